This is an optimization exercise on Yosys and OpenROAD, whose aim is small area, a short achievable clock period and few clock cycles per item, not a production implementation.
At most, simulation tests tie the RTL to the original design; equivalence was not proved.
Runs are listed by start time; runs that overlapped did not see each other's results, and the first one shown may already differ from the original design.
Some runs may be left out. An edit can pass the tests and still lose a function that they never use.
For runs 2 to 6 and 8, only the layout was checked, not whether the RTL still works.

--- flow/design.v ---
module VECTOR_MODE
   #(
      parameter DATA_LENGTH = 13,
      parameter ITER_IDX    = 3 ,
      parameter NUM_SIGN    = 2
      )
   (in_X,in_Y,iter_num,sign_d,out_X,out_Y);
  input  signed [DATA_LENGTH-1:0]  in_X;
  input  signed [DATA_LENGTH-1:0]  in_Y;
  input         [NUM_SIGN:0]   iter_num;
  output        [NUM_SIGN-1:0]   sign_d;
  output signed [DATA_LENGTH-1:0] out_X;
  output signed [DATA_LENGTH-1:0] out_Y;
wire [ITER_IDX-1:0] iter_num_add1 = iter_num + 'd1;
wire sign_even = in_X[12] ^ in_Y[12];
wire signed [DATA_LENGTH-1:0] cal_X_temp_w = sign_even ? in_X  + (in_Y >>> iter_num) : in_X  - (in_Y >>> iter_num);
wire signed [DATA_LENGTH-1:0] cal_Y_temp_w = sign_even ? in_Y  - (in_X >>> iter_num) : in_Y  + (in_X >>> iter_num);
wire sign_odd  = cal_X_temp_w[12] ^ cal_Y_temp_w[12];
assign sign_d = {sign_odd,sign_even};
assign out_X = sign_odd ? cal_X_temp_w  + (cal_Y_temp_w >>> iter_num_add1) : cal_X_temp_w  - (cal_Y_temp_w >>> iter_num_add1);
assign out_Y = sign_odd ? cal_Y_temp_w  - (cal_X_temp_w >>> iter_num_add1) : cal_Y_temp_w  + (cal_X_temp_w >>> iter_num_add1);
endmodule
module ROTATION_MODE
   #(
      parameter DATA_LENGTH = 13,
      parameter ITER_IDX    = 3 ,
      parameter NUM_SIGN    = 2
      )
   (in_X,in_Y,iter_num,sign_d,out_X,out_Y);
  input signed  [DATA_LENGTH-1:0]  in_X;
  input signed  [DATA_LENGTH-1:0]  in_Y;
  input         [ITER_IDX-1:0] iter_num;
  input         [NUM_SIGN-1:0]   sign_d;
  output signed [DATA_LENGTH-1:0] out_X;
  output signed [DATA_LENGTH-1:0] out_Y;
wire [ITER_IDX-1:0] iter_num_add1 = iter_num + 'd1;
wire signed [12:0] cal_X_temp_w = sign_d[0] ? in_X  + (in_Y >>> iter_num) : in_X  - (in_Y >>> iter_num);
wire signed [12:0] cal_Y_temp_w = sign_d[0] ? in_Y  - (in_X >>> iter_num) : in_Y  + (in_X >>> iter_num);
assign out_X = sign_d[1] ? cal_X_temp_w  + (cal_Y_temp_w >>> iter_num_add1) : cal_X_temp_w  - (cal_Y_temp_w >>> iter_num_add1);
assign out_Y = sign_d[1] ? cal_Y_temp_w  - (cal_X_temp_w >>> iter_num_add1) : cal_Y_temp_w  + (cal_X_temp_w >>> iter_num_add1);
endmodule
module QR_CORDIC #(
parameter  DATA_LENGTH = 13,
parameter  NUM_SIGN  = 2,  
parameter  ITER_IDX  = 3  
  )
  (
    input                        clk,
    input                        rst_n,
    input                        valid,
    output                       out_vallid,
    input    [51:0] in,
    output   [51:0] out
  );
integer i;
localparam signed [10:0] K = 11'sb01001101110;
localparam IDLE = 2'b00;
localparam CAL  = 2'b01;
localparam OUT  = 2'b10;
localparam K_LENGTH  = 11;
localparam ROW_INDEX = 3;  
localparam NUM_COL   = 4;  
localparam NUM_ROW   = 8;  
localparam NUM_STATE = 2;  
reg [NUM_STATE-1:0] cur_state;
reg [ROW_INDEX-1:0] counter;
reg [ITER_IDX-1:0] iter_num_r_gg1,iter_num_r_gg2,iter_num_r_gg3,iter_num_r_gg4;
reg [ITER_IDX-1:0] iter_num_r_gg1_d,iter_num_r_gg2_d,iter_num_r_gg3_d;
reg [ITER_IDX-1:0] iter_num_r_gg1_d2,iter_num_r_gg2_d2;
reg [ITER_IDX-1:0] iter_num_r_gg1_d3;
reg [ROW_INDEX-1:0] row_index_gg1,row_index_gg2,row_index_gg3,row_index_gg4;
reg [ROW_INDEX-1:0] row_index_gg1_d,row_index_gg2_d,row_index_gg3_d;
reg [ROW_INDEX-1:0] row_index_gg1_d2,row_index_gg2_d2;
reg [ROW_INDEX-1:0] row_index_gg1_d3;
reg [ROW_INDEX-1:0] row_index_gg1_sub1_d,row_index_gg2_sub1_d,row_index_gg3_sub1_d;
reg [ROW_INDEX-1:0] row_index_gg1_sub1_d2,row_index_gg2_sub1_d2;
reg [ROW_INDEX-1:0] row_index_gg1_sub1_d3;
reg signed [DATA_LENGTH-1:0] in_reg_c0[0:NUM_ROW-1];  
reg signed [DATA_LENGTH-1:0] in_reg_c1[0:NUM_ROW-1];  
reg signed [DATA_LENGTH-1:0] in_reg_c2[0:NUM_ROW-1];  
reg signed [DATA_LENGTH-1:0] in_reg_c3[0:NUM_ROW-1];  
reg [NUM_COL-1:0] enable_gg; 
reg [NUM_COL-2:0] enable_d;  
reg [NUM_COL-3:0] enable_d2; 
reg [NUM_COL-4:0] enable_d3; 
reg [NUM_COL-1:0] stall_gg; 
reg [NUM_COL-2:0] stall_d;  
reg [NUM_COL-3:0] stall_d2; 
reg [NUM_COL-4:0] stall_d3; 
reg signed [DATA_LENGTH-1:0] in_m1_w;
reg signed [DATA_LENGTH-1:0] in_m2_w;
reg signed [DATA_LENGTH-1:0] in_m3_w;
reg signed [DATA_LENGTH-1:0] in_m4_w;
reg signed [DATA_LENGTH-1:0] in_gg1_X_w;
reg signed [DATA_LENGTH-1:0] in_gg2_X_w;
reg signed [DATA_LENGTH-1:0] in_gg3_X_w;
reg signed [DATA_LENGTH-1:0] in_gg4_X_w;
reg signed [DATA_LENGTH-1:0] in_gg1_Y_w;
reg signed [DATA_LENGTH-1:0] in_gg2_Y_w;
reg signed [DATA_LENGTH-1:0] in_gg3_Y_w;
reg signed [DATA_LENGTH-1:0] in_gg4_Y_w;
wire signed [DATA_LENGTH-1:0] out_gg1_X_w;
wire signed [DATA_LENGTH-1:0] out_gg2_X_w;
wire signed [DATA_LENGTH-1:0] out_gg3_X_w;
wire signed [DATA_LENGTH-1:0] out_gg4_X_w;
wire signed [DATA_LENGTH-1:0] out_gg1_Y_w;
wire signed [DATA_LENGTH-1:0] out_gg2_Y_w;
wire signed [DATA_LENGTH-1:0] out_gg3_Y_w;
wire signed [DATA_LENGTH-1:0] out_gg4_Y_w;
wire [NUM_SIGN-1:0] sign_gg1,sign_gg2,sign_gg3,sign_gg4;
reg  [NUM_SIGN-1:0] sign_gg1_d,sign_gg2_d,sign_gg3_d; 
reg  [NUM_SIGN-1:0] sign_gg1_d2,sign_gg2_d2; 
reg  [NUM_SIGN-1:0] sign_gg1_d3; 
reg  signed [DATA_LENGTH-1:0] in_gr1_X_w,in_gr2_X_w,in_gr3_X_w,in_gr4_X_w,in_gr5_X_w,in_gr6_X_w;
reg  signed [DATA_LENGTH-1:0] in_gr1_Y_w,in_gr2_Y_w,in_gr3_Y_w,in_gr4_Y_w,in_gr5_Y_w,in_gr6_Y_w;
wire signed [DATA_LENGTH-1:0] out_gr1_X_w,out_gr2_X_w,out_gr3_X_w,out_gr4_X_w,out_gr5_X_w,out_gr6_X_w;
wire signed [DATA_LENGTH-1:0] out_gr1_Y_w,out_gr2_Y_w,out_gr3_Y_w,out_gr4_Y_w,out_gr5_Y_w,out_gr6_Y_w;
wire cal_start = valid          && counter       == 'd0;
wire cal_done  = stall_gg[3]    && row_index_gg4 == 'd4;
wire out_done  = counter == 'd0 && cur_state[1];
wire signed [DATA_LENGTH+K_LENGTH-1:0] out_m1_w = in_m1_w * K;
wire signed [DATA_LENGTH+K_LENGTH-1:0] out_m2_w = in_m2_w * K;
wire signed [DATA_LENGTH+K_LENGTH-1:0] out_m3_w = in_m3_w * K;
wire signed [DATA_LENGTH+K_LENGTH-1:0] out_m4_w = in_m4_w * K;
wire [ROW_INDEX-1:0] row_index_gg1_sub1 = row_index_gg1 - 'd1;
wire [ROW_INDEX-1:0] row_index_gg2_sub1 = row_index_gg2 - 'd1;
wire [ROW_INDEX-1:0] row_index_gg3_sub1 = row_index_gg3 - 'd1;
wire [ROW_INDEX-1:0] row_index_gg4_sub1 = row_index_gg4 - 'd1;
wire [ITER_IDX-1:0] iter_num_r_gg1_add2 = iter_num_r_gg1 + 'd2;
wire [ITER_IDX-1:0] iter_num_r_gg2_add2 = iter_num_r_gg2 + 'd2;
wire [ITER_IDX-1:0] iter_num_r_gg3_add2 = iter_num_r_gg3 + 'd2;
wire [ITER_IDX-1:0] iter_num_r_gg4_add2 = iter_num_r_gg4 + 'd2;
assign out_vallid = cur_state[1];
assign out        = cur_state[1] ? {in_reg_c3[counter],in_reg_c2[counter],in_reg_c1[counter],in_reg_c0[counter]} : 'd0;
always @(posedge clk or negedge rst_n) begin 
  if(!rst_n) begin
    cur_state <= IDLE;
  end 
  else begin
    if     (cal_start) cur_state <= CAL;
    else if(cal_done)  cur_state <= cur_state << 1;
    else if(out_done)  cur_state <= IDLE;
  end
end
always @(posedge clk or negedge rst_n) begin 
   if(!rst_n) begin
     counter <= NUM_ROW - 1;
   end 
   else if(valid) begin
     counter <= counter - 'd1;
   end
   else if(cur_state[1]) begin
     counter <= counter - 'd1;
   end
end 
always @(posedge clk or negedge rst_n) begin 
  if(!rst_n) begin
    for(i=0;i<NUM_ROW;i=i+1) begin
      in_reg_c0[i] <= 'd0;
    end
  end 
  else if(valid) begin
    in_reg_c0[counter] <= $signed(in[12:0] );
  end
  else begin 
    if(enable_gg[0]) begin
      in_reg_c0[row_index_gg1       ] <= (stall_gg[0] ? {out_m1_w[23],out_m1_w[21:10]} : out_gg1_X_w);  
      in_reg_c0[row_index_gg1_sub1  ] <= (stall_gg[0] ? {out_m2_w[23],out_m2_w[21:10]} : out_gg1_Y_w);  
    end
  end
end
always @(posedge clk or negedge rst_n) begin 
  if(!rst_n) begin
    for(i=0;i<NUM_ROW;i=i+1) begin
      in_reg_c1[i] <= 'd0;
    end
  end 
  else if(valid) begin
    in_reg_c1[counter] <= $signed(in[25:13] );
  end
  else begin
    if(enable_gg[1]) begin
      in_reg_c1[row_index_gg2       ]  <=  (stall_gg[1] ? {out_m3_w[23],out_m3_w[21:10]} : out_gg2_X_w);  
      in_reg_c1[row_index_gg2_sub1  ]  <=  (stall_gg[1] ? {out_m4_w[23],out_m4_w[21:10]} : out_gg2_Y_w);  
    end
    if(enable_d [0]) begin
      in_reg_c1[row_index_gg1_d     ]  <=  (stall_d [0] ? {out_m1_w[23],out_m1_w[21:10]} : out_gr1_X_w);  
      in_reg_c1[row_index_gg1_sub1_d]  <=  (stall_d [0] ? {out_m2_w[23],out_m2_w[21:10]} : out_gr1_Y_w);  
    end
  end
end
always @(posedge clk or negedge rst_n) begin 
  if(!rst_n) begin
    for(i=0;i<NUM_ROW;i=i+1) begin
      in_reg_c2[i] <= 'd0;
    end
  end 
  else if(valid) begin
    in_reg_c2[counter] <= $signed(in[38:26] );
  end
  else begin
    if(enable_gg[2]) begin
      in_reg_c2[row_index_gg3        ]  <= (stall_gg[2] ? {out_m3_w[23],out_m3_w[21:10]} : out_gg3_X_w);  
      in_reg_c2[row_index_gg3_sub1   ]  <= (stall_gg[2] ? {out_m4_w[23],out_m4_w[21:10]} : out_gg3_Y_w);  
    end
    if(enable_d [1]) begin
      in_reg_c2[row_index_gg2_d      ]  <= (stall_d [1] ? {out_m3_w[23],out_m3_w[21:10]} : out_gr4_X_w);  
      in_reg_c2[row_index_gg2_sub1_d ]  <= (stall_d [1] ? {out_m4_w[23],out_m4_w[21:10]} : out_gr4_Y_w);  
    end
    if(enable_d2[0]) begin
      in_reg_c2[row_index_gg1_d2     ]  <= (stall_d2[0] ? {out_m1_w[23],out_m1_w[21:10]} : out_gr2_X_w);  
      in_reg_c2[row_index_gg1_sub1_d2]  <= (stall_d2[0] ? {out_m2_w[23],out_m2_w[21:10]} : out_gr2_Y_w);  
    end
  end
end
always @(posedge clk or negedge rst_n) begin 
  if(!rst_n) begin
    for(i=0;i<NUM_ROW;i=i+1) begin
      in_reg_c3[i] <= 'd0;
    end
  end 
  else if(valid) begin
    in_reg_c3[counter] <= $signed(in[51:39] );
  end
  else begin
    if(enable_gg[3]) begin
      in_reg_c3[row_index_gg4        ]  <= (stall_gg[3] ? {out_m1_w[23],out_m1_w[21:10]} : out_gg4_X_w);  
      in_reg_c3[row_index_gg4_sub1   ]  <= (stall_gg[3] ? {out_m2_w[23],out_m2_w[21:10]} : out_gg4_Y_w);  
    end
    if(enable_d [2]) begin
      in_reg_c3[row_index_gg3_d      ]  <= (stall_d [2] ? {out_m3_w[23],out_m3_w[21:10]} : out_gr6_X_w);  
      in_reg_c3[row_index_gg3_sub1_d ]  <= (stall_d [2] ? {out_m4_w[23],out_m4_w[21:10]} : out_gr6_Y_w);  
    end
    if(enable_d2[1]) begin
      in_reg_c3[row_index_gg2_d2     ]  <= (stall_d2[1] ? {out_m3_w[23],out_m3_w[21:10]} : out_gr5_X_w);  
      in_reg_c3[row_index_gg2_sub1_d2]  <= (stall_d2[1] ? {out_m4_w[23],out_m4_w[21:10]} : out_gr5_Y_w);  
    end
    if(enable_d3   ) begin
      in_reg_c3[row_index_gg1_d3     ]  <= (stall_d3    ? {out_m1_w[23],out_m1_w[21:10]} : out_gr3_X_w);  
      in_reg_c3[row_index_gg1_sub1_d3]  <= (stall_d3    ? {out_m2_w[23],out_m2_w[21:10]} : out_gr3_Y_w);  
    end
  end
end
always @(posedge clk or negedge rst_n) begin 
   if(!rst_n)                     stall_gg    <=  4'b0000;
   else if(out_done)              stall_gg    <=  4'b0000;
   else if(iter_num_r_gg1 == 'd6) stall_gg    <=  4'b0001;
   else if(iter_num_r_gg2 == 'd6) stall_gg    <=  4'b0010;
   else if(iter_num_r_gg3 == 'd6) stall_gg    <=  4'b0100;
   else if(iter_num_r_gg4 == 'd6) stall_gg    <=  4'b1000;
   else                           stall_gg    <=  4'b0000;
end 
always @(posedge clk or negedge rst_n) begin 
   if(!rst_n) begin
     stall_d <= 'd0;
   end
   else if(out_done) begin
     stall_d <= 'd0;
   end
   else begin
     stall_d <= stall_gg[2:0];
   end
end 
always @(posedge clk or negedge rst_n) begin 
   if(!rst_n) begin
     stall_d2 <= 'd0;
   end
   else if(out_done) begin
     stall_d2 <= 'd0;
   end
   else begin
     stall_d2 <= stall_d[1:0];
   end
end 
always @(posedge clk or negedge rst_n) begin 
   if(!rst_n) begin
     stall_d3 <= 'd0;
   end
   else if(out_done) begin
     stall_d3 <= 'd0;
   end
   else begin
     stall_d3 <= stall_d2[0];
   end
end
always @(posedge clk or negedge rst_n) begin 
   if(!rst_n) begin
     enable_gg <= 'd0;
   end
   else if(out_done) begin
     enable_gg <= 'd0;
   end
   else if(cal_start) begin
     enable_gg[0] <= 1;
   end
   else if(cur_state[0]) begin
     if     (row_index_gg1 == 'd5 && iter_num_r_gg1 == 'd0 && !stall_gg[0]) enable_gg[1] <= 1;
     else if(row_index_gg2 == 'd5 && iter_num_r_gg2 == 'd4                ) enable_gg[2] <= 1;
     else if(row_index_gg1 == 'd1 && stall_gg[0]) enable_gg    <= 4'b1110;
     else if(row_index_gg2 == 'd2 && stall_gg[1]) enable_gg[1] <= 0;
     else if(row_index_gg3 == 'd3 && stall_gg[2]) enable_gg[2] <= 0;
     else if(row_index_gg4 == 'd4 && stall_gg[3]) enable_gg[3] <= 0;
   end
end 
always @(posedge clk or negedge rst_n) begin 
   if(!rst_n) begin
     enable_d <= 'd0;
   end
   else if(out_done) begin
     enable_d <= 'd0;
   end
   else begin
     enable_d <= enable_gg[2:0];
   end
end 
always @(posedge clk or negedge rst_n) begin 
   if(!rst_n) begin
     enable_d2 <= 'd0;
   end
   else if(out_done) begin
     enable_d2 <= 'd0;
   end
   else begin
     enable_d2 <= enable_d[1:0];
   end
end 
always @(posedge clk or negedge rst_n) begin 
   if(!rst_n) begin
     enable_d3 <= 'd0;
   end
   else if(out_done) begin
     enable_d3 <= 'd0;
   end
   else begin
     enable_d3 <= enable_d2[0];
   end
end
always @(posedge clk or negedge rst_n) begin 
   if(!rst_n) begin
     {sign_gg1_d,sign_gg2_d,sign_gg3_d} <= 'd0;
   end
   else if(out_done) begin
     {sign_gg1_d,sign_gg2_d,sign_gg3_d} <= 'd0;
   end
   else begin
     {sign_gg1_d,sign_gg2_d,sign_gg3_d} <= {sign_gg1,sign_gg2,sign_gg3};
   end
end
always @(posedge clk or negedge rst_n) begin 
   if(!rst_n) begin
     {sign_gg1_d2,sign_gg2_d2} <= 'd0;
   end
   else if(out_done) begin
     {sign_gg1_d2,sign_gg2_d2} <= 'd0;
   end
   else begin
     {sign_gg1_d2,sign_gg2_d2} <= {sign_gg1_d,sign_gg2_d};
   end
end
always @(posedge clk or negedge rst_n) begin 
   if(!rst_n) begin
     sign_gg1_d3 <= 'd0;
   end
   else if(out_done) begin
     sign_gg1_d3 <= 'd0;
   end
   else begin
     sign_gg1_d3 <= sign_gg1_d2;
   end
end
always @(posedge clk or negedge rst_n) begin 
   if(!rst_n) begin
     iter_num_r_gg1 <= 'd0;
   end
   else if(out_done) begin
     iter_num_r_gg1 <= 'd0;
   end
   else if(cur_state[0]) begin
     iter_num_r_gg1 <= enable_gg[0] ? (stall_gg[0] ? iter_num_r_gg1 : iter_num_r_gg1_add2) : 'd0;
   end
end 
always @(posedge clk or negedge rst_n) begin 
   if(!rst_n) begin
     iter_num_r_gg2 <= 'd0;
   end
   else if(out_done) begin
     iter_num_r_gg2 <= 'd0;
   end
   else if(cur_state[0]) begin
     iter_num_r_gg2 <= enable_gg[1] ? (stall_gg[1] ? iter_num_r_gg2 : iter_num_r_gg2_add2) : 'd0;
   end
end
always @(posedge clk or negedge rst_n) begin 
   if(!rst_n) begin
     iter_num_r_gg3 <= 'd0;
   end
   else if(out_done) begin
     iter_num_r_gg3 <= 'd0;
   end
   else if(cur_state[0]) begin
     iter_num_r_gg3 <= enable_gg[2] ? (stall_gg[2] ? iter_num_r_gg3 : iter_num_r_gg3_add2) : 'd0;
   end
end
always @(posedge clk or negedge rst_n) begin 
   if(!rst_n) begin
     iter_num_r_gg4 <= 'd0;
   end
   else if(out_done) begin
     iter_num_r_gg4 <= 'd0;
   end
   else if(cur_state[0]) begin
     iter_num_r_gg4 <= enable_gg[3] ? (stall_gg[3] ? iter_num_r_gg4 : iter_num_r_gg4_add2) : 'd0;
   end
end
always @(posedge clk or negedge rst_n) begin 
   if(!rst_n) begin
     {iter_num_r_gg1_d,iter_num_r_gg2_d,iter_num_r_gg3_d} <= 'd0;
   end
   else if(out_done) begin
     {iter_num_r_gg1_d,iter_num_r_gg2_d,iter_num_r_gg3_d} <= 'd0;
   end
   else if(cur_state[0]) begin
     {iter_num_r_gg1_d,iter_num_r_gg2_d,iter_num_r_gg3_d} <= {iter_num_r_gg1,iter_num_r_gg2,iter_num_r_gg3};
   end
end
always @(posedge clk or negedge rst_n) begin 
   if(!rst_n) begin
     {iter_num_r_gg1_d2,iter_num_r_gg2_d2} <= 'd0;
   end
   else if(out_done) begin
     {iter_num_r_gg1_d2,iter_num_r_gg2_d2} <= 'd0;
   end
   else if(cur_state[0]) begin
     {iter_num_r_gg1_d2,iter_num_r_gg2_d2} <= {iter_num_r_gg1_d,iter_num_r_gg2_d};
   end
end
always @(posedge clk or negedge rst_n) begin 
   if(!rst_n) begin
     iter_num_r_gg1_d3 <= 'd0;
   end
   else if(out_done) begin
     iter_num_r_gg1_d3 <= 'd0;
   end
   else if(cur_state[0]) begin
     iter_num_r_gg1_d3 <= iter_num_r_gg1_d2;
   end
end
always @(posedge clk or negedge rst_n) begin 
   if(!rst_n) begin
     row_index_gg1 <= 'd7;
   end
   else if(out_done) begin
     row_index_gg1 <= 'd7;
   end
   else if(stall_gg[0] & enable_gg[0]) begin
     row_index_gg1 <= row_index_gg1_sub1;
   end
end 
always @(posedge clk or negedge rst_n) begin 
   if(!rst_n) begin
     row_index_gg2 <= 'd7;
   end
   else if(out_done) begin
     row_index_gg2 <= 'd7;
   end
   else if(stall_gg[1] & enable_gg[1]) begin
     row_index_gg2 <= row_index_gg2_sub1;
   end
end 
always @(posedge clk or negedge rst_n) begin 
   if(!rst_n) begin
     row_index_gg3 <= 'd7;
   end
   else if(out_done) begin
     row_index_gg3 <= 'd7;
   end
   else if(stall_gg[2] & enable_gg[2]) begin
     row_index_gg3 <= row_index_gg3_sub1;
   end
end 
always @(posedge clk or negedge rst_n) begin 
   if(!rst_n) begin
     row_index_gg4 <= 'd7;
   end
   else if(out_done) begin
     row_index_gg4 <= 'd7;
   end
   else if(stall_gg[3] & enable_gg[3]) begin
     row_index_gg4 <= row_index_gg4_sub1;
   end
end 
always @(posedge clk or negedge rst_n) begin 
   if(!rst_n) begin
     {row_index_gg1_d,row_index_gg2_d,row_index_gg3_d} <= 'd0;
   end
   else if(out_done) begin
     {row_index_gg1_d,row_index_gg2_d,row_index_gg3_d} <= 'd0;
   end
   else if(cur_state[0]) begin
     {row_index_gg1_d,row_index_gg2_d,row_index_gg3_d} <= {row_index_gg1,row_index_gg2,row_index_gg3};
   end
end
always @(posedge clk or negedge rst_n) begin 
   if(!rst_n) begin
     {row_index_gg1_d2,row_index_gg2_d2} <= 'd0;
   end
   else if(out_done) begin
     {row_index_gg1_d2,row_index_gg2_d2} <= 'd0;
   end
   else if(cur_state[0]) begin
     {row_index_gg1_d2,row_index_gg2_d2} <= {row_index_gg1_d,row_index_gg2_d};
   end
end
always @(posedge clk or negedge rst_n) begin 
   if(!rst_n) begin
     row_index_gg1_d3 <= 'd0;
   end
   else if(out_done) begin
     row_index_gg1_d3 <= 'd0;
   end
   else if(cur_state[0]) begin
     row_index_gg1_d3 <= row_index_gg1_d2;
   end
end
always @(posedge clk or negedge rst_n) begin 
   if(!rst_n) begin
     {row_index_gg1_sub1_d,row_index_gg2_sub1_d,row_index_gg3_sub1_d} <= 'd0;
   end
   else if(out_done) begin
     {row_index_gg1_sub1_d,row_index_gg2_sub1_d,row_index_gg3_sub1_d} <= 'd0;
   end
   else if(cur_state[0]) begin
     {row_index_gg1_sub1_d,row_index_gg2_sub1_d,row_index_gg3_sub1_d} <= {row_index_gg1_sub1,row_index_gg2_sub1,row_index_gg3_sub1};
   end
end
always @(posedge clk or negedge rst_n) begin 
   if(!rst_n) begin
     {row_index_gg1_sub1_d2,row_index_gg2_sub1_d2} <= 'd0;
   end
   else if(out_done) begin
     {row_index_gg1_sub1_d2,row_index_gg2_sub1_d2} <= 'd0;
   end
   else if(cur_state[0]) begin
     {row_index_gg1_sub1_d2,row_index_gg2_sub1_d2} <= {row_index_gg1_sub1_d,row_index_gg2_sub1_d};
   end
end
always @(posedge clk or negedge rst_n) begin 
   if(!rst_n) begin
     row_index_gg1_sub1_d3 <= 'd0;
   end
   else if(out_done) begin
     row_index_gg1_sub1_d3 <= 'd0;
   end
   else if(cur_state[0]) begin
     row_index_gg1_sub1_d3 <= row_index_gg1_sub1_d2;
   end
end
always @(*) begin
  if(cur_state[0]) begin
    in_gg1_X_w = in_reg_c0[row_index_gg1];
    in_gg2_X_w = in_reg_c1[row_index_gg2];
    in_gg3_X_w = in_reg_c2[row_index_gg3];
    in_gg4_X_w = in_reg_c3[row_index_gg4];
    in_gg1_Y_w = in_reg_c0[row_index_gg1_sub1];
    in_gg2_Y_w = in_reg_c1[row_index_gg2_sub1];
    in_gg3_Y_w = in_reg_c2[row_index_gg3_sub1];
    in_gg4_Y_w = in_reg_c3[row_index_gg4_sub1];
  end
  else begin
    in_gg1_X_w = 'd0;
    in_gg2_X_w = 'd0;
    in_gg3_X_w = 'd0;
    in_gg4_X_w = 'd0;
    in_gg1_Y_w = 'd0;
    in_gg2_Y_w = 'd0;
    in_gg3_Y_w = 'd0;
    in_gg4_Y_w = 'd0;
  end
end
always @(*) begin
  if(cur_state[0]) begin
    in_gr1_X_w = in_reg_c1[row_index_gg1_d ];
    in_gr2_X_w = in_reg_c2[row_index_gg1_d2];
    in_gr3_X_w = in_reg_c3[row_index_gg1_d3];
    in_gr4_X_w = in_reg_c2[row_index_gg2_d ];
    in_gr5_X_w = in_reg_c3[row_index_gg2_d2];
    in_gr6_X_w = in_reg_c3[row_index_gg3_d ];
    in_gr1_Y_w = in_reg_c1[row_index_gg1_sub1_d ];
    in_gr2_Y_w = in_reg_c2[row_index_gg1_sub1_d2];
    in_gr3_Y_w = in_reg_c3[row_index_gg1_sub1_d3];
    in_gr4_Y_w = in_reg_c2[row_index_gg2_sub1_d ];
    in_gr5_Y_w = in_reg_c3[row_index_gg2_sub1_d2];
    in_gr6_Y_w = in_reg_c3[row_index_gg3_sub1_d ];
  end
  else begin
    in_gr1_X_w = 'd0;
    in_gr2_X_w = 'd0;
    in_gr3_X_w = 'd0;
    in_gr4_X_w = 'd0;
    in_gr5_X_w = 'd0;
    in_gr6_X_w = 'd0;
    in_gr1_Y_w = 'd0;
    in_gr2_Y_w = 'd0;
    in_gr3_Y_w = 'd0;
    in_gr4_Y_w = 'd0;
    in_gr5_Y_w = 'd0;
    in_gr6_Y_w = 'd0;
  end
end
always @(*) begin
  if     (stall_gg[0]) in_m1_w = in_reg_c0[row_index_gg1   ];
  else if(stall_d [0]) in_m1_w = in_reg_c1[row_index_gg1_d ];
  else if(stall_d2[0]) in_m1_w = in_reg_c2[row_index_gg1_d2];
  else if(stall_d3[0]) in_m1_w = in_reg_c3[row_index_gg1_d3];
  else if(stall_gg[3]) in_m1_w = in_reg_c3[row_index_gg4   ];
  else                 in_m1_w = 'd0;
end
always @(*) begin
  if     (stall_gg[0]) in_m2_w = in_reg_c0[row_index_gg1_sub1   ];
  else if(stall_d [0]) in_m2_w = in_reg_c1[row_index_gg1_sub1_d ];
  else if(stall_d2[0]) in_m2_w = in_reg_c2[row_index_gg1_sub1_d2];
  else if(stall_d3[0]) in_m2_w = in_reg_c3[row_index_gg1_sub1_d3];
  else if(stall_gg[3]) in_m2_w = in_reg_c3[row_index_gg4_sub1   ];
  else                 in_m2_w = 'd0;
end
always @(*) begin
  if     (stall_gg[1]) in_m3_w = in_reg_c1[row_index_gg2   ];
  else if(stall_d [1]) in_m3_w = in_reg_c2[row_index_gg2_d ];
  else if(stall_d2[1]) in_m3_w = in_reg_c3[row_index_gg2_d2];
  else if(stall_gg[2]) in_m3_w = in_reg_c2[row_index_gg3   ];
  else if(stall_d [2]) in_m3_w = in_reg_c3[row_index_gg3_d ];
  else                 in_m3_w = 'd0;
end
always @(*) begin
  if     (stall_gg[1]) in_m4_w = in_reg_c1[row_index_gg2_sub1   ];
  else if(stall_d [1]) in_m4_w = in_reg_c2[row_index_gg2_sub1_d ];
  else if(stall_d2[1]) in_m4_w = in_reg_c3[row_index_gg2_sub1_d2];
  else if(stall_gg[2]) in_m4_w = in_reg_c2[row_index_gg3_sub1   ];
  else if(stall_d [2]) in_m4_w = in_reg_c3[row_index_gg3_sub1_d ];
  else                 in_m4_w = 'd0;
end
    VECTOR_MODE 
    #(
      .DATA_LENGTH(DATA_LENGTH),
      .ITER_IDX(ITER_IDX),
      .NUM_SIGN(NUM_SIGN)
      )
    inst_GG1(
      .in_X     (in_gg1_X_w),
      .in_Y     (in_gg1_Y_w),
      .iter_num (iter_num_r_gg1),
      .sign_d   (sign_gg1),
      .out_X    (out_gg1_X_w),
      .out_Y    (out_gg1_Y_w)
    );
    VECTOR_MODE
    #(
      .DATA_LENGTH(DATA_LENGTH),
      .ITER_IDX(ITER_IDX),
      .NUM_SIGN(NUM_SIGN)
      ) 
    inst_GG2(
      .in_X     (in_gg2_X_w),
      .in_Y     (in_gg2_Y_w),
      .iter_num (iter_num_r_gg2),
      .sign_d   (sign_gg2),
      .out_X    (out_gg2_X_w),
      .out_Y    (out_gg2_Y_w)
    );
    VECTOR_MODE 
    #(
      .DATA_LENGTH(DATA_LENGTH),
      .ITER_IDX(ITER_IDX),
      .NUM_SIGN(NUM_SIGN)
      )
    inst_GG3(
      .in_X     (in_gg3_X_w),
      .in_Y     (in_gg3_Y_w),
      .iter_num (iter_num_r_gg3),
      .sign_d   (sign_gg3),
      .out_X    (out_gg3_X_w),
      .out_Y    (out_gg3_Y_w)
    );
    VECTOR_MODE 
    #(
      .DATA_LENGTH(DATA_LENGTH),
      .ITER_IDX(ITER_IDX),
      .NUM_SIGN(NUM_SIGN)
      )
    inst_GG4(
      .in_X     (in_gg4_X_w),
      .in_Y     (in_gg4_Y_w),
      .iter_num (iter_num_r_gg4),
      .sign_d   (sign_gg4),
      .out_X    (out_gg4_X_w),
      .out_Y    (out_gg4_Y_w)
    );
    ROTATION_MODE 
    #(
      .DATA_LENGTH(DATA_LENGTH),
      .ITER_IDX(ITER_IDX),
      .NUM_SIGN(NUM_SIGN)
      )
    inst_GR1(
      .in_X     (in_gr1_X_w),
      .in_Y     (in_gr1_Y_w),
      .iter_num (iter_num_r_gg1_d),
      .sign_d   (sign_gg1_d),
      .out_X    (out_gr1_X_w),
      .out_Y    (out_gr1_Y_w)
    );
    ROTATION_MODE 
    #(
      .DATA_LENGTH(DATA_LENGTH),
      .ITER_IDX(ITER_IDX),
      .NUM_SIGN(NUM_SIGN)
      )
    inst_GR2(
      .in_X     (in_gr2_X_w),
      .in_Y     (in_gr2_Y_w),
      .iter_num (iter_num_r_gg1_d2),
      .sign_d   (sign_gg1_d2),
      .out_X    (out_gr2_X_w),
      .out_Y    (out_gr2_Y_w)
    );
    ROTATION_MODE 
    #(
      .DATA_LENGTH(DATA_LENGTH),
      .ITER_IDX(ITER_IDX),
      .NUM_SIGN(NUM_SIGN)
      )
    inst_GR3(
      .in_X     (in_gr3_X_w),
      .in_Y     (in_gr3_Y_w),
      .iter_num (iter_num_r_gg1_d3),
      .sign_d   (sign_gg1_d3),
      .out_X    (out_gr3_X_w),
      .out_Y    (out_gr3_Y_w)
    );
    ROTATION_MODE 
    #(
      .DATA_LENGTH(DATA_LENGTH),
      .ITER_IDX(ITER_IDX),
      .NUM_SIGN(NUM_SIGN)
      )
    inst_GR4(
      .in_X     (in_gr4_X_w),
      .in_Y     (in_gr4_Y_w),
      .iter_num (iter_num_r_gg2_d),
      .sign_d   (sign_gg2_d),
      .out_X    (out_gr4_X_w),
      .out_Y    (out_gr4_Y_w)
    );
    ROTATION_MODE 
    #(
      .DATA_LENGTH(DATA_LENGTH),
      .ITER_IDX(ITER_IDX),
      .NUM_SIGN(NUM_SIGN)
      )
    inst_GR5(
      .in_X     (in_gr5_X_w),
      .in_Y     (in_gr5_Y_w),
      .iter_num (iter_num_r_gg2_d2),
      .sign_d   (sign_gg2_d2),
      .out_X    (out_gr5_X_w),
      .out_Y    (out_gr5_Y_w)
    );
    ROTATION_MODE 
    #(
      .DATA_LENGTH(DATA_LENGTH),
      .ITER_IDX(ITER_IDX),
      .NUM_SIGN(NUM_SIGN)
      )
    inst_GR6(
      .in_X     (in_gr6_X_w),
      .in_Y     (in_gr6_Y_w),
      .iter_num (iter_num_r_gg3_d),
      .sign_d   (sign_gg3_d),
      .out_X    (out_gr6_X_w),
      .out_Y    (out_gr6_Y_w)
    );
endmodule
--- flow/run.sh ---
#!/bin/bash
# synth_recipe.tcl (not shown) runs the flow's synth.tcl, then flattens the netlist and writes it again
# the make line also repeats each setting of config.mk as NAME=value (left out here)
make -C /OpenROAD-flow-scripts/flow DESIGN_CONFIG=/design/flow/config.mk WORK_HOME=/design/flow/orfs CLKGATE_MAP_FILE= SYNTH_SCRIPT=/design/flow/synth_recipe.tcl finish
--- flow/config.mk ---
export PLATFORM = sky130hd
export DESIGN_NAME = QR_CORDIC
export DESIGN_NICKNAME = QR_CORDIC
export VERILOG_FILES = /design/flow/design.v
export SDC_FILE = /design/flow/constraint.sdc
export NUM_CORES = 4
export LEC_CHECK = 0
export CAP_MARGIN = 20
export CORE_MARGIN = 2
export CORE_UTILIZATION = 22
export PLACE_DENSITY = 0.35
export SLEW_MARGIN = 20
--- flow/constraint.sdc ---
create_clock -name core_clock -period 13.0 [get_ports {clk}]
set_input_delay 2.6000 -clock core_clock [delete_from_list [all_inputs] [get_ports {clk}]]
set_output_delay 2.6000 -clock core_clock [all_outputs]
set_load 0.01 [all_outputs]
==> Implementation_results.wiki, run 1 <==
{| class="wikitable"
! Metric !! Value
|-
| Count of nets left with antenna violations after detail routing || 0
|-
| Core Box Area || 0.573 mm^2
|-
| Total area of sequential cells || 0.0132 mm^2
|-
| Non-filler instance count after layout || 25678
|-
| Number of warnings reported in the yosys synthesis log || 5
|-
| Slew Viols, Final || 0
|-
| Instance count after placement with tap cells included || 25429
|-
| Final worst path period need || 12.63 ns
|-
| Area of combinational cells with multiple inputs || 0.104 mm^2
|-
| Number of buffers between clock root and the deepest sink || 4
|-
| Std cell rows || 278
|-
| Placer Congestion || 1.07
|-
| Number of hold buffers added after CTS || 0
|-
| Number of buffers created by CTS || 93
|-
| Critical path startpoint category || flip-flop
|-
| Synthesized Nets || 19387
|-
| Fraction of the cycle the final worst path needs || 97.2%
|-
| Layout cells sized above 1 || 10.9%
|-
| Number of buffers and inverters on the critical path || 5
|-
| Main synth FF type || sky130_fd_sc_hd__dfrtp_1
|-
| Post-Syn Area || 0.126 mm^2
|-
| Asr flop ratio synth || 100%
|-
| Normalized max-slew margin || 12.1%
|-
| Vias per inst || 6.22
|-
| Pin count of the biggest net entering global routing || 131
|-
| Number of distinct library cells after synthesis || 115
|-
| Most common cell type on the critical path || sky130_fd_sc_hd__fa_1
|-
| Most frequent cells in the layout || sky130_fd_sc_hd__nand2_1 (1955), sky130_fd_sc_hd__nor2_1 (1712), sky130_fd_sc_hd__a21oi_1 (1450)
|-
| Y dimension of the die || 762 um
|-
| # DRC || 0
|-
| CP endpoint kind || flip-flop
|-
| Crit path arrival time || 13.35 ns
|-
| Family of cells with the greatest summed delay on the critical path || compound AO/OA/AOI/OAI gates
|-
| First-pass GRT wire length || 1340000 um
|-
| Max FO, Critical Path || 24
|-
| GRT Residual Overflow || 0
|-
| Slew at the pin closest to its max-slew limit || 1.32 ns
|-
| Largest cells by area after synthesis || sky130_fd_sc_hd__dfrtp_1 (10%), sky130_fd_sc_hd__ha_1 (7.8%), sky130_fd_sc_hd__a21oi_1 (5.8%)
|-
| Fmax || 79.2 MHz
|-
| Maximum cell stage delay along the critical path || 0.98 ns
|-
| Filler Cells Inserted || 64219
|-
| Required time reported for the critical path endpoint || 13.72 ns
|-
| Antenna violations before repair || 123
|-
| Vias after detailed routing || 159753
|-
| Cell with the largest stage delay on the worst path || sky130_fd_sc_hd__dfrtp_1
|-
| Effective utilization at floorplan || 22.1%
|-
| Share of the yosys chip area belonging to registers || 10.4%
|-
| Number of setup buffers added after CTS || 0
|-
| Routed length per instance || 39.2 um
|-
| Count of clock tree sinks || 524
|-
| Floorplan die width || 762 um
|-
| Average cell area after synthesis || 6.90 um^2
|-
| Worst min-delay path class || reg2reg
|-
| Clock skew after layout || 0.153 ns
|-
| Dpl hpwl || 773000 um
|-
| Total Wirelength || 1010000 um
|-
| Count of final hold-check violations || 0
|-
| Count of buffers inserted at the top-level ports || 107
|-
| DIE AREA || 0.581 mm^2
|-
| Ports placed on the boundary || 108
|-
| Area share of the largest cell type after synthesis || 10.1%
|-
| Unrepaired setup endpoints after global routing || false
|-
| Final layout net count || 19029
|-
| TritonRoute pass-1 iters || 11
|-
| Clock slew at the register clock pins of the worst setup and hold paths || 0.06 ns
|-
| Pre-CTS WS || 0.559 ns
|-
| Synth Register Bits || 524
|-
| Class of the most critical setup path || reg2reg
|-
| Finish-stage setup viols || 0
|-
| Result of the run || no timing/DRC/antenna violations
|-
| Setup TNS || 0 ns
|-
| Clock tree from TritonCTS || built
|-
| Deepest level of the CTS H-tree || 3
|-
| Root buffer selected by CTS || sky130_fd_sc_hd__clkbuf_16
|-
| EDFF count, synth || 0
|-
| Relative area change from synthesis to final layout || 13.3%
|-
| DRC violation total after the first TritonRoute iteration || 22851
|-
| Least setup slack across all paths after layout || 0.366 ns
|-
| Clock latency at the later pin of the worst-skew pair || 0.99 ns
|-
| Syn Inst Count || 18325
|-
| Vias in the first global route || 148558
|-
| All-layer global routing usage || 32.9%
|-
| Cell type with the largest total area after synthesis || sky130_fd_sc_hd__dfrtp_1
|-
| Leading cell type in the layout, fill and taps excluded || sky130_fd_sc_hd__nand2_1
|-
| Count of maximum capacitance violations || 0
|}
worst register-to-register path, delay by kind of cell (launching register included):
family | cells | cell delay, ns
simple gates | 4 | 1.07
compound gates | 15 | 6.58
fa+ha+maj | 6 | 2.62
flops | 1 | 0.98
buf+inv | 5 | 1.23
timing repair:
action | CTS | global route
setup endpoints to repair | 0 | 3
gates resized for setup | 0 | 3
hold endpoints to repair | 0 | 0
cells in the mapped netlist (all sizes together) (220+ instances only):
| library cell | instances |
|---|---|
| mux2 | 235 |
| a31oi | 420 |
| nand2 | 1960 |
| nor2 | 1719 |
| o21ai | 1325 |
| xor2 | 266 |
| a21oi | 1470 |
| inv | 1019 |
| clkbuf | 1207 |
| buf | 364 |
| mux2i | 639 |
| fa | 220 |
| o22ai | 867 |
| xnor2 | 447 |
| a211oi | 295 |
| nor3 | 344 |
| dfrtp | 509 |
| a22oi | 289 |
| nand3 | 301 |
| a221oi | 326 |
| ha | 787 |
cells by family after synthesis:
group,Yosys count,synth area share (%)
AOI/OAI and AO/OA,6960,36.5
xor gates and xnor gates,718,5.05
adders and majority gates,1007,11.3
buffers and inverters,2605,7.92
DFF,524,10.4
muxes,985,9.13
and+or+nand+nor,5526,19.8
path summary, 6_finish.rpt:
path                                               start               end  slack, ns  cells past startpoint
worst max-delay path            row_index_gg1_sub1_d3[0]  in_reg_c3[5][12]       0.37                     30
worst min-delay path                    row_index_gg4[1]  row_index_gg4[1]       0.54                      2
worst max register to register  row_index_gg1_sub1_d3[0]  in_reg_c3[5][12]       0.37                     30
worst min register to register          row_index_gg4[1]  row_index_gg4[1]       0.54                      2
max in group asynchronous                          rst_n   in_reg_c3[5][1]       8.78                      3
min in group asynchronous                          rst_n   in_reg_c1[5][3]       1.71                      1
registers in the layout (all words and copies together) (netlist names), 4 cells and up:
signal / flops
in_reg_c2: 104
stall_gg: 4
in_reg_c0: 104
in_reg_c3: 104
enable_gg: 4
in_reg_c1: 104
metrics by stage:
| stage | instance area [um^2] | hold WS [ns] | utilization [%] |
|---|---|---|---|
| floorplan | 126000 | 0.479 | - |
| global placement | 140000 | 0.526 | 24.4 |
| detailed placement | 140000 | 0.529 | 24.4 |
| CTS | 143000 | 0.538 | 24.9 |
| global route | 143000 | 0.562 | 25.0 |
| finish | 143000 | 0.540 | 25.0 |
per-layer routing:
metal | vias up | wire (um) | track usage (%)
met3 | 2594 | 104000 | 9.43
met2 | 10159 | 415000 | 48.3
met4 | 75 | 74900 | 20.0
met5 | - | 860 | 0.557
li1 | 67454 | - | -
met1 | 79471 | 412000 | 42.4
layout make-up:
type / count / area share [%]
Antenna cell: 82 / 0.143
Clock buffer: 122 / 1.80
Clock inverter: 42 / 0.400
Inverter: 1034 / 2.73
Multi-Input combinational cell: 15196 / 73.0
Sequential cell: 524 / 9.24
Tap cell: 7560 / 6.61
Timing Repair Buffer: 1118 / 6.11
Testbench counts, summed over its fixed seeds: cycles 22,720, items 320.
Power of run 1 is not shown: default switching activity piles up to over one toggle a cycle in this logic, so the estimate is an artifact.
==> run 2, diff against run 1 <==
==> flow/design.v (replaced) <==
module VECTOR_MODE (
  input  signed [12:0] x,
  output signed [12:0] y
);
  wire signed [22:0] xe = x;
  wire signed [22:0] p  = (xe <<< 9) + (xe <<< 7) - (xe <<< 4) - (xe <<< 1);
  assign y = p[22:10];
endmodule
module ROTATION_MODE (
  input  signed [12:0] in_X,
  input  signed [12:0] in_Y,
  input         [2:0]  k,
  input                sgn,
  output signed [12:0] out_X,
  output signed [12:0] out_Y
);
  wire signed [12:0] ys = in_Y >>> k;
  wire signed [12:0] xs = in_X >>> k;
  assign out_X = in_X + (ys ^ {13{~sgn}}) + {12'd0, ~sgn};
  assign out_Y = in_Y + (xs ^ {13{sgn}})  + {12'd0, sgn};
endmodule
module QR_CORDIC (
    input          clk,
    input          rst_n,
    input          valid,
    output         out_vallid,
    input  [51:0]  in,
    output [51:0]  out
);
reg [3:0] loaded;    
reg [3:0] k;         
reg [3:0] s;         
reg       done0;     
reg [1:0] wcnt;      
reg       outst;     
reg [2:0] ocnt;
wire ld     = valid & ~loaded[3] & ~outst;
wire outrot = outst;
assign out_vallid = outst;
wire go = ~done0 & ((k != 4'd0) | (loaded > {1'b0, s[2:0]}) | s[3]);
wire last_out = outst & (ocnt == 3'd7);
always @(posedge clk or negedge rst_n) begin
  if (!rst_n) begin
    loaded <= 4'd0;
    k      <= 4'd0;
    s      <= 4'd1;
    done0  <= 1'b0;
    wcnt   <= 2'd0;
    outst  <= 1'b0;
    ocnt   <= 3'd0;
  end else if (last_out) begin
    loaded <= 4'd0;
    k      <= 4'd0;
    s      <= 4'd1;
    done0  <= 1'b0;
    wcnt   <= 2'd0;
    outst  <= 1'b0;
    ocnt   <= 3'd0;
  end else begin
    if (ld) loaded <= loaded + 4'd1;
    if (go) begin
      if (k == 4'd8) begin
        k <= 4'd0;
        s <= s + 4'd1;
        if (s == 4'd10) done0 <= 1'b1;
      end else begin
        k <= k + 4'd1;
      end
    end
    if (done0 & ~outst) begin
      wcnt <= wcnt + 2'd1;
      if (wcnt == 2'd2) outst <= 1'b1;
    end
    if (outst) ocnt <= ocnt + 3'd1;
  end
end
wire [3:0] act0;
assign act0[0] = (s >= 4'd1) & (s <= 4'd7);
assign act0[1] = (s >= 4'd3) & (s <= 4'd8);
assign act0[2] = (s >= 4'd5) & (s <= 4'd9);
assign act0[3] = (s >= 4'd7) & (s <= 4'd10);
wire [9:0] ctl0 = {go & (k == 4'd7), go & ~k[3], go & k[3], k[2:0], act0};
reg  [9:0] ctl1, ctl2, ctl3;
always @(posedge clk or negedge rst_n) begin
  if (!rst_n) begin
    ctl1 <= 10'd0;
    ctl2 <= 10'd0;
    ctl3 <= 10'd0;
  end else begin
    ctl1 <= ctl0;
    ctl2 <= ctl1;
    ctl3 <= ctl2;
  end
end
wire [39:0] ctl = {ctl3, ctl2, ctl1, ctl0};
wire [415:0] R;
wire [207:0] BX, BY;
wire [51:0] SX, SY;
wire [3:0] sgnv;
reg  [2:0] sd0;
reg  [1:0] sd1;
reg        sd2;
always @(posedge clk) begin
  sd0 <= {sd0[1:0], sgnv[0]};
  sd1 <= {sd1[0], sgnv[1]};
  sd2 <= sgnv[2];
end
genvar c, j, p;
generate
  for (j = 0; j < 4; j = j + 1) begin : g_stage
    wire [12:0] vx = R[(8*j + 2*j) * 13 +: 13];
    wire [12:0] vy = R[(8*j + ((2*j + 7) % 8)) * 13 +: 13];
    assign sgnv[j] = vx[12] ^ vy[12];
    reg [12:0] mx, my;
    integer cc;
    always @(*) begin
      mx = 13'd0;
      my = 13'd0;
      for (cc = j; cc < 4; cc = cc + 1) begin
        if (ctl[cc*10 + 9]) begin
          mx = mx | BX[(4*cc + j) * 13 +: 13];
          my = my | BY[(4*cc + j) * 13 +: 13];
        end
      end
    end
    reg [12:0] sxin, syin;
    always @(posedge clk) begin
      sxin <= mx;
      syin <= my;
    end
    VECTOR_MODE u_sx (.x(sxin), .y(SX[j*13 +: 13]));
    VECTOR_MODE u_sy (.x(syin), .y(SY[j*13 +: 13]));
  end
  for (c = 0; c < 4; c = c + 1) begin : g_col
    wire       step = ctl[c*10 + 8];
    wire       rot  = ctl[c*10 + 7];
    wire [2:0] kk   = ctl[c*10 + 4 +: 3];
    wire [3:0] act  = ctl[c*10 +: 4];
    reg  [2:0] cfg;
    always @(posedge clk or negedge rst_n) begin
      if (!rst_n)        cfg <= 3'd1;
      else if (last_out) cfg <= 3'd1;
      else if (rot)      cfg <= cfg + 3'd1;
    end
    wire [2:0] waddr = cfg + {2'd0, rot} + 3'd7 - loaded[2:0];
    for (j = 0; j < 4; j = j + 1) begin : g_cell
      if (j <= c) begin : g_on
        wire sg;
        if (c == j)          assign sg = sgnv[j];
        else if (j == 0)     assign sg = sd0[c-1];
        else if (j == 1)     assign sg = sd1[c-2];
        else                 assign sg = sd2;
        ROTATION_MODE u_bf (
          .in_X  (R[(8*c + 2*j) * 13 +: 13]),
          .in_Y  (R[(8*c + ((2*j + 7) % 8)) * 13 +: 13]),
          .k     (kk),
          .sgn   (sg),
          .out_X (BX[(4*c + j) * 13 +: 13]),
          .out_Y (BY[(4*c + j) * 13 +: 13])
        );
      end else begin : g_off
        assign BX[(4*c + j) * 13 +: 13] = 13'd0;
        assign BY[(4*c + j) * 13 +: 13] = 13'd0;
      end
    end
    for (p = 0; p < 8; p = p + 1) begin : g_pos
      localparam integer SRC = (p + 7) % 8;        
      localparam integer OWN = p / 2;              
      localparam integer CMP = ((p + 1) % 8) / 2;  
      reg [12:0] q;
      assign R[(8*c + p) * 13 +: 13] = q;
      wire [12:0] prev = R[(8*c + SRC) * 13 +: 13];
      wire [12:0] scl  = (p % 2 == 1) ? SX[OWN*13 +: 13] : SY[OWN*13 +: 13];
      wire [12:0] bfo  = (p % 2 == 0) ? BX[(4*c + CMP) * 13 +: 13] : BY[(4*c + CMP) * 13 +: 13];
      wire own_on = (OWN <= c) && act[OWN];
      wire cmp_on = (CMP <= c) && act[CMP];
      wire wr_in  = ld && (waddr == p);
      always @(posedge clk) begin
        if (wr_in) begin
          q <= in[13*c +: 13];
        end else if (outrot) begin
          q <= prev;
        end else if (rot) begin
          q <= own_on ? scl : prev;
        end else if (step & cmp_on) begin
          q <= bfo;
        end
      end
    end
  end
endgenerate
assign out = {R[(8*3 + 2) * 13 +: 13], R[(8*2 + 2) * 13 +: 13],
              R[(8*1 + 2) * 13 +: 13], R[(8*0 + 2) * 13 +: 13]};
endmodule
--- a/flow/config.mk
+++ b/flow/config.mk
@@ -5,8 +5,9 @@
 export SDC_FILE = /design/flow/constraint.sdc
 export NUM_CORES = 4
 export LEC_CHECK = 0
+export ABC_CLOCK_PERIOD_IN_PS = 4000
 export CAP_MARGIN = 20
 export CORE_MARGIN = 2
-export CORE_UTILIZATION = 22
-export PLACE_DENSITY = 0.35
+export CORE_UTILIZATION = 45
+export PLACE_DENSITY = 0.65
 export SLEW_MARGIN = 20
==> run 2 against run 1 <==
Against the previous run: still clean on timing, DRC and antenna; clock skew fell by 0.090 ns; final cell count shrank 67%; setup slack better by 6.9 ns; die area fell by 76%; register-to-register slack better by 6.9 ns; synthesized area fell by 52%; clock-buffer cell count shrank 41; fmax grew 120%; non-clock buffer count fell by 910; wire length shrank 76%; first-iteration DRC count decreased by 70%.
==> Implementation_results.wiki, run 2 <==
{| class="wikitable"
! Metric !! Value
|-
| Capture instance of the worst register-to-register path || g_col[3].g_pos[7].q[12]
|-
| Cell type with the largest total area after synthesis || sky130_fd_sc_hd__edfxtp_1
|-
| Y dimension of the die || 372 um (-51%)
|-
| Dpl hpwl || 182000 um (-76%)
|-
| Relative area change from synthesis to final layout || 8.16%
|-
| Std cell rows || 135 (-51%)
|-
| Most common cell in the synthesized netlist || sky130_fd_sc_hd__nand2_1
|-
| Count of clock tree sinks || 587 (+12%)
|-
| Combinational family with the most area after synthesis || compound AO/OA/AOI/OAI gates
|-
| Instance count after placement with tap cells included || 8414 (-67%)
|-
| Total Wirelength || 238000 um (-76%)
|-
| CP endpoint kind || flip-flop
|-
| Share of the yosys chip area belonging to registers || 26.6% (+16 points)
|-
| Critical path startpoint category || flip-flop
|-
| Post-synthesis compound-gate area fraction || 19.4% (-17 points)
|-
| Number of warnings reported in the yosys synthesis log || 1 (-4)
|-
| Antenna violations before repair || 14 (-89%)
|-
| Vias after detailed routing || 54698 (-66%)
|-
| Class of the most critical setup path || reg2reg
|-
| Largest cells by area after synthesis || sky130_fd_sc_hd__edfxtp_1 (21%), sky130_fd_sc_hd__ha_1 (10%), sky130_fd_sc_hd__mux2i_1 (6.1%)
|-
| Required time reported for the critical path endpoint || 13.47 ns (-0.25 ns)
|-
| Area share of fa/ha/maj cells after synthesis || 15.9% (+4.6 points)
|-
| Setup TNS || 0 ns (unchanged)
|-
| Top post-synthesis cells by count || sky130_fd_sc_hd__nand2_1 (615), sky130_fd_sc_hd__a21oi_1 (508), sky130_fd_sc_hd__ha_1 (489), sky130_fd_sc_hd__nor2_1 (489), sky130_fd_sc_hd__inv_1 (473)
|-
| Leading cell type in the layout, fill and taps excluded || sky130_fd_sc_hd__nand2_1
|-
| Hold path cells || 0 (-2)
|-
| Final worst path period need || 5.69 ns (-6.94 ns)
|-
| Fraction of synthesized area in multiplexers || 11.6% (+2.5 points)
|-
| DRC violation total after the first TritonRoute iteration || 6914 (-70%)
|-
| Number of buffers between clock root and the deepest sink || 3 (-1)
|-
| DIE AREA || 0.138 mm^2 (-76%)
|-
| Asr flop ratio synth || 10.4% (-90 points)
|-
| Vias per inst || 6.40 (+2.8%)
|-
| Slew at the pin closest to its max-slew limit || 1.28 ns (-0.0385 ns)
|-
| Number of flip-flops in the largest register || 416
|-
| Main synth FF type || sky130_fd_sc_hd__edfxtp_1
|-
| Clock skew after layout || 0.0634 ns (-0.0900 ns)
|-
| Clock latency at the later pin of the worst-skew pair || 0.69 ns (-0.30 ns)
|-
| Number of distinct library cells after synthesis || 90 (-22%)
|-
| Count of final hold-check violations || 0 (unchanged)
|-
| Max FO, Critical Path || 39 (+63%)
|-
| Area share of the largest cell type after synthesis || 20.5% (+10 points)
|-
| Synthesized Nets || 7568 (-61%)
|-
| Reg-to-reg slack, setup || 7.31 ns (+6.94 ns)
|-
| Worst Hold Endpoint || ctl2[5]
|-
| Normalized max-slew margin || 14.1% (+2.0 points)
|-
| Effective utilization at floorplan || 45.2% (+23 points)
|-
| Post-Syn Area || 0.0609 mm^2 (-52%)
|-
| First-pass GRT wire length || 343000 um (-74%)
|-
| Number of setup buffers added after CTS || 0 (unchanged)
|-
| Routed length per instance || 27.8 um (-29%)
|-
| Synth Register Bits || 587 (+12%)
|-
| Clock slew at the register clock pins of the worst setup and hold paths || 0.07 ns (about the same)
|-
| All-layer global routing usage || 33.5% (+0.58 points)
|-
| Average cell area after synthesis || 8.90 um^2 (+29%)
|-
| Syn Inst Count || 6845 (-63%)
|-
| Core Box Area || 0.135 mm^2 (-76%)
|-
| GRT Residual Overflow || 0 (unchanged)
|-
| Post-CTS resize count || 0 (unchanged)
|-
| TritonRoute pass-1 iters || 10 (-1)
|-
| Origin of the worst setup path || ctl3[4]
|-
| Placer Congestion || 1.07 (+0.52%)
|-
| Count of nets left with antenna violations after detail routing || 0 (unchanged)
|-
| Post-route worst hold slack || 0.391 ns (-0.150 ns)
|-
| Floorplan die width || 372 um (-51%)
|-
| Final layout net count || 7431 (-61%)
|-
| EDFF count, synth || 416 (+416)
|-
| Slew Viols, Final || 0 (unchanged)
|-
| Root buffer selected by CTS || sky130_fd_sc_hd__clkbuf_16
|-
| Startpoint of the worst-slack reg-to-reg timing path || ctl3[4]
|-
| Number of buffers created by CTS || 71 (-24%)
|-
| Vias in the first global route || 51601 (-65%)
|-
| Crit path arrival time || 6.17 ns (-7.18 ns)
|-
| Fraction of the cycle the final worst path needs || 43.8% (-53 points)
|-
| Fmax || 176 MHz (+120%)
|-
| Most frequent cells in the layout || sky130_fd_sc_hd__nand2_1 (615), sky130_fd_sc_hd__a21oi_1 (508), sky130_fd_sc_hd__ha_1 (489)
|-
| Logic depth of the worst register-to-register path || 15 (-50%)
|-
| Ports placed on the boundary || 108 (unchanged)
|-
| Synth Area in Simple Gates || 12.0% (-7.7 points)
|-
| Layout cells sized above 1 || 8.09% (-2.8 points)
|-
| Post-synthesis share of cell area spent on xor and xnor gates || 8.38% (+3.3 points)
|-
| Deepest level of the CTS H-tree || 3 (unchanged)
|-
| # DRC || 0 (unchanged)
|-
| Number of hold buffers added after CTS || 0 (unchanged)
|-
| Clock tree from TritonCTS || built
|-
| Worst min-delay path class || reg2reg
|-
| Beginning of the worst hold path || ctl1[5]
|-
| Count of maximum capacitance violations || 0 (unchanged)
|-
| Count of buffers inserted at the top-level ports || 107 (unchanged)
|-
| Unrepaired setup endpoints after global routing || false
|-
| Non-filler instance count after layout || 8553 (-67%)
|-
| Finish-stage setup viols || 0 (unchanged)
|-
| Pin count of the biggest net entering global routing || 72 (-45%)
|-
| Register with the highest flop count || g_col.g_pos.q
|-
| Largest registers || g_col.g_pos.q x416, g_stage.sxin x52, g_stage.syin x52
|-
| Result of the run || no timing/DRC/antenna violations
|}
[run 2: cell count changes after synthesis, moves of 268 or more]
cell,previous run,this run
sky130_fd_sc_hd__a21oi_1,1470,508
sky130_fd_sc_hd__a221oi_1,324,56
sky130_fd_sc_hd__a31oi_1,420,90
sky130_fd_sc_hd__clkbuf_1,1202,280
sky130_fd_sc_hd__dfrtp_1,509,56
sky130_fd_sc_hd__edfxtp_1,0,416
sky130_fd_sc_hd__ha_1,787,489
sky130_fd_sc_hd__inv_1,1014,473
sky130_fd_sc_hd__nand2_1,1960,615
sky130_fd_sc_hd__nor2_1,1718,489
sky130_fd_sc_hd__o21ai_0,1224,451
sky130_fd_sc_hd__o22ai_1,867,68
[run 2: per-layer routing]
metal / vias to the layer above / global-route usage [%] / wire length (um)
met5: - / 0 / 60
met4: 10 / 23.1 / 19800
met3: 805 / 8.12 / 26200
met2: 3286 / 50.8 / 102000
met1: 26220 / 42.0 / 90000
li1: 24377 / - / -
[run 2: cell families after synthesis]
group	after synthesis
AOI/OAI and AO/OA	1854
and+or+nand+nor	1642
buffers and inverters	898
adders and majority gates	668
muxes	614
DFF	587
xor gates and xnor gates	582
[run 2: cell type report]
| type | count | area, um^2 |
|---|---|---|
| diodes | 8 | 20.0 |
| clock buffers | 81 | 1850 |
| clock inverters | 48 | 652 |
| fillers | 12662 | 69100 |
| inverters | 480 | 1800 |
| multi-input cells | 5360 | 41300 |
| flip-flops and latches | 587 | 16300 |
| well taps | 1781 | 2230 |
| repair buffers | 208 | 1830 |
[run 2: critical path, stage by stage (launching register included)]
cell and delay, ns:
sky130_fd_sc_hd__dfrtp_2 0.53, sky130_fd_sc_hd__inv_2 0.49, sky130_fd_sc_hd__buf_4 0.55, sky130_fd_sc_hd__mux4_2 0.60, sky130_fd_sc_hd__mux2_2 0.31, sky130_fd_sc_hd__fa_1 0.44, sky130_fd_sc_hd__a21o_1 0.21, sky130_fd_sc_hd__a21oi_1 0.22
sky130_fd_sc_hd__nor2b_1 0.08, sky130_fd_sc_hd__o21a_1 0.22, sky130_fd_sc_hd__o2111ai_1 0.26, sky130_fd_sc_hd__a21boi_0 0.12, sky130_fd_sc_hd__o22ai_1 0.20, sky130_fd_sc_hd__xor2_1 0.77, sky130_fd_sc_hd__a221oi_1 0.21, sky130_fd_sc_hd__o21ai_0 0.22
[run 2: how the worst max path moves through the flow]
stage	end	depth (start not counted)
detailed placement	g_col[1].g_pos[7].q[3]	6
global placement	g_col[1].g_pos[7].q[3]	6
floorplan	g_col[2].g_pos[2].q[12]	18
global route	g_col[3].g_pos[7].q[12]	15
CTS	g_col[3].g_pos[5].q[12]	15
finish	g_col[3].g_pos[7].q[12]	15
[run 2: per-stage QoR]
step / worst slack (ns) / cell area, um^2 / util, %
floorplan: 8.20 / 60900 / -
global placement: 7.32 / 63300 / 46.9
detailed placement: 7.26 / 63400 / 46.9
CTS: 7.50 / 65900 / 48.8
global route: 7.00 / 65900 / 48.8
finish: 7.31 / 65900 / 48.8
Power of run 2 is not shown: the default activity estimate is doubtful for this run.
==> run 3, diff against run 2 <==
--- a/flow/design.v
+++ b/flow/design.v
@@ -28,68 +28,74 @@
     output [51:0]  out
 );
 reg [3:0] loaded;    
+reg       acc;       
 reg [3:0] k;         
 reg [3:0] s;         
 reg       done0;     
 reg [1:0] wcnt;      
 reg       outst;     
 reg [2:0] ocnt;
-wire ld     = valid & ~loaded[3] & ~outst;
+wire ld     = valid & acc;
 wire outrot = outst;
 assign out_vallid = outst;
-wire go = ~done0 & ((k != 4'd0) | (loaded > {1'b0, s[2:0]}) | s[3]);
+wire [3:0] loaded_n = loaded + {3'd0, ld};
+wire issue = ~done0 & ((k != 4'd0) | (loaded_n > s) | s[3]);
 wire last_out = outst & (ocnt == 3'd7);
+wire [3:0] act0;
+assign act0[0] = (s >= 4'd1) & (s <= 4'd7);
+assign act0[1] = (s >= 4'd3) & (s <= 4'd8);
+assign act0[2] = (s >= 4'd5) & (s <= 4'd9);
+assign act0[3] = (s >= 4'd7) & (s <= 4'd10);
+reg  [9:0] ctl0, ctl1, ctl2, ctl3;
 always @(posedge clk or negedge rst_n) begin
   if (!rst_n) begin
     loaded <= 4'd0;
+    acc    <= 1'b1;
     k      <= 4'd0;
     s      <= 4'd1;
     done0  <= 1'b0;
     wcnt   <= 2'd0;
     outst  <= 1'b0;
     ocnt   <= 3'd0;
-  end else if (last_out) begin
-    loaded <= 4'd0;
-    k      <= 4'd0;
-    s      <= 4'd1;
-    done0  <= 1'b0;
-    wcnt   <= 2'd0;
-    outst  <= 1'b0;
-    ocnt   <= 3'd0;
-  end else begin
-    if (ld) loaded <= loaded + 4'd1;
-    if (go) begin
-      if (k == 4'd8) begin
-        k <= 4'd0;
-        s <= s + 4'd1;
-        if (s == 4'd10) done0 <= 1'b1;
-      end else begin
-        k <= k + 4'd1;
-      end
-    end
-    if (done0 & ~outst) begin
-      wcnt <= wcnt + 2'd1;
-      if (wcnt == 2'd2) outst <= 1'b1;
-    end
-    if (outst) ocnt <= ocnt + 3'd1;
-  end
-end
-wire [3:0] act0;
-assign act0[0] = (s >= 4'd1) & (s <= 4'd7);
-assign act0[1] = (s >= 4'd3) & (s <= 4'd8);
-assign act0[2] = (s >= 4'd5) & (s <= 4'd9);
-assign act0[3] = (s >= 4'd7) & (s <= 4'd10);
-wire [9:0] ctl0 = {go & (k == 4'd7), go & ~k[3], go & k[3], k[2:0], act0};
-reg  [9:0] ctl1, ctl2, ctl3;
-always @(posedge clk or negedge rst_n) begin
-  if (!rst_n) begin
-    ctl1 <= 10'd0;
-    ctl2 <= 10'd0;
-    ctl3 <= 10'd0;
+    ctl0   <= 10'd0;
+    ctl1   <= 10'd0;
+    ctl2   <= 10'd0;
+    ctl3   <= 10'd0;
   end else begin
     ctl1 <= ctl0;
     ctl2 <= ctl1;
     ctl3 <= ctl2;
+    if (last_out) begin
+      loaded <= 4'd0;
+      acc    <= 1'b1;
+      k      <= 4'd0;
+      s      <= 4'd1;
+      done0  <= 1'b0;
+      wcnt   <= 2'd0;
+      outst  <= 1'b0;
+      ocnt   <= 3'd0;
+      ctl0   <= 10'd0;
+    end else begin
+      loaded <= loaded_n;
+      if (ld & (loaded == 4'd7)) acc <= 1'b0;
+      if (issue) begin
+        ctl0 <= {k == 4'd7, ~k[3], k[3], k[2:0], act0};
+        if (k == 4'd8) begin
+          k <= 4'd0;
+          s <= s + 4'd1;
+          if (s == 4'd10) done0 <= 1'b1;
+        end else begin
+          k <= k + 4'd1;
+        end
+      end else begin
+        ctl0 <= 10'd0;
+      end
+      if (done0 & ~outst) begin
+        wcnt <= wcnt + 2'd1;
+        if (wcnt == 2'd3) outst <= 1'b1;
+      end
+      if (outst) ocnt <= ocnt + 3'd1;
+    end
   end
 end
 wire [39:0] ctl = {ctl3, ctl2, ctl1, ctl0};
@@ -111,18 +117,14 @@
     wire [12:0] vx = R[(8*j + 2*j) * 13 +: 13];
     wire [12:0] vy = R[(8*j + ((2*j + 7) % 8)) * 13 +: 13];
     assign sgnv[j] = vx[12] ^ vy[12];
-    reg [12:0] mx, my;
-    integer cc;
-    always @(*) begin
-      mx = 13'd0;
-      my = 13'd0;
-      for (cc = j; cc < 4; cc = cc + 1) begin
-        if (ctl[cc*10 + 9]) begin
-          mx = mx | BX[(4*cc + j) * 13 +: 13];
-          my = my | BY[(4*cc + j) * 13 +: 13];
-        end
-      end
-    end
+    wire [12:0] mx = ({13{ctl[ 9]}} & BX[(4*0 + j) * 13 +: 13])
+                   | ({13{ctl[19]}} & BX[(4*1 + j) * 13 +: 13])
+                   | ({13{ctl[29]}} & BX[(4*2 + j) * 13 +: 13])
+                   | ({13{ctl[39]}} & BX[(4*3 + j) * 13 +: 13]);
+    wire [12:0] my = ({13{ctl[ 9]}} & BY[(4*0 + j) * 13 +: 13])
+                   | ({13{ctl[19]}} & BY[(4*1 + j) * 13 +: 13])
+                   | ({13{ctl[29]}} & BY[(4*2 + j) * 13 +: 13])
+                   | ({13{ctl[39]}} & BY[(4*3 + j) * 13 +: 13]);
     reg [12:0] sxin, syin;
     always @(posedge clk) begin
       sxin <= mx;
@@ -136,13 +138,13 @@
     wire       rot  = ctl[c*10 + 7];
     wire [2:0] kk   = ctl[c*10 + 4 +: 3];
     wire [3:0] act  = ctl[c*10 +: 4];
-    reg  [2:0] cfg;
+    reg  [2:0] wp;
     always @(posedge clk or negedge rst_n) begin
-      if (!rst_n)        cfg <= 3'd1;
-      else if (last_out) cfg <= 3'd1;
-      else if (rot)      cfg <= cfg + 3'd1;
+      if (!rst_n)        wp <= 3'd0;
+      else if (last_out) wp <= 3'd0;
+      else               wp <= wp + {2'd0, rot} - {2'd0, ld};
     end
-    wire [2:0] waddr = cfg + {2'd0, rot} + 3'd7 - loaded[2:0];
+    wire [2:0] waddr = wp + {2'd0, rot};
     for (j = 0; j < 4; j = j + 1) begin : g_cell
       if (j <= c) begin : g_on
         wire sg;
@@ -174,17 +176,16 @@
       wire [12:0] bfo  = (p % 2 == 0) ? BX[(4*c + CMP) * 13 +: 13] : BY[(4*c + CMP) * 13 +: 13];
       wire own_on = (OWN <= c) && act[OWN];
       wire cmp_on = (CMP <= c) && act[CMP];
-      wire wr_in  = ld && (waddr == p);
+      wire wr_in  = valid & acc & (waddr == p);
       always @(posedge clk) begin
-        if (wr_in) begin
+        if (wr_in)
           q <= in[13*c +: 13];
-        end else if (outrot) begin
+        else if (outrot | (rot & ~own_on))
           q <= prev;
-        end else if (rot) begin
-          q <= own_on ? scl : prev;
-        end else if (step & cmp_on) begin
+        else if (rot)
+          q <= scl;
+        else if (step & cmp_on)
           q <= bfo;
-        end
       end
     end
   end
==> run 3 against run 2 <==
Against the previous run: core utilization grew 0.30 points; worst hold slack worse by 0.043 ns; final cell count rose by 6.2%; critical endpoint is now g_col[3].g_pos[4].q[12]; critical path type unchanged; first-iteration DRC count rose by 30%; highest routed layer unchanged; register-to-register slack worse by 0.45 ns; global-route usage is 2.7 points higher.
==> Implementation_results.wiki, run 3 <==
{| class="wikitable"
! Metric !! Value
|-
| Final standard cell area without fillers || 0.0685 mm^2 (+3.9%)
|-
| Asr flop ratio synth || 12.0% (+1.6 points)
|-
| Number of distinct library cells after synthesis || 95 (+5.6%)
|-
| Unrepaired setup endpoints after global routing || false
|-
| Effective utilization at floorplan || 45.2% (+0.085 points)
|-
| Normalized max-slew margin || 7.99% (-6.1 points)
|-
| CP endpoint kind || flip-flop
|-
| Post-CTS resize count || 0 (unchanged)
|-
| Vias in the first global route || 54122 (+4.9%)
|-
| Placed Instance Area || 0.0659 mm^2 (+3.9%)
|-
| Final worst path period need || 6.15 ns (+0.453 ns)
|-
| Area share of the largest cell type after synthesis || 19.8% (-0.68 points)
|-
| Required time reported for the critical path endpoint || 13.45 ns (-0.02 ns)
|-
| Register with the highest flop count || g_col.g_pos.q
|-
| Clock slew at the register clock pins of the worst setup and hold paths || 0.06 ns (about the same)
|-
| Deepest level of the CTS H-tree || 3 (unchanged)
|-
| Clock skew after layout || 0.0226 ns (-0.0408 ns)
|-
| Leading cell type in the layout, fill and taps excluded || sky130_fd_sc_hd__nand2_1
|-
| Count of final hold-check violations || 0 (unchanged)
|-
| Count of nets left with antenna violations after detail routing || 0 (unchanged)
|-
| Number of warnings reported in the yosys synthesis log || 1 (unchanged)
|-
| EDFF count, synth || 416 (unchanged)
|-
| Pin count of the biggest net entering global routing || 72 (unchanged)
|-
| Root buffer selected by CTS || sky130_fd_sc_hd__clkbuf_16
|-
| Family of cells with the greatest summed delay on the critical path || compound AO/OA/AOI/OAI gates
|-
| Fmax || 163 MHz (-7.4%)
|-
| Y dimension of the die || 378 um (+1.7%)
|-
| Count of clock tree sinks || 598 (+1.9%)
|-
| Number of buffers and inverters on the critical path || 3 (+1)
|-
| # DRC || 0 (unchanged)
|-
| Fraction of the cycle the final worst path needs || 47.3% (+3.5 points)
|-
| Core Box Area || 0.139 mm^2 (+3.3%)
|-
| All-layer global routing usage || 36.2% (+2.7 points)
|-
| Synth Register Bits || 598 (+1.9%)
|-
| Antenna violations before repair || 23 (+9)
|-
| Clock latency at the later pin of the worst-skew pair || 0.71 ns (+0.02 ns)
|-
| DRC violation total after the first TritonRoute iteration || 8978 (+30%)
|-
| Number of buffers created by CTS || 75 (+5.6%)
|-
| Layout cells sized above 1 || 7.68% (-0.41 points)
|-
| Synthesized Nets || 8031 (+6.1%)
|-
| Max FO, Critical Path || 50 (+28%)
|-
| Cell with the largest stage delay on the worst path || sky130_fd_sc_hd__buf_4
|-
| Maximum cell stage delay along the critical path || 0.72 ns (-0.05 ns)
|-
| Slew Viols, Final || 0 (unchanged)
|-
| Crit path arrival time || 6.60 ns (+0.43 ns)
|-
| Placer Congestion || 1.04 (-3.6%)
|-
| Count of maximum capacitance violations || 0 (unchanged)
|-
| Ports placed on the boundary || 108 (unchanged)
|-
| Main synth FF type || sky130_fd_sc_hd__edfxtp_1
|-
| Cell type with the largest total area after synthesis || sky130_fd_sc_hd__edfxtp_1
|-
| TritonRoute pass-1 iters || 10 (unchanged)
|-
| GRT Residual Overflow || 0 (unchanged)
|-
| Class of the most critical setup path || reg2reg
|-
| Dpl hpwl || 200000 um (+9.8%)
|-
| Routed length per instance || 29.2 um (+5.1%)
|-
| Slew at the pin closest to its max-slew limit || 1.38 ns (+0.0993 ns)
|-
| Setup TNS || 0 ns (unchanged)
|-
| Most common cell in the synthesized netlist || sky130_fd_sc_hd__nand2_1
|-
| DIE AREA || 0.143 mm^2 (+3.4%)
|-
| Result of the run || no timing/DRC/antenna violations
|-
| Largest registers || g_col.g_pos.q x416, g_stage.sxin x52, g_stage.syin x52
|-
| Share of the yosys chip area belonging to registers || 26.2% (-0.46 points)
|-
| Number of buffers between clock root and the deepest sink || 3 (unchanged)
|-
| Largest cells by area after synthesis || sky130_fd_sc_hd__edfxtp_1 (20%), sky130_fd_sc_hd__ha_1 (10%), sky130_fd_sc_hd__mux2i_1 (7.3%)
|-
| Most frequent cells in the layout || sky130_fd_sc_hd__nand2_1 (705), sky130_fd_sc_hd__o21ai_0 (664), sky130_fd_sc_hd__a21oi_1 (568)
|-
| Floorplan die width || 378 um (+1.7%)
|-
| Average cell area after synthesis || 8.63 um^2 (-3.0%)
|-
| Total Wirelength || 265000 um (+12%)
|-
| Number of hold buffers added after CTS || 0 (unchanged)
|-
| Number of setup buffers added after CTS || 0 (unchanged)
|-
| Vias per inst || 6.43 (+0.61%)
|-
| Critical path startpoint category || flip-flop
|-
| Top post-synthesis cells by count || sky130_fd_sc_hd__nand2_1 (705), sky130_fd_sc_hd__o21ai_0 (668), sky130_fd_sc_hd__a21oi_1 (572)
|-
| Post-Syn Area || 0.0630 mm^2 (+3.5%)
|-
| Number of flip-flops in the largest register || 416 (unchanged)
|-
| First-pass GRT wire length || 376000 um (+9.5%)
|-
| Worst min-delay path class || reg2reg
|-
| Clock tree from TritonCTS || built
|-
| Syn Inst Count || 7301 (+6.7%)
|-
| Std cell rows || 137 (+1.5%)
|-
| Count of buffers inserted at the top-level ports || 107 (unchanged)
|-
| Finish-stage setup viols || 0 (unchanged)
|-
| Ordered list of cells on the worst path || buf_4 -> buf_4 -> nor2_1 -> buf_4 -> a22o_1 -> o21ai_0 -> o21ai_0 -> fa_1 -> a21o_1 -> a21oi_1 -> nor2b_1 -> o41ai_1 -> o21ai_0 -> o41a_1 -> xor2_1 -> o221ai_1 -> nor2_1 -> a21o_1
|-
| Relative area change from synthesis to final layout || 8.62%
|-
| Final layout net count || 7861 (+5.8%)
|-
| Vias after detailed routing || 58466 (+6.9%)
|}
==> run 3: through the flow <==
step	instances	worst slack [ns]	utilization (%)	hold slack [ns]
CTS	9066	6.96	49.0	0.352
detailed placement	8929	6.75	47.3	0.339
floorplan	7301	7.97	-	0.329
global route	9070	6.51	49.1	0.356
global placement	8928	6.77	47.2	0.336
finish	9087	6.85	49.1	0.348
==> run 3: worst paths after layout <==
check                         from                      end  depth (start not counted)  slack (ns)
setup / recovery           ctl3[5]  g_col[3].g_pos[4].q[12]                         18        6.85
hold / removal             ctl0[2]                  ctl1[2]                          0        0.35
setup reg to reg           ctl3[5]  g_col[3].g_pos[4].q[12]                         18        6.85
hold reg to reg            ctl0[2]                  ctl1[2]                          0        0.35
max in group asynchronous    rst_n                  ctl1[6]                          2        9.87
min in group asynchronous    rst_n                  ctl1[1]                          1        1.94
==> run 3: kinds of logic after synthesis <==
group                      Yosys count  share of synthesized area [%]
and+or+nand+nor                   1839                           12.9
AOI/OAI and AO/OA                 2034                           19.7
DFF                                598                           26.2
muxes                              622                           11.4
xor gates and xnor gates           602                           8.36
buffers and inverters              931                           5.97
adders and majority gates          675                           15.4
==> run 3: layout make-up <==
class / instances / area, um^2
timing repair buffer: 240 / 2070
antenna: 20 / 50.0
multi-input combinational: 5772 / 43300
clock inverter: 29 / 308
tap: 1876 / 2350
fill: 13203 / 70900
sequential: 598 / 16500
clock buffer: 108 / 2160
inverter: 444 / 1670
==> run 3: metal layers <==
layer,share of wire (%),GRT usage (%)
met1,36,45.3
met5,0.16,0.720
met2,41,51.8
met4,8.7,26.1
met3,14,12.4
==> run 3: worst reg2reg max path, cell delays in order (launching register included) <==
cell and delay (ns):
sky130_fd_sc_hd__dfrtp_4 0.70, sky130_fd_sc_hd__buf_4 0.65, sky130_fd_sc_hd__buf_4 0.80, sky130_fd_sc_hd__nor2_1 0.29, sky130_fd_sc_hd__buf_4 0.28, sky130_fd_sc_hd__a22o_1 0.21, sky130_fd_sc_hd__o21ai_0 0.19, sky130_fd_sc_hd__o21ai_0 0.23
sky130_fd_sc_hd__fa_1 0.48, sky130_fd_sc_hd__a21o_1 0.17, sky130_fd_sc_hd__a21oi_1 0.22, sky130_fd_sc_hd__nor2b_1 0.09, sky130_fd_sc_hd__o41ai_1 0.39, sky130_fd_sc_hd__o21ai_0 0.22, sky130_fd_sc_hd__o41a_1 0.36, sky130_fd_sc_hd__xor2_1 0.17
sky130_fd_sc_hd__o221ai_1 0.21, sky130_fd_sc_hd__nor2_1 0.08, sky130_fd_sc_hd__a21o_1 0.15
Power of run 3 is not shown: default switching activity piles up to over one toggle a cycle in this logic, so the estimate is an artifact.
==> run 4, diff against run 3 <==
--- a/flow/design.v
+++ b/flow/design.v
@@ -36,10 +36,14 @@
 reg       outst;     
 reg [2:0] ocnt;
 wire ld     = valid & acc;
+wire ld_first  = ld & (loaded == 4'd0);
+wire ld_second = ld & (loaded == 4'd1);
+wire ld_rest   = ld & (loaded[3:1] != 3'd0);
 wire outrot = outst;
 assign out_vallid = outst;
 wire [3:0] loaded_n = loaded + {3'd0, ld};
-wire issue = ~done0 & ((k != 4'd0) | (loaded_n > s) | s[3]);
+wire issue = ~done0 & ((s != 4'd1) | ((k == 4'd0) ? (loaded_n >= 4'd2) :
+                                       (k == 4'd7) ? loaded_n[3] : 1'b1));
 wire last_out = outst & (ocnt == 3'd7);
 wire [3:0] act0;
 assign act0[0] = (s >= 4'd1) & (s <= 4'd7);
@@ -138,13 +142,6 @@
     wire       rot  = ctl[c*10 + 7];
     wire [2:0] kk   = ctl[c*10 + 4 +: 3];
     wire [3:0] act  = ctl[c*10 +: 4];
-    reg  [2:0] wp;
-    always @(posedge clk or negedge rst_n) begin
-      if (!rst_n)        wp <= 3'd0;
-      else if (last_out) wp <= 3'd0;
-      else               wp <= wp + {2'd0, rot} - {2'd0, ld};
-    end
-    wire [2:0] waddr = wp + {2'd0, rot};
     for (j = 0; j < 4; j = j + 1) begin : g_cell
       if (j <= c) begin : g_on
         wire sg;
@@ -176,11 +173,12 @@
       wire [12:0] bfo  = (p % 2 == 0) ? BX[(4*c + CMP) * 13 +: 13] : BY[(4*c + CMP) * 13 +: 13];
       wire own_on = (OWN <= c) && act[OWN];
       wire cmp_on = (CMP <= c) && act[CMP];
-      wire wr_in  = valid & acc & (waddr == p);
+      wire wr_in  = (p == 0) ? ld_first : (p == 7) ? ld_second : (p == 1) ? ld_rest : 1'b0;
+      wire wr_sh  = (p >= 2 && p <= 6) ? ld_rest : 1'b0;
       always @(posedge clk) begin
         if (wr_in)
           q <= in[13*c +: 13];
-        else if (outrot | (rot & ~own_on))
+        else if (wr_sh | outrot | (rot & ~own_on))
           q <= prev;
         else if (rot)
           q <= scl;
==> flow/config.mk (replaced) <==
export PLATFORM = sky130hd
export DESIGN_NAME = QR_CORDIC
export DESIGN_NICKNAME = QR_CORDIC
export VERILOG_FILES = /design/flow/design.v
export SDC_FILE = /design/flow/constraint.sdc
export NUM_CORES = 4
export LEC_CHECK = 0
export ABC_AREA = 1
export CAP_MARGIN = 20
export CORE_MARGIN = 2
export CORE_UTILIZATION = 55
export PLACE_DENSITY = 0.7
export SLEW_MARGIN = 20
==> run 4 against run 3 <==
Against the previous run: still clean; register-to-register slack improved by 0.66 ns; die area fell by 18%; clock-buffer cell count fell by 10; non-clock buffer count fell by 75; worst hold slack got worse by 0.00096 ns; synthesized cell count rose by 24%.
==> Implementation_results.wiki, run 4 <==
{| class="wikitable"
! Metric !! Value
|-
| Result of the run || no timing/DRC/antenna violations
|-
| Asr flop ratio synth || 10.2% (-1.8 points)
|-
| Top post-synthesis cells by count || sky130_fd_sc_hd__nand2_1 (2371), sky130_fd_sc_hd__inv_1 (1035), sky130_fd_sc_hd__o21ai_0 (918)
|-
| Vias per inst || 6.30 (-2.1%)
|-
| Fmax || 178 MHz (+9.6%)
|-
| Origin of the worst setup path || valid
|-
| Worst min-delay path class || reg2reg
|-
| Clock latency at the later pin of the worst-skew pair || 0.68 ns (-0.03 ns)
|-
| Relative area change from synthesis to final layout || 6.39%
|-
| Register with the highest flop count || g_col.g_pos.q
|-
| Post-Syn Area || 0.0627 mm^2 (-0.58%)
|-
| Layout cells sized above 1 || 3.45% (-4.2 points)
|-
| Final worst path period need || 5.61 ns (-0.539 ns)
|-
| Normalized max-slew margin || 16.5% (+8.5 points)
|-
| Number of hold buffers added after CTS || 0 (unchanged)
|-
| Vias in the first global route || 58971 (+9.0%)
|-
| EDFF count, synth || 416 (unchanged)
|-
| Number of buffers created by CTS || 72 (-4.0%)
|-
| Pin count of the biggest net entering global routing || 108 (+50%)
|-
| Most common cell in the synthesized netlist || sky130_fd_sc_hd__nand2_1
|-
| Final layout net count || 9605 (+22%)
|-
| Vias after detailed routing || 65884 (+13%)
|-
| Startpoint of the worst-slack reg-to-reg timing path || ctl3[4]
|-
| All-layer global routing usage || 44.9% (+8.7 points)
|-
| Unrepaired setup endpoints after global routing || false
|-
| Antenna violations before repair || 22 (-4.3%)
|-
| Count of final hold-check violations || 0 (unchanged)
|-
| GRT Residual Overflow || 0 (unchanged)
|-
| Y dimension of the die || 342 um (-9.7%)
|-
| Deepest level of the CTS H-tree || 3 (unchanged)
|-
| Core Box Area || 0.113 mm^2 (-19%)
|-
| Main synth FF type || sky130_fd_sc_hd__edfxtp_1
|-
| Std cell rows || 123 (-10%)
|-
| Total Wirelength || 270000 um (+1.7%)
|-
| TritonRoute pass-1 iters || 7 (-3)
|-
| Slew Viols, Final || 0 (unchanged)
|-
| Number of distinct library cells after synthesis || 57 (-40%)
|-
| # DRC || 0 (unchanged)
|-
| Class of the most critical setup path || in2reg
|-
| Routed length per instance || 25.8 um (-12%)
|-
| Count of clock tree sinks || 586 (-2.0%)
|-
| Crit path arrival time || 5.98 ns (-0.62 ns)
|-
| Count of buffers inserted at the top-level ports || 107 (unchanged)
|-
| Hold path cells || 0 (unchanged)
|-
| Clock slew at the register clock pins of the worst setup and hold paths || 0.06 ns (about the same)
|-
| Filler Cells Inserted || 10909 (-17%)
|-
| Count of maximum capacitance violations || 0 (unchanged)
|-
| Placer Congestion || 1.13 (+8.7%)
|-
| Ports placed on the boundary || 108 (unchanged)
|-
| Post-CTS resize count || 0 (unchanged)
|-
| Floorplan die width || 342 um (-9.7%)
|-
| Effective utilization at floorplan || 55.6% (+10 points)
|-
| Clock skew after layout || 0.0408 ns (+0.0182 ns)
|-
| Slew at the pin closest to its max-slew limit || 1.25 ns (-0.130 ns)
|-
| CP Capture Point || g_col[0].g_pos[5].q[1]
|-
| DIE AREA || 0.117 mm^2 (-18%)
|-
| Syn Inst Count || 9042 (+24%)
|-
| Cell type with the largest total area after synthesis || sky130_fd_sc_hd__edfxtp_1
|-
| Largest registers || g_col.g_pos.q x416, g_stage.sxin x52, g_stage.syin x52
|-
| DRC violation total after the first TritonRoute iteration || 10866 (+21%)
|-
| Fraction of the cycle the final worst path needs || 43.1% (-4.1 points)
|-
| Max FO, Critical Path || 77 (+54%)
|-
| Share of the yosys chip area belonging to registers || 25.8% (-0.33 points)
|-
| CP endpoint kind || flip-flop
|-
| Number of setup buffers added after CTS || 0 (unchanged)
|-
| Finish-stage setup viols || 0 (unchanged)
|-
| Leading cell type in the layout, fill and taps excluded || sky130_fd_sc_hd__nand2_1
|-
| Most frequent cells in the layout || sky130_fd_sc_hd__nand2_1 (2371), sky130_fd_sc_hd__inv_1 (1027), sky130_fd_sc_hd__o21ai_0 (916)
|-
| Reg-to-reg slack, setup || 7.51 ns (+0.66 ns)
|-
| Synthesized Nets || 9756 (+21%)
|-
| Area share of the largest cell type after synthesis || 19.9% (+0.11 points)
|-
| Required time reported for the critical path endpoint || 13.37 ns (-0.08 ns)
|-
| Logic depth of the worst register-to-register path || 17 (-1)
|-
| Clock tree from TritonCTS || built
|-
| First-pass GRT wire length || 386000 um (+2.8%)
|-
| Capture instance of the worst register-to-register path || g_col[3].g_pos[4].q[10]
|-
| Synth Register Bits || 586 (-2.0%)
|-
| Setup TNS || 0 ns (unchanged)
|-
| Critical path startpoint category || input port
|-
| Dpl hpwl || 218000 um (+8.8%)
|-
| Count of nets left with antenna violations after detail routing || 0 (unchanged)
|-
| Largest cells by area after synthesis || sky130_fd_sc_hd__edfxtp_1 (20%), sky130_fd_sc_hd__nand2_1 (14%), sky130_fd_sc_hd__ha_1 (9.7%)
|-
| Number of buffers between clock root and the deepest sink || 3 (unchanged)
|-
| Root buffer selected by CTS || sky130_fd_sc_hd__clkbuf_16
|-
| Number of warnings reported in the yosys synthesis log || 1 (unchanged)
|-
| Average cell area after synthesis || 6.93 um^2 (-20%)
|-
| Number of flip-flops in the largest register || 416 (unchanged)
|}
## run 4: cell types whose count changed after synthesis, sizes merged, moves of 101 or more
cell / delta
clkbuf: -128
mux2i: -422
o21ai: +299
xor2: +123
inv: +611
nand2: +1682
xnor2: -318
nand3: +741
a211oi: -101
## run 4: cell type report
class                      count  area (um^2)  area share (%)
clock inverter                36          367           0.550
inverter                    1058         3980            5.96
antenna                        7         17.5          0.0263
multi-input combinational   7008        40700            61.0
clock buffer                  98         2060            3.08
timing repair buffer         165         1500            2.26
sequential                   586        16200            24.3
tap                         1500         1880            2.81
## run 4: how the worst min path moves through the flow
| stage | from | end | slack (ns) |
|---|---|---|---|
| floorplan | sd0[0] | sd0[1] | 0.33 |
| global placement | ctl1[3] | ctl2[3] | 0.34 |
| detailed placement | ctl0[3] | ctl1[3] | 0.34 |
| CTS | ctl0[3] | ctl1[3] | 0.35 |
| global route | ctl0[3] | ctl1[3] | 0.35 |
| finish | ctl0[3] | ctl1[3] | 0.35 |
## run 4: cell families (layout without fill, tap and decap cells)
group	Yosys count	count (layout)	share of synthesized area [%]
AO/OA/AOI/OAI	1861	1861	16.2
XOR/XNOR	407	407	5.70
adder cells (fa/ha/maj)	659	659	15.2
buffers and inverters	1448	1357	9.34
flip-flops	586	586	25.8
multiplexers	40	40	0.639
other	0	7	0
AND/OR/NAND/NOR	4041	4041	27.1
## run 4: layer usage
metal	up-vias	share of wire, %	GRT usage (%)
li1	29810	-	-
met1	30765	39	62.3
met2	4562	39	61.3
met3	727	17	17.6
met4	20	5.3	19.5
met5	-	0.076	0.613
## run 4: per-stage QoR
step | hold WS [ns] | area, um^2 | util (%) | cells | setup slack, ns
2_1_floorplan | 0.329 | 62700 | - | 9042 | 8.33
3_3_place_gp | 0.338 | 64200 | 56.9 | 10317 | 6.98
3_5_place_dp | 0.336 | 64200 | 56.9 | 10317 | 6.75
4_1_cts | 0.345 | 66600 | 59.1 | 10451 | 7.42
5_1_grt | 0.347 | 66700 | 59.1 | 10452 | 7.23
6_report | 0.347 | 66700 | 59.1 | 10458 | 7.39
## run 4: worst max-delay path, cell delays in order
cell                              delay, ns
sky130_fd_sc_hd__clkdlybuf4s50_1       0.50
sky130_fd_sc_hd__nand2_1               0.15
sky130_fd_sc_hd__inv_2                 0.10
sky130_fd_sc_hd__nand2_2               0.11
sky130_fd_sc_hd__inv_2                 0.58
sky130_fd_sc_hd__nor2_4                0.02
sky130_fd_sc_hd__buf_4                 0.30
sky130_fd_sc_hd__inv_4                 0.60
sky130_fd_sc_hd__buf_4                 0.71
sky130_fd_sc_hd__o21ai_0               0.24
Power of run 4 is left out for the same reason.
==> run 5, diff against run 4 <==
--- a/flow/design.v
+++ b/flow/design.v
@@ -51,6 +51,7 @@
 assign act0[2] = (s >= 4'd5) & (s <= 4'd9);
 assign act0[3] = (s >= 4'd7) & (s <= 4'd10);
 reg  [9:0] ctl0, ctl1, ctl2, ctl3;
+wire [9:0] ctl0_n = (issue & ~last_out) ? {k == 4'd7, ~k[3], k[3], k[2:0], act0} : 10'd0;
 always @(posedge clk or negedge rst_n) begin
   if (!rst_n) begin
     loaded <= 4'd0;
@@ -82,8 +83,8 @@
     end else begin
       loaded <= loaded_n;
       if (ld & (loaded == 4'd7)) acc <= 1'b0;
+      ctl0 <= ctl0_n;
       if (issue) begin
-        ctl0 <= {k == 4'd7, ~k[3], k[3], k[2:0], act0};
         if (k == 4'd8) begin
           k <= 4'd0;
           s <= s + 4'd1;
@@ -91,8 +92,6 @@
         end else begin
           k <= k + 4'd1;
         end
-      end else begin
-        ctl0 <= 10'd0;
       end
       if (done0 & ~outst) begin
         wcnt <= wcnt + 2'd1;
@@ -103,6 +102,7 @@
   end
 end
 wire [39:0] ctl = {ctl3, ctl2, ctl1, ctl0};
+wire [39:0] ctl_n = {ctl2, ctl1, ctl0, ctl0_n};
 wire [415:0] R;
 wire [207:0] BX, BY;
 wire [51:0] SX, SY;
@@ -140,7 +140,6 @@
   for (c = 0; c < 4; c = c + 1) begin : g_col
     wire       step = ctl[c*10 + 8];
     wire       rot  = ctl[c*10 + 7];
-    wire [2:0] kk   = ctl[c*10 + 4 +: 3];
     wire [3:0] act  = ctl[c*10 +: 4];
     for (j = 0; j < 4; j = j + 1) begin : g_cell
       if (j <= c) begin : g_on
@@ -149,10 +148,12 @@
         else if (j == 0)     assign sg = sd0[c-1];
         else if (j == 1)     assign sg = sd1[c-2];
         else                 assign sg = sd2;
+        reg [2:0] ksh;
+        always @(posedge clk) ksh <= ctl_n[c*10 + 4 +: 3] & {3{ctl_n[c*10 + j]}};
         ROTATION_MODE u_bf (
           .in_X  (R[(8*c + 2*j) * 13 +: 13]),
           .in_Y  (R[(8*c + ((2*j + 7) % 8)) * 13 +: 13]),
-          .k     (kk),
+          .k     (ksh),
           .sgn   (sg),
           .out_X (BX[(4*c + j) * 13 +: 13]),
           .out_Y (BY[(4*c + j) * 13 +: 13])
==> run 5 against run 4 <==
Against the previous run: fmax up 0.81%; worst hold slack better by 0.013 ns; critical path depth is 1 lower; core utilization fell by 0.11 points; setup slack better by 0.045 ns; wire length shrank 5.3%; clock skew fell by 0.0035 ns; non-clock buffer count is 13 lower; cell area is 1.0% higher; flip-flop and latch count up 27; sequential share of layout area up 0.51 points.
==> Implementation_results.wiki, run 5 <==
{| class="wikitable"
! Metric !! Value
|-
| Clock tree from TritonCTS || built
|-
| Clock latency at the later pin of the worst-skew pair || 0.69 ns (about the same)
|-
| Antenna violations before repair || 11 (-50%)
|-
| Finish-stage setup viols || 0 (unchanged)
|-
| Normalized max-slew margin || 11.0% (-5.5 points)
|-
| Number of buffers between clock root and the deepest sink || 3 (unchanged)
|-
| Leading cell type in the layout, fill and taps excluded || sky130_fd_sc_hd__nand2_1
|-
| Vias in the first global route || 58676 (-0.50%)
|-
| Worst min-delay path class || reg2reg
|-
| Global-route track usage on met1 || 57.2% (-5.1 points)
|-
| Asr flop ratio synth || 9.30% (-0.94 points)
|-
| Clock skew after layout || 0.0373 ns (-0.00350 ns)
|-
| Most common cell type on the critical path || sky130_fd_sc_hd__inv_2
|-
| Final worst path period need || 5.56 ns (-0.0449 ns)
|-
| CP endpoint kind || flip-flop
|-
| Max FO, Critical Path || 94 (+22%)
|-
| Slew Viols, Final || 0 (unchanged)
|-
| GRT met3 Usage || 9.20% (-8.4 points)
|-
| GRT Residual Overflow || 0 (unchanged)
|-
| Count of nets left with antenna violations after detail routing || 0 (unchanged)
|-
| Floorplan die width || 343 um (+0.49%)
|-
| Number of distinct library cells after synthesis || 62 (+8.8%)
|-
| Maximum cell stage delay along the critical path || 0.80 ns (+0.09 ns)
|-
| Top post-synthesis cells by count || sky130_fd_sc_hd__nand2_1 (2407), sky130_fd_sc_hd__inv_1 (1037), sky130_fd_sc_hd__o21ai_0 (914)
|-
| Class of the most critical setup path || in2reg
|-
| Worst Hold Endpoint || ctl1[3]
|-
| Count of buffers inserted at the top-level ports || 107 (unchanged)
|-
| Main synth FF type || sky130_fd_sc_hd__edfxtp_1
|-
| Pin count of the biggest net entering global routing || 95 (-12%)
|-
| Hold path cells || 0 (unchanged)
|-
| Post-CTS resize count || 0 (unchanged)
|-
| Startpoint of the worst-slack reg-to-reg timing path || g_col[3].g_cell[1].g_on.ksh[1]
|-
| Register with the highest flop count || g_col.g_pos.q
|-
| Synthesized Nets || 9828 (+0.74%)
|-
| Logic depth of the worst register-to-register path || 15 (-2)
|-
| Vias per inst || 6.14 (-2.5%)
|-
| Count of final hold-check violations || 0 (unchanged)
|-
| Share of the yosys chip area belonging to registers || 26.4% (+0.57 points)
|-
| Dpl hpwl || 206000 um (-5.2%)
|-
| Layout cells sized above 1 || 3.34% (-0.12 points)
|-
| Clock slew at the register clock pins of the worst setup and hold paths || 0.06 ns (about the same)
|-
| Critical path startpoint category || input port
|-
| Syn Inst Count || 9114 (+0.80%)
|-
| Number of warnings reported in the yosys synthesis log || 1 (unchanged)
|-
| Most frequent cells in the layout || sky130_fd_sc_hd__nand2_1 (2407), sky130_fd_sc_hd__inv_1 (1033), sky130_fd_sc_hd__o21ai_0 (908)
|-
| Fmax || 180 MHz (+0.81%)
|-
| Final layout net count || 9678 (+0.76%)
|-
| Count of clock tree sinks || 613 (+4.6%)
|-
| Cell type with the largest total area after synthesis || sky130_fd_sc_hd__edfxtp_1
|-
| Core Box Area || 0.114 mm^2 (+1.2%)
|-
| Deepest level of the CTS H-tree || 3 (unchanged)
|-
| Placer Congestion || 1.08 (-4.5%)
|-
| Largest registers || g_col.g_pos.q x416, g_stage.sxin x52, g_stage.syin x52
|-
| Result of the run || no timing/DRC/antenna violations
|-
| DIE AREA || 0.118 mm^2 (+0.99%)
|-
| Capture instance of the worst register-to-register path || g_col[3].g_pos[1].q[12]
|-
| Origin of the worst setup path || valid
|-
| DRC violation total after the first TritonRoute iteration || 8673 (-20%)
|-
| Vias after detailed routing || 64722 (-1.8%)
|-
| Average cell area after synthesis || 6.95 um^2 (+0.20%)
|-
| Fraction of the cycle the final worst path needs || 42.8% (-0.35 points)
|-
| Routed length per instance || 24.2 um (-6.0%)
|-
| Largest cells by area after synthesis || sky130_fd_sc_hd__edfxtp_1 (20%), sky130_fd_sc_hd__nand2_1 (14%), sky130_fd_sc_hd__ha_1 (9.6%)
|-
| Top Usage Layer GRT || met2
|-
| Y dimension of the die || 343 um (+0.49%)
|-
| Post-Syn Area || 0.0633 mm^2 (+1.0%)
|-
| Beginning of the worst hold path || ctl0[3]
|-
| Slew at the pin closest to its max-slew limit || 1.33 ns (+0.0822 ns)
|-
| Relative area change from synthesis to final layout || 6.42% (about the same)
|-
| Ports placed on the boundary || 108 (unchanged)
|-
| First-pass GRT wire length || 372000 um (-3.7%)
|-
| Count of maximum capacitance violations || 0 (unchanged)
|-
| Synth Register Bits || 613 (+4.6%)
|-
| Reg-to-reg slack, setup || 8.10 ns (+0.59 ns)
|-
| Crit path arrival time || 5.94 ns (-0.04 ns)
|-
| Area share of the largest cell type after synthesis || 19.7% (-0.20 points)
|-
| Met2 GRT Util || 62.2% (+0.91 points)
|-
| Number of flip-flops in the largest register || 416 (unchanged)
|-
| Std cell rows || 124 (+0.81%)
|-
| All-layer global routing usage || 42.3% (-2.6 points)
|-
| Total Wirelength || 256000 um (-5.3%)
|-
| Unrepaired setup endpoints after global routing || false
|-
| Most common cell in the synthesized netlist || sky130_fd_sc_hd__nand2_1
|-
| Cell with the largest stage delay on the worst path || sky130_fd_sc_hd__buf_4
|-
| TritonRoute pass-1 iters || 7 (unchanged)
|-
| Ordered list of cells on the worst path || clkdlybuf4s50_1 -> nand2_1 -> inv_2 -> nand2_4 -> inv_2 -> nor2_4 -> inv_4 -> buf_4 -> o21ai_0
|-
| Required time reported for the critical path endpoint || 13.37 ns (about the same)
|-
| # DRC || 0 (unchanged)
|-
| Number of setup buffers added after CTS || 0 (unchanged)
|-
| Setup TNS || 0 ns (unchanged)
|-
| Effective utilization at floorplan || 55.4% (-0.12 points)
|-
| EDFF count, synth || 416 (unchanged)
|-
| Filler Cells Inserted || 11020 (+1.0%)
|-
| Root buffer selected by CTS || sky130_fd_sc_hd__clkbuf_16
|-
| Number of hold buffers added after CTS || 0 (unchanged)
|-
| Number of buffers created by CTS || 73 (+1.4%)
|}
==> run 5: changes by cell type after synthesis, sizes merged, moves of 7 or more <==
cell | before | now
nand2 | 2387 | 2418
dfxtp | 110 | 140
inv | 1051 | 1079
nand3 | 846 | 828
buf | 201 | 184
nor2 | 547 | 562
a31oi | 83 | 92
or2 | 56 | 47
o21a | 27 | 19
nand4 | 70 | 63
xor2 | 329 | 322
==> run 5: area by class of cell <==
class                   count  area (um^2)  share of cell area, %
multi-input cells        7038        40700                   60.5
diodes                      4         10.0                 0.0149
repair buffers            152         1420                   2.10
clock inverters            43          528                  0.784
clock buffers              92         1970                   2.92
flip-flops and latches    613        16700                   24.8
well taps                1512         1890                   2.81
inverters                1086         4090                   6.07
==> run 5: worst max path at each step <==
stage                                    to  slack [ns]  depth (start not counted)
floorplan            g_col[0].g_pos[2].q[0]        7.48                          7
global placement     g_col[0].g_pos[4].q[0]        6.60                         10
detailed placement  g_col[0].g_pos[2].q[12]        6.41                         10
CTS                 g_col[0].g_pos[2].q[12]        7.13                         10
global route         g_col[0].g_pos[5].q[4]        7.26                          9
finish               g_col[0].g_pos[4].q[3]        7.44                          9
==> run 5: worst max-delay path: cells and delay by family <==
family | cells | cell delay, ns
buffers and inverters | 5 | 2.39
AO/OA/AOI/OAI | 1 | 0.27
AND/OR/NAND/NOR | 3 | 0.57
==> run 5: stage by stage <==
stage | area, um^2 | hold slack, ns | setup slack (ns) | cells | util, %
floorplan | 63300 | 0.329 | 7.48 | 9114 | -
global placement | 64800 | 0.338 | 6.60 | 10400 | 56.8
finish | 67400 | 0.360 | 7.44 | 10540 | 59.0
global route | 67400 | 0.363 | 7.26 | 10536 | 59.0
CTS | 67300 | 0.361 | 7.13 | 10535 | 59.0
detailed placement | 64800 | 0.348 | 6.41 | 10400 | 56.8
==> run 5: cells by family after synthesis <==
kind of cell / count (synthesis) / synth area share, %
compound gates: 1876 / 16.1
mux: 39 / 0.617
fa+ha+maj: 659 / 15.1
buf+inv: 1463 / 9.31
xor+xnor: 404 / 5.60
flops: 613 / 26.4
simple gates: 4060 / 26.9
==> run 5: metal layers <==
layer | vias to the layer above | share of wire [%]
met5 | - | 0.032
met4 | 14 | 7.2
met3 | 744 | 12
met2 | 3902 | 41
met1 | 30047 | 39
li1 | 30015 | -
Power of run 5 is left out for the same reason.
==> run 6, diff against run 5 <==
--- a/flow/design.v
+++ b/flow/design.v
@@ -9,15 +9,17 @@
 module ROTATION_MODE (
   input  signed [12:0] in_X,
   input  signed [12:0] in_Y,
-  input         [2:0]  k,
-  input                sgn,
+  input         [2:0]  kx_n,
+  input         [2:0]  ky,
+  input                sgn_x,
+  input                sgn_y,
   output signed [12:0] out_X,
   output signed [12:0] out_Y
 );
-  wire signed [12:0] ys = in_Y >>> k;
-  wire signed [12:0] xs = in_X >>> k;
-  assign out_X = in_X + (ys ^ {13{~sgn}}) + {12'd0, ~sgn};
-  assign out_Y = in_Y + (xs ^ {13{sgn}})  + {12'd0, sgn};
+  wire signed [12:0] ys = in_Y >>> ky;
+  wire signed [12:0] xs = in_X >>> (~kx_n);
+  assign out_X = in_X + (ys ^ {13{~sgn_x}}) + {12'd0, ~sgn_x};
+  assign out_Y = in_Y + (xs ^ {13{sgn_y}})  + {12'd0, sgn_y};
 endmodule
 module QR_CORDIC (
     input          clk,
@@ -29,13 +31,16 @@
 );
 reg [3:0] loaded;    
 reg       acc;       
+reg [2:0] taken;     
+reg       vin;       
+reg [51:0] in_r;     
 reg [3:0] k;         
 reg [3:0] s;         
 reg       done0;     
 reg [1:0] wcnt;      
 reg       outst;     
 reg [2:0] ocnt;
-wire ld     = valid & acc;
+wire ld     = vin;
 wire ld_first  = ld & (loaded == 4'd0);
 wire ld_second = ld & (loaded == 4'd1);
 wire ld_rest   = ld & (loaded[3:1] != 3'd0);
@@ -56,6 +61,8 @@
   if (!rst_n) begin
     loaded <= 4'd0;
     acc    <= 1'b1;
+    taken  <= 3'd0;
+    vin    <= 1'b0;
     k      <= 4'd0;
     s      <= 4'd1;
     done0  <= 1'b0;
@@ -73,6 +80,8 @@
     if (last_out) begin
       loaded <= 4'd0;
       acc    <= 1'b1;
+      taken  <= 3'd0;
+      vin    <= 1'b0;
       k      <= 4'd0;
       s      <= 4'd1;
       done0  <= 1'b0;
@@ -82,7 +91,11 @@
       ctl0   <= 10'd0;
     end else begin
       loaded <= loaded_n;
-      if (ld & (loaded == 4'd7)) acc <= 1'b0;
+      vin <= valid & acc;
+      if (valid & acc) begin
+        taken <= taken + 3'd1;
+        if (taken == 3'd7) acc <= 1'b0;
+      end
       ctl0 <= ctl0_n;
       if (issue) begin
         if (k == 4'd8) begin
@@ -95,25 +108,29 @@
       end
       if (done0 & ~outst) begin
         wcnt <= wcnt + 2'd1;
-        if (wcnt == 2'd3) outst <= 1'b1;
+        if (wcnt == 2'd2) outst <= 1'b1;
       end
       if (outst) ocnt <= ocnt + 3'd1;
     end
   end
 end
 wire [39:0] ctl = {ctl3, ctl2, ctl1, ctl0};
+always @(posedge clk) in_r <= in;
 wire [39:0] ctl_n = {ctl2, ctl1, ctl0, ctl0_n};
 wire [415:0] R;
 wire [207:0] BX, BY;
 wire [51:0] SX, SY;
 wire [3:0] sgnv;
-reg  [2:0] sd0;
-reg  [1:0] sd1;
-reg        sd2;
+reg  [2:0] sd0, sd0_n;
+reg  [1:0] sd1, sd1_n;
+reg        sd2, sd2_n;
 always @(posedge clk) begin
-  sd0 <= {sd0[1:0], sgnv[0]};
-  sd1 <= {sd1[0], sgnv[1]};
-  sd2 <= sgnv[2];
+  sd0   <= {sd0[1:0], sgnv[0]};
+  sd0_n <= {sd0_n[1:0], ~sgnv[0]};
+  sd1   <= {sd1[0], sgnv[1]};
+  sd1_n <= {sd1_n[0], ~sgnv[1]};
+  sd2   <= sgnv[2];
+  sd2_n <= ~sgnv[2];
 end
 genvar c, j, p;
 generate
@@ -143,18 +160,32 @@
     wire [3:0] act  = ctl[c*10 +: 4];
     for (j = 0; j < 4; j = j + 1) begin : g_cell
       if (j <= c) begin : g_on
-        wire sg;
-        if (c == j)          assign sg = sgnv[j];
-        else if (j == 0)     assign sg = sd0[c-1];
-        else if (j == 1)     assign sg = sd1[c-2];
-        else                 assign sg = sd2;
-        reg [2:0] ksh;
-        always @(posedge clk) ksh <= ctl_n[c*10 + 4 +: 3] & {3{ctl_n[c*10 + j]}};
+        wire sgx, sgy;
+        if (c == j) begin : g_vec
+          assign sgx = sgnv[j];
+          assign sgy = sgnv[j];
+        end else if (j == 0) begin : g_r0
+          assign sgx = sd0[c-1];
+          assign sgy = ~sd0_n[c-1];
+        end else if (j == 1) begin : g_r1
+          assign sgx = sd1[c-2];
+          assign sgy = ~sd1_n[c-2];
+        end else begin : g_r2
+          assign sgx = sd2;
+          assign sgy = ~sd2_n;
+        end
+        reg [2:0] kx_n, ky;
+        always @(posedge clk) begin
+          ky   <=   ctl_n[c*10 + 4 +: 3] & {3{ctl_n[c*10 + j]}};
+          kx_n <= ~(ctl_n[c*10 + 4 +: 3] & {3{ctl_n[c*10 + j]}});
+        end
         ROTATION_MODE u_bf (
           .in_X  (R[(8*c + 2*j) * 13 +: 13]),
           .in_Y  (R[(8*c + ((2*j + 7) % 8)) * 13 +: 13]),
-          .k     (ksh),
-          .sgn   (sg),
+          .kx_n  (kx_n),
+          .ky    (ky),
+          .sgn_x (sgx),
+          .sgn_y (sgy),
           .out_X (BX[(4*c + j) * 13 +: 13]),
           .out_Y (BY[(4*c + j) * 13 +: 13])
         );
@@ -178,8 +209,8 @@
       wire wr_sh  = (p >= 2 && p <= 6) ? ld_rest : 1'b0;
       always @(posedge clk) begin
         if (wr_in)
-          q <= in[13*c +: 13];
-        else if (wr_sh | outrot | (rot & ~own_on))
+          q <= in_r[13*c +: 13];
+        else if (wr_sh | (outrot & ~rot) | (rot & ~own_on))
           q <= prev;
         else if (rot)
           q <= scl;
@@ -189,6 +220,6 @@
     end
   end
 endgenerate
-assign out = {R[(8*3 + 2) * 13 +: 13], R[(8*2 + 2) * 13 +: 13],
+assign out = {R[(8*3 + 1) * 13 +: 13], R[(8*2 + 2) * 13 +: 13],
               R[(8*1 + 2) * 13 +: 13], R[(8*0 + 2) * 13 +: 13]};
 endmodule
==> run 6 against run 5 <==
Against the previous run: flip-flop and latch count up 92; critical path type is now reg2out; final cell count up 2.0%; synthesized area up 3.0%; via count up 1.7%; first-iteration DRC count up 9.1%; global-route usage up 0.11 points; register-to-register slack better by 0.52 ns; largest cell class unchanged; worst hold slack better by 0.016 ns; sequential share of layout area up 1.7 points; critical path depth down 8; still clean on timing, DRC and antenna; synthesized cell count up 1.5%.
==> Implementation_results.wiki, run 6 <==
{| class="wikitable"
! Metric !! Value
|-
| Cell with the largest stage delay on the worst path || sky130_fd_sc_hd__edfxtp_1
|-
| Leading cell type in the layout, fill and taps excluded || sky130_fd_sc_hd__nand2_1
|-
| Total area of sequential cells || 0.0186 mm^2 (+11%)
|-
| Std cell rows || 126 (+1.6%)
|-
| DIE AREA || 0.121 mm^2 (+3.0%)
|-
| First-pass GRT wire length || 385000 um (+3.4%)
|-
| Clock tree from TritonCTS || built
|-
| Normalized max-slew margin || 21.4% (+10 points)
|-
| DRC violation total after the first TritonRoute iteration || 9463 (+9.1%)
|-
| Placer Congestion || 1.08 (+0.46%)
|-
| Hold path cells || 0 (unchanged)
|-
| Number of setup buffers added after CTS || 0 (unchanged)
|-
| Fraction of the cycle the final worst path needs || 36.4% (-6.4 points)
|-
| Syn Inst Count || 9255 (+1.5%)
|-
| Asr flop ratio synth || 8.65% (-0.65 points)
|-
| Routed length per instance || 24.6 um (+1.4%)
|-
| Number of distinct library cells after synthesis || 67 (+8.1%)
|-
| Class of the most critical setup path || reg2out
|-
| Floorplan die width || 348 um (+1.5%)
|-
| Startpoint of the worst-slack reg-to-reg timing path || g_col[2].g_pos[4].q[12]
|-
| Ordered list of cells on the worst path || clkdlybuf4s50_1
|-
| Slew at the pin closest to its max-slew limit || 1.17 ns (-0.156 ns)
|-
| Register with the highest flop count || g_col.g_pos.q
|-
| Reg-to-reg slack, setup || 8.62 ns (+0.52 ns)
|-
| Max FO, Critical Path || 5 (-95%)
|-
| Count of maximum capacitance violations || 0 (unchanged)
|-
| Synth Register Bits || 705 (+15%)
|-
| Result of the run || no timing/DRC/antenna violations
|-
| Unrepaired setup endpoints after global routing || false
|-
| Slew Viols, Final || 0 (unchanged)
|-
| All-layer global routing usage || 42.4% (+0.11 points)
|-
| Maximum cell stage delay along the critical path || 0.75 ns (-0.05 ns)
|-
| Cell type with the largest total area after synthesis || sky130_fd_sc_hd__edfxtp_1
|-
| Layout cells sized above 1 || 3.19% (-0.14 points)
|-
| Y dimension of the die || 348 um (+1.5%)
|-
| Share of the yosys chip area belonging to registers || 28.5% (+2.1 points)
|-
| TritonRoute pass-1 iters || 9 (+2)
|-
| Number of flip-flops in the largest register || 416 (unchanged)
|-
| Effective utilization at floorplan || 55.4% (about the same)
|-
| Largest cells by area after synthesis || sky130_fd_sc_hd__edfxtp_1 (19%), sky130_fd_sc_hd__nand2_1 (14%), sky130_fd_sc_hd__ha_1 (9.4%)
|-
| Final layout net count || 9854 (+1.8%)
|-
| Deepest level of the CTS H-tree || 3 (unchanged)
|-
| Number of buffers between clock root and the deepest sink || 3 (unchanged)
|-
| Count of final hold-check violations || 0 (unchanged)
|-
| Final worst path period need || 4.73 ns (-0.837 ns)
|-
| Crit path arrival time || 2.13 ns (-3.81 ns)
|-
| Synthesized Nets || 9971 (+1.5%)
|-
| EDFF count, synth || 416 (unchanged)
|-
| Fmax || 212 MHz (+18%)
|-
| Vias in the first global route || 60755 (+3.5%)
|-
| Number of buffers and inverters on the critical path || 1 (-4)
|-
| Ports placed on the boundary || 108 (unchanged)
|-
| Logic depth of the worst register-to-register path || 14 (-1)
|-
| Count of clock tree sinks || 705 (+15%)
|-
| Total Wirelength || 264000 um (+3.5%)
|-
| Root buffer selected by CTS || sky130_fd_sc_hd__clkbuf_16
|-
| Number of buffers created by CTS || 84 (+15%)
|-
| Vias per inst || 6.12 (-0.27%)
|-
| Most frequent cells in the layout || sky130_fd_sc_hd__nand2_1 (2473), sky130_fd_sc_hd__inv_1 (1111), sky130_fd_sc_hd__o21ai_0 (972)
|-
| Core Box Area || 0.118 mm^2 (+3.1%)
|-
| Capture instance of the worst register-to-register path || g_col[2].g_pos[4].q[10]
|-
| Vias after detailed routing || 65837 (+1.7%)
|-
| # DRC || 0 (unchanged)
|-
| Required time reported for the critical path endpoint || 10.40 ns (-2.97 ns)
|-
| Finish-stage setup viols || 0 (unchanged)
|-
| Clock slew at the register clock pins of the worst setup and hold paths || 0.07 ns (about the same)
|-
| Pin count of the biggest net entering global routing || 116 (+22%)
|-
| Top post-synthesis cells by count || sky130_fd_sc_hd__nand2_1 (2474), sky130_fd_sc_hd__inv_1 (1113), sky130_fd_sc_hd__o21ai_0 (976)
|-
| Antenna violations before repair || 12 (+1)
|-
| Clock latency at the later pin of the worst-skew pair || 0.71 ns (+0.02 ns)
|-
| Worst Hold Endpoint || ctl1[3]
|-
| Number of hold buffers added after CTS || 0 (unchanged)
|-
| Area share of the largest cell type after synthesis || 19.2% (-0.58 points)
|-
| Main synth FF type || sky130_fd_sc_hd__edfxtp_1
|-
| Dpl hpwl || 211000 um (+2.3%)
|-
| Count of nets left with antenna violations after detail routing || 0 (unchanged)
|-
| Count of buffers inserted at the top-level ports || 107 (unchanged)
|-
| Most common cell in the synthesized netlist || sky130_fd_sc_hd__nand2_1
|-
| Filler Cells Inserted || 11098 (+0.71%)
|-
| Beginning of the worst hold path || ctl0[3]
|-
| Clock skew after layout || 0.0266 ns (-0.0107 ns)
|-
| Post-CTS resize count || 0 (unchanged)
|-
| GRT Residual Overflow || 0 (unchanged)
|-
| Number of warnings reported in the yosys synthesis log || 1 (unchanged)
|-
| Post-Syn Area || 0.0652 mm^2 (+3.0%)
|-
| Worst min-delay path class || reg2reg
|-
| CP endpoint kind || output port
|-
| Family of cells with the greatest summed delay on the critical path || flip-flops
|-
| Area of combinational cells with multiple inputs || 0.0408 mm^2 (about the same)
|-
| Relative area change from synthesis to final layout || 7.28%
|-
| Setup TNS || 0 ns (unchanged)
|-
| Critical path startpoint category || flip-flop
|-
| Average cell area after synthesis || 7.05 um^2 (+1.5%)
|}
==> run 6: cell types whose count changed in the layout (fill, tap and decap cells not counted), moves of 24 or more <==
cell,before,now
sky130_fd_sc_hd__o21ai_1,58,32
sky130_fd_sc_hd__inv_1,1033,1111
sky130_fd_sc_hd__nand3_1,826,742
sky130_fd_sc_hd__dfxtp_1,139,228
sky130_fd_sc_hd__nand2_1,2407,2473
sky130_fd_sc_hd__xor2_1,321,345
sky130_fd_sc_hd__o21ai_0,908,972
==> run 6: final cells by class <==
| class | count | share of cell area, % |
|---|---|---|
| Clock buffer | 115 | 3.54 |
| Inverter | 1154 | 6.21 |
| Sequential cell | 705 | 26.6 |
| Tap cell | 1536 | 2.75 |
| Clock inverter | 43 | 0.733 |
| Timing Repair Buffer | 145 | 1.94 |
| Multi-Input combinational cell | 7048 | 58.2 |
| Antenna cell | 5 | 0.0179 |
==> run 6: worst max path at each step <==
stage                                  from  cells after the start                      end
finish              g_col[3].g_pos[1].q[10]                      1                  out[49]
global route        g_col[2].g_pos[4].q[12]                     14  g_col[2].g_pos[4].q[10]
CTS                  g_col[3].g_pos[1].q[7]                      1                  out[46]
detailed placement  g_col[2].g_pos[4].q[12]                     14  g_col[2].g_pos[4].q[10]
global placement    g_col[2].g_pos[4].q[12]                     14  g_col[2].g_pos[4].q[10]
floorplan                         loaded[2]                      6   g_col[0].g_pos[2].q[0]
==> run 6: metrics by stage <==
step | worst slack (ns) | utilization, % | instances | instance area (um^2) | hold slack (ns)
after global routing | 8.27 | 59.4 | 10747 | 70000 | 0.375
final | 8.27 | 59.4 | 10751 | 70000 | 0.376
after detailed placement | 8.69 | 56.9 | 10588 | 67000 | 0.354
after floorplan | 9.71 | - | 9255 | 65200 | 0.329
after CTS | 8.35 | 59.4 | 10746 | 70000 | 0.373
after global placement | 8.76 | 56.9 | 10588 | 67000 | 0.345
==> run 6: kinds of logic after synthesis <==
logic type	synth area share [%]
AOI/OAI and AO/OA	16.0
xor gates and xnor gates	5.85
adders and majority gates	14.7
buffers and inverters	9.05
DFF	28.5
muxes	0.445
and+or+nand+nor	25.5
==> run 6: per-layer routing <==
metal	vias up	part of all wire [%]	track usage (%)	wire length (um)
li1	30418	-	-	-
met1	30684	39	56.6	104000
met2	3956	41	61.9	109000
met3	771	12	10.9	32000
met4	8	7.1	25.2	18800
met5	-	0.018	0	47
Power of run 6 is left out for the same reason.
==> run 7, diff against run 6 <==
--- a/flow/design.v
+++ b/flow/design.v
@@ -9,17 +9,15 @@
 module ROTATION_MODE (
   input  signed [12:0] in_X,
   input  signed [12:0] in_Y,
-  input         [2:0]  kx_n,
-  input         [2:0]  ky,
-  input                sgn_x,
-  input                sgn_y,
+  input         [2:0]  k,
+  input                sgn,
   output signed [12:0] out_X,
   output signed [12:0] out_Y
 );
-  wire signed [12:0] ys = in_Y >>> ky;
-  wire signed [12:0] xs = in_X >>> (~kx_n);
-  assign out_X = in_X + (ys ^ {13{~sgn_x}}) + {12'd0, ~sgn_x};
-  assign out_Y = in_Y + (xs ^ {13{sgn_y}})  + {12'd0, sgn_y};
+  wire signed [12:0] ys = in_Y >>> k;
+  wire signed [12:0] xs = in_X >>> k;
+  assign out_X = in_X + (ys ^ {13{~sgn}}) + {12'd0, ~sgn};
+  assign out_Y = in_Y + (xs ^ {13{sgn}})  + {12'd0, sgn};
 endmodule
 module QR_CORDIC (
     input          clk,
@@ -121,16 +119,13 @@
 wire [207:0] BX, BY;
 wire [51:0] SX, SY;
 wire [3:0] sgnv;
-reg  [2:0] sd0, sd0_n;
-reg  [1:0] sd1, sd1_n;
-reg        sd2, sd2_n;
+reg  [2:0] sd0;
+reg  [1:0] sd1;
+reg        sd2;
 always @(posedge clk) begin
-  sd0   <= {sd0[1:0], sgnv[0]};
-  sd0_n <= {sd0_n[1:0], ~sgnv[0]};
-  sd1   <= {sd1[0], sgnv[1]};
-  sd1_n <= {sd1_n[0], ~sgnv[1]};
-  sd2   <= sgnv[2];
-  sd2_n <= ~sgnv[2];
+  sd0 <= {sd0[1:0], sgnv[0]};
+  sd1 <= {sd1[0], sgnv[1]};
+  sd2 <= sgnv[2];
 end
 genvar c, j, p;
 generate
@@ -160,32 +155,18 @@
     wire [3:0] act  = ctl[c*10 +: 4];
     for (j = 0; j < 4; j = j + 1) begin : g_cell
       if (j <= c) begin : g_on
-        wire sgx, sgy;
-        if (c == j) begin : g_vec
-          assign sgx = sgnv[j];
-          assign sgy = sgnv[j];
-        end else if (j == 0) begin : g_r0
-          assign sgx = sd0[c-1];
-          assign sgy = ~sd0_n[c-1];
-        end else if (j == 1) begin : g_r1
-          assign sgx = sd1[c-2];
-          assign sgy = ~sd1_n[c-2];
-        end else begin : g_r2
-          assign sgx = sd2;
-          assign sgy = ~sd2_n;
-        end
-        reg [2:0] kx_n, ky;
-        always @(posedge clk) begin
-          ky   <=   ctl_n[c*10 + 4 +: 3] & {3{ctl_n[c*10 + j]}};
-          kx_n <= ~(ctl_n[c*10 + 4 +: 3] & {3{ctl_n[c*10 + j]}});
-        end
+        wire sg;
+        if (c == j)          assign sg = sgnv[j];
+        else if (j == 0)     assign sg = sd0[c-1];
+        else if (j == 1)     assign sg = sd1[c-2];
+        else                 assign sg = sd2;
+        reg [2:0] ksh;
+        always @(posedge clk) ksh <= ctl_n[c*10 + 4 +: 3] & {3{ctl_n[c*10 + j]}};
         ROTATION_MODE u_bf (
           .in_X  (R[(8*c + 2*j) * 13 +: 13]),
           .in_Y  (R[(8*c + ((2*j + 7) % 8)) * 13 +: 13]),
-          .kx_n  (kx_n),
-          .ky    (ky),
-          .sgn_x (sgx),
-          .sgn_y (sgy),
+          .k     (ksh),
+          .sgn   (sg),
           .out_X (BX[(4*c + j) * 13 +: 13]),
           .out_Y (BY[(4*c + j) * 13 +: 13])
         );
==> run 7 against run 6 <==
Against the previous run: synthesized area fell by 1.0%; core utilization down 0.10 points; global-route usage increased by 0.42 points; fmax is essentially flat; final cell count down 0.42%; first-iteration DRC count shrank 0.75%; cell area shrank 1.4%.
==> Implementation_results.wiki, run 7 <==
{| class="wikitable"
! Metric !! Value
|-
| Critical path startpoint category || flip-flop
|-
| Fmax || 212 MHz (about the same)
|-
| Max FO, Critical Path || 5 (unchanged)
|-
| Post-CTS resize count || 0 (unchanged)
|-
| Startpoint of the worst-slack reg-to-reg timing path || ctl3[7]
|-
| Beginning of the worst hold path || ctl1[3]
|-
| Normalized max-slew margin || 16.3% (-5.1 points)
|-
| Synthesized Nets || 9963 (-0.080%)
|-
| All-layer global routing usage || 42.8% (+0.42 points)
|-
| Number of setup buffers added after CTS || 0 (unchanged)
|-
| Layout cells sized above 1 || 3.19% (about the same)
|-
| Clock latency at the later pin of the worst-skew pair || 0.71 ns (about the same)
|-
| Vias per inst || 6.16 (+0.62%)
|-
| Maximum cell stage delay along the critical path || 0.77 ns (+0.02 ns)
|-
| Final layout net count || 9821 (-0.33%)
|-
| Hold path cells || 0 (unchanged)
|-
| Class of the most critical setup path || reg2out
|-
| Worst min-delay path class || reg2reg
|-
| GRT Residual Overflow || 0 (unchanged)
|-
| EDFF count, synth || 416 (unchanged)
|-
| Number of buffers between clock root and the deepest sink || 3 (unchanged)
|-
| Setup TNS || 0 ns (unchanged)
|-
| Placer Congestion || 1.07 (-0.81%)
|-
| Number of buffers and inverters on the critical path || 1 (unchanged)
|-
| Leading cell type in the layout, fill and taps excluded || sky130_fd_sc_hd__nand2_1
|-
| Logic depth of the worst register-to-register path || 8 (-6)
|-
| Syn Inst Count || 9249 (-0.065%)
|-
| Capture instance of the worst register-to-register path || g_col[3].g_pos[2].q[6]
|-
| Average cell area after synthesis || 6.98 um^2 (-0.94%)
|-
| Synth Register Bits || 669 (-5.1%)
|-
| Most common cell in the synthesized netlist || sky130_fd_sc_hd__nand2_1
|-
| Reg-to-reg slack, setup || 8.29 ns (-0.33 ns)
|-
| Core Box Area || 0.116 mm^2 (-1.2%)
|-
| Root buffer selected by CTS || sky130_fd_sc_hd__clkbuf_16
|-
| Clock skew after layout || 0.0321 ns (+0.00548 ns)
|-
| Largest cells by area after synthesis || sky130_fd_sc_hd__edfxtp_1 (19%), sky130_fd_sc_hd__nand2_1 (15%), sky130_fd_sc_hd__ha_1 (9.4%)
|-
| Ordered list of cells on the worst path || clkdlybuf4s50_1
|-
| Slew at the pin closest to its max-slew limit || 1.25 ns (+0.0762 ns)
|-
| Total Wirelength || 264000 um (-0.20%)
|-
| Pin count of the biggest net entering global routing || 111 (-4.3%)
|-
| Number of warnings reported in the yosys synthesis log || 1 (unchanged)
|-
| Cell with the largest stage delay on the worst path || sky130_fd_sc_hd__edfxtp_1
|-
| Cell type with the largest total area after synthesis || sky130_fd_sc_hd__edfxtp_1
|-
| Register with the highest flop count || g_col.g_pos.q
|-
| Worst Hold Endpoint || ctl2[3]
|-
| Most frequent cells in the layout || sky130_fd_sc_hd__nand2_1 (2498), sky130_fd_sc_hd__inv_1 (1053), sky130_fd_sc_hd__o21ai_0 (930)
|-
| Area share of the largest cell type after synthesis || 19.3% (+0.19 points)
|-
| Family of cells with the greatest summed delay on the critical path || flip-flops
|-
| Vias after detailed routing || 65967 (+0.20%)
|-
| Dpl hpwl || 210000 um (-0.49%)
|-
| Number of buffers created by CTS || 82 (-2.4%)
|-
| Deepest level of the CTS H-tree || 3 (unchanged)
|-
| Least setup slack across all paths after layout || 8.28 ns (+0.00252 ns)
|-
| Antenna violations before repair || 11 (-1)
|-
| Unrepaired setup endpoints after global routing || false
|-
| Routed length per instance || 24.7 um (+0.22%)
|-
| DIE AREA || 0.120 mm^2 (-0.99%)
|-
| Relative area change from synthesis to final layout || 6.89%
|-
| DRC violation total after the first TritonRoute iteration || 9392 (-0.75%)
|-
| Count of maximum capacitance violations || 0 (unchanged)
|-
| # DRC || 0 (unchanged)
|-
| Clock slew at the register clock pins of the worst setup and hold paths || 0.06 ns (about the same)
|-
| Number of flip-flops in the largest register || 416 (unchanged)
|-
| Ports placed on the boundary || 108 (unchanged)
|-
| Number of hold buffers added after CTS || 0 (unchanged)
|-
| TritonRoute pass-1 iters || 7 (-2)
|-
| Effective utilization at floorplan || 55.5% (+0.11 points)
|-
| Final worst path period need || 4.72 ns (-0.00252 ns)
|-
| Top post-synthesis cells by count || sky130_fd_sc_hd__nand2_1 (2499), sky130_fd_sc_hd__inv_1 (1057), sky130_fd_sc_hd__o21ai_0 (934)
|-
| Result of the run || no timing/DRC/antenna violations
|-
| Finish-stage setup viols || 0 (unchanged)
|-
| Count of clock tree sinks || 669 (-5.1%)
|-
| Count of buffers inserted at the top-level ports || 107 (unchanged)
|-
| Clock tree from TritonCTS || built
|-
| Post-Syn Area || 0.0646 mm^2 (-1.0%)
|-
| CP endpoint kind || output port
|-
| Count of nets left with antenna violations after detail routing || 0 (unchanged)
|-
| Main synth FF type || sky130_fd_sc_hd__edfxtp_1
|-
| Y dimension of the die || 347 um (-0.50%)
|-
| Pre-CTS WS || 8.41 ns (-0.286 ns)
|-
| Required time reported for the critical path endpoint || 10.40 ns (about the same)
|-
| Vias in the first global route || 61201 (+0.73%)
|-
| Count of final hold-check violations || 0 (unchanged)
|-
| First-pass GRT wire length || 387000 um (+0.70%)
|-
| Crit path arrival time || 2.12 ns (about the same)
|-
| Slew Viols, Final || 0 (unchanged)
|-
| Fraction of the cycle the final worst path needs || 36.3% (about the same)
|-
| Filler Cells Inserted || 11162 (+0.58%)
|-
| Number of distinct library cells after synthesis || 61 (-9.0%)
|-
| Floorplan die width || 347 um (-0.50%)
|-
| Share of the yosys chip area belonging to registers || 27.7% (-0.83 points)
|-
| Std cell rows || 125 (-0.79%)
|-
| Asr flop ratio synth || 9.12% (+0.47 points)
|}
-- run 7: changes by cell type after synthesis, sizes merged, moves of 9 or more --
cell / delta
nor2: +20
xnor2: -13
xor2: -24
a21oi: -16
o21ai: -44
dfxtp: -36
clkinv: -9
nand3: +112
inv: -56
clkbuf: -21
buf: +58
o211ai: +15
nand2: +26
-- run 7: area by class of cell --
cell class / instances / area, um^2 / share of cell area [%]
Multi-Input combinational cell: 7106 / 40800 / 59.1
Sequential cell: 669 / 17900 / 25.9
Inverter: 1089 / 4090 / 5.93
Clock buffer: 108 / 2330 / 3.37
Tap cell: 1524 / 1910 / 2.76
Timing Repair Buffer: 159 / 1460 / 2.11
Clock inverter: 46 / 533 / 0.772
Antenna cell: 5 / 12.5 / 0.0181
-- run 7: cell families after synthesis --
family | count (synthesis) | synth area share [%]
fa+ha+maj | 659 | 14.8
compound gates | 1849 | 15.6
simple gates | 4169 | 26.9
xor+xnor | 396 | 5.37
flops | 669 | 27.7
buf+inv | 1474 | 9.16
mux | 33 | 0.512
-- run 7: worst max-delay path by stage --
stage,start,end,slack [ns],cells past startpoint
6_report,g_col[3].g_pos[1].q[3],out[42],8.28,1
5_1_grt,g_col[0].g_cell[0].g_on.ksh[1],g_stage[0].syin[4],7.94,12
4_1_cts,g_col[3].g_pos[1].q[3],out[42],8.35,1
3_5_place_dp,g_col[0].g_cell[0].g_on.ksh[1],g_stage[0].syin[4],8.41,12
3_3_place_gp,g_col[0].g_cell[0].g_on.ksh[1],g_stage[0].syin[4],7.57,11
2_1_floorplan,loaded[2],g_col[0].g_pos[2].q[0],9.75,6
-- run 7: routing by layer --
| metal | wire, um | up-vias | share of wire [%] | GRT usage [%] |
|---|---|---|---|---|
| li1 | - | 30431 | - | - |
| met1 | 105000 | 30620 | 40 | 58.4 |
| met2 | 109000 | 4173 | 41 | 62.9 |
| met3 | 32000 | 739 | 12 | 9.88 |
| met4 | 17400 | 4 | 6.6 | 23.4 |
| met5 | 22 | - | 0.0083 | 0.120 |
-- run 7: stage by stage --
step	hold slack [ns]	instance area (um^2)	std cells	utilization [%]
after floorplan	0.326	64600	9249	-
after global placement	0.341	66100	10546	56.8
after detailed placement	0.340	66100	10547	56.8
after CTS	0.354	69000	10701	59.3
after global routing	0.369	69000	10701	59.3
final	0.354	69000	10706	59.3
Testbench counts for the RTL of run 7, summed over its fixed seeds: cycles 32,960, items 320.
Power of run 7 is left out for the same reason.
==> run 8, diff against run 7 <==
==> flow/design.v: back to that of run 6 <==
==> flow/flow/run.sh (new file) <==
#!/bin/bash
# The standard layout, with a tighter setup margin for ORFS's timing repair
# (after CTS and after global routing). The clock period and all constraints
# are the design's; only the repair aims further below them.
set -euo pipefail
export SETUP_SLACK_MARGIN=8.5
export TNS_END_PERCENT=100
bash standard.sh finish SETUP_SLACK_MARGIN=8.5 TNS_END_PERCENT=100 > standard_flow.log 2>&1
==> flow/standard.sh (new file) <==
#!/bin/bash
# synth_recipe.tcl (not shown) runs the flow's synth.tcl, then flattens the netlist and writes it again
# the make line also repeats each setting of config.mk as NAME=value (left out here)
make -C /OpenROAD-flow-scripts/flow DESIGN_CONFIG=/design/flow/config.mk WORK_HOME=/design/flow/orfs CLKGATE_MAP_FILE= SYNTH_SCRIPT=/design/flow/synth_recipe.tcl "${@:-finish}"
--- a/flow/config.mk
+++ b/flow/config.mk
@@ -10,4 +10,6 @@
 export CORE_MARGIN = 2
 export CORE_UTILIZATION = 55
 export PLACE_DENSITY = 0.7
+export SETUP_SLACK_MARGIN = 5
 export SLEW_MARGIN = 20
+export TNS_END_PERCENT = 100
removed: flow/run.sh
==> run 8 against run 7 <==
Against the previous run: global-route usage down 0.36 points; synthesized area increased by 1.0%; die area grew 1.0%; setup slack improved by 0.23 ns; first-iteration DRC count down 0.57%; register-to-register slack improved by 0.42 ns; clock-buffer cell count grew 7; core utilization rose by 0.22 points; critical path type unchanged; wire length increased by 0.42%; worst hold slack better by 0.020 ns; still clean on timing, DRC and antenna; critical path depth unchanged.
==> Implementation_results.wiki, run 8 <==
{| class="wikitable"
! Metric !! Value
|-
| Crit path arrival time || 1.90 ns (-0.22 ns)
|-
| Number of warnings reported in the yosys synthesis log || 1 (unchanged)
|-
| Ports placed on the boundary || 108 (unchanged)
|-
| Clock tree from TritonCTS || built
|-
| Ordered list of cells on the worst path || clkdlybuf4s50_1
|-
| Maximum cell stage delay along the critical path || 0.62 ns (-0.15 ns)
|-
| Met3 WL post-DR || 32800 um (+2.6%)
|-
| Asr flop ratio synth || 8.65% (-0.47 points)
|-
| Family of cells with the greatest summed delay on the critical path || buffers and inverters
|-
| Post-synthesis share of cell area spent on xor and xnor gates || 5.85% (+0.48 points)
|-
| Final core occ || 59.5% (+0.22 points)
|-
| Result of the run || no timing/DRC/antenna violations
|-
| All-layer global routing usage || 42.5% (-0.36 points)
|-
| Vias after detailed routing || 66095 (+0.19%)
|-
| Class of the most critical setup path || reg2out
|-
| Combinational family with the most area after synthesis || simple AND/OR/NAND/NOR gates
|-
| Finish-stage setup viols || 0 (unchanged)
|-
| Synthesized Nets || 9971 (+0.080%)
|-
| Main synth FF type || sky130_fd_sc_hd__edfxtp_1
|-
| Syn Inst Count || 9255 (+0.065%)
|-
| Share of the yosys chip area belonging to registers || 28.5% (+0.83 points)
|-
| Cell type with the largest total area after synthesis || sky130_fd_sc_hd__edfxtp_1
|-
| Fmax || 222 MHz (+5.1%)
|-
| EDFF count, synth || 416 (unchanged)
|-
| Synth Area in Simple Gates || 25.5% (-1.4 points)
|-
| Final layout net count || 9868 (+0.48%)
|-
| Std cell rows || 126 (+0.80%)
|-
| Number of buffers created by CTS || 84 (+2.4%)
|-
| Count of buffers inserted at the top-level ports || 107 (unchanged)
|-
| Average cell area after synthesis || 7.05 um^2 (+0.94%)
|-
| DIE AREA || 0.121 mm^2 (+1.0%)
|-
| # DRC || 0 (unchanged)
|-
| Worst min-delay path class || reg2reg
|-
| Vias per inst || 6.14 (-0.38%)
|-
| Y dimension of the die || 348 um (+0.50%)
|-
| Post-Syn Area || 0.0652 mm^2 (+1.0%)
|-
| Fraction of synthesized area in multiplexers || 0.445% (-0.066 points)
|-
| Count of maximum capacitance violations || 0 (unchanged)
|-
| Largest cells by area after synthesis || sky130_fd_sc_hd__edfxtp_1 (19%), sky130_fd_sc_hd__nand2_1 (14%), sky130_fd_sc_hd__ha_1 (9.4%)
|-
| Top layer in use || met5
|-
| Wire length on met2 || 109000 um (about the same)
|-
| Layout cells sized above 1 || 3.35% (+0.16 points)
|-
| Fraction of the cycle the final worst path needs || 34.6% (-1.8 points)
|-
| Most common cell in the synthesized netlist || sky130_fd_sc_hd__nand2_1
|-
| Routed length per instance || 24.6 um (-0.15%)
|-
| DRC violation total after the first TritonRoute iteration || 9338 (-0.57%)
|-
| TritonRoute pass-1 iters || 7 (unchanged)
|-
| Area share of the largest cell type after synthesis || 19.2% (-0.19 points)
|-
| Relative area change from synthesis to final layout || 7.49%
|-
| Area share of fa/ha/maj cells after synthesis || 14.7% (-0.11 points)
|-
| Required time reported for the critical path endpoint || 10.40 ns (about the same)
|-
| GRT Residual Overflow || 0 (unchanged)
|-
| Placer Congestion || 1.08 (+0.82%)
|-
| Synth Register Bits || 705 (+5.4%)
|-
| Register with the highest flop count || g_col.g_pos.q
|-
| Slew at the pin closest to its max-slew limit || 1.23 ns (-0.0255 ns)
|-
| Deepest level of the CTS H-tree || 3 (unchanged)
|-
| Most frequent cells in the layout || sky130_fd_sc_hd__nand2_1 (2473), sky130_fd_sc_hd__inv_1 (1111), sky130_fd_sc_hd__o21ai_0 (972)
|-
| Core Box Area || 0.118 mm^2 (+1.2%)
|-
| Number of flip-flops in the largest register || 416 (unchanged)
|-
| Vias in the first global route || 60752 (-0.73%)
|-
| Setup TNS || 0 ns (unchanged)
|-
| Top post-synthesis cells by count || sky130_fd_sc_hd__nand2_1 (2474), sky130_fd_sc_hd__inv_1 (1113), sky130_fd_sc_hd__o21ai_0 (976)
|-
| Met1 wire length || 104000 um (-0.88%)
|-
| Critical path startpoint category || flip-flop
|-
| Count of clock tree sinks || 705 (+5.4%)
|-
| Leading cell type in the layout, fill and taps excluded || sky130_fd_sc_hd__nand2_1
|-
| Post-synthesis compound-gate area fraction || 16.0% (+0.36 points)
|-
| Number of buffers between clock root and the deepest sink || 3 (unchanged)
|-
| Number of hold buffers added after CTS || 0 (unchanged)
|-
| Total Wirelength || 265000 um (+0.42%)
|-
| Antenna violations before repair || 9 (-2)
|-
| Unrepaired setup endpoints after global routing || false
|-
| Root buffer selected by CTS || sky130_fd_sc_hd__clkbuf_16
|-
| First-pass GRT wire length || 385000 um (-0.59%)
|-
| Number of buffers and inverters on the critical path || 1 (unchanged)
|-
| Final worst path period need || 4.50 ns (-0.228 ns)
|-
| Floorplan die width || 348 um (+0.50%)
|-
| Effective utilization at floorplan || 55.4% (-0.11 points)
|-
| Pin count of the biggest net entering global routing || 116 (+4.5%)
|-
| Cell with the largest stage delay on the worst path || sky130_fd_sc_hd__clkdlybuf4s50_1
|-
| Normalized max-slew margin || 18.0% (+1.7 points)
|-
| CP endpoint kind || output port
|-
| Clock latency at the later pin of the worst-skew pair || 0.72 ns (about the same)
|-
| Count of nets left with antenna violations after detail routing || 0 (unchanged)
|-
| Clock slew at the register clock pins of the worst setup and hold paths || 0.07 ns (about the same)
|-
| Dpl hpwl || 211000 um (+0.49%)
|-
| Number of distinct library cells after synthesis || 67 (+9.8%)
|-
| Max FO, Critical Path || 5 (unchanged)
|-
| Count of final hold-check violations || 0 (unchanged)
|-
| Slew Viols, Final || 0 (unchanged)
|-
| Clock skew after layout || 0.0271 ns (-0.00497 ns)
|}
run 8: logic make-up after synthesis:
family / after synthesis
DFF: 705
muxes: 29
xor gates and xnor gates: 433
AOI/OAI and AO/OA: 1909
adders and majority gates: 661
buffers and inverters: 1502
and+or+nand+nor: 4016
run 8: final timing paths:
kind / startpoint / to / slack (ns) / depth (start not counted)
max: g_col[2].g_pos[2].q[6] / out[32] / 8.50 / 1
min: ctl0[3] / ctl1[3] / 0.37 / 0
max reg2reg: g_stage[0].syin[2] / g_col[2].g_pos[0].q[2] / 8.71 / 12
min reg2reg: ctl0[3] / ctl1[3] / 0.37 / 0
max in group asynchronous: rst_n / ctl3[7] / 10.20 / 1
min in group asynchronous: rst_n / s[3] / 2.04 / 1
run 8: metal layers:
metal	track usage [%]	vias to the layer above
met5	0	-
met4	24.5	12
met3	10.9	797
met2	62.2	4044
met1	56.8	30789
li1	-	30453
run 8: worst reg2reg max path, cell delays in order, from the launching register on:
cell and delay [ns]:
sky130_fd_sc_hd__dfxtp_1 0.47, sky130_fd_sc_hd__inv_1 0.16, sky130_fd_sc_hd__fa_1 0.51, sky130_fd_sc_hd__fa_1 0.49, sky130_fd_sc_hd__inv_1 0.04, sky130_fd_sc_hd__ha_1 0.33
sky130_fd_sc_hd__nand2_1 0.12, sky130_fd_sc_hd__nor2_1 0.14, sky130_fd_sc_hd__nor3b_1 0.46, sky130_fd_sc_hd__a21oi_1 0.17, sky130_fd_sc_hd__xor2_1 0.78, sky130_fd_sc_hd__o21ai_0 0.26
sky130_fd_sc_hd__a31oi_1 0.19
run 8: metrics by stage:
step	area [um^2]	hold WS (ns)	cells	setup slack (ns)
final	70100	0.374	10768	8.50
after global routing	70100	0.375	10761	8.50
after CTS	70000	0.373	10756	8.50
after detailed placement	67000	0.354	10588	8.69
after global placement	67000	0.345	10588	8.76
after floorplan	65200	0.329	9255	9.71
run 8: repair_timing:
action                                  in CTS  in global routing
setup buffers                               10                  4
endpoints found under the setup margin      12                 10
gates cloned                                 0                  0
gates resized for setup                      3                  6
run 8: layout make-up:
cell class	instances	area, um^2
Multi-Input combinational cell	7048	40800
Sequential cell	705	18600
Antenna cell	8	20.0
Clock inverter	43	513
Fill cell	11089	47700
Inverter	1154	4350
Tap cell	1536	1920
Timing Repair Buffer	159	1480
Clock buffer	115	2480
Power of run 8 is left out for the same reason.
==> run 9, diff against run 8 <==
--- a/flow/design.v
+++ b/flow/design.v
@@ -50,6 +50,7 @@
 wire issue = ~done0 & ((s != 4'd1) | ((k == 4'd0) ? (loaded_n >= 4'd2) :
                                        (k == 4'd7) ? loaded_n[3] : 1'b1));
 wire last_out = outst & (ocnt == 3'd7);
+wire outst_n = ~last_out & (outst | (done0 & (wcnt == 2'd2)));
 wire [3:0] act0;
 assign act0[0] = (s >= 4'd1) & (s <= 4'd7);
 assign act0[1] = (s >= 4'd3) & (s <= 4'd8);
@@ -118,6 +119,7 @@
 always @(posedge clk) in_r <= in;
 wire [39:0] ctl_n = {ctl2, ctl1, ctl0, ctl0_n};
 wire [415:0] R;
+wire [51:0] O;
 wire [207:0] BX, BY;
 wire [51:0] SX, SY;
 wire [3:0] sgnv;
@@ -207,19 +209,18 @@
       wire cmp_on = (CMP <= c) && act[CMP];
       wire wr_in  = (p == 0) ? ld_first : (p == 7) ? ld_second : (p == 1) ? ld_rest : 1'b0;
       wire wr_sh  = (p >= 2 && p <= 6) ? ld_rest : 1'b0;
-      always @(posedge clk) begin
-        if (wr_in)
-          q <= in_r[13*c +: 13];
-        else if (wr_sh | (outrot & ~rot) | (rot & ~own_on))
-          q <= prev;
-        else if (rot)
-          q <= scl;
-        else if (step & cmp_on)
-          q <= bfo;
+      wire [12:0] qn = wr_in ? in_r[13*c +: 13] :
+                       (wr_sh | (outrot & ~rot) | (rot & ~own_on)) ? prev :
+                       rot ? scl :
+                       (step & cmp_on) ? bfo : q;
+      always @(posedge clk) q <= qn;
+      if (p == ((c == 3) ? 1 : 2)) begin : g_out
+        reg [12:0] qo;
+        always @(posedge clk) if (outst_n) qo <= qn;
+        assign O[13*c +: 13] = qo;
       end
     end
   end
 endgenerate
-assign out = {R[(8*3 + 1) * 13 +: 13], R[(8*2 + 2) * 13 +: 13],
-              R[(8*1 + 2) * 13 +: 13], R[(8*0 + 2) * 13 +: 13]};
+assign out = O;
 endmodule
==> flow/run.sh (new file) <==
#!/bin/bash
# synth_recipe.tcl (not shown) runs the flow's synth.tcl, then flattens the netlist and writes it again
# the make line also repeats each setting of config.mk as NAME=value (left out here)
make -C /OpenROAD-flow-scripts/flow DESIGN_CONFIG=/design/flow/config.mk WORK_HOME=/design/flow/orfs CLKGATE_MAP_FILE= SYNTH_SCRIPT=/design/flow/synth_recipe.tcl finish
--- a/flow/config.mk
+++ b/flow/config.mk
@@ -10,6 +10,4 @@
 export CORE_MARGIN = 2
 export CORE_UTILIZATION = 55
 export PLACE_DENSITY = 0.7
-export SETUP_SLACK_MARGIN = 5
 export SLEW_MARGIN = 20
-export TNS_END_PERCENT = 100
removed: flow/flow/run.sh
removed: flow/standard.sh
==> run 9 against run 8 <==
Against the previous run: synthesized area grew 2.1%; flip-flop and latch count is 52 higher; core utilization rose by 0.41 points.
==> Implementation_results.wiki, run 9 <==
{| class="wikitable"
! Metric !! Value
|-
| Normalized max-slew margin || 26.8% (+8.8 points)
|-
| TritonRoute pass-1 iters || 9 (+2)
|-
| Final worst path period need || 4.77 ns (+0.278 ns)
|-
| Asr flop ratio synth || 8.06% (-0.59 points)
|-
| Count of clock tree sinks || 757 (+7.4%)
|-
| Class of the most critical setup path || reg2out
|-
| Total Wirelength || 273000 um (+3.0%)
|-
| Max FO, Critical Path || 12 (+7)
|-
| Placer Congestion || 1.08 (-0.22%)
|-
| Post-CTS resize count || 0 (-3)
|-
| DRC violation total after the first TritonRoute iteration || 9826 (+5.2%)
|-
| Number of setup buffers added after CTS || 0 (-10)
|-
| Ordered list of cells on the worst path || clkdlybuf4s50_1
|-
| Deepest level of the CTS H-tree || 3 (unchanged)
|-
| Number of distinct library cells after synthesis || 68 (+1.5%)
|-
| Unrepaired setup endpoints after global routing || false
|-
| Area share of the largest cell type after synthesis || 18.8% (-0.40 points)
|-
| Count of maximum capacitance violations || 0 (unchanged)
|-
| Clock latency at the later pin of the worst-skew pair || 0.74 ns (+0.02 ns)
|-
| Leading cell type in the layout, fill and taps excluded || sky130_fd_sc_hd__nand2_1
|-
| Slew at the pin closest to its max-slew limit || 1.10 ns (-0.129 ns)
|-
| Number of warnings reported in the yosys synthesis log || 1 (unchanged)
|-
| Register with the highest flop count || g_col.g_pos.q
|-
| Relative area change from synthesis to final layout || 7.96%
|-
| Most common cell in the synthesized netlist || sky130_fd_sc_hd__nand2_1
|-
| Finish-stage setup viols || 0 (unchanged)
|-
| Average cell area after synthesis || 7.17 um^2 (+1.7%)
|-
| Number of buffers and inverters on the critical path || 1 (unchanged)
|-
| Number of flip-flops in the largest register || 416 (unchanged)
|-
| Worst min-delay path class || reg2reg
|-
| Syn Inst Count || 9295 (+0.43%)
|-
| Top post-synthesis cells by count || sky130_fd_sc_hd__nand2_1 (2378), sky130_fd_sc_hd__inv_1 (1111), sky130_fd_sc_hd__o21ai_0 (968)
|-
| Crit path arrival time || 2.17 ns (+0.27 ns)
|-
| Count of buffers inserted at the top-level ports || 107 (unchanged)
|-
| Number of hold buffers added after CTS || 0 (unchanged)
|-
| Number of buffers between clock root and the deepest sink || 3 (unchanged)
|-
| Setup TNS || 0 ns (unchanged)
|-
| Core Box Area || 0.120 mm^2 (+1.9%)
|-
| Family of cells with the greatest summed delay on the critical path || flip-flops
|-
| Floorplan die width || 352 um (+1.0%)
|-
| Std cell rows || 127 (+0.79%)
|-
| Share of the yosys chip area belonging to registers || 29.5% (+0.97 points)
|-
| Vias per inst || 6.16 (+0.28%)
|-
| DIE AREA || 0.124 mm^2 (+2.1%)
|-
| Main synth FF type || sky130_fd_sc_hd__edfxtp_1
|-
| Synthesized Nets || 10011 (+0.40%)
|-
| Maximum cell stage delay along the critical path || 0.79 ns (+0.17 ns)
|-
| Filler Cells Inserted || 11225 (+1.2%)
|-
| Clock skew after layout || 0.0332 ns (+0.00609 ns)
|-
| Routed length per instance || 25.0 um (+1.4%)
|-
| Largest cells by area after synthesis || sky130_fd_sc_hd__edfxtp_1 (19%), sky130_fd_sc_hd__nand2_1 (13%), sky130_fd_sc_hd__ha_1 (9.2%)
|-
| Number of buffers created by CTS || 89 (+6.0%)
|-
| Dpl hpwl || 218000 um (+3.3%)
|-
| Most frequent cells in the layout || sky130_fd_sc_hd__nand2_1 (2377), sky130_fd_sc_hd__inv_1 (1110), sky130_fd_sc_hd__o21ai_0 (968)
|-
| Vias in the first global route || 62365 (+2.7%)
|-
| Count of nets left with antenna violations after detail routing || 0 (unchanged)
|-
| Cell type with the largest total area after synthesis || sky130_fd_sc_hd__edfxtp_1
|-
| First-pass GRT wire length || 396000 um (+2.9%)
|-
| Slew Viols, Final || 0 (unchanged)
|-
| Cell with the largest stage delay on the worst path || sky130_fd_sc_hd__dfrtp_1
|-
| CP endpoint kind || output port
|-
| All-layer global routing usage || 42.5% (about the same)
|-
| Root buffer selected by CTS || sky130_fd_sc_hd__clkbuf_16
|-
| Y dimension of the die || 352 um (+1.0%)
|-
| Required time reported for the critical path endpoint || 10.40 ns (about the same)
|-
| Ports placed on the boundary || 108 (unchanged)
|-
| Clock slew at the register clock pins of the worst setup and hold paths || 0.06 ns (about the same)
|-
| Layout cells sized above 1 || 3.86% (+0.51 points)
|-
| Clock tree from TritonCTS || built
|-
| Antenna violations before repair || 28 (+19)
|-
| Final layout net count || 9953 (+0.86%)
|-
| Post-Syn Area || 0.0666 mm^2 (+2.1%)
|-
| Critical path startpoint category || flip-flop
|-
| Vias after detailed routing || 67339 (+1.9%)
|-
| Effective utilization at floorplan || 55.5% (+0.14 points)
|-
| EDFF count, synth || 416 (unchanged)
|-
| Count of final hold-check violations || 0 (unchanged)
|-
| GRT Residual Overflow || 0 (unchanged)
|-
| Result of the run || no timing/DRC/antenna violations
|-
| Synth Register Bits || 757 (+7.4%)
|-
| Pin count of the biggest net entering global routing || 108 (-6.9%)
|-
| Fmax || 209 MHz (-5.8%)
|-
| # DRC || 0 (unchanged)
|-
| Fraction of the cycle the final worst path needs || 36.7% (+2.1 points)
|}
==> run 9: kinds of logic after synthesis <==
group	Yosys count	synth area share, %
buf+inv	1460	8.55
mux	37	0.556
compound gates	1970	16.3
fa+ha+maj	661	14.4
flops	757	29.5
simple gates	4001	25.4
xor+xnor	409	5.42
==> run 9: final cells by class <==
cell class	count	area [um^2]	area share, %
multi-input combinational	7078	41300	57.4
clock buffer	107	2470	3.44
antenna	16	40.0	0.0557
timing repair buffer	146	1360	1.89
inverter	1165	4390	6.11
sequential	757	19600	27.3
tap	1612	2020	2.80
clock inverter	59	683	0.950
==> run 9: layer usage <==
layer  part of all wire, %  global-route usage [%]  vias to the layer above
li1                      -                       -                    30924
met2                    42                    62.9                     4305
met1                    39                    56.5                    31237
met4                   7.3                    26.2                       18
met5                 0.042                       0                        -
met3                    12                    9.30                      855
==> run 9: worst paths after layout <==
kind                                                 endpoint  cells after the start  slack [ns]                       startpoint
worst min-delay path                                  ctl2[3]                      0        0.37                          ctl1[3]
worst min register to register                        ctl2[3]                      0        0.37                          ctl1[3]
worst max register to register  g_col[3].g_pos[1].g_out.qo[8]                     19        8.72  g_col[3].g_cell[1].g_on.kx_n[1]
min in group asynchronous                             wcnt[0]                      2        2.07                            rst_n
worst max-delay path                               out_vallid                      1        8.23                            outst
max in group asynchronous                             ctl3[7]                      2       10.28                            rst_n
==> run 9: stage by stage <==
step,util [%],area [um^2],hold slack (ns),std cells,setup slack (ns)
floorplan,-,66600,0.326,9295,9.73
global placement,57.3,68700,0.340,10758,8.84
detailed placement,57.3,68700,0.339,10758,8.84
CTS,59.9,71900,0.364,10924,8.21
global route,59.9,71900,0.373,10931,8.21
finish,59.9,71900,0.371,10940,8.23
Testbench counts for the RTL of run 9, summed over its fixed seeds: cycles 32,960, items 320.
Power of run 9 is left out for the same reason.
==> run 10, diff against run 9 <==
==> flow/flow/run.sh (new file) <==
#!/bin/bash
# The standard layout, with a tighter setup margin for ORFS's timing repair
# (after CTS and after global routing). The clock period and all constraints
# are the design's; only the repair aims further below them.
set -euo pipefail
export SETUP_SLACK_MARGIN=9.0
export TNS_END_PERCENT=100
bash standard.sh finish SETUP_SLACK_MARGIN=9.0 TNS_END_PERCENT=100 > standard_flow.log 2>&1
==> flow/standard.sh (new file) <==
#!/bin/bash
# synth_recipe.tcl (not shown) runs the flow's synth.tcl, then flattens the netlist and writes it again
# the make line also repeats each setting of config.mk as NAME=value (left out here)
make -C /OpenROAD-flow-scripts/flow DESIGN_CONFIG=/design/flow/config.mk WORK_HOME=/design/flow/orfs CLKGATE_MAP_FILE= SYNTH_SCRIPT=/design/flow/synth_recipe.tcl "${@:-finish}"
--- a/flow/config.mk
+++ b/flow/config.mk
@@ -10,4 +10,6 @@
 export CORE_MARGIN = 2
 export CORE_UTILIZATION = 55
 export PLACE_DENSITY = 0.7
+export SETUP_SLACK_MARGIN = 5
 export SLEW_MARGIN = 20
+export TNS_END_PERCENT = 100
removed: flow/run.sh
==> run 10 against run 9 <==
Against the previous run: still clean; sequential share of layout area is essentially flat; critical path depth is the same; synthesized cell count unchanged; worst hold slack got worse by 0.0077 ns; global-route usage barely moved; final cell count hardly changed; clock skew is 0.0020 ns higher; fmax rose by 14%; clock-buffer cell count unchanged; setup slack improved by 0.60 ns; via count hardly changed; synthesized area unchanged; critical endpoint is now out[42].
==> Implementation_results.wiki, run 10 <==
{| class="wikitable"
! Metric !! Value
|-
| Result of the run || no timing/DRC/antenna violations
|-
| Core Box Area || 0.120 mm^2 (unchanged)
|-
| Post-Syn Area || 0.0666 mm^2 (unchanged)
|-
| Cell type with the largest total area after synthesis || sky130_fd_sc_hd__edfxtp_1
|-
| Least setup slack across all paths after layout || 8.83 ns (+0.600 ns)
|-
| Slew at the pin closest to its max-slew limit || 1.07 ns (-0.0265 ns)
|-
| Finish-stage setup viols || 0 (unchanged)
|-
| Worst min-delay path class || reg2reg
|-
| Number of buffers between clock root and the deepest sink || 3 (unchanged)
|-
| Synthesized Nets || 10011 (unchanged)
|-
| Placer Congestion || 1.08 (unchanged)
|-
| Deepest level of the CTS H-tree || 3 (unchanged)
|-
| DRC violation total after the first TritonRoute iteration || 9925 (+1.0%)
|-
| Final worst path period need || 4.17 ns (-0.600 ns)
|-
| Class of the most critical setup path || reg2out
|-
| Area share of the largest cell type after synthesis || 18.8% (unchanged)
|-
| Number of flip-flops in the largest register || 416 (unchanged)
|-
| Startpoint of the worst-slack reg-to-reg timing path || g_stage[3].syin[2]
|-
| Count of maximum capacitance violations || 0 (unchanged)
|-
| Fmax || 240 MHz (+14%)
|-
| Slew Viols, Final || 0 (unchanged)
|-
| GRT Residual Overflow || 0 (unchanged)
|-
| Count of nets left with antenna violations after detail routing || 0 (unchanged)
|-
| Count of final hold-check violations || 0 (unchanged)
|-
| Top post-synthesis cells by count || sky130_fd_sc_hd__nand2_1 (2378), sky130_fd_sc_hd__inv_1 (1111), sky130_fd_sc_hd__o21ai_0 (968)
|-
| Average cell area after synthesis || 7.17 um^2 (unchanged)
|-
| Relative area change from synthesis to final layout || 8.23%
|-
| Pre-CTS WS || 8.84 ns (unchanged)
|-
| Count of clock tree sinks || 757 (unchanged)
|-
| Critical path startpoint category || flip-flop
|-
| EDFF count, synth || 416 (unchanged)
|-
| Cell with the largest stage delay on the worst path || sky130_fd_sc_hd__edfxtp_1
|-
| # DRC || 0 (unchanged)
|-
| Number of distinct library cells after synthesis || 68 (unchanged)
|-
| Floorplan die width || 352 um (unchanged)
|-
| Origin of the worst setup path || g_col[3].g_pos[1].g_out.qo[3]
|-
| Synth Register Bits || 757 (unchanged)
|-
| Vias per inst || 6.15 (-0.12%)
|-
| Normalized max-slew margin || 28.6% (+1.8 points)
|-
| Final core occ || 60.1% (+0.15 points)
|-
| Effective utilization at floorplan || 55.5% (unchanged)
|-
| Most frequent cells in the layout || sky130_fd_sc_hd__nand2_1 (2373), sky130_fd_sc_hd__inv_1 (1109), sky130_fd_sc_hd__o21ai_0 (962)
|-
| Max FO, Critical Path || 1 (-11)
|-
| Most common cell in the synthesized netlist || sky130_fd_sc_hd__nand2_1
|-
| Filler Cells Inserted || 11211 (-0.12%)
|-
| Layout cells sized above 1 || 4.87% (+1.0 points)
|-
| Family of cells with the greatest summed delay on the critical path || flip-flops
|-
| Antenna violations before repair || 23 (-18%)
|-
| First-pass GRT wire length || 396000 um (about the same)
|-
| Maximum cell stage delay along the critical path || 0.62 ns (-0.17 ns)
|-
| Y dimension of the die || 352 um (unchanged)
|-
| Pin count of the biggest net entering global routing || 108 (unchanged)
|-
| Vias in the first global route || 62380 (+0.024%)
|-
| All-layer global routing usage || 42.5% (about the same)
|-
| Syn Inst Count || 9295 (unchanged)
|-
| Vias after detailed routing || 67298 (-0.061%)
|-
| Clock latency at the later pin of the worst-skew pair || 0.74 ns (about the same)
|-
| Leading cell type in the layout, fill and taps excluded || sky130_fd_sc_hd__nand2_1
|-
| Fraction of the cycle the final worst path needs || 32.1% (-4.6 points)
|-
| Routed length per instance || 24.9 um (about the same)
|-
| Clock slew at the register clock pins of the worst setup and hold paths || 0.06 ns (about the same)
|-
| Number of buffers and inverters on the critical path || 1 (unchanged)
|-
| Std cell rows || 127 (unchanged)
|-
| Total area of sequential cells || 0.0197 mm^2 (+0.17%)
|-
| Register with the highest flop count || g_col.g_pos.q
|-
| Number of buffers created by CTS || 89 (unchanged)
|-
| Count of buffers inserted at the top-level ports || 107 (unchanged)
|-
| Area of combinational cells with multiple inputs || 0.0415 mm^2 (+0.51%)
|-
| Final layout net count || 9960 (+0.070%)
|-
| Share of the yosys chip area belonging to registers || 29.5% (unchanged)
|-
| Asr flop ratio synth || 8.06% (unchanged)
|-
| Ports placed on the boundary || 108 (unchanged)
|-
| Number of warnings reported in the yosys synthesis log || 1 (unchanged)
|-
| CP endpoint kind || output port
|-
| Largest cells by area after synthesis || sky130_fd_sc_hd__edfxtp_1 (19%), sky130_fd_sc_hd__nand2_1 (13%), sky130_fd_sc_hd__ha_1 (9.2%)
|-
| Setup TNS || 0 ns (unchanged)
|-
| Beginning of the worst hold path || ctl1[3]
|-
| Clock tree from TritonCTS || built
|-
| Required time reported for the critical path endpoint || 10.40 ns (about the same)
|-
| Unrepaired setup endpoints after global routing || true
|-
| Dpl hpwl || 218000 um (unchanged)
|-
| Ordered list of cells on the worst path || buf_2
|-
| Root buffer selected by CTS || sky130_fd_sc_hd__clkbuf_16
|-
| DIE AREA || 0.124 mm^2 (unchanged)
|-
| Total Wirelength || 273000 um (about the same)
|-
| Clock skew after layout || 0.0352 ns (+0.00199 ns)
|-
| TritonRoute pass-1 iters || 9 (unchanged)
|-
| Crit path arrival time || 1.57 ns (-0.60 ns)
|-
| Main synth FF type || sky130_fd_sc_hd__edfxtp_1
|}
-- run 10: cell counts after synthesis --
Identical to the previous run, type by type.
-- run 10: timing repair --
item,in CTS,in global routing
gates resized for setup,150,70
endpoints found under the setup margin,59,132
cloned,0,0
hold buffers,0,0
pin swaps,0,4
setup buffers,1,6
-- run 10: final timing paths --
check                                              end  slack (ns)  cells after the start
worst max register to register  g_col[3].g_pos[6].q[8]        9.07                     14
min in group asynchronous                      ocnt[0]        2.06                      2
worst min-delay path                           ctl2[3]        0.36                      0
worst max-delay path                           out[42]        8.83                      1
worst min register to register                 ctl2[3]        0.36                      0
max in group asynchronous                      ctl3[7]       10.29                      2
-- run 10: logic make-up after synthesis --
logic type | count (synthesis) | synth area share, %
AND/OR/NAND/NOR | 4001 | 25.4
AO/OA/AOI/OAI | 1970 | 16.3
buffers and inverters | 1460 | 8.55
flip-flops | 757 | 29.5
adder cells (fa/ha/maj) | 661 | 14.4
XOR/XNOR | 409 | 5.42
multiplexers | 37 | 0.556
-- run 10: final cells by class --
| type | instances | share of cell area (%) |
|---|---|---|
| well taps | 1612 | 2.80 |
| inverters | 1165 | 6.10 |
| diodes | 15 | 0.0521 |
| clock buffers | 107 | 3.43 |
| flip-flops and latches | 757 | 27.3 |
| repair buffers | 153 | 1.80 |
| multi-input cells | 7078 | 57.6 |
| clock inverters | 59 | 0.948 |
-- run 10: metal layers --
layer | track usage, % | up-vias | part of all wire, %
met5 | 0 | - | 0.022
met4 | 26.0 | 12 | 7.3
met3 | 9.27 | 864 | 12
met2 | 63.0 | 4270 | 42
met1 | 56.5 | 31222 | 39
li1 | - | 30930 | -
-- run 10: metrics by stage --
stage | cells | hold slack (ns) | cell area (um^2)
2_1_floorplan | 9295 | 0.326 | 66600
3_3_place_gp | 10758 | 0.340 | 68700
3_5_place_dp | 10758 | 0.339 | 68700
4_1_cts | 10925 | 0.364 | 71800
5_1_grt | 10939 | 0.373 | 72100
6_report | 10946 | 0.363 | 72100
Power of run 10 is left out for the same reason.
==> run 11, diff against run 10 <==
==> flow/flow/run.sh (replaced) <==
#!/bin/bash
# The standard layout, with a tighter setup margin for ORFS's timing repair
# (after CTS and after global routing). The clock period and all constraints
# are the design's; only the repair aims further below them.
set -euo pipefail
export SETUP_SLACK_MARGIN=9.2
export TNS_END_PERCENT=100
bash standard.sh finish SETUP_SLACK_MARGIN=9.2 TNS_END_PERCENT=100 > standard_flow.log 2>&1
--- a/flow/config.mk
+++ b/flow/config.mk
@@ -8,8 +8,8 @@
 export ABC_AREA = 1
 export CAP_MARGIN = 20
 export CORE_MARGIN = 2
-export CORE_UTILIZATION = 55
-export PLACE_DENSITY = 0.7
+export CORE_UTILIZATION = 65
+export PLACE_DENSITY = 0.8
 export SETUP_SLACK_MARGIN = 5
 export SLEW_MARGIN = 20
 export TNS_END_PERCENT = 100
==> run 11 against run 10 <==
Against the previous run: setup slack better by 0.10 ns; critical path depth is the same; still clean on timing, DRC and antenna; cell area is 0.30% higher; clock-buffer cell count increased by 6; sequential share of layout area about the same; worst hold slack worse by 0.0055 ns; synthesized cell count is the same; highest routed layer unchanged; fmax grew 2.6%; critical path type unchanged; flip-flop and latch count unchanged; register-to-register slack about the same; global-route usage increased by 6.8 points; largest cell class unchanged; clock skew decreased by 0.0046 ns.
==> Implementation_results.wiki, run 11 <==
{| class="wikitable"
! Metric !! Value
|-
| Placed Instance Area || 0.0684 mm^2 (-0.52%)
|-
| Effective utilization at floorplan || 65.5% (+9.9 points)
|-
| Post-Syn Area || 0.0666 mm^2 (unchanged)
|-
| Vias after detailed routing || 69458 (+3.2%)
|-
| Antenna violations before repair || 36 (+57%)
|-
| Vias per inst || 6.48 (+5.4%)
|-
| TritonRoute pass-1 iters || 10 (+1)
|-
| Max FO, Critical Path || 1 (unchanged)
|-
| Y dimension of the die || 324 um (-7.9%)
|-
| Routed length per instance || 24.9 um (-0.34%)
|-
| Largest cells by area after synthesis || sky130_fd_sc_hd__edfxtp_1 (19%), sky130_fd_sc_hd__nand2_1 (13%), sky130_fd_sc_hd__ha_1 (9.2%)
|-
| Clock latency at the later pin of the worst-skew pair || 0.72 ns (-0.02 ns)
|-
| Count of nets left with antenna violations after detail routing || 0 (unchanged)
|-
| Reg-to-reg slack, setup || 9.08 ns (about the same)
|-
| Dpl hpwl || 207000 um (-5.2%)
|-
| First-pass GRT wire length || 386000 um (-2.5%)
|-
| Top post-synthesis cells by count || sky130_fd_sc_hd__nand2_1 (2378), sky130_fd_sc_hd__inv_1 (1111), sky130_fd_sc_hd__o21ai_0 (968)
|-
| DIE AREA || 0.105 mm^2 (-15%)
|-
| Number of hold buffers added after CTS || 0 (unchanged)
|-
| Number of warnings reported in the yosys synthesis log || 1 (unchanged)
|-
| Register with the highest flop count || g_col.g_pos.q
|-
| Fraction of the cycle the final worst path needs || 31.3% (-0.81 points)
|-
| Slew at the pin closest to its max-slew limit || 1.04 ns (-0.0302 ns)
|-
| Floorplan die width || 324 um (-7.9%)
|-
| Setup TNS || 0 ns (unchanged)
|-
| Class of the most critical setup path || reg2out
|-
| Main synth FF type || sky130_fd_sc_hd__edfxtp_1
|-
| GRT Residual Overflow || 0 (unchanged)
|-
| Post-route worst hold slack || 0.357 ns (-0.00551 ns)
|-
| Number of buffers created by CTS || 87 (-2.2%)
|-
| Clock tree from TritonCTS || built
|-
| Final layout net count || 9974 (+0.14%)
|-
| Maximum cell stage delay along the critical path || 0.54 ns (-0.08 ns)
|-
| Asr flop ratio synth || 8.06% (unchanged)
|-
| Logic depth of the worst register-to-register path || 8 (-6)
|-
| Ports placed on the boundary || 108 (unchanged)
|-
| # DRC || 0 (unchanged)
|-
| Pin count of the biggest net entering global routing || 94 (-13%)
|-
| Count of final hold-check violations || 0 (unchanged)
|-
| Normalized max-slew margin || 30.7% (+2.1 points)
|-
| Deepest level of the CTS H-tree || 3 (unchanged)
|-
| Std cell rows || 117 (-7.9%)
|-
| Synth Register Bits || 757 (unchanged)
|-
| Most frequent cells in the layout || sky130_fd_sc_hd__nand2_1 (2361), sky130_fd_sc_hd__inv_1 (1094), sky130_fd_sc_hd__o21ai_0 (950)
|-
| Cell type with the largest total area after synthesis || sky130_fd_sc_hd__edfxtp_1
|-
| Crit path arrival time || 1.47 ns (-0.10 ns)
|-
| Total Wirelength || 266000 um (-2.4%)
|-
| Filler Cells Inserted || 8464 (-25%)
|-
| Number of buffers between clock root and the deepest sink || 3 (unchanged)
|-
| Share of the yosys chip area belonging to registers || 29.5% (unchanged)
|-
| Ordered list of cells on the worst path || buf_2
|-
| Relative area change from synthesis to final layout || 8.55%
|-
| Unrepaired setup endpoints after global routing || true
|-
| Count of maximum capacitance violations || 0 (unchanged)
|-
| Slew Viols, Final || 0 (unchanged)
|-
| Synthesized Nets || 10011 (unchanged)
|-
| Final core occ || 71.1% (+11 points)
|-
| Number of flip-flops in the largest register || 416 (unchanged)
|-
| Final standard cell area without fillers || 0.0723 mm^2 (+0.30%)
|-
| Critical path startpoint category || flip-flop
|-
| Cell with the largest stage delay on the worst path || sky130_fd_sc_hd__edfxtp_1
|-
| Most common cell in the synthesized netlist || sky130_fd_sc_hd__nand2_1
|-
| Final worst path period need || 4.07 ns (-0.105 ns)
|-
| Family of cells with the greatest summed delay on the critical path || flip-flops
|-
| Clock skew after layout || 0.0306 ns (-0.00462 ns)
|-
| Worst Hold Endpoint || ctl2[3]
|-
| Layout cells sized above 1 || 6.72% (+1.8 points)
|-
| Count of buffers inserted at the top-level ports || 107 (unchanged)
|-
| Area share of the largest cell type after synthesis || 18.8% (unchanged)
|-
| Result of the run || no timing/DRC/antenna violations
|-
| Capture instance of the worst register-to-register path || g_col[1].g_pos[3].q[5]
|-
| Beginning of the worst hold path || ctl1[3]
|-
| Vias in the first global route || 64174 (+2.9%)
|-
| Core Box Area || 0.102 mm^2 (-15%)
|-
| Finish-stage setup viols || 0 (unchanged)
|-
| Number of distinct library cells after synthesis || 68 (unchanged)
|-
| Hold path cells || 0 (unchanged)
|-
| Number of buffers and inverters on the critical path || 1 (unchanged)
|-
| Placer Congestion || 1.12 (+4.2%)
|-
| Clock slew at the register clock pins of the worst setup and hold paths || 0.06 ns (about the same)
|-
| Startpoint of the worst-slack reg-to-reg timing path || ctl1[7]
|-
| Root buffer selected by CTS || sky130_fd_sc_hd__clkbuf_16
|-
| Fmax || 246 MHz (+2.6%)
|-
| CP endpoint kind || output port
|-
| All-layer global routing usage || 49.3% (+6.8 points)
|-
| Syn Inst Count || 9295 (unchanged)
|-
| Required time reported for the critical path endpoint || 10.40 ns (about the same)
|-
| Worst min-delay path class || reg2reg
|-
| EDFF count, synth || 416 (unchanged)
|-
| Count of clock tree sinks || 757 (unchanged)
|-
| Leading cell type in the layout, fill and taps excluded || sky130_fd_sc_hd__nand2_1
|-
| Average cell area after synthesis || 7.17 um^2 (unchanged)
|-
| DRC violation total after the first TritonRoute iteration || 12040 (+21%)
|}
## run 11: kinds of logic (layout without fill, tap and decap cells)
logic type | after synthesis | after routing | share of synthesized area [%]
buf+inv | 1460 | 1498 | 8.55
fa+ha+maj | 661 | 661 | 14.4
compound gates | 1970 | 1970 | 16.3
simple gates | 4001 | 4001 | 25.4
mux | 37 | 37 | 0.556
flops | 757 | 757 | 29.5
xor+xnor | 409 | 409 | 5.42
other cells | 0 | 14 | 0
## run 11: layout make-up
class                   count  area (um^2)  area share (%)
multi-input cells        7078        42000            58.1
flip-flops and latches    757        19700            27.3
inverters                1165         4420            6.11
clock buffers             113         2410            3.33
well taps                1368         1710            2.37
repair buffers            168         1320            1.82
clock inverters            51          657           0.909
diodes                     14         35.0          0.0485
repair inverters            1         5.00         0.00692
## run 11: through the flow
step | std cells | setup WS, ns
2_1_floorplan | 9295 | 9.73
3_3_place_gp | 10509 | 8.96
3_5_place_dp | 10509 | 8.83
4_1_cts | 10677 | 8.97
5_1_grt | 10705 | 8.95
6_report | 10715 | 8.93
## run 11: routing by layer
layer  part of all wire (%)  vias to the layer above  GRT usage (%)
met1                     35                    31485           60.9
li1                       -                    30948              -
met2                     41                     5479           71.3
met3                     15                     1514           16.5
met4                    9.4                       32           36.7
met5                   0.15                        -          0.787
## run 11: worst max path at each step
stage | start | to | slack, ns | depth (start not counted)
after floorplan | g_stage[1].sxin[2] | g_col[3].g_pos[3].q[8] | 9.73 | 13
after global placement | g_stage[0].sxin[12] | g_col[3].g_pos[1].g_out.qo[12] | 8.96 | 11
after detailed placement | g_stage[0].sxin[1] | g_col[3].g_pos[1].g_out.qo[1] | 8.83 | 13
after CTS | g_col[3].g_pos[1].g_out.qo[2] | out[41] | 8.97 | 1
after global routing | g_col[3].g_pos[1].g_out.qo[0] | out[39] | 8.95 | 1
final | g_col[3].g_pos[1].g_out.qo[2] | out[41] | 8.93 | 1
## run 11: repair_timing
action,CTS,global route
resized for setup,246,220
pin swaps,1,18
cloned,0,1
setup endpoints to repair,106,339
setup buffers,4,23
Power of run 11 is left out for the same reason.

## static timing again, ports no longer ideal
In the flow no input, the clock included, has a driving cell. The finished layouts below were timed again as built, in two steps.
Step 1 sets driving cells, clkbuf_16 on the clock port and buf_2 on the other inputs (assumed; they add their load-dependent delay and slew).
Step 2, shift: input delay + t, output delay - t, t = (earliest + latest rising clock arrival at the registers) / 2. This alone moves slack from input paths to output paths.
a / b / c = no drivers / after step 1 / after step 2; a / b = the first two.
| run | t (ns) | setup WS [ns] | worst setup path at the end |
|---|---|---|---|
| run 1 | 1.030 | 0.366 / 0.366 / 0.366 | register to register |
| run 2 | 0.738 | 7.305 / 7.305 / 7.222 | input to register |
| run 3 | 0.776 | 6.852 / 6.852 / 6.693 | input to register |
| run 4 | 0.740 | 7.392 / 7.434 / 6.695 | input to register |
| run 5 | 0.748 | 7.437 / 7.486 / 6.738 | input to register |
| run 6 | 0.778 | 8.273 / 8.194 / 8.624 | register to register |
| run 7 | 0.776 | 8.276 / 8.195 / 8.290 | register to register |
| run 8 | 0.782 | 8.504 / 8.425 / 8.714 | register to register |
| run 9 | 0.794 | 8.226 / 8.147 / 8.723 | register to register |
| run 10 | 0.793 | 8.826 / 8.749 / 9.069 | register to register |
| run 11 | 0.794 | 8.931 / 8.848 / 9.078 | register to register |
After both steps setup and hold are still met in every run listed. For run 5, which loses most, drivers alone change the setup slack by +0.049 ns; drivers and shift together by -0.699 ns.
